What follows belongs to an exercise in optimizing a design on an open flow for small area and a short achievable clock period; a production flow would make more cautious choices. At most, simulation tests tie the RTL to the original design; equivalence was not proved. The runs stand in the order in which they began. Some may have run side by side, so a run need not build on the results above it, and the first need not be the original design. Some runs may be left out. An edit can pass the tests and still lose a function that they never use. For runs 4 and 5, only the layout was checked, not whether the RTL still works. Power and IR drop assume default switching activity.

`flow/run.sh`:
```
#!/bin/bash
# synth_recipe.tcl (not shown) runs the flow's synth.tcl, then flattens the netlist and writes it again
# the make line also repeats each setting of config.mk as NAME=value (left out here)
make -C /OpenROAD-flow-scripts/flow DESIGN_CONFIG=/design/flow/config.mk WORK_HOME=/design/flow/orfs CLKGATE_MAP_FILE= SYNTH_SCRIPT=/design/flow/synth_recipe.tcl finish
```
`flow/config.mk`:
```
export PLATFORM = sky130hd
export DESIGN_NAME = gen_pack_TSE
export DESIGN_NICKNAME = gen_pack_TSE
export VERILOG_FILES = /design/flow/design.v
export SDC_FILE = /design/flow/constraint.sdc
export NUM_CORES = 4
export LEC_CHECK = 0
export CAP_MARGIN = 20
export CORE_MARGIN = 2
export CORE_UTILIZATION = 45
export PLACE_DENSITY = 0.6
export SLEW_MARGIN = 20
```
`flow/constraint.sdc`:
```
create_clock -name core_clock -period 8.0 [get_ports {clk_i}]
set_input_delay 1.6000 -clock core_clock [delete_from_list [all_inputs] [get_ports {clk_i}]]
set_output_delay 1.6000 -clock core_clock [all_outputs]
set_load 0.01 [all_outputs]
```
`flow/design.v`:
```
module simple_ram
#(parameter DATA_WIDTH = 32, parameter ADDR_WIDTH = 9)
(
	input [(DATA_WIDTH-1):0] data,
	input [(ADDR_WIDTH-1):0] r_w_addr,
	input we, clk,
	output reg [(DATA_WIDTH-1):0] q
);
	reg [DATA_WIDTH-1:0] ram[2**ADDR_WIDTH-1:0];
	always @ (posedge clk)
	begin
		if (we)
			ram[r_w_addr] <= data;
		q <= ram[r_w_addr];
	end
endmodule
module gen_pack_TSE (
input clk_i,
input srst_i,
input [9:0]gen_address_AvMM_S_i,
input gen_write_AvMM_S_i,
input [31:0]gen_writedata_AvMM_S_i,
input gen_read_AvMM_S_i,
output [31:0]gen_readdata_AvMM_S_o,
output gen_readdatavalid_AvMM_S_o,
output gen_waitrequest_AvMM_S_o,
input [31:0]gen_readdata_AvMM_M_i,
input gen_waitrequest_AvMM_M_i,
output [7:0]gen_address_AvMM_M_o,
output gen_write_AvMM_M_o,
output [31:0]gen_writedata_AvMM_M_o,
output gen_read_AvMM_M_o,
input  gen_ready_i,
output [7:0]gen_data_o,
output gen_valid_o,
output gen_startofpacket_o,
output gen_endofpacket_o
);
struct packed{
  logic [31:0]control;
  logic [31:0]count_pack_work;
  logic [31:0]time_work;
  logic [31:0]rand_val_speed;
  } gen_reg;
parameter ADDR_REG      = 10'h3;
parameter ADDR_RAM_1    = 10'h10;
parameter ADDR_RAM_2    = 10'h17D;
parameter ADDR_TSE_1    = 10'h200;
parameter ADDR_TSE_2    = 10'h2E3;
parameter VAL_NOT_FOUND = 32'h404;
parameter INIT_BIT      = 24;
parameter START_S_BIT   = 0;
parameter SIZE_PACK_BIT = 1;
parameter PACK_OR_SEC   = 2;
parameter DATA_WIDTH    = 32;
parameter ADDR_WIDTH    = 6;  
parameter TSE_REG_ADR_COMCONF   = 8'h2;
parameter TSE_REG_VAL_RESET     = 32'h2008;       
parameter TSE_REG_VAL_RESET_COR = 32'h8;          
parameter TSE_REG_VAL_2_COMCONF = 32'h900001b;    
parameter GEN_VAL_PART_OF_SEC   = 32'h30d4;       
parameter RANGE_1024  = 11'h400;     
parameter RANGE_512   = 11'h200;     
parameter RANGE_256   = 11'h100;     
parameter RANGE_128   = 11'h80;      
parameter RANGE_64    = 11'h40;      
parameter RANGE_32    = 11'h20;      
parameter RANGE_16    = 11'h10;      
parameter RANGE_8     = 11'h8;       
parameter RANGE_4     = 11'h4;       
parameter RANGE_2     = 11'h2;       
parameter QUEUE_VAL_0 = 2'h0; 
parameter QUEUE_VAL_1 = 2'h1;
parameter QUEUE_VAL_2 = 2'h2;
parameter QUEUE_VAL_3 = 2'h3;
logic [31:0]gen_readdata_AvMM_S_o_tv;
logic gen_readdatavalid_AvMM_S_o_tv;
logic gen_waitrequest_AvMM_S_o_tv;
logic [7:0]gen_address_AvMM_M_o_tv;
logic gen_write_AvMM_M_o_tv;
logic [31:0]gen_writedata_AvMM_M_o_tv;
logic gen_read_AvMM_M_o_tv;
logic we_tv;
logic [(ADDR_WIDTH-1):0] r_w_addr_tv;
logic [(ADDR_WIDTH-1):0] r_w_addr_tv_ST;
logic [(DATA_WIDTH-1):0] q_tv;
logic [(ADDR_WIDTH-1):0] ram_offset;
assign ram_offset = gen_address_AvMM_S_i[(ADDR_WIDTH-1):0] - ADDR_RAM_1[(ADDR_WIDTH-1):0];
simple_ram     #(
            .DATA_WIDTH (DATA_WIDTH),
            .ADDR_WIDTH (ADDR_WIDTH)
        )     simple_ram_ex (
                .clk        (clk_i),
                .we         (we_tv),
                .data       (gen_writedata_AvMM_S_i),
                .r_w_addr   ((gen_reg.control[START_S_BIT] == 1) ? r_w_addr_tv_ST : r_w_addr_tv ),
                .q          (q_tv)
                );
typedef enum logic [2:0] {IDLE         = 3'b000,
                          WORK_REG     = 3'b001,
                          WORK_RAM     = 3'b010,
                          TSE_RW       = 3'b011,
                          INIT_TSE_ST  = 3'b100,
                          INIT_TSE_RD  = 3'b101,
                          INIT_TSE_WR  = 3'b110,
                          INIT_TSE_CHK = 3'b111    } state_e_MM;                    
state_e_MM state_MM, next_MM;
always_ff @( posedge clk_i )
  begin
    if(srst_i)
      state_MM <= IDLE;
    else
      state_MM <= next_MM;
  end
logic flag_set_control_0_bit;
always_comb
  begin
    next_MM = IDLE;
    case (state_MM)
      IDLE:         if( gen_reg.control[INIT_BIT] == 1 )
                      next_MM = INIT_TSE_ST;
                    else if(( gen_address_AvMM_S_i <= ADDR_REG )&&((gen_write_AvMM_S_i == 1)||(gen_read_AvMM_S_i == 1)))
                      next_MM = WORK_REG;
                    else if((( ADDR_RAM_1 <= gen_address_AvMM_S_i )&&(gen_address_AvMM_S_i <= ADDR_RAM_2))&&((gen_write_AvMM_S_i == 1)||(gen_read_AvMM_S_i == 1)))
                      next_MM = WORK_RAM;
                    else if((( ADDR_TSE_1 <= gen_address_AvMM_S_i )&&( gen_address_AvMM_S_i <= ADDR_TSE_2 ))&&((gen_write_AvMM_S_i == 1)||(gen_read_AvMM_S_i == 1)))
                      next_MM = TSE_RW;
                    else
                      next_MM = IDLE;
      WORK_REG:     if( gen_waitrequest_AvMM_S_o_tv == 0 )
                      next_MM = IDLE;
                    else
                      next_MM = WORK_REG;
      WORK_RAM:     if( gen_waitrequest_AvMM_S_o_tv == 0 )
                      next_MM = IDLE;
                    else
                      next_MM = WORK_RAM;
      TSE_RW  :     if( gen_waitrequest_AvMM_S_o_tv == 0 )
                      next_MM = IDLE;
                    else
                      next_MM = TSE_RW;
      INIT_TSE_ST : if( gen_waitrequest_AvMM_M_i == 0 )
                      next_MM = INIT_TSE_RD;
                    else
                      next_MM = INIT_TSE_ST;
      INIT_TSE_RD : if( gen_waitrequest_AvMM_M_i == 0 )
                      if( gen_readdata_AvMM_M_i == TSE_REG_VAL_RESET_COR )
                        next_MM = INIT_TSE_WR;
                      else
                        next_MM = INIT_TSE_RD;
                    else
                      next_MM = INIT_TSE_RD;
      INIT_TSE_WR : if( gen_waitrequest_AvMM_M_i == 0 )
                      next_MM = INIT_TSE_CHK;
                    else
                      next_MM = INIT_TSE_WR;
      INIT_TSE_CHK: if( gen_waitrequest_AvMM_M_i == 0 )
                      next_MM = IDLE;
                    else
                      next_MM = INIT_TSE_CHK;
      default:    next_MM = IDLE;
    endcase
  end
always_ff @(posedge clk_i)
  begin
    if(srst_i)
      begin
        gen_readdata_AvMM_S_o_tv      <= 0;
        gen_readdatavalid_AvMM_S_o_tv <= 0; 
        gen_waitrequest_AvMM_S_o_tv   <= 1;
        gen_reg.control               <= 0;
        gen_reg.count_pack_work       <= 0;
        gen_reg.time_work             <= 0;
        gen_reg.rand_val_speed        <= 0;
        we_tv                         <= 0;
        r_w_addr_tv                   <= 0;
      end
    else
      begin
        gen_readdatavalid_AvMM_S_o_tv <= 0; 
        gen_waitrequest_AvMM_S_o_tv   <= 1;
        gen_readdata_AvMM_S_o_tv      <= 0;
        we_tv                         <= 0;
        gen_write_AvMM_M_o_tv         <= 0;
        gen_read_AvMM_M_o_tv          <= 0;
        if(flag_set_control_0_bit == 1)
          gen_reg.control[START_S_BIT] <= 0;
        case (next_MM)
          IDLE:     begin
                      if( gen_reg.control[INIT_BIT] == 0 )
                        begin
                          if(( gen_write_AvMM_S_i == 1 ) && (gen_waitrequest_AvMM_S_o_tv != 0))
                            begin
                              gen_waitrequest_AvMM_S_o_tv <= 0;
                            end
                          if(( gen_read_AvMM_S_i == 1 )&&( gen_readdatavalid_AvMM_S_o_tv != 1 ))
                            begin
                              gen_waitrequest_AvMM_S_o_tv   <= 0;
                              gen_readdata_AvMM_S_o_tv      <= VAL_NOT_FOUND;
                              gen_readdatavalid_AvMM_S_o_tv <= 1;
                            end
                        end
                      if( gen_waitrequest_AvMM_M_i == 0 )
                        begin
                          gen_read_AvMM_M_o_tv      <= 0;
                          if( gen_readdata_AvMM_M_i == TSE_REG_VAL_2_COMCONF )
                            gen_reg.control[INIT_BIT] <= 0;
                        end
                    end
          WORK_REG: begin
                      if( gen_write_AvMM_S_i == 1 )
                        begin
                          gen_waitrequest_AvMM_S_o_tv <= 0;
                          if( gen_address_AvMM_S_i == 0 )
                            gen_reg.control         <= gen_writedata_AvMM_S_i;
                          else if( gen_address_AvMM_S_i == 10'h1 )
                            gen_reg.count_pack_work <= gen_writedata_AvMM_S_i;
                          else if( gen_address_AvMM_S_i == 10'h2 )
                            gen_reg.time_work       <= gen_writedata_AvMM_S_i;
                          else if( gen_address_AvMM_S_i == 10'h3 )
                            gen_reg.rand_val_speed  <= gen_writedata_AvMM_S_i;
                        end
                      if( gen_read_AvMM_S_i == 1 )
                        begin
                          gen_waitrequest_AvMM_S_o_tv <= 0;
                          if( gen_address_AvMM_S_i == 0 )
                            begin
                              gen_readdata_AvMM_S_o_tv      <= gen_reg.control;
                              gen_readdatavalid_AvMM_S_o_tv <= 1;
                            end
                          else if( gen_address_AvMM_S_i == 10'h1 )
                            begin
                              gen_readdata_AvMM_S_o_tv      <= gen_reg.count_pack_work;
                              gen_readdatavalid_AvMM_S_o_tv <= 1;
                            end
                          else if( gen_address_AvMM_S_i == 10'h2 )
                            begin
                              gen_readdata_AvMM_S_o_tv      <= gen_reg.time_work;
                              gen_readdatavalid_AvMM_S_o_tv <= 1;
                            end
                          else if( gen_address_AvMM_S_i == 10'h3 )
                            begin
                              gen_readdata_AvMM_S_o_tv      <= gen_reg.rand_val_speed;
                              gen_readdatavalid_AvMM_S_o_tv <= 1;
                            end
                        end
                    end
          WORK_RAM: begin
                      if( gen_reg.control[START_S_BIT] == 0 )
                        begin
                          if( gen_write_AvMM_S_i == 1 )
                            begin
                              gen_waitrequest_AvMM_S_o_tv <= 0;
                              r_w_addr_tv                 <= ram_offset;
                              we_tv                       <= 1;
                            end
                          if( gen_read_AvMM_S_i == 1 )
                            begin
                              r_w_addr_tv <= ram_offset;
                              if(r_w_addr_tv == ram_offset)
                                begin
                                  gen_waitrequest_AvMM_S_o_tv   <= 0;
                                  gen_readdata_AvMM_S_o_tv      <= q_tv;
                                  gen_readdatavalid_AvMM_S_o_tv <= 1;
                                end
                            end
                        end
                      else
                        gen_waitrequest_AvMM_S_o_tv <= 1;
                    end
          TSE_RW  : begin
                      if( gen_read_AvMM_S_i == 1 )
                        begin
                          gen_address_AvMM_M_o_tv <= ( gen_address_AvMM_S_i[7:0] - ADDR_TSE_1[7:0]);
                          gen_read_AvMM_M_o_tv    <= 1;
                          if( gen_waitrequest_AvMM_M_i == 0 )
                            begin
                              gen_waitrequest_AvMM_S_o_tv   <= 0;
                              gen_readdata_AvMM_S_o_tv      <= gen_readdata_AvMM_M_i;
                              gen_readdatavalid_AvMM_S_o_tv <= 1;
                              gen_read_AvMM_M_o_tv          <= 0;
                            end
                        end
                      if( gen_write_AvMM_S_i == 1 )
                        begin
                          gen_address_AvMM_M_o_tv   <= ( gen_address_AvMM_S_i[7:0] - ADDR_TSE_1[7:0]);
                          gen_writedata_AvMM_M_o_tv <= gen_writedata_AvMM_S_i;
                          gen_write_AvMM_M_o_tv     <= 1;
                          if( gen_waitrequest_AvMM_M_i == 0 )
                            begin
                              gen_waitrequest_AvMM_S_o_tv <= 0;
                              gen_write_AvMM_M_o_tv       <= 0;
                            end
                        end
                    end
        INIT_TSE_ST:begin
                      gen_address_AvMM_M_o_tv   <= TSE_REG_ADR_COMCONF;
                      gen_writedata_AvMM_M_o_tv <= TSE_REG_VAL_RESET;   
                      gen_write_AvMM_M_o_tv     <= 1;
                    end
        INIT_TSE_RD:begin
                      gen_address_AvMM_M_o_tv   <= TSE_REG_ADR_COMCONF;
                      gen_read_AvMM_M_o_tv      <= 1;
                    end
        INIT_TSE_WR:begin
                      gen_address_AvMM_M_o_tv   <= TSE_REG_ADR_COMCONF;
                      gen_writedata_AvMM_M_o_tv <= TSE_REG_VAL_2_COMCONF;    
                      gen_write_AvMM_M_o_tv     <= 1;
                    end
      INIT_TSE_CHK: begin
                      gen_address_AvMM_M_o_tv   <= TSE_REG_ADR_COMCONF;
                      gen_read_AvMM_M_o_tv      <= 1;
                    end
       default:     begin
                    end
        endcase
      end  
  end
logic [7:0]gen_data_o_tv;
logic gen_valid_o_tv;
logic gen_startofpacket_o_tv;
logic gen_endofpacket_o_tv;
logic [31:0]temp_val_data_tx;
logic [1:0]count_32to8;
logic [8:0]size_tv;
logic [10:0]count_end_tx;
logic [10:0]size_pack;
logic [31:0]count_pack_work;
logic flag_startwork_tx;
logic [13:0] cout_one_sec;    
logic [31:0] count_time_work;
logic [9:0]work_speed;
logic [9:0]wait_speed;
logic [9:0]wait_speed_const;
logic [10:0]count_work_speed;
logic [10:0]rand_range;
logic flag_range_1_ready;
logic flag_range_2_ready;
logic flag_range_3_ready;
logic [10:0]rand_range_1;
logic [10:0]rand_range_2;
logic [10:0]rand_range_3;
logic flag_next_rand_size;
logic [10:0]rand_range_1_count;
logic [9:0]rand_range_2_count;
logic [9:0]rand_range_3_count;
logic [1:0]range_queue;
logic [10:0]value_rnd_1;
logic [9:0]value_rnd_2;
logic [9:0]value_rnd_3;
typedef enum logic [1:0] {IDLE_ST = 2'b00,
                          SOP     = 2'b01,
                          SEND    = 2'b10,
                          EOP     = 2'b11    } state_e_ST;
state_e_ST state_ST, next_ST;
always_ff @( posedge clk_i )
  begin
    if(srst_i)
      state_ST <= IDLE_ST;
    else
      state_ST <= next_ST;
  end
always_comb
  begin
    next_ST = IDLE_ST;
    case (state_ST)
      IDLE_ST:      if((gen_reg.control[START_S_BIT] == 1 )&&(count_work_speed == 0))
                      next_ST = SOP;
                    else
                      next_ST = IDLE_ST;
      SOP:          if(( gen_ready_i == 1 )&&(gen_startofpacket_o_tv == 1)&&(gen_reg.control[START_S_BIT] != 0))
                      next_ST = SEND;
                    else if(r_w_addr_tv_ST == 5)
                      next_ST = IDLE_ST;
                    else
                      next_ST = SOP;
      SEND:         if(( gen_ready_i == 1 )&&((count_end_tx + 1 ) == size_pack))
                      next_ST = EOP;
                    else
                      next_ST = SEND;
      EOP:          if((count_work_speed > 0)&&((gen_ready_i == 1)))
                      next_ST = IDLE_ST;
                    else if((flag_startwork_tx == 1)&&( gen_ready_i == 1 ))
                      next_ST = SOP;
                    else if( gen_ready_i == 1 )
                      next_ST = IDLE_ST;
                    else
                      next_ST = EOP;
      default:    next_ST = IDLE_ST;
    endcase
  end
always_ff @(posedge clk_i)
  begin
    if(srst_i)
      begin
        gen_data_o_tv          <= 0;
        gen_valid_o_tv         <= 0;
        gen_startofpacket_o_tv <= 0;
        gen_endofpacket_o_tv   <= 0;
        r_w_addr_tv_ST   <= 0;
        count_32to8      <= 0;
        temp_val_data_tx <= 0;
        size_tv          <= 0;
        count_end_tx     <= 0;
        count_pack_work  <= 0;
        flag_startwork_tx <= 0;
        flag_set_control_0_bit <= 0;
      end
    else
      begin
        gen_startofpacket_o_tv <= 0;
        flag_set_control_0_bit <= 0;
        case (next_ST)
          IDLE_ST:  begin
                      if(flag_startwork_tx == 0)
                        r_w_addr_tv_ST       <= 1;
                      else
                        r_w_addr_tv_ST       <= 0;
                      gen_data_o_tv          <= 0;
                      gen_valid_o_tv         <= 0;
                      gen_endofpacket_o_tv   <= 0;
                      count_32to8          <= 0;
                      size_tv              <= 0;
                      count_end_tx         <= 0;
                      if(gen_reg.control[START_S_BIT] == 0)
                        count_pack_work      <= 0;
                    end
          SOP:      begin
                      if( gen_reg.control[START_S_BIT] == 1 )
                        r_w_addr_tv_ST <= 0;
                      else
                        r_w_addr_tv_ST <= 5;
                      if(r_w_addr_tv_ST == 0)
                        count_end_tx <= 1;
                      if(count_end_tx == 1)
                        begin
                          temp_val_data_tx       <= q_tv;
                          gen_data_o_tv          <= q_tv[7:0];
                          gen_valid_o_tv         <= 1;
                          gen_startofpacket_o_tv <= 1;
                          count_32to8            <= 1;
                          size_tv                <= 0;
                        end
                      else if(gen_reg.control[START_S_BIT] == 0)
                        flag_startwork_tx <= 0;
                      else if(flag_startwork_tx == 1)
                        begin
                          count_end_tx           <= 1;
                          temp_val_data_tx       <= q_tv;
                          gen_data_o_tv          <= q_tv[7:0];
                          gen_valid_o_tv         <= 1;
                          gen_startofpacket_o_tv <= 1;
                          count_32to8            <= 1;
                          size_tv                <= 0;
                        end
                      gen_endofpacket_o_tv   <= 0;
                    end
          SEND:     begin
                      gen_valid_o_tv <= 1;
                      if(gen_ready_i == 1)
                        begin
                          if( count_32to8 == 0)
                            gen_data_o_tv <= temp_val_data_tx[7:0];
                          else if( count_32to8 == 1)
                            begin
                              gen_data_o_tv <= temp_val_data_tx[15:8];
                              r_w_addr_tv_ST   <= size_tv + 9'h1;
                            end
                          else if( count_32to8 == 2)
                            gen_data_o_tv <= temp_val_data_tx[23:16];
                          else if( count_32to8 == 3)
                            gen_data_o_tv <= temp_val_data_tx[31:24];
                          count_end_tx <= count_end_tx + 11'h1;
                          count_32to8  <= count_32to8 + 2'h1;
                          if( count_32to8 == 3 )
                            begin
                              size_tv          <= size_tv + 9'h1;
                              temp_val_data_tx <= q_tv;
                            end
                          if(( count_end_tx + 2 ) == size_pack )
                            r_w_addr_tv_ST   <= 0;
                        end
                      if(gen_ready_i == 1)                    
                        if(( count_end_tx + 2 ) == size_pack )
                            begin
                              if( gen_reg.control[PACK_OR_SEC] == 0 )
                                begin
                                  count_pack_work <= count_pack_work + 1;
                                  if((count_pack_work + 1) >= gen_reg.count_pack_work)
                                    begin
                                      flag_set_control_0_bit <= 1;
                                    end
                                end
                              else if(( count_time_work >= gen_reg.time_work) && ( gen_reg.control[PACK_OR_SEC] == 1 ))
                                begin
                                  flag_set_control_0_bit <= 1;
                                end
                            end
                    end
          EOP:      begin
                      gen_valid_o_tv <= 1;
                      if(gen_ready_i == 1)
                        begin
                          if( count_32to8 == 0)
                            gen_data_o_tv <= temp_val_data_tx[7:0];
                          else if( count_32to8 == 1)
                            begin
                              gen_data_o_tv <= temp_val_data_tx[15:8];
                            end
                          else if( count_32to8 == 2)
                            gen_data_o_tv <= temp_val_data_tx[23:16];
                          else if( count_32to8 == 3)
                            gen_data_o_tv <= temp_val_data_tx[31:24];
                          count_end_tx <= count_end_tx + 11'h1;
                          count_32to8  <= count_32to8 + 2'h1;
                          if( count_32to8 == 3 )
                            begin
                              size_tv          <= size_tv + 9'h1;
                              temp_val_data_tx <= q_tv;
                            end
                          r_w_addr_tv_ST   <= 0;
                          if((count_end_tx + 1 )  == size_pack)
                            gen_endofpacket_o_tv <= 1;
                          flag_startwork_tx <= 1;
                        end
                    end
        endcase
      end  
  end
always_ff @( posedge clk_i )
  begin
    if(srst_i)
      begin
        cout_one_sec    <= 0;
        count_time_work <= 0;
      end
    else
      begin
        if( gen_reg.control[START_S_BIT] == 0 )
          begin
            cout_one_sec    <= 0;
            count_time_work <= 0;
          end
        else if( cout_one_sec >= GEN_VAL_PART_OF_SEC )
          begin
            cout_one_sec    <= 0;
            count_time_work <= count_time_work + 1;
          end
        else if( gen_reg.control[START_S_BIT] == 1 )
          begin
            cout_one_sec <= cout_one_sec + 14'h1;
          end
      end
  end                             
always_ff @( posedge clk_i )
  begin
    if(srst_i)
      begin
        work_speed       <= 0;
        wait_speed       <= 0;
        wait_speed_const <= 0;
        count_work_speed <= 0;
      end
    else
      begin
        wait_speed_const <= 10'h000 - gen_reg.rand_val_speed[31:22];
        if(gen_reg.control[START_S_BIT] == 1)
          begin
            if(gen_valid_o_tv == 1)
              begin
                if( (work_speed + 1) < gen_reg.rand_val_speed[31:22] )
                  work_speed <= work_speed + 10'h1;
                else if( gen_reg.rand_val_speed[31:22] < 1000 )
                  begin
                    work_speed       <= 0;
                    count_work_speed <= count_work_speed + 11'h1;
                  end
              end
            else if((gen_valid_o_tv == 0)&&(gen_reg.control[START_S_BIT] == 1)&&(count_work_speed > 0))
              begin
                if((wait_speed + 1) < wait_speed_const)
                  wait_speed <= wait_speed + 10'h1;
                else 
                  begin
                    count_work_speed <= count_work_speed - 11'h1;
                    wait_speed       <= 0;
                  end
              end
          end
        else
          begin
            work_speed       <= 0;
            count_work_speed <= 0;
            wait_speed       <= 0;
          end
      end
  end
always_ff @( posedge clk_i )
  begin
    if(srst_i)
      begin
        size_pack           <= 62;
        flag_next_rand_size <= 0;
        range_queue         <= 0;
        rand_range_1_count  <= 0;
        rand_range_2_count  <= 0;
        rand_range_3_count  <= 0;
        value_rnd_1         <= 0;
        value_rnd_2         <= 0;
        value_rnd_3         <= 0;
      end
    else
      begin
        if( gen_reg.control[SIZE_PACK_BIT] == 0 )
          if( gen_reg.control[13:3] >= 62 )
            size_pack <= gen_reg.control[13:3];              
          else
            size_pack <= 62;
        else if((rand_range == 0)&&(gen_reg.control[SIZE_PACK_BIT] == 1))
          size_pack <= 62;
        if((flag_range_1_ready == 1)&&(flag_range_2_ready == 1)&&(flag_range_3_ready == 1)&&(flag_next_rand_size == 0)&&(next_ST != EOP))
          begin
            range_queue         <= range_queue + 2'h1;
            flag_next_rand_size <= 1;
            if(( ((range_queue == QUEUE_VAL_3)||(range_queue == QUEUE_VAL_1))|| 
                 ((range_queue == QUEUE_VAL_2)&&(rand_range_2_count >= rand_range_2))||
                 ((range_queue == QUEUE_VAL_0)&&(rand_range_3_count >= rand_range_3)) 
                ) &&(rand_range_1_count < rand_range_1))
              begin
                rand_range_1_count <= rand_range_1_count + 11'h1;
                value_rnd_1        <= (value_rnd_1 << 2) + value_rnd_1 + 11'h1;   
                size_pack          <= value_rnd_1 + gen_reg.rand_val_speed[10:0];
              end
            else if(( ( range_queue == QUEUE_VAL_2 )||
                      ((range_queue == QUEUE_VAL_3)||(range_queue == QUEUE_VAL_1))||
                      ((range_queue == QUEUE_VAL_0)&&(rand_range_3_count >= rand_range_3))
                     ) &&(rand_range_2_count < rand_range_2))
              begin
                rand_range_2_count <= rand_range_2_count + 10'h1;
                value_rnd_2        <= (value_rnd_2 << 2) + value_rnd_2 + 10'h1;
                size_pack          <= value_rnd_2 + gen_reg.rand_val_speed[10:0] + rand_range_1;
              end
            else if(rand_range_3_count < rand_range_3)
              begin
                rand_range_3_count <= rand_range_3_count + 10'h1;
                value_rnd_3        <= value_rnd_3 + 10'h1;
                size_pack          <= value_rnd_3 + gen_reg.rand_val_speed[10:0] + rand_range_1 + rand_range_2;
              end
          end
        if((flag_next_rand_size == 1)&&(next_ST == EOP))
          begin
            flag_next_rand_size <= 0;
            if((rand_range_1_count >= rand_range_1)&&
               (rand_range_2_count >= rand_range_2)&&
               (rand_range_3_count >= rand_range_3)   )
              begin
                  rand_range_1_count  <= 0;
                  rand_range_2_count  <= 0;
                  rand_range_3_count  <= 0;
                  value_rnd_1         <= 0;
                  value_rnd_2         <= 0;
                  value_rnd_3         <= 0;
              end
            if     (rand_range_1 == RANGE_1024)     
              value_rnd_1 <= value_rnd_1[9:0];
            else if(rand_range_1 == RANGE_512)     
              value_rnd_1 <= value_rnd_1[8:0];
            else if(rand_range_1 == RANGE_256)     
              value_rnd_1 <= value_rnd_1[7:0];
            else if(rand_range_1 == RANGE_128)     
              value_rnd_1 <= value_rnd_1[6:0];
            else if(rand_range_1 == RANGE_64)      
              value_rnd_1 <= value_rnd_1[5:0];
            else if(rand_range_1 == RANGE_32)      
              value_rnd_1 <= value_rnd_1[4:0];
            else if(rand_range_1 == RANGE_16)      
              value_rnd_1 <= value_rnd_1[3:0];
            else if(rand_range_1 == RANGE_8)       
              value_rnd_1 <= value_rnd_1[2:0];
            else if(rand_range_1 == RANGE_4)       
              value_rnd_1 <= value_rnd_1[1:0];
            else if(rand_range_1 == RANGE_2)       
              value_rnd_1 <= value_rnd_1[0];
            if     (rand_range_2 == RANGE_512)     
              value_rnd_2 <= value_rnd_2[8:0];
            else if(rand_range_2 == RANGE_256)     
              value_rnd_2 <= value_rnd_2[7:0];
            else if(rand_range_2 == RANGE_128)     
              value_rnd_2 <= value_rnd_2[6:0];
            else if(rand_range_2 == RANGE_64)      
              value_rnd_2 <= value_rnd_2[5:0];
            else if(rand_range_2 == RANGE_32)      
              value_rnd_2 <= value_rnd_2[4:0];
            else if(rand_range_2 == RANGE_16)      
              value_rnd_2 <= value_rnd_2[3:0];
            else if(rand_range_2 == RANGE_8)       
             value_rnd_2 <= value_rnd_2[2:0];
            else if(rand_range_2 == RANGE_4)       
              value_rnd_2 <= value_rnd_2[1:0];
            else if(rand_range_2 == RANGE_2)       
              value_rnd_2 <= value_rnd_2[0];
          end
      end
  end
always_ff @( posedge clk_i )
  begin
    if(srst_i)
      begin
        flag_range_1_ready <= 0;
        flag_range_2_ready <= 0;
        flag_range_3_ready <= 0;
        rand_range_1       <= 0;
        rand_range_2       <= 0;
        rand_range_3       <= 0;
        rand_range         <= 0;
      end
    else
      begin
        if((gen_reg.control[START_S_BIT] == 1)&&(gen_reg.control[SIZE_PACK_BIT] == 1))
          rand_range <= gen_reg.rand_val_speed[21:11] - gen_reg.rand_val_speed[10:0] + 11'h1;
        else
          begin
            flag_range_1_ready <= 0;
            flag_range_2_ready <= 0;
            flag_range_3_ready <= 0;
            rand_range         <= 0;
          end
        if(rand_range != 0)
          begin
            if(flag_range_1_ready == 0)
              begin
                if(rand_range > RANGE_1024)     
                  begin
                    rand_range_1        <= RANGE_1024;
                    flag_range_1_ready  <= 1;
                  end
                else if(rand_range > RANGE_512)     
                  begin
                    rand_range_1        <= RANGE_512;
                    flag_range_1_ready  <= 1;
                  end
                else if(rand_range > RANGE_256)     
                  begin
                    rand_range_1        <= RANGE_256;
                    flag_range_1_ready  <= 1;
                  end
                else if(rand_range > RANGE_128)     
                  begin
                    rand_range_1        <= RANGE_128;
                    flag_range_1_ready  <= 1;
                  end
                else if(rand_range > RANGE_64)     
                  begin
                    rand_range_1        <= RANGE_64;
                    flag_range_1_ready  <= 1;
                  end
                else if(rand_range > RANGE_32)     
                  begin
                    rand_range_1        <= RANGE_32;
                    flag_range_1_ready  <= 1;
                  end
                else if(rand_range > RANGE_16)     
                  begin
                    rand_range_1        <= RANGE_16;
                    flag_range_1_ready  <= 1;
                  end
                else if(rand_range > RANGE_8)     
                  begin
                    rand_range_1        <= RANGE_8;
                    flag_range_1_ready  <= 1;
                  end
                else if(rand_range > RANGE_4)     
                  begin
                    rand_range_1        <= RANGE_4;
                    flag_range_1_ready  <= 1;
                  end
                else if(rand_range > RANGE_2)     
                  begin
                    rand_range_1        <= RANGE_2;
                    flag_range_1_ready  <= 1;
                  end
                else
                  begin
                    rand_range_1        <= 0;
                    flag_range_1_ready  <= 1;
                  end
              end
            else if(flag_range_2_ready == 0)
              begin
                if((rand_range - rand_range_1) > RANGE_512)     
                  begin
                    rand_range_2       <= RANGE_512;
                    flag_range_2_ready <= 1;
                  end
                else if((rand_range - rand_range_1) > RANGE_256)     
                  begin
                    rand_range_2       <= RANGE_256;
                    flag_range_2_ready <= 1;
                  end
                else if((rand_range - rand_range_1) > RANGE_128)     
                  begin
                    rand_range_2       <= RANGE_128;
                    flag_range_2_ready <= 1;
                  end
                else if((rand_range - rand_range_1) > RANGE_64)     
                  begin
                    rand_range_2       <= RANGE_64;
                    flag_range_2_ready <= 1;
                  end
                else if((rand_range - rand_range_1) > RANGE_32)     
                  begin
                    rand_range_2       <= RANGE_32;
                    flag_range_2_ready <= 1;
                  end
                else if((rand_range - rand_range_1) > RANGE_16)     
                  begin
                    rand_range_2       <= RANGE_16;
                    flag_range_2_ready <= 1;
                  end
                else if((rand_range - rand_range_1) > RANGE_8)     
                  begin
                    rand_range_2       <= RANGE_8;
                    flag_range_2_ready <= 1;
                  end
                else if((rand_range - rand_range_1) > RANGE_4)     
                  begin
                    rand_range_2       <= RANGE_4;
                    flag_range_2_ready <= 1;
                  end
                else if((rand_range - rand_range_1) > RANGE_2)     
                  begin
                    rand_range_2       <= RANGE_2;
                    flag_range_2_ready <= 1;
                  end
                else
                  begin
                    rand_range_2        <= 0;
                    flag_range_2_ready  <= 1;
                  end
              end
            else if(flag_range_3_ready == 0)             
              begin
                rand_range_3        <= rand_range - rand_range_1 - rand_range_2;
                flag_range_3_ready  <= 1;
              end
          end                      
      end
  end
assign gen_readdata_AvMM_S_o      = gen_readdata_AvMM_S_o_tv;
assign gen_readdatavalid_AvMM_S_o = gen_readdatavalid_AvMM_S_o_tv;
assign gen_waitrequest_AvMM_S_o   = gen_waitrequest_AvMM_S_o_tv;
assign gen_address_AvMM_M_o   = gen_address_AvMM_M_o_tv;
assign gen_write_AvMM_M_o     = gen_write_AvMM_M_o_tv;
assign gen_writedata_AvMM_M_o = gen_writedata_AvMM_M_o_tv;
assign gen_read_AvMM_M_o      = gen_read_AvMM_M_o_tv;
assign gen_data_o          = gen_data_o_tv;
assign gen_valid_o         = gen_valid_o_tv;
assign gen_startofpacket_o = gen_startofpacket_o_tv;
assign gen_endofpacket_o   = gen_endofpacket_o_tv;
endmodule
```
==> run_results.csv, run 1 <==
group,metric,value,unit
synth,syn_area_per_cell,13.6,µm²
floorplanning,die-area,239000,µm²
synth,ys_seq_elements,2605,
floorplanning,die_h,489,µm
place,dp_slack,2.24,ns
place,numPlacedInstances,10853,
detailed_routing,ant_nets,0,
synth,async_reset_ff_share,0,%
timing,max_slew.worst_pin.slew,1.15,ns
floorplanning,die_w,489,µm
clock_tree,ctsResizeCount,0,
synth,yosysSeqAreaShare,68.9,%
synth,syn_nets,8121,
synth,syn_inst,7777,
power,pwr-share-seq,48.0,%
synth,yosys_warnings,2,
timing,drv_slew,0,
worst_setup_path,reg2reg_to,"simple_ram_ex.q[18]$_DFF_P_",
worst_setup_path,cp-end-kind,"register",
synth,ys.flop_type,"edfxtp_1",
place,placedInstanceArea,112000,µm²
final_layout,seqCellArea,73100,µm²
final_layout,n_fill_cell,19696,
worst_setup_path,r2r_slack,2.68,ns
clock_tree,htreeDepth,5,
timing,fin_crit,5.32,ns
timing,timing.slew.headroom,22.5,%
worst_setup_path,crit_path_start,"gen_reg[96]$_SDFF_PP0_",
power,leakagePower,38.9,nW
detailed_routing,initialDrtViolationCount,10422,
detailed_routing,routed_wirelength,354000,µm
detailed_routing,viasPerCell,6.36,
final_layout,final_nets,8337,
clock_tree,numCtsBuffers,286,
global_route,first_global_vias,68172,
final_layout,area_growth,14.2,%
global_route,grt_use_total,28.8,%
clock_tree,cts_hold_buf,0,
global_route,antenna_found_initial,24,
timing,tns,0,ns
worst_setup_path,reg2reg_from,"gen_reg[96]$_SDFF_PP0_",
job,drv_cap,0,
hold_path,hold_path_depth,2,
final_layout,largest_reg_flops,2048,
power,p_comb_share,11.6,%
global_route,grt_max_degree,96,
place,port-buffer-count,166,
worst_setup_path,critPathRequiredTime,8.56,ns
detailed_routing,first_pass_iters,7,
clock_tree,cts-root-buf,"clkbuf_16",
worst_setup_path,reg2reg_depth,11,
timing,fmax,188,MHz
detailed_routing,drc,0,
global_route,grt_use_met2,44.4,%
final_layout,fin_area,121000,µm²
timing,rsz0062_at_grt,"false",
power,powerDensity,259,nW/µm²
final_layout,final_cell_count_no_fill,11346,
worst_setup_path,critPathArrivalTime,5.87,ns
worst_setup_path,endpoint,"simple_ram_ex.q[18]$_DFF_P_",
synth,synth.distinct_cells,90,
clock_tree,clkSinkCount,2605,
synth,syn_area,106000,µm²
synth,synth-edff-count,2090,
power,pwr-share-clk,40.3,%
hold_path,min_path_type,"register to register",
timing,finalHoldViolCount,0,
worst_setup_path,worst-path-max-fanout,82,
floorplanning,fp.coreArea,235000,µm²
global_route,globalRouteMet1Util,40.3,%
global_route,grt_use_met3,5.17,%
power,internal_power,0.0231,W
floorplanning,rows,178,
global_route,grt_overflow,0,
clock_tree,cts.path.max_buffers,4,
floorplanning,ioPinCount,167,
place,gp_congestion,0.942,
timing,fin_crit_sh,66.5,%
clock_tree,clk_pin_slew,0.06,ns
final_layout,multi_input_area,31000,µm²
power,ir_worst_vdd,0.246,mV
status,status,"finished clean",
clock_tree,clk_latency,0.95,ns
timing,skew,0.0759,ns
detailed_routing,dr_total_vias,72140,
detailed_routing,wire_per_inst,31.2,µm
clock_tree,cts_tree,"yes",
clock_tree,cts_setup_buffers,0,
power,sw_frac_of_total,26.2,%
worst_setup_path,worstSetupStartpointType,"register",
power,p_switching,0.00821,W
power,power,0.0313,W
final_layout,drive_gt1_share,10.0,%
timing,setup_violations,0,
place,hpwl,210000,µm
floorplanning,start_util,45.1,%
global_route,globalRoute.busiestLayer,"met2",
worst_setup_path,critical_path_class,"register to register",
timing,finalWorstSetupSlack,2.68,ns
global_route,grt_pass1_wl,498000,µm
[cell usage after synthesis (12+ instances only)]
library cell	number	area, µm²
ha_1	230	2880
mux2i_1	53	531
o21a_1	18	135
a311oi_1	20	175
nand4_1	117	732
and3_1	56	350
a21oi_1	454	2270
nand3b_1	13	97.6
a21o_1	41	308
a31oi_1	107	669
or3_1	28	175
buf_2	35	175
nand3_1	150	751
a222oi_1	84	841
o211ai_1	26	195
o31ai_1	12	90.1
edfxtp_1	2090	62800
a22o_1	93	815
nor2b_1	58	363
mux4_2	32	721
a31o_2	12	105
fa_1	34	681
nor3b_1	16	120
xnor2_1	128	1120
o221ai_1	12	105
nor4_1	45	282
inv_1	240	901
a22oi_1	758	5690
xor2_1	87	762
or4_1	14	105
buf_1	63	236
and2_1	19	119
a221oi_1	110	963
or2_2	15	93.8
nor3_1	85	425
a41oi_1	65	569
o22ai_1	31	194
o21ai_0	191	956
clkbuf_1	356	1340
nand2_1	615	2310
nand2b_1	34	213
a211oi_1	43	323
nor2_1	411	1540
dfxtp_1	515	10300
[cell families (layout without fill, tap and decap cells)]
| kind of cell | Yosys count | after routing | synth area share, % |
|---|---|---|---|
| other | 0 | 4 | 0 |
| muxes | 89 | 89 | 1.22 |
| adders and majority gates | 264 | 264 | 3.36 |
| AOI/OAI and AO/OA | 2191 | 2191 | 14.6 |
| buffers and inverters | 700 | 1115 | 2.54 |
| and+or+nand+nor | 1711 | 1711 | 7.56 |
| DFF | 2605 | 2605 | 68.9 |
| xor gates and xnor gates | 217 | 217 | 1.81 |
[power by group through the flow]
stage	Sequential [W]	Clock [W]	Combinational, W
final	0.0150	0.0126	0.00364
after global routing	0.0150	0.0133	0.00372
after CTS	0.0150	0.0127	0.00354
after detailed placement	0.0153	0	0.00353
after global placement	0.0153	0	0.00351
after floorplan	0.0151	0	0.00157
[how the worst min path moves through the flow]
stage	startpoint	end	slack, ns
floorplan	flag_set_control_0_bit$_SDFF_PP0_	gen_reg[96]$_SDFF_PP0_	0.40
detailed placement	gen_reg[112]$_SDFFE_PP0P_	gen_reg[112]$_SDFFE_PP0P_	0.45
global route	count_pack_work[22]$_SDFFE_PP0P_	count_pack_work[22]$_SDFFE_PP0P_	0.47
finish	count_pack_work[22]$_SDFFE_PP0P_	count_pack_work[22]$_SDFFE_PP0P_	0.45
CTS	gen_reg[112]$_SDFFE_PP0P_	gen_reg[112]$_SDFFE_PP0P_	0.46
global placement	temp_val_data_tx[27]$_SDFFE_PP0P_	temp_val_data_tx[27]$_SDFFE_PP0P_	0.44
[critical path: stages (launching register included)]
cell and delay, ns:
dfxtp_2 0.56, buf_4 0.44, mux2i_4 0.32, buf_12 0.49, nor2_4 0.22, buf_4 0.40
a222oi_1 0.42, a31oi_1 0.21, nor2_1 0.21, o21ai_0 0.12, nor4_1 0.75, o21ai_0 0.69
[layer usage]
layer,wire [µm],vias to the layer above
li1,-,30867
met1,141000,36435
met2,159000,4159
met3,37200,679
met4,16600,0
met5,0,-
[metrics by stage]
stage | utilization [%] | hold WS (ns)
after floorplan | - | 0.398
after global placement | 47.8 | 0.442
after detailed placement | 47.8 | 0.447
after CTS | 51.5 | 0.455
after global routing | 51.6 | 0.471
final | 51.6 | 0.453
[cell usage in the layout, fill, tap and decap left out, types with 58 or more instances in the layout]
cell / n
nand4_1: 117
clkbuf_16: 294
ha_1: 230
a222oi_1: 84
a221oi_1: 110
buf_4: 204
o21ai_0: 188
a22oi_1: 758
a31oi_1: 103
clkdlybuf4s50_1: 131
dfxtp_1: 514
xor2_1: 87
nand3_1: 150
edfxtp_1: 2090
nor3_1: 80
nor2b_1: 58
a22o_1: 93
nor2_1: 336
nor2_4: 73
clkbuf_1: 64
a21oi_1: 451
nand2_1: 610
a41oi_1: 65
inv_1: 240
xnor2_1: 128
[cell type report]
type / count / area share, %
diodes: 4 / 0.00827
repair buffers: 386 / 2.78
clock inverters: 116 / 0.839
well taps: 3150 / 3.26
inverters: 242 / 0.750
multi-input cells: 4472 / 25.6
clock buffers: 371 / 6.42
flip-flops and latches: 2605 / 60.4
==> run 2: changes to the inputs <==
--- a/flow/config.mk
+++ b/flow/config.mk
@@ -6,7 +6,10 @@
 export NUM_CORES = 4
 export LEC_CHECK = 0
+export ABC_CLOCK_PERIOD_IN_PS = 4000
 export CAP_MARGIN = 20
 export CORE_MARGIN = 2
 export CORE_UTILIZATION = 45
 export PLACE_DENSITY = 0.6
+export SETUP_SLACK_MARGIN = 4
 export SLEW_MARGIN = 20
+export TNS_END_PERCENT = 100
==> run_results.csv, run 2 <==
group,metric,value,unit
worst_setup_path,worstSetupStartpointType,"register",
detailed_routing,drc,0,
timing,fmax,244,MHz
synth,ys_seq_elements,2605,
power,pwr-share-seq,47.1,%
power,power,0.0320,W
worst_setup_path,r2r_slack,3.90,ns
power,pwr-share-clk,40.8,%
synth,syn_nets,8121,
final_layout,final_cell_mix,"edfxtp_1, a22oi_1, nand2_1",
timing,rsz0062_at_grt,"true",
synth,async_reset_ff_share,0,%
timing,tns,0,ns
timing,skew,0.102,ns
clock_tree,clkSinkCount,2605,
final_layout,drive_gt1_share,12.1,%
synth,syn_area_per_cell,13.6,µm²
timing,drv_slew,0,
global_route,first_global_vias,68925,
synth,yosysSeqAreaShare,68.9,%
synth,yosysMostFrequentCell,"edfxtp_1",
power,ir_worst_vdd,0.214,mV
synth,synth_top_area_share,59.2,%
synth,ys.flop_type,"edfxtp_1",
detailed_routing,routed_wirelength,364000,µm
final_layout,fin_area,123000,µm²
synth,synth_common_cells,"edfxtp_1, a22oi_1, nand2_1, dfxtp_1, a21oi_1",
detailed_routing,dr_total_vias,73134,
place,gp_congestion,0.925,
final_layout,largest_reg_flops,2048,
clock_tree,clk_pin_slew,0.06,ns
synth,synthMuxAreaShare,1.22,%
detailed_routing,viasPerCell,6.40,
timing,fin_crit_sh,51.3,%
worst_setup_path,worst-path-max-fanout,40,
global_route,antenna_found_initial,19,
job,drv_cap,0,
clock_tree,clk_latency,0.96,ns
detailed_routing,initialDrtViolationCount,10239,
final_layout,final_nets,8415,
worst_setup_path,cp-end-kind,"register",
worst_setup_path,crit_path_start,"gen_reg[96]$_SDFF_PP0_",
power,p_switching,0.00846,W
detailed_routing,first_pass_iters,9,
clock_tree,htreeDepth,5,
floorplanning,die_h,489,µm
synth,synth_top_family_by_area,"compound AO/OA/AOI/OAI gates",
power,powerDensity,261,nW/µm²
final_layout,final_common_cell,"edfxtp_1",
floorplanning,rows,178,
synth,synth-simple-area-share,7.56,%
place,port-buffer-count,166,
power,sw_frac_of_total,26.4,%
timing,timing.slew.headroom,21.0,%
synth,yosys_warnings,2,
floorplanning,fp.coreArea,235000,µm²
synth,synth-edff-count,2090,
synth,syn_area,106000,µm²
global_route,grt_max_degree,98,
timing,max_slew.worst_pin.slew,1.18,ns
hold_path,min_path_type,"register to register",
synth,syn_inst,7777,
clock_tree,cts_hold_buf,0,
worst_setup_path,critPathRequiredTime,8.76,ns
power,internal_power,0.0236,W
hold_path,min_from,"flag_set_control_0_bit$_SDFF_PP0_",
timing,setup_violations,0,
synth,synth_top_area_cell,"edfxtp_1",
timing,finalHoldViolCount,0,
power,p_comb_share,12.1,%
floorplanning,start_util,45.1,%
synth,synth_area_leaders,"edfxtp_1, dfxtp_1, a22oi_1, ha_1, nand2_1",
final_layout,area_growth,15.9,%
worst_setup_path,critical_path_class,"register to register",
clock_tree,cts-root-buf,"clkbuf_16",
detailed_routing,wire_per_inst,31.9,µm
detailed_routing,ant_nets,0,
status,status,"finished clean",
global_route,grt_pass1_wl,510000,µm
power,leakagePower,39.7,nW
place,hpwl,216000,µm
floorplanning,ioPinCount,167,
timing,fin_crit,4.10,ns
global_route,grt_overflow,0,
synth,synth-compound-area-share,14.6,%
floorplanning,die-area,239000,µm²
floorplanning,die_w,489,µm
clock_tree,cts_tree,"yes",
place,placedInstanceArea,112000,µm²
worst_setup_path,critPathArrivalTime,4.86,ns
synth,synth-xor-area-share,1.81,%
synth,synth_adder_area_share,3.36,%
clock_tree,cts.path.max_buffers,4,
clock_tree,numCtsBuffers,290,
synth,synth.distinct_cells,90,
global_route,grt_use_total,29.6,%
worst_setup_path,reg2reg_from,"gen_reg[96]$_SDFF_PP0_",
-- run 2: metal layers --
| layer | vias up | part of all wire, % | GRT usage, % |
|---|---|---|---|
| met5 | - | 0.021 | 0 |
| met4 | 10 | 5.1 | 13.4 |
| met3 | 765 | 11 | 5.73 |
| met2 | 4503 | 45 | 45.9 |
| met1 | 36803 | 39 | 40.6 |
| li1 | 31053 | - | - |
-- run 2: final cells by class --
cell class | instances | area [µm²]
inverter | 242 | 913
antenna | 4 | 10.0
fill | 19569 | 112000
clock buffer | 363 | 7860
sequential | 2605 | 73100
timing repair buffer | 450 | 4080
tap | 3150 | 3940
multi-input combinational | 4482 | 31700
clock inverter | 132 | 1290
-- run 2: worst max-delay path, cell delays in order, from the launching register on --
cell,delay (ns)
dfxtp_4,0.45
mux2i_4,0.38
buf_6,0.45
nor2_4,0.16
buf_4,0.21
buf_4,0.31
a22oi_1,0.23
nand4_1,0.25
a21oi_1,0.70
nor2_1,0.26
nor3_1,0.28
o221ai_1,0.15
-- run 2: logic make-up after synthesis --
family | Yosys count
DFF | 2605
AOI/OAI and AO/OA | 2191
and+or+nand+nor | 1711
buffers and inverters | 700
adders and majority gates | 264
xor gates and xnor gates | 217
muxes | 89
-- run 2: path summary, 6_finish.rpt --
check / to / cells past startpoint
setup / recovery: simple_ram_ex.q[3]$_DFF_P_ / 11
hold / removal: gen_reg[96]$_SDFF_PP0_ / 1
setup reg to reg: simple_ram_ex.q[3]$_DFF_P_ / 11
hold reg to reg: gen_reg[96]$_SDFF_PP0_ / 1
-- run 2: metrics by stage --
step / std cells / hold WS [ns] / utilization (%) / setup slack (ns)
6_report: 11428 / 0.388 / 52.3 / 3.90
2_1_floorplan: 7777 / 0.398 / - / 3.73
3_3_place_gp: 10856 / 0.404 / 47.8 / 1.80
3_5_place_dp: 10858 / 0.412 / 47.8 / 1.76
4_1_cts: 11394 / 0.392 / 52.1 / 3.96
5_1_grt: 11424 / 0.430 / 52.3 / 3.94
-- run 2: repair_timing --
| item | in CTS | in global routing |
|---|---|---|
| endpoints found under the setup margin | 1952 | 354 |
| resized for setup | 129 | 50 |
| pin swaps | 25 | 13 |
| gates cloned | 9 | 5 |
| setup buffers | 32 | 25 |
| endpoints found under the hold margin | 0 | 0 |
-- run 2: power groups by stage --
| stage | clock (W) | combinational, W | sequential [W] |
|---|---|---|---|
| floorplan | 0 | 0.00159 | 0.0151 |
| global placement | 0 | 0.00353 | 0.0154 |
| detailed placement | 0 | 0.00354 | 0.0153 |
| CTS | 0.0132 | 0.00371 | 0.0151 |
| global route | 0.0137 | 0.00393 | 0.0151 |
| finish | 0.0131 | 0.00387 | 0.0151 |
==> run 3: changes to the inputs <==
--- a/flow/config.mk
+++ b/flow/config.mk
@@ -6,10 +6,10 @@
 export NUM_CORES = 4
 export LEC_CHECK = 0
-export ABC_CLOCK_PERIOD_IN_PS = 4000
+export ABC_CLOCK_PERIOD_IN_PS = 5000
 export CAP_MARGIN = 20
 export CORE_MARGIN = 2
 export CORE_UTILIZATION = 45
 export PLACE_DENSITY = 0.6
-export SETUP_SLACK_MARGIN = 4
+export SETUP_SLACK_MARGIN = 3
 export SLEW_MARGIN = 20
 export TNS_END_PERCENT = 100
==> run_results.csv, run 3 <==
group,metric,value,unit
global_route,grt_max_degree,180,
worst_setup_path,r2r_slack,2.96,ns
final_layout,largest_reg_flops,2048,
worst_setup_path,critPathRequiredTime,8.54,ns
timing,finalHoldViolCount,0,
worst_setup_path,reg2reg_depth,7,
hold_path,hold_path_depth,1,
synth,synth_top_area_cell,"edfxtp_1",
global_route,grt_use_met2,44.7,%
synth,async_reset_ff_share,0,%
worst_setup_path,worstPathCellList,"nand3_1 > o21a_1 > nor2_4 > buf_4 > nand2_1 > nor2_4 > buf_4",
power,p_switching,0.00828,W
clock_tree,cts_hold_buf,0,
power,p_comb_share,11.7,%
detailed_routing,viasPerCell,6.37,
status,status,"finished clean",
worst_setup_path,critical_path_class,"register to register",
detailed_routing,drc,0,
global_route,grt_overflow,0,
synth,synth-edff-count,2090,
clock_tree,clk_pin_slew,0.06,ns
clock_tree,cts_tree,"yes",
power,ir_worst_vdd,0.229,mV
synth,syn_inst,7777,
job,drv_cap,0,
timing,skew,0.0668,ns
synth,synth_top_area_share,59.2,%
final_layout,final_common_cell,"edfxtp_1",
timing,timing.slew.headroom,20.6,%
worst_setup_path,crit_buf_inv,2,
global_route,first_global_vias,68279,
timing,drv_slew,0,
timing,fin_crit_sh,63.0,%
worst_setup_path,critPathArrivalTime,5.58,ns
final_layout,final_nets,8349,
floorplanning,die_h,489,µm
synth,syn_nets,8121,
detailed_routing,ant_nets,0,
final_layout,fin_area,121000,µm²
timing,rsz0062_at_grt,"false",
place,placedInstanceArea,112000,µm²
detailed_routing,wire_per_inst,31.5,µm
synth,yosysSeqAreaShare,68.9,%
synth,synth_common_cells,"edfxtp_1, a22oi_1, nand2_1, dfxtp_1, a21oi_1",
worst_setup_path,cp_slowest_cell,"nor2_4",
worst_setup_path,max_stage_delay,0.88,ns
synth,synth.distinct_cells,90,
global_route,grt_use_met3,5.84,%
timing,fmax,199,MHz
synth,synth_area_leaders,"edfxtp_1, dfxtp_1, a22oi_1, ha_1, nand2_1",
final_layout,area_growth,14.1,%
worst_setup_path,cp-end-kind,"register",
global_route,grt_use_total,29.2,%
worst_setup_path,worstSetupStartpointType,"register",
detailed_routing,dr_total_vias,72363,
synth,syn_area,106000,µm²
place,port-buffer-count,166,
synth,yosys_warnings,2,
detailed_routing,first_pass_iters,8,
power,leakagePower,38.9,nW
clock_tree,cts.path.max_buffers,4,
synth,ys_seq_elements,2605,
timing,tns,0,ns
synth,yosysMostFrequentCell,"edfxtp_1",
synth,syn_area_per_cell,13.6,µm²
place,hpwl,214000,µm
final_layout,final_cell_mix,"edfxtp_1, a22oi_1, nand2_1",
clock_tree,htreeDepth,5,
timing,fin_crit,5.04,ns
clock_tree,clk_latency,0.95,ns
global_route,grt_pass1_wl,504000,µm
floorplanning,die_w,489,µm
power,pwr-share-seq,48.4,%
timing,setup_violations,0,
worst_setup_path,path_depth,7,
place,gp_congestion,0.932,
clock_tree,clkSinkCount,2605,
final_layout,drive_gt1_share,10.1,%
detailed_routing,routed_wirelength,358000,µm
clock_tree,cts-root-buf,"clkbuf_16",
power,powerDensity,257,nW/µm²
worst_setup_path,worst-path-max-fanout,23,
floorplanning,die-area,239000,µm²
hold_path,min_path_type,"register to register",
global_route,globalRouteMet1Util,40.8,%
clock_tree,numCtsBuffers,286,
floorplanning,ioPinCount,167,
timing,max_slew.worst_pin.slew,1.19,ns
floorplanning,fp.coreArea,235000,µm²
power,pwr-share-clk,39.8,%
detailed_routing,initialDrtViolationCount,10349,
power,internal_power,0.0228,W
global_route,antenna_found_initial,30,
synth,ys.flop_type,"edfxtp_1",
worst_setup_path,critPathTopFamily,"simple AND/OR/NAND/NOR gates",
floorplanning,start_util,45.1,%
global_route,globalRoute.busiestLayer,"met2",
floorplanning,rows,178,
power,sw_frac_of_total,26.6,%
run 3: cell count changes in the layout (fill, tap and decap cells not counted), moves of 9 or more:
| cell | delta |
|---|---|
| buf_4 | -23 |
| buf_6 | -23 |
| bufinv_16 | -14 |
| clkbuf_1 | +24 |
| clkbuf_16 | -9 |
| clkinv_1 | -18 |
| dfxtp_1 | +9 |
| nor4_1 | +9 |
| o21ai_0 | +14 |
| o21ai_1 | -10 |
run 3: routing by layer:
| layer | vias to the layer above | part of all wire [%] |
|---|---|---|
| met2 | 4264 | 45 |
| met3 | 721 | 11 |
| met1 | 36469 | 40 |
| li1 | 30893 | - |
| met4 | 16 | 4.6 |
| met5 | - | 0.028 |
run 3: area by class of cell:
class / instances / area (µm²)
inverter: 242 / 908
fill: 19662 / 114000
sequential: 2605 / 73100
timing repair buffer: 397 / 3450
tap: 3150 / 3940
antenna: 6 / 15.0
multi-input combinational: 4473 / 31000
clock buffer: 374 / 7680
clock inverter: 110 / 878
run 3: path summary, 6_finish.rpt:
path | start | end
min | flag_set_control_0_bit$_SDFF_PP0_ | gen_reg[96]$_SDFF_PP0_
max | gen_reg[96]$_SDFF_PP0_ | simple_ram_ex.ram[7][14]$_DFFE_PP_
min reg2reg | flag_set_control_0_bit$_SDFF_PP0_ | gen_reg[96]$_SDFF_PP0_
max reg2reg | gen_reg[96]$_SDFF_PP0_ | simple_ram_ex.ram[7][14]$_DFFE_PP_
run 3: timing repair:
action / 4_1_cts / 5_1_grt
gates cloned: 0 / 1
pin swaps: 1 / 1
endpoints found under the setup margin: 2 / 112
buffers inserted: 1 / 6
resized for setup: 0 / 6
run 3: logic make-up after synthesis:
group,synth area share (%)
AND/OR/NAND/NOR,7.56
AO/OA/AOI/OAI,14.6
adder cells (fa/ha/maj),3.36
buffers and inverters,2.54
flip-flops,68.9
multiplexers,1.22
XOR/XNOR,1.81
run 3: power groups by stage:
stage / Combinational, W / Clock, W / Sequential [W]
after floorplan: 0.00157 / 0 / 0.0151
after global placement: 0.00353 / 0 / 0.0153
after detailed placement: 0.00355 / 0 / 0.0153
after CTS: 0.00355 / 0.0125 / 0.0150
after global routing: 0.00373 / 0.0130 / 0.0150
final: 0.00366 / 0.0124 / 0.0151
run 3: per-stage QoR:
stage          setup slack (ns)  total power (W)  utilization [%]  hold slack, ns  instances
2_1_floorplan              3.25           0.0167                -           0.398       7777
5_1_grt                    3.00           0.0318             51.5           0.411      11354
3_3_place_gp               2.42           0.0189             47.8           0.412      10859
4_1_cts                    3.04           0.0311             51.5           0.402      11344
3_5_place_dp               2.30           0.0189             47.8           0.414      10859
6_report                   2.96           0.0311             51.5           0.404      11357
==> run 4: changes to the inputs <==
==> flow/design.v (replaced) <==
module simple_ram
#(parameter DATA_WIDTH = 32, parameter ADDR_WIDTH = 9)
(
	input [(DATA_WIDTH-1):0] data,
	input [(ADDR_WIDTH-1):0] r_w_addr,
	input we, clk,
	output reg [(DATA_WIDTH-1):0] q
);
	reg [DATA_WIDTH-1:0] ram[2**ADDR_WIDTH-1:0];
	always @ (posedge clk)
	begin
		if (we)
			ram[r_w_addr] <= data;
		q <= ram[r_w_addr];
	end
endmodule
module gen_pack_TSE (
input clk_i,
input srst_i,
input [9:0]gen_address_AvMM_S_i,
input gen_write_AvMM_S_i,
input [31:0]gen_writedata_AvMM_S_i,
input gen_read_AvMM_S_i,
output [31:0]gen_readdata_AvMM_S_o,
output gen_readdatavalid_AvMM_S_o,
output gen_waitrequest_AvMM_S_o,
input [31:0]gen_readdata_AvMM_M_i,
input gen_waitrequest_AvMM_M_i,
output [7:0]gen_address_AvMM_M_o,
output gen_write_AvMM_M_o,
output [31:0]gen_writedata_AvMM_M_o,
output gen_read_AvMM_M_o,
input  gen_ready_i,
output [7:0]gen_data_o,
output gen_valid_o,
output gen_startofpacket_o,
output gen_endofpacket_o
);
localparam [31:0] VAL_NOT_FOUND         = 32'h404;
localparam [31:0] TSE_REG_VAL_RESET     = 32'h2008;
localparam [31:0] TSE_REG_VAL_RESET_COR = 32'h8;
localparam [31:0] TSE_REG_VAL_2_COMCONF = 32'h900001b;
localparam [13:0] GEN_VAL_PART_OF_SEC   = 14'h30d4;
localparam [2:0] IDLE         = 3'b000,
                 WORK_REG     = 3'b001,
                 WORK_RAM     = 3'b010,
                 TSE_RW       = 3'b011,
                 INIT_TSE_ST  = 3'b100,
                 INIT_TSE_RD  = 3'b101,
                 INIT_TSE_WR  = 3'b110,
                 INIT_TSE_CHK = 3'b111;
localparam [1:0] IDLE_ST = 2'b00,
                 SOP     = 2'b01,
                 SEND    = 2'b10,
                 EOP     = 2'b11;
logic [31:0] control, count_pack_reg, time_work, rand_val_speed;
logic [31:0] rdata_s;
logic        rvalid_s;
logic        waitreq_s;
logic [7:0]  addr_m;
logic        write_m;
logic [31:0] wdata_m;
logic        read_m;
logic        we_tv;
logic [5:0]  r_w_addr_tv;
logic [5:0]  r_w_addr_tv_ST;
logic [5:0]  ram_addr;
logic [31:0] q_tv;
logic [2:0]  state_MM;
logic [1:0]  state_ST;
logic [7:0]  data_o;
logic        valid_o;
logic        sop_o;
logic        eop_o;
logic [31:0] temp_val_data_tx;
logic [1:0]  count_32to8;
logic [8:0]  size_tv;
logic [10:0] count_end_tx;
logic [10:0] size_pack;
logic [31:0] count_pack_work;
logic        flag_startwork_tx;
logic        flag_set_control_0_bit;
logic [13:0] cout_one_sec;
logic [31:0] count_time_work;
logic [9:0]  work_speed;
logic [9:0]  wait_speed;
logic [9:0]  wait_speed_const;
logic [10:0] count_work_speed;
logic [10:0] rand_range;
logic        flag_range_1_ready;
logic        flag_range_2_ready;
logic        flag_range_3_ready;
logic [10:0] rand_range_1;
logic [10:0] rand_range_2;
logic [10:0] rand_range_3;
logic        flag_next_rand_size;
logic [10:0] rand_range_1_count;
logic [9:0]  rand_range_2_count;
logic [9:0]  rand_range_3_count;
logic [1:0]  range_queue;
logic [10:0] value_rnd_1;
logic [9:0]  value_rnd_2;
logic [9:0]  value_rnd_3;
simple_ram #(.DATA_WIDTH(32), .ADDR_WIDTH(6)) simple_ram_ex (
  .clk      (clk_i),
  .we       (we_tv),
  .data     (gen_writedata_AvMM_S_i),
  .r_w_addr (ram_addr),
  .q        (q_tv)
);
wire [9:0] a_s   = gen_address_AvMM_S_i;
wire       req_s = gen_write_AvMM_S_i | gen_read_AvMM_S_i;
wire [5:0] ram_offset = a_s[5:0] - 6'h10;
wire       m_ok  = ~gen_waitrequest_AvMM_M_i;
logic [2:0] next_MM;
always_comb begin
  next_MM = IDLE;
  case (state_MM)
    IDLE:         if (control[24])
                    next_MM = INIT_TSE_ST;
                  else if (a_s <= 10'h3 && req_s)
                    next_MM = WORK_REG;
                  else if (a_s >= 10'h10 && a_s <= 10'h17D && req_s)
                    next_MM = WORK_RAM;
                  else if (a_s >= 10'h200 && a_s <= 10'h2E3 && req_s)
                    next_MM = TSE_RW;
                  else
                    next_MM = IDLE;
    WORK_REG,
    WORK_RAM,
    TSE_RW:       next_MM = waitreq_s ? state_MM : IDLE;
    INIT_TSE_ST:  next_MM = m_ok ? INIT_TSE_RD : INIT_TSE_ST;
    INIT_TSE_RD:  next_MM = (m_ok && gen_readdata_AvMM_M_i == TSE_REG_VAL_RESET_COR) ? INIT_TSE_WR : INIT_TSE_RD;
    INIT_TSE_WR:  next_MM = m_ok ? INIT_TSE_CHK : INIT_TSE_WR;
    INIT_TSE_CHK: next_MM = m_ok ? IDLE : INIT_TSE_CHK;
    default:      next_MM = IDLE;
  endcase
end
logic [31:0] control_mm_n, count_pack_reg_n, time_work_n, rand_val_speed_n;
logic [31:0] rdata_s_n;
logic        rvalid_s_n, waitreq_s_n;
logic [7:0]  addr_m_n;
logic        write_m_n, read_m_n;
logic [31:0] wdata_m_n;
logic        we_tv_n;
logic [5:0]  r_w_addr_tv_n;
always_comb begin
  rvalid_s_n       = 1'b0;
  waitreq_s_n      = 1'b1;
  rdata_s_n        = 32'h0;
  we_tv_n          = 1'b0;
  write_m_n        = 1'b0;
  read_m_n         = 1'b0;
  addr_m_n         = addr_m;
  wdata_m_n        = wdata_m;
  r_w_addr_tv_n    = r_w_addr_tv;
  control_mm_n     = control;
  count_pack_reg_n = count_pack_reg;
  time_work_n      = time_work;
  rand_val_speed_n = rand_val_speed;
  if (flag_set_control_0_bit)
    control_mm_n[0] = 1'b0;
  case (next_MM)
    IDLE: begin
      if (!control[24]) begin
        if (gen_write_AvMM_S_i && waitreq_s)
          waitreq_s_n = 1'b0;
        if (gen_read_AvMM_S_i && !rvalid_s) begin
          waitreq_s_n = 1'b0;
          rdata_s_n   = VAL_NOT_FOUND;
          rvalid_s_n  = 1'b1;
        end
      end
      if (m_ok && gen_readdata_AvMM_M_i == TSE_REG_VAL_2_COMCONF)
        control_mm_n[24] = 1'b0;
    end
    WORK_REG: begin
      if (gen_write_AvMM_S_i) begin
        waitreq_s_n = 1'b0;
        if (a_s == 10'h0)      control_mm_n     = gen_writedata_AvMM_S_i;
        else if (a_s == 10'h1) count_pack_reg_n = gen_writedata_AvMM_S_i;
        else if (a_s == 10'h2) time_work_n      = gen_writedata_AvMM_S_i;
        else if (a_s == 10'h3) rand_val_speed_n = gen_writedata_AvMM_S_i;
      end
      if (gen_read_AvMM_S_i) begin
        waitreq_s_n = 1'b0;
        if (a_s[9:2] == 8'h0) begin
          rvalid_s_n = 1'b1;
          case (a_s[1:0])
            2'd0: rdata_s_n = control;
            2'd1: rdata_s_n = count_pack_reg;
            2'd2: rdata_s_n = time_work;
            2'd3: rdata_s_n = rand_val_speed;
          endcase
        end
      end
    end
    WORK_RAM: begin
      if (!control[0]) begin
        if (gen_write_AvMM_S_i) begin
          waitreq_s_n   = 1'b0;
          r_w_addr_tv_n = ram_offset;
          we_tv_n       = 1'b1;
        end
        if (gen_read_AvMM_S_i) begin
          r_w_addr_tv_n = ram_offset;
          if (r_w_addr_tv == ram_offset) begin
            waitreq_s_n = 1'b0;
            rdata_s_n   = q_tv;
            rvalid_s_n  = 1'b1;
          end
        end
      end
    end
    TSE_RW: begin
      if (gen_read_AvMM_S_i) begin
        addr_m_n = a_s[7:0];
        read_m_n = 1'b1;
        if (m_ok) begin
          waitreq_s_n = 1'b0;
          rdata_s_n   = gen_readdata_AvMM_M_i;
          rvalid_s_n  = 1'b1;
          read_m_n    = 1'b0;
        end
      end
      if (gen_write_AvMM_S_i) begin
        addr_m_n  = a_s[7:0];
        wdata_m_n = gen_writedata_AvMM_S_i;
        write_m_n = 1'b1;
        if (m_ok) begin
          waitreq_s_n = 1'b0;
          write_m_n   = 1'b0;
        end
      end
    end
    INIT_TSE_ST: begin
      addr_m_n  = 8'h2;
      wdata_m_n = TSE_REG_VAL_RESET;
      write_m_n = 1'b1;
    end
    INIT_TSE_RD: begin
      addr_m_n = 8'h2;
      read_m_n = 1'b1;
    end
    INIT_TSE_WR: begin
      addr_m_n  = 8'h2;
      wdata_m_n = TSE_REG_VAL_2_COMCONF;
      write_m_n = 1'b1;
    end
    INIT_TSE_CHK: begin
      addr_m_n = 8'h2;
      read_m_n = 1'b1;
    end
    default: ;
  endcase
end
logic [1:0] next_ST;
wire [10:0] cnt_p1 = count_end_tx + 11'h1;
wire        last1  = ({1'b0, count_end_tx} + 12'h1 == {1'b0, size_pack});
wire        last2  = ({1'b0, count_end_tx} + 12'h2 == {1'b0, size_pack});
always_comb begin
  next_ST = IDLE_ST;
  case (state_ST)
    IDLE_ST: next_ST = (control[0] && count_work_speed == 11'h0) ? SOP : IDLE_ST;
    SOP:     if (gen_ready_i && sop_o && control[0])
               next_ST = SEND;
             else if (r_w_addr_tv_ST == 6'd5)
               next_ST = IDLE_ST;
             else
               next_ST = SOP;
    SEND:    next_ST = (gen_ready_i && last1) ? EOP : SEND;
    EOP:     if (count_work_speed != 11'h0 && gen_ready_i)
               next_ST = IDLE_ST;
             else if (flag_startwork_tx && gen_ready_i)
               next_ST = SOP;
             else if (gen_ready_i)
               next_ST = IDLE_ST;
             else
               next_ST = EOP;
    default: next_ST = IDLE_ST;
  endcase
end
logic [7:0]  data_o_n;
logic        valid_o_n, sop_o_n, eop_o_n;
logic [5:0]  r_w_addr_tv_ST_n;
logic [1:0]  count_32to8_n;
logic [31:0] temp_val_data_tx_n;
logic [8:0]  size_tv_n;
logic [10:0] count_end_tx_n;
logic [31:0] count_pack_work_n;
logic        flag_startwork_tx_n;
logic        flag_set_n;
logic [7:0] byte_sel;
always_comb begin
  case (count_32to8)
    2'd0: byte_sel = temp_val_data_tx[7:0];
    2'd1: byte_sel = temp_val_data_tx[15:8];
    2'd2: byte_sel = temp_val_data_tx[23:16];
    2'd3: byte_sel = temp_val_data_tx[31:24];
  endcase
end
wire [31:0] cpw_p1 = count_pack_work + 32'h1;
always_comb begin
  data_o_n            = data_o;
  valid_o_n           = valid_o;
  sop_o_n             = 1'b0;
  eop_o_n             = eop_o;
  r_w_addr_tv_ST_n    = r_w_addr_tv_ST;
  count_32to8_n       = count_32to8;
  temp_val_data_tx_n  = temp_val_data_tx;
  size_tv_n           = size_tv;
  count_end_tx_n      = count_end_tx;
  count_pack_work_n   = count_pack_work;
  flag_startwork_tx_n = flag_startwork_tx;
  flag_set_n          = 1'b0;
  case (next_ST)
    IDLE_ST: begin
      r_w_addr_tv_ST_n = flag_startwork_tx ? 6'd0 : 6'd1;
      data_o_n       = 8'h0;
      valid_o_n      = 1'b0;
      eop_o_n        = 1'b0;
      count_32to8_n  = 2'd0;
      size_tv_n      = 9'd0;
      count_end_tx_n = 11'd0;
      if (!control[0])
        count_pack_work_n = 32'h0;
    end
    SOP: begin
      r_w_addr_tv_ST_n = control[0] ? 6'd0 : 6'd5;
      if (r_w_addr_tv_ST == 6'd0)
        count_end_tx_n = 11'd1;
      if (count_end_tx == 11'd1) begin
        temp_val_data_tx_n = q_tv;
        data_o_n           = q_tv[7:0];
        valid_o_n          = 1'b1;
        sop_o_n            = 1'b1;
        count_32to8_n      = 2'd1;
        size_tv_n          = 9'd0;
      end
      else if (!control[0])
        flag_startwork_tx_n = 1'b0;
      else if (flag_startwork_tx) begin
        count_end_tx_n     = 11'd1;
        temp_val_data_tx_n = q_tv;
        data_o_n           = q_tv[7:0];
        valid_o_n          = 1'b1;
        sop_o_n            = 1'b1;
        count_32to8_n      = 2'd1;
        size_tv_n          = 9'd0;
      end
      eop_o_n = 1'b0;
    end
    SEND: begin
      valid_o_n = 1'b1;
      if (gen_ready_i) begin
        data_o_n = byte_sel;
        if (count_32to8 == 2'd1)
          r_w_addr_tv_ST_n = size_tv[5:0] + 6'h1;
        count_end_tx_n = cnt_p1;
        count_32to8_n  = count_32to8 + 2'h1;
        if (count_32to8 == 2'd3) begin
          size_tv_n          = size_tv + 9'h1;
          temp_val_data_tx_n = q_tv;
        end
        if (last2) begin
          r_w_addr_tv_ST_n = 6'd0;
          if (!control[2]) begin
            count_pack_work_n = cpw_p1;
            if (cpw_p1 >= count_pack_reg)
              flag_set_n = 1'b1;
          end
          else if (count_time_work >= time_work)
            flag_set_n = 1'b1;
        end
      end
    end
    EOP: begin
      valid_o_n = 1'b1;
      if (gen_ready_i) begin
        data_o_n       = byte_sel;
        count_end_tx_n = cnt_p1;
        count_32to8_n  = count_32to8 + 2'h1;
        if (count_32to8 == 2'd3) begin
          size_tv_n          = size_tv + 9'h1;
          temp_val_data_tx_n = q_tv;
        end
        r_w_addr_tv_ST_n = 6'd0;
        if (last1)
          eop_o_n = 1'b1;
        flag_startwork_tx_n = 1'b1;
      end
    end
  endcase
end
always_ff @(posedge clk_i) begin
  if (srst_i) begin
    state_MM       <= IDLE;
    rdata_s        <= 32'h0;
    rvalid_s       <= 1'b0;
    waitreq_s      <= 1'b1;
    control        <= 32'h0;
    count_pack_reg <= 32'h0;
    time_work      <= 32'h0;
    rand_val_speed <= 32'h0;
    we_tv          <= 1'b0;
    r_w_addr_tv    <= 6'h0;
    ram_addr       <= 6'h0;
    state_ST          <= IDLE_ST;
    data_o            <= 8'h0;
    valid_o           <= 1'b0;
    sop_o             <= 1'b0;
    eop_o             <= 1'b0;
    r_w_addr_tv_ST    <= 6'h0;
    count_32to8       <= 2'h0;
    temp_val_data_tx  <= 32'h0;
    size_tv           <= 9'h0;
    count_end_tx      <= 11'h0;
    count_pack_work   <= 32'h0;
    flag_startwork_tx <= 1'b0;
    flag_set_control_0_bit <= 1'b0;
  end
  else begin
    state_MM       <= next_MM;
    rdata_s        <= rdata_s_n;
    rvalid_s       <= rvalid_s_n;
    waitreq_s      <= waitreq_s_n;
    control        <= control_mm_n;
    count_pack_reg <= count_pack_reg_n;
    time_work      <= time_work_n;
    rand_val_speed <= rand_val_speed_n;
    we_tv          <= we_tv_n;
    r_w_addr_tv    <= r_w_addr_tv_n;
    ram_addr       <= control_mm_n[0] ? r_w_addr_tv_ST_n : r_w_addr_tv_n;
    state_ST          <= next_ST;
    data_o            <= data_o_n;
    valid_o           <= valid_o_n;
    sop_o             <= sop_o_n;
    eop_o             <= eop_o_n;
    r_w_addr_tv_ST    <= r_w_addr_tv_ST_n;
    count_32to8       <= count_32to8_n;
    temp_val_data_tx  <= temp_val_data_tx_n;
    size_tv           <= size_tv_n;
    count_end_tx      <= count_end_tx_n;
    count_pack_work   <= count_pack_work_n;
    flag_startwork_tx <= flag_startwork_tx_n;
    flag_set_control_0_bit <= flag_set_n;
  end
end
always_ff @(posedge clk_i) begin
  write_m <= write_m_n;
  read_m  <= read_m_n;
  addr_m  <= addr_m_n;
  wdata_m <= wdata_m_n;
end
always_ff @(posedge clk_i) begin
  if (srst_i) begin
    cout_one_sec    <= 14'h0;
    count_time_work <= 32'h0;
  end
  else if (!control[0]) begin
    cout_one_sec    <= 14'h0;
    count_time_work <= 32'h0;
  end
  else if (cout_one_sec >= GEN_VAL_PART_OF_SEC) begin
    cout_one_sec    <= 14'h0;
    count_time_work <= count_time_work + 32'h1;
  end
  else
    cout_one_sec <= cout_one_sec + 14'h1;
end
wire [9:0] spd = rand_val_speed[31:22];
always_ff @(posedge clk_i) begin
  if (srst_i) begin
    work_speed       <= 10'h0;
    wait_speed       <= 10'h0;
    wait_speed_const <= 10'h0;
    count_work_speed <= 11'h0;
  end
  else begin
    wait_speed_const <= 10'h000 - spd;
    if (control[0]) begin
      if (valid_o) begin
        if ({1'b0, work_speed} + 11'h1 < {1'b0, spd})
          work_speed <= work_speed + 10'h1;
        else if (spd < 10'd1000) begin
          work_speed       <= 10'h0;
          count_work_speed <= count_work_speed + 11'h1;
        end
      end
      else if (count_work_speed != 11'h0) begin
        if ({1'b0, wait_speed} + 11'h1 < {1'b0, wait_speed_const})
          wait_speed <= wait_speed + 10'h1;
        else begin
          count_work_speed <= count_work_speed - 11'h1;
          wait_speed       <= 10'h0;
        end
      end
    end
    else begin
      work_speed       <= 10'h0;
      count_work_speed <= 11'h0;
      wait_speed       <= 10'h0;
    end
  end
end
wire [10:0] rmin = rand_val_speed[10:0];
wire        next_is_eop = (next_ST == EOP);
always_ff @(posedge clk_i) begin
  if (srst_i) begin
    size_pack           <= 11'd62;
    flag_next_rand_size <= 1'b0;
    range_queue         <= 2'h0;
    rand_range_1_count  <= 11'h0;
    rand_range_2_count  <= 10'h0;
    rand_range_3_count  <= 10'h0;
    value_rnd_1         <= 11'h0;
    value_rnd_2         <= 10'h0;
    value_rnd_3         <= 10'h0;
  end
  else begin
    if (!control[1])
      size_pack <= (control[13:3] >= 11'd62) ? control[13:3] : 11'd62;
    else if (rand_range == 11'h0)
      size_pack <= 11'd62;
    if (flag_range_1_ready && flag_range_2_ready && flag_range_3_ready && !flag_next_rand_size && !next_is_eop) begin
      range_queue         <= range_queue + 2'h1;
      flag_next_rand_size <= 1'b1;
      if ((range_queue[0] ||
           (range_queue == 2'd2 && {1'b0, rand_range_2_count} >= rand_range_2) ||
           (range_queue == 2'd0 && {1'b0, rand_range_3_count} >= rand_range_3)) &&
          rand_range_1_count < rand_range_1) begin
        rand_range_1_count <= rand_range_1_count + 11'h1;
        value_rnd_1        <= (value_rnd_1 << 2) + value_rnd_1 + 11'h1;
        size_pack          <= value_rnd_1 + rmin;
      end
      else if ((range_queue != 2'd0 ||
                {1'b0, rand_range_3_count} >= rand_range_3) &&
               {1'b0, rand_range_2_count} < rand_range_2) begin
        rand_range_2_count <= rand_range_2_count + 10'h1;
        value_rnd_2        <= (value_rnd_2 << 2) + value_rnd_2 + 10'h1;
        size_pack          <= {1'b0, value_rnd_2} + rmin + rand_range_1;
      end
      else if ({1'b0, rand_range_3_count} < rand_range_3) begin
        rand_range_3_count <= rand_range_3_count + 10'h1;
        value_rnd_3        <= value_rnd_3 + 10'h1;
        size_pack          <= {1'b0, value_rnd_3} + rmin + rand_range_1 + rand_range_2;
      end
    end
    if (flag_next_rand_size && next_is_eop) begin
      flag_next_rand_size <= 1'b0;
      if (rand_range_1_count >= rand_range_1 &&
          {1'b0, rand_range_2_count} >= rand_range_2 &&
          {1'b0, rand_range_3_count} >= rand_range_3) begin
        rand_range_1_count <= 11'h0;
        rand_range_2_count <= 10'h0;
        rand_range_3_count <= 10'h0;
        value_rnd_1        <= 11'h0;
        value_rnd_2        <= 10'h0;
        value_rnd_3        <= 10'h0;
      end
      if      (rand_range_1 == 11'h400) value_rnd_1 <= {1'b0, value_rnd_1[9:0]};
      else if (rand_range_1 == 11'h200) value_rnd_1 <= {2'b0, value_rnd_1[8:0]};
      else if (rand_range_1 == 11'h100) value_rnd_1 <= {3'b0, value_rnd_1[7:0]};
      else if (rand_range_1 == 11'h080) value_rnd_1 <= {4'b0, value_rnd_1[6:0]};
      else if (rand_range_1 == 11'h040) value_rnd_1 <= {5'b0, value_rnd_1[5:0]};
      else if (rand_range_1 == 11'h020) value_rnd_1 <= {6'b0, value_rnd_1[4:0]};
      else if (rand_range_1 == 11'h010) value_rnd_1 <= {7'b0, value_rnd_1[3:0]};
      else if (rand_range_1 == 11'h008) value_rnd_1 <= {8'b0, value_rnd_1[2:0]};
      else if (rand_range_1 == 11'h004) value_rnd_1 <= {9'b0, value_rnd_1[1:0]};
      else if (rand_range_1 == 11'h002) value_rnd_1 <= {10'b0, value_rnd_1[0]};
      if      (rand_range_2 == 11'h200) value_rnd_2 <= {1'b0, value_rnd_2[8:0]};
      else if (rand_range_2 == 11'h100) value_rnd_2 <= {2'b0, value_rnd_2[7:0]};
      else if (rand_range_2 == 11'h080) value_rnd_2 <= {3'b0, value_rnd_2[6:0]};
      else if (rand_range_2 == 11'h040) value_rnd_2 <= {4'b0, value_rnd_2[5:0]};
      else if (rand_range_2 == 11'h020) value_rnd_2 <= {5'b0, value_rnd_2[4:0]};
      else if (rand_range_2 == 11'h010) value_rnd_2 <= {6'b0, value_rnd_2[3:0]};
      else if (rand_range_2 == 11'h008) value_rnd_2 <= {7'b0, value_rnd_2[2:0]};
      else if (rand_range_2 == 11'h004) value_rnd_2 <= {8'b0, value_rnd_2[1:0]};
      else if (rand_range_2 == 11'h002) value_rnd_2 <= {9'b0, value_rnd_2[0]};
    end
  end
end
function automatic [10:0] pow2_below(input [10:0] r, input bit top1024);
  if (top1024 && r > 11'h400) pow2_below = 11'h400;
  else if (r > 11'h200) pow2_below = 11'h200;
  else if (r > 11'h100) pow2_below = 11'h100;
  else if (r > 11'h080) pow2_below = 11'h080;
  else if (r > 11'h040) pow2_below = 11'h040;
  else if (r > 11'h020) pow2_below = 11'h020;
  else if (r > 11'h010) pow2_below = 11'h010;
  else if (r > 11'h008) pow2_below = 11'h008;
  else if (r > 11'h004) pow2_below = 11'h004;
  else if (r > 11'h002) pow2_below = 11'h002;
  else pow2_below = 11'h000;
endfunction
wire [10:0] rr_left = rand_range - rand_range_1;
always_ff @(posedge clk_i) begin
  if (srst_i) begin
    flag_range_1_ready <= 1'b0;
    flag_range_2_ready <= 1'b0;
    flag_range_3_ready <= 1'b0;
    rand_range_1       <= 11'h0;
    rand_range_2       <= 11'h0;
    rand_range_3       <= 11'h0;
    rand_range         <= 11'h0;
  end
  else begin
    if (control[0] && control[1])
      rand_range <= rand_val_speed[21:11] - rand_val_speed[10:0] + 11'h1;
    else begin
      flag_range_1_ready <= 1'b0;
      flag_range_2_ready <= 1'b0;
      flag_range_3_ready <= 1'b0;
      rand_range         <= 11'h0;
    end
    if (rand_range != 11'h0) begin
      if (!flag_range_1_ready) begin
        rand_range_1       <= pow2_below(rand_range, 1'b1);
        flag_range_1_ready <= 1'b1;
      end
      else if (!flag_range_2_ready) begin
        rand_range_2       <= pow2_below(rr_left, 1'b0);
        flag_range_2_ready <= 1'b1;
      end
      else if (!flag_range_3_ready) begin
        rand_range_3       <= rr_left - rand_range_2;
        flag_range_3_ready <= 1'b1;
      end
    end
  end
end
assign gen_readdata_AvMM_S_o      = rdata_s;
assign gen_readdatavalid_AvMM_S_o = rvalid_s;
assign gen_waitrequest_AvMM_S_o   = waitreq_s;
assign gen_address_AvMM_M_o   = addr_m;
assign gen_write_AvMM_M_o     = write_m;
assign gen_writedata_AvMM_M_o = wdata_m;
assign gen_read_AvMM_M_o      = read_m;
assign gen_data_o          = data_o;
assign gen_valid_o         = valid_o;
assign gen_startofpacket_o = sop_o;
assign gen_endofpacket_o   = eop_o;
endmodule
--- a/flow/config.mk
+++ b/flow/config.mk
@@ -6,10 +6,9 @@
 export NUM_CORES = 4
 export LEC_CHECK = 0
-export ABC_CLOCK_PERIOD_IN_PS = 5000
 export CAP_MARGIN = 20
 export CORE_MARGIN = 2
 export CORE_UTILIZATION = 45
 export PLACE_DENSITY = 0.6
-export SETUP_SLACK_MARGIN = 3
+export SETUP_SLACK_MARGIN = 5
 export SLEW_MARGIN = 20
 export TNS_END_PERCENT = 100
==> run_results.csv, run 4 <==
group,metric,value,unit
final_layout,final_cell_mix,"edfxtp_1, a22oi_1, dfxtp_1",
synth,synth_area_leaders,"edfxtp_1, dfxtp_1, a22oi_1, ha_1, a21oi_1",
final_layout,fin_area,130000,µm²
clock_tree,numCtsBuffers,296,
clock_tree,clk_pin_slew,0.06,ns
final_layout,seqCellArea,73400,µm²
global_route,grt_use_total,29.0,%
final_layout,largest-register,"simple_ram_ex.ram",
clock_tree,clkSinkCount,2611,
detailed_routing,ant_nets,0,
job,drv_cap,0,
power,leakagePower,43.2,nW
synth,ys_seq_elements,2611,
place,hpwl,196000,µm
synth,yosysSeqAreaShare,69.2,%
timing,setup_violations,0,
timing,drv_slew,0,
synth,ys.flop_type,"edfxtp_1",
worst_setup_path,worstSetupStartpointType,"register",
synth,synth_common_cells,"edfxtp_1, a22oi_1, dfxtp_1, nand2_1, nor2_1",
clock_tree,cts-root-buf,"clkbuf_16",
worst_setup_path,critical_path_class,"register to register",
global_route,grt_overflow,0,
global_route,antenna_found_initial,19,
synth,yosys_warnings,2,
timing,fmax,288,MHz
place,placedInstanceArea,112000,µm²
worst_setup_path,critPathArrivalTime,4.27,ns
final_layout,final_cell_count_no_fill,11587,
synth,syn_nets,7970,
floorplanning,die_h,489,µm
floorplanning,rows,177,
detailed_routing,first_pass_iters,6,
detailed_routing,viasPerCell,6.37,
worst_setup_path,cp-end-kind,"register",
timing,tns,0,ns
clock_tree,cts.path.max_buffers,4,
final_layout,largest_reg_flops,2048,
place,numPlacedInstances,10643,
final_layout,n_fill_cell,18479,
floorplanning,die_w,489,µm
timing,max_slew.worst_pin.slew,1.28,ns
final_layout,final_nets,8590,
clock_tree,cts_tree,"yes",
timing,finalHoldViolCount,0,
global_route,grt_max_degree,110,
final_layout,drive_gt1_share,25.2,%
timing,skew,0.0545,ns
synth,yosysMostFrequentCell,"edfxtp_1",
place,port-buffer-count,166,
timing,fin_crit,3.48,ns
worst_setup_path,critPathRequiredTime,8.79,ns
detailed_routing,initialDrtViolationCount,10232,
status,status,"finished clean",
floorplanning,start_util,45.4,%
synth,synth_top_area_share,59.3,%
power,powerDensity,235,nW/µm²
detailed_routing,wire_per_inst,31.6,µm
floorplanning,fp.coreArea,233000,µm²
final_layout,area_growth,23.3,%
synth,syn_area_per_cell,13.9,µm²
synth,synth.distinct_cells,97,
final_layout,final_common_cell,"edfxtp_1",
synth,async_reset_ff_share,0,%
power,ir_worst_vdd,0.239,mV
detailed_routing,drc,0,
global_route,grt_pass1_wl,501000,µm
synth,syn_area,106000,µm²
clock_tree,htreeDepth,5,
timing,timing.slew.headroom,14.5,%
floorplanning,ioPinCount,167,
hold_path,min_path_type,"register to register",
detailed_routing,dr_total_vias,73850,
synth,synth-edff-count,2088,
detailed_routing,routed_wirelength,366000,µm
synth,syn_inst,7628,
floorplanning,die-area,239000,µm²
final_layout,multi_input_area,35400,µm²
synth,synth_top_area_cell,"edfxtp_1",
timing,rsz0062_at_grt,"true",
worst_setup_path,worst-path-max-fanout,4,
place,gp_congestion,0.935,
power,power,0.0306,W
clock_tree,clk_latency,0.94,ns
timing,fin_crit_sh,43.5,%
global_route,first_global_vias,69747,
## run 4: changes by cell type after synthesis, sizes merged, moves of 25 or more
cell	previous run	this run
xor2	87	112
o21ai	194	132
a21oi	457	417
a22oi	758	721
nand4	117	161
inv	240	194
a41oi	65	6
a222oi	84	8
a31oi	107	185
a221oi	110	191
a22o	93	187
nand2	615	507
## run 4: worst paths after layout
check / slack (ns) / depth (start not counted) / endpoint / start
min reg2reg: 0.46 / 2 / temp_val_data_tx[0]$_SDFFE_PP0P_ / temp_val_data_tx[0]$_SDFFE_PP0P_
max: 4.52 / 16 / flag_set_control_0_bit$_SDFF_PP0_ / count_pack_work[0]$_SDFFE_PP0P_
max reg2reg: 4.52 / 16 / flag_set_control_0_bit$_SDFF_PP0_ / count_pack_work[0]$_SDFFE_PP0P_
min: 0.46 / 2 / temp_val_data_tx[0]$_SDFFE_PP0P_ / temp_val_data_tx[0]$_SDFFE_PP0P_
## run 4: cells by family (layout without fill, tap and decap cells)
logic type | after synthesis | in the layout | share of synthesized area (%)
adder cells (fa/ha/maj) | 262 | 262 | 3.34
AO/OA/AOI/OAI | 2115 | 2118 | 14.2
buffers and inverters | 649 | 1439 | 2.40
XOR/XNOR | 236 | 236 | 1.97
AND/OR/NAND/NOR | 1669 | 1695 | 7.68
other | 0 | 8 | 0
flip-flops | 2611 | 2611 | 69.2
multiplexers | 86 | 86 | 1.19
## run 4: layout make-up
class | count | area share, %
multi-input combinational | 4397 | 27.2
timing repair buffer | 747 | 6.00
inverter | 195 | 0.602
clock inverter | 118 | 0.805
antenna | 8 | 0.0154
clock buffer | 379 | 6.07
sequential | 2611 | 56.3
tap | 3132 | 3.01
## run 4: repair_timing
item | CTS | global route
setup buffers | 237 | 133
hold buffers | 0 | 0
endpoints found under the setup margin | 2504 | 1014
gates resized for setup | 1147 | 663
pin swaps | 294 | 315
cloned | 46 | 23
## run 4: per-stage QoR
stage / worst slack (ns) / hold WS [ns] / utilization (%)
6_report: 4.52 / 0.458 / 55.9
5_1_grt: 4.39 / 0.474 / 55.9
4_1_cts: 4.62 / 0.455 / 54.1
3_5_place_dp: 2.46 / 0.445 / 48.1
3_3_place_gp: 2.48 / 0.434 / 48.0
2_1_floorplan: 4.08 / 0.429 / -
## run 4: critical path, stage by stage, from the launching register on
cell	delay, ns
dfxtp_4	0.38
ha_4	0.15
nand3_4	0.07
nor2_4	0.10
and3_4	0.21
nand3_4	0.10
nor2_4	0.20
buf_6	0.14
buf_6	0.08
nand4_1	0.18
xnor2_2	0.24
ha_2	0.33
nand4_1	0.13
o211ai_1	0.18
buf_4	0.19
o2111ai_2	0.23
a211oi_4	0.42
## run 4: metal layers
metal / global-route usage (%) / part of all wire, %
met4: 13.2 / 5.2
met2: 44.8 / 45
met1: 39.2 / 38
met3: 6.47 / 11
met5: 0 / 0
## run 4: where the power goes
group | internal, W | total [W] | switching, W
logic | 0.000770 | 0.00266 | 0.00189
registers | 0.0148 | 0.0151 | 0.000315
clock network | 0.00749 | 0.0128 | 0.00535
total | 0.0230 | 0.0306 | 0.00756
==> run 5: changes to the inputs <==
--- a/flow/config.mk
+++ b/flow/config.mk
@@ -8,7 +8,7 @@
 export CAP_MARGIN = 20
 export CORE_MARGIN = 2
-export CORE_UTILIZATION = 45
-export PLACE_DENSITY = 0.6
-export SETUP_SLACK_MARGIN = 5
+export CORE_UTILIZATION = 55
+export PLACE_DENSITY = 0.65
+export SETUP_SLACK_MARGIN = 4.5
 export SLEW_MARGIN = 20
 export TNS_END_PERCENT = 100
==> run_results.csv, run 5 <==
group,metric,value,unit
worst_setup_path,reg2reg_to,"flag_set_control_0_bit$_SDFF_PP0_",
worst_setup_path,crit_buf_inv,2,
synth,syn_area,106000,µm²
timing,finalHoldViolCount,0,
floorplanning,fp.coreArea,191000,µm²
place,hpwl,190000,µm
floorplanning,die_w,442,µm
worst_setup_path,reg2reg_depth,18,
timing,rsz0062_at_grt,"true",
clock_tree,numCtsBuffers,285,
power,leakagePower,40.0,nW
synth,syn_area_per_cell,13.9,µm²
global_route,grt_use_met3,5.97,%
worst_setup_path,max_stage_delay,0.38,ns
synth,synth_top_area_cell,"edfxtp_1",
worst_setup_path,r2r_slack,4.37,ns
timing,fin_crit_sh,45.3,%
worst_setup_path,critical_path_class,"register to register",
place,dp_slack,2.37,ns
worst_setup_path,critPathRequiredTime,8.70,ns
timing,drv_slew,0,
global_route,grt_use_total,32.8,%
detailed_routing,viasPerCell,6.68,
detailed_routing,initialDrtViolationCount,9357,
synth,ys.flop_type,"edfxtp_1",
worst_setup_path,critPathTopFamily,"simple AND/OR/NAND/NOR gates",
worst_setup_path,reg2reg_from,"count_pack_work[1]$_SDFFE_PP0P_",
synth,yosys_warnings,2,
global_route,first_global_vias,66094,
timing,finalWorstSetupSlack,4.37,ns
timing,max_slew.worst_pin.slew,1.20,ns
clock_tree,clk_latency,0.93,ns
worst_setup_path,endpoint,"flag_set_control_0_bit$_SDFF_PP0_",
global_route,globalRouteMet1Util,45.1,%
worst_setup_path,cp_slowest_cell,"dfxtp_4",
synth,syn_nets,7970,
detailed_routing,wire_per_inst,31.0,µm
hold_path,min_path_type,"register to register",
floorplanning,rows,160,
synth,yosysSeqAreaShare,69.2,%
timing,fmax,276,MHz
power,ir_worst_vdd,0.229,mV
synth,synth_area_leaders,"edfxtp_1, dfxtp_1, a22oi_1, ha_1, a21oi_1",
synth,ys_seq_elements,2611,
clock_tree,cts_tree,"yes",
final_layout,n_fill_cell,13926,
job,drv_cap,0,
power,powerDensity,245,nW/µm²
detailed_routing,ant_nets,0,
detailed_routing,dr_total_vias,70991,
clock_tree,htreeDepth,5,
floorplanning,start_util,55.5,%
global_route,grt_use_met2,50.1,%
timing,skew,0.0593,ns
synth,synth-edff-count,2088,
place,gp_congestion,0.935,
global_route,grt_pass1_wl,468000,µm
worst_setup_path,worstSetupStartpointType,"register",
status,status,"finished clean",
timing,setup_violations,0,
timing,fin_crit,3.63,ns
detailed_routing,first_pass_iters,6,
global_route,grt_max_degree,108,
synth,synth_top_area_share,59.3,%
worst_setup_path,critPathArrivalTime,4.32,ns
worst_setup_path,path_depth,18,
hold_path,min_from,"temp_val_data_tx[1]$_SDFFE_PP0P_",
floorplanning,die-area,196000,µm²
synth,syn_inst,7628,
clock_tree,clkSinkCount,2611,
final_layout,final_common_cell,"edfxtp_1",
global_route,globalRoute.busiestLayer,"met2",
worst_setup_path,crit_path_start,"count_pack_work[1]$_SDFFE_PP0P_",
synth,async_reset_ff_share,0,%
final_layout,area_growth,15.5,%
detailed_routing,drc,0,
synth,synth.distinct_cells,97,
clock_tree,cts.path.max_buffers,4,
global_route,grt_overflow,0,
clock_tree,cts-root-buf,"clkbuf_16",
power,power,0.0299,W
final_layout,final_nets,8262,
final_layout,drive_gt1_share,14.0,%
worst_setup_path,cp-end-kind,"register",
floorplanning,die_h,442,µm
timing,timing.slew.headroom,20.0,%
clock_tree,clk_pin_slew,0.06,ns
final_layout,largest-register,"simple_ram_ex.ram",
final_layout,post-route-util,64.0,%
final_layout,final_cell_mix,"edfxtp_1, a22oi_1, dfxtp_1",
synth,synth_common_cells,"edfxtp_1, a22oi_1, dfxtp_1, nand2_1, nor2_1",
place,port-buffer-count,166,
worst_setup_path,worstPathCellList,"ha_4 > nand3_4 > nor2_4 > and3_4 > nand3_4 > nor2_4 > and4_4 > nand3_2 > xnor2_2 > ha_1 > nor2b_1 > o21ai_0 > o211ai_1 > buf_4 > buf_4 > or3_1 > a21oi_2 > a211oi_2",
floorplanning,ioPinCount,167,
global_route,antenna_found_initial,14,
timing,tns,0,ns
detailed_routing,routed_wirelength,330000,µm
worst_setup_path,worst-path-max-fanout,5,
final_layout,largest_reg_flops,2048,
synth,yosysMostFrequentCell,"edfxtp_1",
## run 5: tightest hold or removal path, delay by kind of cell (launching register included)
kind,cells,cell delay (ns)
compound gates,1,0.05
flops,1,0.31
simple gates,1,0.05
## run 5: worst min-delay path by stage
stage                                             end  cells after the start
floorplan                    control[14]$_SDFFE_PP0P_                      2
global placement             control[14]$_SDFFE_PP0P_                      2
detailed placement       rand_range_3[9]$_SDFFE_PP0P_                      2
CTS                 temp_val_data_tx[23]$_SDFFE_PP0P_                      2
global route               cout_one_sec[0]$_SDFF_PP0_                      1
finish               temp_val_data_tx[1]$_SDFFE_PP0P_                      2
## run 5: cells by family (layout without fill, tap and decap cells)
logic type | count (synthesis) | count (layout) | share of synthesized area [%]
other | 0 | 4 | 0
flip-flops | 2611 | 2611 | 69.2
adder cells (fa/ha/maj) | 262 | 262 | 3.34
AO/OA/AOI/OAI | 2115 | 2115 | 14.2
AND/OR/NAND/NOR | 1669 | 1674 | 7.68
XOR/XNOR | 236 | 236 | 1.97
multiplexers | 86 | 86 | 1.19
buffers and inverters | 649 | 1133 | 2.40
## run 5: area by class of cell
type / count / area [µm²] / share of cell area, %
inverter: 195 / 766 / 0.627
timing repair buffer: 454 / 4350 / 3.57
tap: 2511 / 3140 / 2.57
clock inverter: 117 / 1020 / 0.833
antenna: 4 / 10.0 / 0.00820
sequential: 2611 / 73300 / 60.0
multi-input combinational: 4373 / 31800 / 26.0
clock buffer: 367 / 7740 / 6.34
## run 5: repair_timing
action | CTS | global route
hold buffers | 0 | 0
resized for setup | 249 | 243
pin swaps | 42 | 90
gates cloned | 12 | 5
endpoints found under the setup margin | 1432 | 562
buffers inserted | 47 | 43
## run 5: where the power goes
group          total [W]  leakage, nW  internal, W  switching, W
sequential        0.0151         23.0       0.0148      0.000323
combinational    0.00229         12.6     0.000617       0.00167
clock             0.0125         4.30      0.00740       0.00515
total             0.0299         40.0       0.0228       0.00714
## run 5: metal layers
metal | part of all wire [%] | vias up
met4 | 6.0 | 8
met1 | 39 | 35769
met5 | 0.013 | -
li1 | - | 30545
met3 | 9.9 | 739
met2 | 45 | 3930
## run 5: stage by stage
step	instance area, µm²	instances	hold slack [ns]
2_1_floorplan	106000	7628	0.429
3_3_place_gp	111000	10035	0.434
4_1_cts	121000	10578	0.451
6_report	122000	10632	0.452
3_5_place_dp	111000	10035	0.443
5_1_grt	122000	10629	0.464
==> run 6: changes to the inputs <==
--- a/flow/design.v
+++ b/flow/design.v
@@ -67,5 +67,4 @@
 logic [5:0]  ram_addr;
 logic [31:0] q_tv;
-logic [2:0]  state_MM;
 logic [1:0]  state_ST;
 logic [7:0]  data_o;
@@ -78,5 +77,5 @@
 logic [10:0] count_end_tx;
 logic [10:0] size_pack;
-logic [31:0] count_pack_work;
+logic [31:0] count_pack_work1;    
 logic        flag_startwork_tx;
 logic        flag_set_control_0_bit;
@@ -113,28 +112,22 @@
 wire [5:0] ram_offset = a_s[5:0] - 6'h10;
 wire       m_ok  = ~gen_waitrequest_AvMM_M_i;
-logic [2:0] next_MM;
-always_comb begin
-  next_MM = IDLE;
-  case (state_MM)
-    IDLE:         if (control[24])
-                    next_MM = INIT_TSE_ST;
-                  else if (a_s <= 10'h3 && req_s)
-                    next_MM = WORK_REG;
-                  else if (a_s >= 10'h10 && a_s <= 10'h17D && req_s)
-                    next_MM = WORK_RAM;
-                  else if (a_s >= 10'h200 && a_s <= 10'h2E3 && req_s)
-                    next_MM = TSE_RW;
-                  else
-                    next_MM = IDLE;
-    WORK_REG,
-    WORK_RAM,
-    TSE_RW:       next_MM = waitreq_s ? state_MM : IDLE;
-    INIT_TSE_ST:  next_MM = m_ok ? INIT_TSE_RD : INIT_TSE_ST;
-    INIT_TSE_RD:  next_MM = (m_ok && gen_readdata_AvMM_M_i == TSE_REG_VAL_RESET_COR) ? INIT_TSE_WR : INIT_TSE_RD;
-    INIT_TSE_WR:  next_MM = m_ok ? INIT_TSE_CHK : INIT_TSE_WR;
-    INIT_TSE_CHK: next_MM = m_ok ? IDLE : INIT_TSE_CHK;
-    default:      next_MM = IDLE;
-  endcase
-end
+wire in_reg = (a_s[9:2] == 8'h0);                                    
+wire in_ram = ~a_s[9] & (a_s[8] ? (~a_s[7] & ~(&a_s[6:1]))           
+                                : (a_s[7:4] != 4'h0));               
+wire in_tse = a_s[9] & ~a_s[8] & ~((&a_s[7:5]) & (a_s[4:2] != 3'h0));  
+logic s_idle, s_reg, s_ram, s_tse, s_ist, s_ird, s_iwr, s_ichk;
+wire idle_ok = s_idle & ~control[24];
+wire rd_cor  = (gen_readdata_AvMM_M_i == TSE_REG_VAL_RESET_COR);
+wire rd_conf = (gen_readdata_AvMM_M_i == TSE_REG_VAL_2_COMCONF);
+wire n_reg  = (idle_ok & req_s & in_reg) | (s_reg & waitreq_s);
+wire n_ram  = (idle_ok & req_s & in_ram) | (s_ram & waitreq_s);
+wire n_tse  = (idle_ok & req_s & in_tse) | (s_tse & waitreq_s);
+wire n_ist  = (s_idle & control[24]) | (s_ist & ~m_ok);
+wire n_ird  = (s_ist & m_ok) | (s_ird & ~(m_ok & rd_cor));
+wire n_iwr  = (s_ird & m_ok & rd_cor) | (s_iwr & ~m_ok);
+wire n_ichk = (s_iwr & m_ok) | (s_ichk & ~m_ok);
+wire n_idle = (idle_ok & ~(req_s & (in_reg | in_ram | in_tse))) |
+              ((s_reg | s_ram | s_tse) & ~waitreq_s) |
+              (s_ichk & m_ok);
 logic [31:0] control_mm_n, count_pack_reg_n, time_work_n, rand_val_speed_n;
 logic [31:0] rdata_s_n;
@@ -145,14 +138,32 @@
 logic        we_tv_n;
 logic [5:0]  r_w_addr_tv_n;
+wire rd_s = gen_read_AvMM_S_i;
+wire wr_s = gen_write_AvMM_S_i;
+wire ack_404 = n_idle & ~control[24] & rd_s & ~rvalid_s;
+wire ack_reg = n_reg & rd_s & in_reg;
+wire ram_hit = (r_w_addr_tv == ram_offset);
+wire ack_ram = n_ram & ~control[0] & rd_s & ram_hit;
+wire ack_tse = n_tse & rd_s & m_ok;
+logic [31:0] reg_sel;
+always_comb
+  case (a_s[1:0])
+    2'd0: reg_sel = control;
+    2'd1: reg_sel = count_pack_reg;
+    2'd2: reg_sel = time_work;
+    2'd3: reg_sel = rand_val_speed;
+  endcase
+wire wr_reg = n_reg & wr_s & in_reg;
 always_comb begin
-  rvalid_s_n       = 1'b0;
-  waitreq_s_n      = 1'b1;
-  rdata_s_n        = 32'h0;
-  we_tv_n          = 1'b0;
-  write_m_n        = 1'b0;
-  read_m_n         = 1'b0;
-  addr_m_n         = addr_m;
-  wdata_m_n        = wdata_m;
-  r_w_addr_tv_n    = r_w_addr_tv;
+  rvalid_s_n  = ack_404 | ack_reg | ack_ram | ack_tse;
+  waitreq_s_n = ~((n_idle & ~control[24] & ((wr_s & waitreq_s) | (rd_s & ~rvalid_s))) |
+                  (n_reg & req_s) |
+                  (n_ram & ~control[0] & (wr_s | (rd_s & ram_hit))) |
+                  (n_tse & req_s & m_ok));
+  rdata_s_n   = ({32{ack_404}} & VAL_NOT_FOUND) |
+                ({32{ack_reg}} & reg_sel) |
+                ({32{ack_ram}} & q_tv) |
+                ({32{ack_tse}} & gen_readdata_AvMM_M_i);
+  we_tv_n       = n_ram & ~control[0] & wr_s;
+  r_w_addr_tv_n = (n_ram & ~control[0] & req_s) ? ram_offset : r_w_addr_tv;
   control_mm_n     = control;
   count_pack_reg_n = count_pack_reg;
@@ -161,97 +172,18 @@
   if (flag_set_control_0_bit)
     control_mm_n[0] = 1'b0;
-  case (next_MM)
-    IDLE: begin
-      if (!control[24]) begin
-        if (gen_write_AvMM_S_i && waitreq_s)
-          waitreq_s_n = 1'b0;
-        if (gen_read_AvMM_S_i && !rvalid_s) begin
-          waitreq_s_n = 1'b0;
-          rdata_s_n   = VAL_NOT_FOUND;
-          rvalid_s_n  = 1'b1;
-        end
-      end
-      if (m_ok && gen_readdata_AvMM_M_i == TSE_REG_VAL_2_COMCONF)
-        control_mm_n[24] = 1'b0;
-    end
-    WORK_REG: begin
-      if (gen_write_AvMM_S_i) begin
-        waitreq_s_n = 1'b0;
-        if (a_s == 10'h0)      control_mm_n     = gen_writedata_AvMM_S_i;
-        else if (a_s == 10'h1) count_pack_reg_n = gen_writedata_AvMM_S_i;
-        else if (a_s == 10'h2) time_work_n      = gen_writedata_AvMM_S_i;
-        else if (a_s == 10'h3) rand_val_speed_n = gen_writedata_AvMM_S_i;
-      end
-      if (gen_read_AvMM_S_i) begin
-        waitreq_s_n = 1'b0;
-        if (a_s[9:2] == 8'h0) begin
-          rvalid_s_n = 1'b1;
-          case (a_s[1:0])
-            2'd0: rdata_s_n = control;
-            2'd1: rdata_s_n = count_pack_reg;
-            2'd2: rdata_s_n = time_work;
-            2'd3: rdata_s_n = rand_val_speed;
-          endcase
-        end
-      end
-    end
-    WORK_RAM: begin
-      if (!control[0]) begin
-        if (gen_write_AvMM_S_i) begin
-          waitreq_s_n   = 1'b0;
-          r_w_addr_tv_n = ram_offset;
-          we_tv_n       = 1'b1;
-        end
-        if (gen_read_AvMM_S_i) begin
-          r_w_addr_tv_n = ram_offset;
-          if (r_w_addr_tv == ram_offset) begin
-            waitreq_s_n = 1'b0;
-            rdata_s_n   = q_tv;
-            rvalid_s_n  = 1'b1;
-          end
-        end
-      end
-    end
-    TSE_RW: begin
-      if (gen_read_AvMM_S_i) begin
-        addr_m_n = a_s[7:0];
-        read_m_n = 1'b1;
-        if (m_ok) begin
-          waitreq_s_n = 1'b0;
-          rdata_s_n   = gen_readdata_AvMM_M_i;
-          rvalid_s_n  = 1'b1;
-          read_m_n    = 1'b0;
-        end
-      end
-      if (gen_write_AvMM_S_i) begin
-        addr_m_n  = a_s[7:0];
-        wdata_m_n = gen_writedata_AvMM_S_i;
-        write_m_n = 1'b1;
-        if (m_ok) begin
-          waitreq_s_n = 1'b0;
-          write_m_n   = 1'b0;
-        end
-      end
-    end
-    INIT_TSE_ST: begin
-      addr_m_n  = 8'h2;
-      wdata_m_n = TSE_REG_VAL_RESET;
-      write_m_n = 1'b1;
-    end
-    INIT_TSE_RD: begin
-      addr_m_n = 8'h2;
-      read_m_n = 1'b1;
-    end
-    INIT_TSE_WR: begin
-      addr_m_n  = 8'h2;
-      wdata_m_n = TSE_REG_VAL_2_COMCONF;
-      write_m_n = 1'b1;
-    end
-    INIT_TSE_CHK: begin
-      addr_m_n = 8'h2;
-      read_m_n = 1'b1;
-    end
-    default: ;
-  endcase
+  if (n_idle & m_ok & rd_conf)
+    control_mm_n[24] = 1'b0;
+  if (wr_reg)
+    case (a_s[1:0])
+      2'd0: control_mm_n     = gen_writedata_AvMM_S_i;
+      2'd1: count_pack_reg_n = gen_writedata_AvMM_S_i;
+      2'd2: time_work_n      = gen_writedata_AvMM_S_i;
+      2'd3: rand_val_speed_n = gen_writedata_AvMM_S_i;
+    endcase
+  write_m_n = (n_tse & wr_s & ~m_ok) | n_ist | n_iwr;
+  read_m_n  = (n_tse & rd_s & ~m_ok) | n_ird | n_ichk;
+  addr_m_n  = n_tse ? a_s[7:0] : 8'h2;
+  wdata_m_n = n_ist ? TSE_REG_VAL_RESET :
+              n_iwr ? TSE_REG_VAL_2_COMCONF : gen_writedata_AvMM_S_i;
 end
 logic [1:0] next_ST;
@@ -288,5 +220,5 @@
 logic [8:0]  size_tv_n;
 logic [10:0] count_end_tx_n;
-logic [31:0] count_pack_work_n;
+logic [31:0] count_pack_work1_n;
 logic        flag_startwork_tx_n;
 logic        flag_set_n;
@@ -300,5 +232,4 @@
   endcase
 end
-wire [31:0] cpw_p1 = count_pack_work + 32'h1;
 always_comb begin
   data_o_n            = data_o;
@@ -311,5 +242,5 @@
   size_tv_n           = size_tv;
   count_end_tx_n      = count_end_tx;
-  count_pack_work_n   = count_pack_work;
+  count_pack_work1_n  = count_pack_work1;
   flag_startwork_tx_n = flag_startwork_tx;
   flag_set_n          = 1'b0;
@@ -324,5 +255,5 @@
       count_end_tx_n = 11'd0;
       if (!control[0])
-        count_pack_work_n = 32'h0;
+        count_pack_work1_n = 32'h1;
     end
     SOP: begin
@@ -366,6 +297,6 @@
           r_w_addr_tv_ST_n = 6'd0;
           if (!control[2]) begin
-            count_pack_work_n = cpw_p1;
-            if (cpw_p1 >= count_pack_reg)
+            count_pack_work1_n = count_pack_work1 + 32'h1;
+            if (count_pack_work1 >= count_pack_reg)
               flag_set_n = 1'b1;
           end
@@ -395,5 +326,6 @@
 always_ff @(posedge clk_i) begin
   if (srst_i) begin
-    state_MM       <= IDLE;
+    s_idle <= 1'b1; s_reg <= 1'b0; s_ram <= 1'b0; s_tse <= 1'b0;
+    s_ist  <= 1'b0; s_ird <= 1'b0; s_iwr <= 1'b0; s_ichk <= 1'b0;
     rdata_s        <= 32'h0;
     rvalid_s       <= 1'b0;
@@ -416,10 +348,11 @@
     size_tv           <= 9'h0;
     count_end_tx      <= 11'h0;
-    count_pack_work   <= 32'h0;
+    count_pack_work1  <= 32'h1;
     flag_startwork_tx <= 1'b0;
     flag_set_control_0_bit <= 1'b0;
   end
   else begin
-    state_MM       <= next_MM;
+    s_idle <= n_idle; s_reg <= n_reg; s_ram <= n_ram; s_tse <= n_tse;
+    s_ist  <= n_ist;  s_ird <= n_ird; s_iwr <= n_iwr; s_ichk <= n_ichk;
     rdata_s        <= rdata_s_n;
     rvalid_s       <= rvalid_s_n;
@@ -442,5 +375,5 @@
     size_tv           <= size_tv_n;
     count_end_tx      <= count_end_tx_n;
-    count_pack_work   <= count_pack_work_n;
+    count_pack_work1  <= count_pack_work1_n;
     flag_startwork_tx <= flag_startwork_tx_n;
     flag_set_control_0_bit <= flag_set_n;
--- a/flow/config.mk
+++ b/flow/config.mk
@@ -8,7 +8,7 @@
 export CAP_MARGIN = 20
 export CORE_MARGIN = 2
-export CORE_UTILIZATION = 55
-export PLACE_DENSITY = 0.65
-export SETUP_SLACK_MARGIN = 4.5
+export CORE_UTILIZATION = 45
+export PLACE_DENSITY = 0.6
+export SETUP_SLACK_MARGIN = 5
 export SLEW_MARGIN = 20
 export TNS_END_PERCENT = 100
==> run_results.csv, run 6 <==
group,metric,value,unit
final_layout,final_cell_mix,"edfxtp_1, a22oi_1, nand2_1",
worst_setup_path,critPathArrivalTime,4.18,ns
worst_setup_path,r2r_slack,4.58,ns
hold_path,holdPathEnd,"control[18]$_SDFFE_PP0P_",
worst_setup_path,reg2reg_to,"size_pack[10]$_SDFF_PP0_",
synth,synth_top_area_share,58.5,%
timing,fin_crit_sh,42.8,%
synth,synth-xor-area-share,1.61,%
worst_setup_path,cp_common_cell,"fa_1",
final_layout,final_nets,8494,
timing,setup_violations,0,
clock_tree,cts_tree,"yes",
synth,synth_common_cells,"edfxtp_1, a22oi_1, dfxtp_1, nand2_1, nor2_1",
synth,syn_area_per_cell,13.9,µm²
clock_tree,cts-root-buf,"clkbuf_16",
worst_setup_path,reg2reg_depth,13,
final_layout,largest_reg_flops,2048,
power,powerDensity,228,nW/µm²
worst_setup_path,worstPathCellList,"fa_1 > fa_1 > ha_2 > inv_2 > fa_2 > nor2b_4 > o2111ai_4 > a31oi_2 > or3_1 > a311oi_2 > a311o_1 > a31oi_1 > nor2_1",
synth,yosys_warnings,2,
synth,synth-edff-count,2048,
worst_setup_path,reg2reg_from,"rand_range_1[2]$_SDFFE_PP0P_",
worst_setup_path,max_stage_delay,0.52,ns
final_layout,final_cell_count_no_fill,11394,
final_layout,drive_gt1_share,21.0,%
worst_setup_path,critPathRequiredTime,8.76,ns
synth,synth-compound-area-share,14.4,%
final_layout,n_fill_cell,18607,
synth,synthMuxAreaShare,1.32,%
timing,fmax,292,MHz
synth,syn_nets,7916,
floorplanning,die_w,487,µm
place,hpwl,197000,µm
floorplanning,ioPinCount,167,
timing,timing.slew.headroom,25.8,%
final_layout,final_common_cell,"edfxtp_1",
power,leakagePower,41.5,nW
synth,ys.flop_type,"edfxtp_1",
floorplanning,fp.coreArea,232000,µm²
synth,yosysSeqAreaShare,69.3,%
timing,fin_crit,3.42,ns
hold_path,hold_path_depth,2,
status,status,"finished clean",
global_route,grt_use_total,29.2,%
synth,synth_area_leaders,"edfxtp_1, dfxtp_1, a22oi_1, ha_1, a21oi_1",
detailed_routing,initialDrtViolationCount,10205,
worst_setup_path,worst-path-max-fanout,4,
place,numPlacedInstances,10540,
worst_setup_path,critical_path_class,"register to register",
timing,drv_slew,0,
timing,skew,0.0547,ns
power,ir_worst_vdd,0.175,mV
synth,synth_adder_area_share,3.33,%
detailed_routing,drc,0,
synth,synth.distinct_cells,99,
worst_setup_path,cp-end-kind,"register",
timing,rsz0062_at_grt,"true",
clock_tree,clk_pin_slew,0.06,ns
clock_tree,cts.path.max_buffers,4,
job,drv_cap,0,
final_layout,post-route-util,54.9,%
global_route,grt_max_degree,114,
synth,syn_inst,7577,
timing,tns,0,ns
global_route,first_global_vias,68582,
floorplanning,rows,177,
hold_path,min_path_type,"register to register",
global_route,grt_overflow,0,
detailed_routing,first_pass_iters,8,
detailed_routing,ant_nets,0,
clock_tree,clk_latency,0.91,ns
clock_tree,numCtsBuffers,287,
timing,max_slew.worst_pin.slew,1.11,ns
final_layout,area_growth,21.2,%
global_route,antenna_found_initial,20,
synth,synth_top_area_cell,"edfxtp_1",
detailed_routing,wire_per_inst,32.5,µm
final_layout,largest-register,"simple_ram_ex.ram",
worst_setup_path,cp_slowest_cell,"fa_1",
synth,syn_area,105000,µm²
floorplanning,start_util,45.2,%
floorplanning,die-area,237000,µm²
timing,finalHoldViolCount,0,
detailed_routing,dr_total_vias,73554,
detailed_routing,routed_wirelength,370000,µm
floorplanning,die_h,487,µm
global_route,grt_pass1_wl,501000,µm
hold_path,min_from,"control[18]$_SDFFE_PP0P_",
worst_setup_path,worstSetupStartpointType,"register",
clock_tree,htreeDepth,5,
place,gp_congestion,0.910,
detailed_routing,viasPerCell,6.46,
synth,synth-simple-area-share,7.66,%
clock_tree,clkSinkCount,2616,
place,port-buffer-count,166,
synth,ys_seq_elements,2616,
synth,yosysMostFrequentCell,"edfxtp_1",
synth,async_reset_ff_share,0,%
synth,synth_top_family_by_area,"compound AO/OA/AOI/OAI gates",
[run 6: worst max-delay path, delay by kind of cell, from the launching register on]
| kind | cells | cell delay [ns] |
|---|---|---|
| adder cells (fa/ha/maj) | 4 | 1.57 |
| AO/OA/AOI/OAI | 5 | 0.93 |
| AND/OR/NAND/NOR | 3 | 0.36 |
| buffers and inverters | 1 | 0.04 |
| flip-flops | 1 | 0.39 |
[run 6: metrics by stage]
stage / power, W / hold WS (ns) / area (µm²) / worst slack [ns]
floorplan: 0.0157 / 0.432 / 107000 / 4.48
global placement: 0.0166 / 0.439 / 112000 / 2.29
detailed placement: 0.0166 / 0.447 / 112000 / 2.24
CTS: 0.0289 / 0.454 / 124000 / 4.63
global route: 0.0297 / 0.476 / 127000 / 4.47
finish: 0.0290 / 0.455 / 127000 / 4.58
[run 6: metal layers]
| layer | track usage, % | wire length, µm | vias up |
|---|---|---|---|
| met5 | 0 | 13 | - |
| met4 | 10.4 | 16200 | 2 |
| met3 | 4.75 | 38000 | 759 |
| met2 | 46.7 | 172000 | 4504 |
| met1 | 40.4 | 145000 | 37185 |
| li1 | - | - | 31104 |
[run 6: worst max-delay path by stage]
stage                                 start  cells past startpoint  slack [ns]                            endpoint
4_1_cts        rand_range_1[2]$_SDFFE_PP0P_                     13        4.63            size_pack[10]$_SDFF_PP0_
2_1_floorplan        ram_addr[2]$_SDFF_PP0_                      7        4.48  simple_ram_ex.ram[13][0]$_DFFE_PP_
6_report       rand_range_1[2]$_SDFFE_PP0P_                     13        4.58            size_pack[10]$_SDFF_PP0_
3_3_place_gp                    gen_ready_i                      9        2.29   count_pack_work1[24]$_SDFFE_PP0P_
5_1_grt        rand_range_1[2]$_SDFFE_PP0P_                     13        4.47            size_pack[10]$_SDFF_PP0_
3_5_place_dp                    gen_ready_i                      9        2.24   count_pack_work1[24]$_SDFFE_PP0P_
[run 6: logic make-up (layout without fill, tap and decap cells)]
logic type	count (synthesis)	after routing
flip-flops	2616	2616
AO/OA/AOI/OAI	2108	2112
AND/OR/NAND/NOR	1659	1667
buffers and inverters	644	1400
adder cells (fa/ha/maj)	259	259
XOR/XNOR	193	193
multiplexers	98	98
other	0	6
[run 6: area by class of cell]
cell class                 count  area (µm²)  share of cell area, %
inverter                     200         800                  0.627
clock buffer                 364        7720                   6.06
timing repair buffer         721        7420                   5.82
sequential                  2616       73100                   57.4
antenna                        6        15.0                 0.0118
clock inverter               115         823                  0.646
tap                         3043        3810                   2.99
multi-input combinational   4329       33700                   26.5
[run 6: what timing repair did]
item,4_1_cts,5_1_grt
setup buffers,141,162
endpoints found under the setup margin,2314,588
pin swaps,118,170
hold buffers,0,0
gates resized for setup,819,366
gates cloned,26,40
[run 6: where the power goes]
part           total (W)  internal [W]  switching [W]
clock             0.0124       0.00713        0.00527
combinational    0.00177      0.000528        0.00124
sequential        0.0149        0.0147       0.000161
total             0.0290        0.0224        0.00667
==> run 7: changes to the inputs <==
--- a/flow/design.v
+++ b/flow/design.v
@@ -472,10 +472,10 @@
         rand_range_2_count <= rand_range_2_count + 10'h1;
         value_rnd_2        <= (value_rnd_2 << 2) + value_rnd_2 + 10'h1;
-        size_pack          <= {1'b0, value_rnd_2} + rmin + rand_range_1;
+        size_pack          <= {1'b0, value_rnd_2} + base_2;
       end
       else if ({1'b0, rand_range_3_count} < rand_range_3) begin
         rand_range_3_count <= rand_range_3_count + 10'h1;
         value_rnd_3        <= value_rnd_3 + 10'h1;
-        size_pack          <= {1'b0, value_rnd_3} + rmin + rand_range_1 + rand_range_2;
+        size_pack          <= {1'b0, value_rnd_3} + base_2 + rand_range_2;
       end
     end
@@ -515,17 +515,26 @@
 end
 function automatic [10:0] pow2_below(input [10:0] r, input bit top1024);
-  if (top1024 && r > 11'h400) pow2_below = 11'h400;
-  else if (r > 11'h200) pow2_below = 11'h200;
-  else if (r > 11'h100) pow2_below = 11'h100;
-  else if (r > 11'h080) pow2_below = 11'h080;
-  else if (r > 11'h040) pow2_below = 11'h040;
-  else if (r > 11'h020) pow2_below = 11'h020;
-  else if (r > 11'h010) pow2_below = 11'h010;
-  else if (r > 11'h008) pow2_below = 11'h008;
-  else if (r > 11'h004) pow2_below = 11'h004;
-  else if (r > 11'h002) pow2_below = 11'h002;
-  else pow2_below = 11'h000;
+  logic [10:0] gt;
+  integer k;
+  for (k = 1; k <= 10; k = k + 1)
+    gt[k] = (|(r >> (k + 1))) | (r[k] & (|(r & ((11'h1 << k) - 11'h1))));
+  gt[0] = 1'b0;
+  if (!top1024) gt[10] = 1'b0;
+  pow2_below = 11'h0;
+  for (k = 1; k <= 10; k = k + 1)
+    if (gt[k]) pow2_below = 11'h1 << k;
 endfunction
 wire [10:0] rr_left = rand_range - rand_range_1;
+wire        rr_go   = (rand_range != 11'h0);
+wire [10:0] rand_range_1_n = (rr_go && !flag_range_1_ready) ? pow2_below(rand_range, 1'b1) : rand_range_1;
+wire wr_rvs = wr_reg & (a_s[1:0] == 2'd3);
+logic [10:0] base_k, base_w;
+logic        base_sel;
+always_ff @(posedge clk_i) begin
+  base_k   <= rand_val_speed[10:0] + rand_range_1;
+  base_w   <= gen_writedata_AvMM_S_i[10:0] + rand_range_1;
+  base_sel <= wr_rvs & ~srst_i;
+end
+wire [10:0] base_2 = base_sel ? base_w : base_k;
 always_ff @(posedge clk_i) begin
   if (srst_i) begin
@@ -547,9 +556,8 @@
       rand_range         <= 11'h0;
     end
-    if (rand_range != 11'h0) begin
-      if (!flag_range_1_ready) begin
-        rand_range_1       <= pow2_below(rand_range, 1'b1);
+    rand_range_1 <= rand_range_1_n;
+    if (rr_go) begin
+      if (!flag_range_1_ready)
         flag_range_1_ready <= 1'b1;
-      end
       else if (!flag_range_2_ready) begin
         rand_range_2       <= pow2_below(rr_left, 1'b0);
--- a/flow/config.mk
+++ b/flow/config.mk
@@ -8,6 +8,9 @@
 export CAP_MARGIN = 20
 export CORE_MARGIN = 2
-export CORE_UTILIZATION = 45
-export PLACE_DENSITY = 0.6
+export CORE_UTILIZATION = 60
+export CTS_BUF_LIST = sky130_fd_sc_hd__clkbuf_16
+export CTS_CLUSTER_DIAMETER = 50
+export CTS_CLUSTER_SIZE = 28
+export PLACE_DENSITY = 0.7
 export SETUP_SLACK_MARGIN = 5
 export SLEW_MARGIN = 20
==> run_results.csv, run 7 <==
group,metric,value,unit
worst_setup_path,worst-path-max-fanout,4,
detailed_routing,routed_wirelength,329000,µm
clock_tree,cts_tree,"yes",
power,power,0.0271,W
worst_setup_path,worstPathCellList,"mux2i_4 > inv_2 > fa_1 > ha_2 > inv_2 > fa_2 > nor2b_4 > o31a_1 > o21a_1 > o211ai_1 > a21boi_1 > nor3b_2 > o211ai_1 > a221oi_2",
floorplanning,start_util,60.4,%
timing,fin_crit_sh,40.9,%
worst_setup_path,critPathRequiredTime,8.68,ns
final_layout,final_nets,8443,
worst_setup_path,reg2reg_to,"size_pack[9]$_SDFF_PP0_",
place,port-buffer-count,166,
global_route,grt_pass1_wl,467000,µm
timing,skew,0.0414,ns
detailed_routing,drc,0,
synth,synth_top_family_by_area,"compound AO/OA/AOI/OAI gates",
floorplanning,rows,154,
timing,fin_crit,3.28,ns
global_route,first_global_vias,69425,
final_layout,largest_reg_flops,2048,
clock_tree,clkSinkCount,2639,
worst_setup_path,reg2reg_from,"base_sel$_DFF_P_",
worst_setup_path,max_stage_delay,0.50,ns
synth,synth_common_cells,"edfxtp_1, a22oi_1, dfxtp_1, nand2_1, a21oi_1",
detailed_routing,viasPerCell,6.94,
clock_tree,cts-root-buf,"clkbuf_16",
global_route,grt_max_degree,98,
final_layout,n_fill_cell,11872,
detailed_routing,dr_total_vias,73603,
synth,syn_inst,7784,
power,ir_worst_vdd,0.233,mV
synth,ys.flop_type,"edfxtp_1",
final_layout,drive_gt1_share,17.7,%
timing,finalHoldViolCount,0,
final_layout,final_cell_mix,"edfxtp_1, a22oi_1, dfxtp_1",
detailed_routing,wire_per_inst,31.0,µm
synth,synthMuxAreaShare,1.08,%
clock_tree,cts.path.max_buffers,3,
final_layout,post-route-util,69.7,%
worst_setup_path,cp_slowest_cell,"fa_1",
floorplanning,ioPinCount,167,
synth,yosysMostFrequentCell,"edfxtp_1",
final_layout,multi_input_area,33400,µm²
final_layout,largest-register,"simple_ram_ex.ram",
synth,synth-xor-area-share,1.47,%
floorplanning,die_h,425,µm
floorplanning,die_w,425,µm
worst_setup_path,cp-end-kind,"register",
synth,synth_top_area_cell,"edfxtp_1",
timing,tns,0,ns
global_route,grt_use_total,35.3,%
global_route,grt_overflow,0,
power,leakagePower,40.0,nW
timing,timing.slew.headroom,15.1,%
clock_tree,clk_latency,0.87,ns
final_layout,final_common_cell,"edfxtp_1",
place,gp_congestion,0.954,
job,drv_cap,0,
floorplanning,die-area,181000,µm²
clock_tree,clk_pin_slew,0.07,ns
status,status,"finished clean",
detailed_routing,first_pass_iters,10,
synth,syn_nets,8126,
hold_path,min_path_type,"register to register",
synth,synth_adder_area_share,3.22,%
synth,syn_area_per_cell,13.7,µm²
worst_setup_path,worstSetupStartpointType,"register",
worst_setup_path,r2r_slack,4.73,ns
floorplanning,fp.coreArea,176000,µm²
final_layout,area_growth,15.5,%
detailed_routing,ant_nets,0,
synth,synth-edff-count,2048,
global_route,antenna_found_initial,16,
timing,setup_violations,0,
hold_path,hold_path_depth,2,
synth,synth-compound-area-share,15.0,%
place,numPlacedInstances,10002,
synth,synth_area_leaders,"edfxtp_1, dfxtp_1, a22oi_1, ha_1, a21oi_1",
worst_setup_path,reg2reg_depth,14,
synth,yosysSeqAreaShare,69.0,%
timing,max_slew.worst_pin.slew,1.27,ns
synth,synth-simple-area-share,7.75,%
power,powerDensity,221,nW/µm²
worst_setup_path,critPathArrivalTime,3.95,ns
synth,yosys_warnings,2,
synth,async_reset_ff_share,0,%
hold_path,min_from,"control[22]$_SDFFE_PP0P_",
hold_path,holdPathEnd,"control[22]$_SDFFE_PP0P_",
final_layout,final_cell_count_no_fill,10613,
clock_tree,htreeDepth,4,
timing,fmax,305,MHz
synth,synth.distinct_cells,91,
clock_tree,numCtsBuffers,193,
place,hpwl,187000,µm
final_layout,seqCellArea,73500,µm²
synth,synth_top_area_share,57.8,%
synth,syn_area,106000,µm²
timing,rsz0062_at_grt,"true",
synth,ys_seq_elements,2639,
timing,drv_slew,0,
worst_setup_path,critical_path_class,"register to register",
detailed_routing,initialDrtViolationCount,11182,
run 7: cells by family after synthesis:
kind of cell | Yosys count
and+or+nand+nor | 1677
muxes | 73
AOI/OAI and AO/OA | 2271
xor gates and xnor gates | 177
adders and majority gates | 263
DFF | 2639
buffers and inverters | 684
run 7: power by group:
group          internal, W  switching [W]
clock              0.00524        0.00539
sequential          0.0148       0.000177
combinational     0.000412        0.00108
run 7: metrics by stage:
stage | hold slack [ns] | cell area, µm² | worst slack, ns
2_1_floorplan | 0.377 | 108000 | 4.43
3_3_place_gp | 0.437 | 112000 | 2.74
3_5_place_dp | 0.444 | 112000 | 2.58
4_1_cts | 0.457 | 121000 | 4.72
5_1_grt | 0.478 | 123000 | 4.61
6_report | 0.456 | 123000 | 4.73
run 7: critical path: cells and delay by family (launching register included):
| kind | cells | cell delay [ns] |
|---|---|---|
| AOI/OAI and AO/OA | 6 | 0.97 |
| adders and majority gates | 3 | 1.08 |
| buffers and inverters | 2 | 0.14 |
| DFF | 1 | 0.39 |
| muxes | 1 | 0.33 |
| and+or+nand+nor | 2 | 0.21 |
run 7: worst max path at each step:
stage                       startpoint                     endpoint  slack, ns  cells after the start
6_report              base_sel$_DFF_P_      size_pack[9]$_SDFF_PP0_       4.73                     14
3_5_place_dp               gen_ready_i  value_rnd_2[2]$_SDFFE_PP0P_       2.58                     10
2_1_floorplan  gen_address_AvMM_S_i[4]       ram_addr[5]$_SDFF_PP0_       4.43                     11
4_1_cts               base_sel$_DFF_P_      size_pack[9]$_SDFF_PP0_       4.72                     14
3_3_place_gp               gen_ready_i  value_rnd_2[2]$_SDFFE_PP0P_       2.74                     10
5_1_grt               base_sel$_DFF_P_      size_pack[9]$_SDFF_PP0_       4.61                     13
run 7: layout make-up:
| class | count | share of cell area, % |
|---|---|---|
| clock buffer | 197 | 4.02 |
| multi-input combinational | 4483 | 27.2 |
| timing repair buffer | 569 | 4.14 |
| tap | 2340 | 2.38 |
| inverter | 215 | 0.693 |
| clock inverter | 164 | 1.65 |
| antenna | 6 | 0.0122 |
| sequential | 2639 | 59.9 |
run 7: repair_timing:
action,4_1_cts,5_1_grt
cloned,20,18
buffers inserted,120,86
pin swaps,112,116
gates resized for setup,690,254
hold buffers,0,0
endpoints found under the hold margin,0,0
endpoints found under the setup margin,2141,528
run 7: routing by layer:
| layer | vias to the layer above | routed length, µm | track usage (%) |
|---|---|---|---|
| met1 | 36660 | 123000 | 48.0 |
| met3 | 810 | 38300 | 7.93 |
| met5 | - | 73 | 0 |
| met4 | 12 | 14200 | 13.2 |
| met2 | 4680 | 153000 | 55.9 |
| li1 | 31441 | - | - |
==> run 8: changes to the inputs <==
--- a/flow/config.mk
+++ b/flow/config.mk
@@ -8,9 +8,9 @@
 export CAP_MARGIN = 20
 export CORE_MARGIN = 2
-export CORE_UTILIZATION = 60
+export CORE_UTILIZATION = 70
 export CTS_BUF_LIST = sky130_fd_sc_hd__clkbuf_16
 export CTS_CLUSTER_DIAMETER = 50
 export CTS_CLUSTER_SIZE = 28
-export PLACE_DENSITY = 0.7
+export PLACE_DENSITY = 0.8
 export SETUP_SLACK_MARGIN = 5
 export SLEW_MARGIN = 20
==> run_results.csv, run 8 <==
group,metric,value,unit
power,powerDensity,217,nW/µm²
global_route,grt_pass1_wl,471000,µm
synth,synth-simple-area-share,7.75,%
floorplanning,fp.coreArea,151000,µm²
floorplanning,rows,143,
synth,synth_common_cells,"edfxtp_1, a22oi_1, dfxtp_1, nand2_1, a21oi_1",
worst_setup_path,worstSetupStartpointType,"register",
timing,fin_crit_sh,44.3,%
synth,yosys_warnings,2,
timing,setup_violations,0,
global_route,grt_max_degree,241,
detailed_routing,viasPerCell,7.44,
worst_setup_path,worst-path-max-fanout,3,
synth,synth.distinct_cells,91,
detailed_routing,routed_wirelength,337000,µm
worst_setup_path,cp-end-kind,"register",
global_route,first_global_vias,71782,
timing,tns,0,ns
clock_tree,clk_pin_slew,0.08,ns
worst_setup_path,critPathRequiredTime,8.69,ns
power,leakagePower,39.8,nW
worst_setup_path,cp_slowest_cell,"o211ai_1",
floorplanning,start_util,70.2,%
final_layout,final_nets,8462,
floorplanning,die_h,394,µm
detailed_routing,drc,0,
detailed_routing,dr_total_vias,76738,
detailed_routing,initialDrtViolationCount,12829,
final_layout,largest-register,"simple_ram_ex.ram",
job,drv_cap,0,
clock_tree,numCtsBuffers,176,
synth,syn_inst,7784,
synth,syn_area_per_cell,13.7,µm²
synth,ys.flop_type,"edfxtp_1",
final_layout,post-route-util,80.9,%
detailed_routing,wire_per_inst,32.7,µm
worst_setup_path,critical_path_class,"register to register",
worst_setup_path,crit_buf_inv,2,
synth,syn_nets,8126,
global_route,antenna_found_initial,19,
final_layout,largest_reg_flops,2048,
timing,max_slew.worst_pin.slew,1.33,ns
synth,synthMuxAreaShare,1.08,%
timing,timing.slew.headroom,11.1,%
detailed_routing,ant_nets,0,
place,gp_congestion,0.948,
clock_tree,clkSinkCount,2639,
final_layout,drive_gt1_share,18.2,%
floorplanning,die-area,155000,µm²
timing,finalHoldViolCount,0,
synth,synth_top_area_share,57.8,%
clock_tree,clk_latency,0.85,ns
worst_setup_path,max_stage_delay,0.48,ns
worst_setup_path,critPathTopFamily,"compound AO/OA/AOI/OAI gates",
timing,drv_slew,0,
synth,async_reset_ff_share,0,%
synth,synth_adder_area_share,3.22,%
synth,synth_area_leaders,"edfxtp_1, dfxtp_1, a22oi_1, ha_1, a21oi_1",
synth,synth-compound-area-share,15.0,%
synth,syn_area,106000,µm²
global_route,grt_overflow,0,
floorplanning,ioPinCount,167,
clock_tree,cts-root-buf,"clkbuf_16",
final_layout,final_cell_mix,"edfxtp_1, a22oi_1, dfxtp_1",
timing,rsz0062_at_grt,"true",
place,numPlacedInstances,9694,
timing,fmax,282,MHz
synth,yosysSeqAreaShare,69.0,%
power,ir_worst_vdd,0.267,mV
final_layout,area_growth,15.1,%
final_layout,n_fill_cell,8025,
synth,ys_seq_elements,2639,
hold_path,min_path_type,"register to register",
final_layout,final_common_cell,"edfxtp_1",
clock_tree,cts.path.max_buffers,3,
synth,synth_top_area_cell,"edfxtp_1",
timing,finalWorstSetupSlack,4.45,ns
global_route,grt_use_total,41.1,%
place,placedInstanceArea,111000,µm²
final_layout,final_cell_count_no_fill,10308,
clock_tree,cts_tree,"yes",
worst_setup_path,critPathArrivalTime,4.23,ns
synth,synth-xor-area-share,1.47,%
place,hpwl,186000,µm
worst_setup_path,worstPathCellList,"mux2i_4 > inv_2 > fa_1 > ha_2 > inv_2 > fa_2 > nor2b_4 > o31a_1 > o21a_1 > o211ai_1 > nand3b_1 > nor3b_2 > o211ai_1 > a221oi_2",
synth,synth-edff-count,2048,
floorplanning,die_w,394,µm
synth,synth_top_family_by_area,"compound AO/OA/AOI/OAI gates",
place,port-buffer-count,166,
synth,yosysMostFrequentCell,"edfxtp_1",
status,status,"finished clean",
timing,skew,0.0398,ns
detailed_routing,first_pass_iters,14,
clock_tree,htreeDepth,4,
final_layout,fin_area,122000,µm²
timing,fin_crit,3.55,ns
place,dp_slack,2.73,ns
==> run 8: final timing paths <==
kind,startpoint,to,slack (ns),depth (start not counted)
worst min-delay path,rand_range_3[8]$_SDFFE_PP0P_,rand_range_3[8]$_SDFFE_PP0P_,0.46,2
worst min register to register,rand_range_3[8]$_SDFFE_PP0P_,rand_range_3[8]$_SDFFE_PP0P_,0.46,2
worst max-delay path,base_sel$_DFF_P_,size_pack[9]$_SDFF_PP0_,4.45,14
worst max register to register,base_sel$_DFF_P_,size_pack[9]$_SDFF_PP0_,4.45,14
==> run 8: cell type report <==
class | count | area, µm² | area share [%]
Antenna cell | 5 | 12.5 | 0.0102
Sequential cell | 2639 | 73500 | 60.1
Timing Repair Buffer | 594 | 5400 | 4.41
Clock buffer | 180 | 4500 | 3.68
Multi-Input combinational cell | 4493 | 33700 | 27.5
Clock inverter | 151 | 1890 | 1.54
Inverter | 215 | 852 | 0.696
Tap cell | 2030 | 2540 | 2.07
Timing Repair inverter | 1 | 5.00 | 0.00409
==> run 8: metrics by stage <==
| stage | power [W] | hold WS, ns |
|---|---|---|
| finish | 0.0265 | 0.457 |
| global route | 0.0270 | 0.467 |
| CTS | 0.0264 | 0.458 |
| detailed placement | 0.0167 | 0.446 |
| global placement | 0.0166 | 0.437 |
| floorplan | 0.0158 | 0.377 |
==> run 8: tightest hold or removal path: stages, from the launching register on <==
cell     delay [ns]
dfxtp_1        0.31
nand2_1        0.05
a21oi_1        0.05
==> run 8: layer usage <==
metal | share of wire, % | global-route usage, % | routed length [µm]
met1 | 33 | 54.5 | 111000
met2 | 45 | 63.5 | 152000
met3 | 15 | 10.4 | 51500
met4 | 6.8 | 21.6 | 23000
met5 | 0.027 | 0 | 90
==> run 8: what timing repair did <==
item | 4_1_cts | 5_1_grt
hold buffers | 0 | 0
resized for setup | 586 | 338
setup endpoints to repair | 2262 | 629
buffers inserted | 99 | 124
pin swaps | 101 | 115
gates cloned | 21 | 33
==> run 8: cell families (layout without fill, tap and decap cells) <==
| logic type | Yosys count | after routing |
|---|---|---|
| XOR/XNOR | 177 | 177 |
| AND/OR/NAND/NOR | 1677 | 1685 |
| AO/OA/AOI/OAI | 2271 | 2295 |
| adder cells (fa/ha/maj) | 263 | 263 |
| buffers and inverters | 684 | 1141 |
| flip-flops | 2639 | 2639 |
| multiplexers | 73 | 73 |
| other | 0 | 5 |
==> run 8: power breakdown <==
group	internal, W	leakage (nW)	switching, W	total, W
Sequential	0.0148	23.2	0.000178	0.0150
Clock	0.00474	3.11	0.00530	0.0100
Combinational	0.000423	13.5	0.00109	0.00152
Total	0.0200	39.8	0.00657	0.0265
==> run 9: changes to the inputs <==
--- a/flow/design.v
+++ b/flow/design.v
@@ -75,5 +75,5 @@
 logic [1:0]  count_32to8;
 logic [8:0]  size_tv;
-logic [10:0] count_end_tx;
+logic [11:0] cet1, cet2;           
 logic [10:0] size_pack;
 logic [31:0] count_pack_work1;    
@@ -84,5 +84,5 @@
 logic [9:0]  work_speed;
 logic [9:0]  wait_speed;
-logic [9:0]  wait_speed_const;
+logic [9:0]  wait_speed_lim;     
 logic [10:0] count_work_speed;
 logic [10:0] rand_range;
@@ -93,4 +93,5 @@
 logic [10:0] rand_range_2;
 logic [10:0] rand_range_3;
+logic [10:0] m1, m2;                
 logic        flag_next_rand_size;
 logic [10:0] rand_range_1_count;
@@ -188,7 +189,8 @@
 end
 logic [1:0] next_ST;
-wire [10:0] cnt_p1 = count_end_tx + 11'h1;
-wire        last1  = ({1'b0, count_end_tx} + 12'h1 == {1'b0, size_pack});
-wire        last2  = ({1'b0, count_end_tx} + 12'h2 == {1'b0, size_pack});
+wire [11:0] cet1_inc = cet1[11] ? 12'd1 : cet1 + 12'd1;
+wire [11:0] cet2_inc = (cet2 == 12'd2049) ? 12'd2 : cet2 + 12'd1;
+wire        last1  = (cet1 == {1'b0, size_pack});
+wire        last2  = (cet2 == {1'b0, size_pack});
 always_comb begin
   next_ST = IDLE_ST;
@@ -219,5 +221,5 @@
 logic [31:0] temp_val_data_tx_n;
 logic [8:0]  size_tv_n;
-logic [10:0] count_end_tx_n;
+logic [11:0] cet1_n, cet2_n;
 logic [31:0] count_pack_work1_n;
 logic        flag_startwork_tx_n;
@@ -241,5 +243,6 @@
   temp_val_data_tx_n  = temp_val_data_tx;
   size_tv_n           = size_tv;
-  count_end_tx_n      = count_end_tx;
+  cet1_n              = cet1;
+  cet2_n              = cet2;
   count_pack_work1_n  = count_pack_work1;
   flag_startwork_tx_n = flag_startwork_tx;
@@ -253,5 +256,6 @@
       count_32to8_n  = 2'd0;
       size_tv_n      = 9'd0;
-      count_end_tx_n = 11'd0;
+      cet1_n = 12'd1;
+      cet2_n = 12'd2;
       if (!control[0])
         count_pack_work1_n = 32'h1;
@@ -260,6 +264,7 @@
       r_w_addr_tv_ST_n = control[0] ? 6'd0 : 6'd5;
       if (r_w_addr_tv_ST == 6'd0)
-        count_end_tx_n = 11'd1;
-      if (count_end_tx == 11'd1) begin
+        cet1_n = 12'd2;
+        cet2_n = 12'd3;
+      if (cet1 == 12'd2) begin
         temp_val_data_tx_n = q_tv;
         data_o_n           = q_tv[7:0];
@@ -272,5 +277,6 @@
         flag_startwork_tx_n = 1'b0;
       else if (flag_startwork_tx) begin
-        count_end_tx_n     = 11'd1;
+        cet1_n             = 12'd2;
+        cet2_n             = 12'd3;
         temp_val_data_tx_n = q_tv;
         data_o_n           = q_tv[7:0];
@@ -288,5 +294,6 @@
         if (count_32to8 == 2'd1)
           r_w_addr_tv_ST_n = size_tv[5:0] + 6'h1;
-        count_end_tx_n = cnt_p1;
+        cet1_n = cet1_inc;
+        cet2_n = cet2_inc;
         count_32to8_n  = count_32to8 + 2'h1;
         if (count_32to8 == 2'd3) begin
@@ -310,5 +317,6 @@
       if (gen_ready_i) begin
         data_o_n       = byte_sel;
-        count_end_tx_n = cnt_p1;
+        cet1_n = cet1_inc;
+        cet2_n = cet2_inc;
         count_32to8_n  = count_32to8 + 2'h1;
         if (count_32to8 == 2'd3) begin
@@ -347,5 +355,6 @@
     temp_val_data_tx  <= 32'h0;
     size_tv           <= 9'h0;
-    count_end_tx      <= 11'h0;
+    cet1              <= 12'd1;
+    cet2              <= 12'd2;
     count_pack_work1  <= 32'h1;
     flag_startwork_tx <= 1'b0;
@@ -374,5 +383,6 @@
     temp_val_data_tx  <= temp_val_data_tx_n;
     size_tv           <= size_tv_n;
-    count_end_tx      <= count_end_tx_n;
+    cet1              <= cet1_n;
+    cet2              <= cet2_n;
     count_pack_work1  <= count_pack_work1_n;
     flag_startwork_tx <= flag_startwork_tx_n;
@@ -403,16 +413,18 @@
 end
 wire [9:0] spd = rand_val_speed[31:22];
+wire work_lt = (work_speed < spd) & ({1'b0, work_speed} + 11'h1 != {1'b0, spd});
+wire wait_lt = (wait_speed < wait_speed_lim) & ~(&wait_speed_lim);
+always_ff @(posedge clk_i)
+  wait_speed_lim <= ~spd;
 always_ff @(posedge clk_i) begin
   if (srst_i) begin
     work_speed       <= 10'h0;
     wait_speed       <= 10'h0;
-    wait_speed_const <= 10'h0;
     count_work_speed <= 11'h0;
   end
   else begin
-    wait_speed_const <= 10'h000 - spd;
     if (control[0]) begin
       if (valid_o) begin
-        if ({1'b0, work_speed} + 11'h1 < {1'b0, spd})
+        if (work_lt)
           work_speed <= work_speed + 10'h1;
         else if (spd < 10'd1000) begin
@@ -422,5 +434,5 @@
       end
       else if (count_work_speed != 11'h0) begin
-        if ({1'b0, wait_speed} + 11'h1 < {1'b0, wait_speed_const})
+        if (wait_lt)
           wait_speed <= wait_speed + 10'h1;
         else begin
@@ -439,4 +451,6 @@
 wire [10:0] rmin = rand_val_speed[10:0];
 wire        next_is_eop = (next_ST == EOP);
+wire c1_lt = m1[10] & ~|(rand_range_1_count & m1);            
+wire c2_lt = m2[10] & ~|({1'b0, rand_range_2_count} & m2);    
 always_ff @(posedge clk_i) begin
   if (srst_i) begin
@@ -460,7 +474,7 @@
       flag_next_rand_size <= 1'b1;
       if ((range_queue[0] ||
-           (range_queue == 2'd2 && {1'b0, rand_range_2_count} >= rand_range_2) ||
+           (range_queue == 2'd2 && !c2_lt) ||
            (range_queue == 2'd0 && {1'b0, rand_range_3_count} >= rand_range_3)) &&
-          rand_range_1_count < rand_range_1) begin
+          c1_lt) begin
         rand_range_1_count <= rand_range_1_count + 11'h1;
         value_rnd_1        <= (value_rnd_1 << 2) + value_rnd_1 + 11'h1;
@@ -469,5 +483,5 @@
       else if ((range_queue != 2'd0 ||
                 {1'b0, rand_range_3_count} >= rand_range_3) &&
-               {1'b0, rand_range_2_count} < rand_range_2) begin
+               c2_lt) begin
         rand_range_2_count <= rand_range_2_count + 10'h1;
         value_rnd_2        <= (value_rnd_2 << 2) + value_rnd_2 + 10'h1;
@@ -482,6 +496,5 @@
     if (flag_next_rand_size && next_is_eop) begin
       flag_next_rand_size <= 1'b0;
-      if (rand_range_1_count >= rand_range_1 &&
-          {1'b0, rand_range_2_count} >= rand_range_2 &&
+      if (!c1_lt && !c2_lt &&
           {1'b0, rand_range_3_count} >= rand_range_3) begin
         rand_range_1_count <= 11'h0;
@@ -492,23 +505,6 @@
         value_rnd_3        <= 10'h0;
       end
-      if      (rand_range_1 == 11'h400) value_rnd_1 <= {1'b0, value_rnd_1[9:0]};
-      else if (rand_range_1 == 11'h200) value_rnd_1 <= {2'b0, value_rnd_1[8:0]};
-      else if (rand_range_1 == 11'h100) value_rnd_1 <= {3'b0, value_rnd_1[7:0]};
-      else if (rand_range_1 == 11'h080) value_rnd_1 <= {4'b0, value_rnd_1[6:0]};
-      else if (rand_range_1 == 11'h040) value_rnd_1 <= {5'b0, value_rnd_1[5:0]};
-      else if (rand_range_1 == 11'h020) value_rnd_1 <= {6'b0, value_rnd_1[4:0]};
-      else if (rand_range_1 == 11'h010) value_rnd_1 <= {7'b0, value_rnd_1[3:0]};
-      else if (rand_range_1 == 11'h008) value_rnd_1 <= {8'b0, value_rnd_1[2:0]};
-      else if (rand_range_1 == 11'h004) value_rnd_1 <= {9'b0, value_rnd_1[1:0]};
-      else if (rand_range_1 == 11'h002) value_rnd_1 <= {10'b0, value_rnd_1[0]};
-      if      (rand_range_2 == 11'h200) value_rnd_2 <= {1'b0, value_rnd_2[8:0]};
-      else if (rand_range_2 == 11'h100) value_rnd_2 <= {2'b0, value_rnd_2[7:0]};
-      else if (rand_range_2 == 11'h080) value_rnd_2 <= {3'b0, value_rnd_2[6:0]};
-      else if (rand_range_2 == 11'h040) value_rnd_2 <= {4'b0, value_rnd_2[5:0]};
-      else if (rand_range_2 == 11'h020) value_rnd_2 <= {5'b0, value_rnd_2[4:0]};
-      else if (rand_range_2 == 11'h010) value_rnd_2 <= {6'b0, value_rnd_2[3:0]};
-      else if (rand_range_2 == 11'h008) value_rnd_2 <= {7'b0, value_rnd_2[2:0]};
-      else if (rand_range_2 == 11'h004) value_rnd_2 <= {8'b0, value_rnd_2[1:0]};
-      else if (rand_range_2 == 11'h002) value_rnd_2 <= {9'b0, value_rnd_2[0]};
+      if (rand_range_1 != 11'h0) value_rnd_1 <= value_rnd_1 & ~m1;
+      if (rand_range_2 != 11'h0) value_rnd_2 <= value_rnd_2 & ~m2[9:0];
     end
   end
@@ -527,4 +523,8 @@
 wire [10:0] rr_left = rand_range - rand_range_1;
 wire        rr_go   = (rand_range != 11'h0);
+function automatic [10:0] or_up(input [10:0] v);
+  integer k;
+  for (k = 0; k < 11; k = k + 1) or_up[k] = |(v & ((11'h2 << k) - 11'h1));
+endfunction
 wire [10:0] rand_range_1_n = (rr_go && !flag_range_1_ready) ? pow2_below(rand_range, 1'b1) : rand_range_1;
 wire wr_rvs = wr_reg & (a_s[1:0] == 2'd3);
@@ -545,4 +545,6 @@
     rand_range_2       <= 11'h0;
     rand_range_3       <= 11'h0;
+    m1                 <= 11'h0;
+    m2                 <= 11'h0;
     rand_range         <= 11'h0;
   end
@@ -557,4 +559,5 @@
     end
     rand_range_1 <= rand_range_1_n;
+    m1           <= or_up(rand_range_1_n);
     if (rr_go) begin
       if (!flag_range_1_ready)
@@ -562,4 +565,5 @@
       else if (!flag_range_2_ready) begin
         rand_range_2       <= pow2_below(rr_left, 1'b0);
+        m2                 <= or_up(pow2_below(rr_left, 1'b0));
         flag_range_2_ready <= 1'b1;
       end
--- a/flow/config.mk
+++ b/flow/config.mk
@@ -8,9 +8,9 @@
 export CAP_MARGIN = 20
 export CORE_MARGIN = 2
-export CORE_UTILIZATION = 70
+export CORE_UTILIZATION = 60
 export CTS_BUF_LIST = sky130_fd_sc_hd__clkbuf_16
 export CTS_CLUSTER_DIAMETER = 50
 export CTS_CLUSTER_SIZE = 28
-export PLACE_DENSITY = 0.8
+export PLACE_DENSITY = 0.7
 export SETUP_SLACK_MARGIN = 5
 export SLEW_MARGIN = 20
==> run_results.csv, run 9 <==
group,metric,value,unit
synth,synth_top_area_share,57.9,%
final_layout,post-route-util,69.1,%
worst_setup_path,worst-path-max-fanout,5,
floorplanning,ioPinCount,167,
synth,yosys_warnings,2,
power,ir_worst_vdd,0.245,mV
power,powerDensity,225,nW/µm²
floorplanning,die_w,425,µm
clock_tree,cts_hold_buf,0,
timing,setup_violations,0,
worst_setup_path,worstSetupStartpointType,"register",
timing,timing.slew.headroom,26.4,%
floorplanning,die-area,180000,µm²
floorplanning,rows,154,
clock_tree,cts-root-buf,"clkbuf_16",
power,power,0.0274,W
synth,syn_inst,7762,
synth,ys_seq_elements,2671,
place,hpwl,190000,µm
final_layout,final_common_cell,"edfxtp_1",
clock_tree,numCtsBuffers,195,
clock_tree,clk_pin_slew,0.07,ns
global_route,grt_max_degree,105,
clock_tree,cts.path.max_buffers,3,
detailed_routing,ant_nets,0,
clock_tree,clk_latency,0.86,ns
timing,fin_crit_sh,39.1,%
detailed_routing,viasPerCell,6.82,
synth,synth.distinct_cells,108,
final_layout,n_fill_cell,12004,
place,port-buffer-count,166,
timing,skew,0.0355,ns
status,status,"finished clean",
global_route,grt_pass1_wl,467000,µm
timing,fmax,320,MHz
timing,tns,0,ns
worst_setup_path,critPathArrivalTime,3.83,ns
synth,yosysMostFrequentCell,"edfxtp_1",
detailed_routing,routed_wirelength,328000,µm
global_route,antenna_found_initial,14,
timing,max_slew.worst_pin.slew,1.10,ns
timing,finalHoldViolCount,0,
job,drv_cap,0,
final_layout,area_growth,14.6,%
timing,rsz0062_at_grt,"true",
timing,drv_slew,0,
place,placedInstanceArea,112000,µm²
final_layout,fin_area,122000,µm²
synth,synth-edff-count,2048,
final_layout,drive_gt1_share,16.6,%
worst_setup_path,critical_path_class,"register to register",
hold_path,min_path_type,"register to register",
global_route,first_global_vias,68381,
clock_tree,cts_tree,"yes",
floorplanning,die_h,425,µm
timing,fin_crit,3.12,ns
detailed_routing,wire_per_inst,31.2,µm
final_layout,final_nets,8343,
worst_setup_path,critPathRequiredTime,8.71,ns
synth,async_reset_ff_share,0,%
synth,syn_nets,8089,
synth,syn_area_per_cell,13.7,µm²
synth,synth_area_leaders,"edfxtp_1, dfxtp_1, a22oi_1, ha_1, a21oi_1",
detailed_routing,dr_total_vias,71902,
floorplanning,fp.coreArea,176000,µm²
detailed_routing,first_pass_iters,8,
clock_tree,htreeDepth,4,
detailed_routing,drc,0,
global_route,grt_use_total,35.5,%
power,leakagePower,39.6,nW
final_layout,largest_reg_flops,2048,
synth,ys.flop_type,"edfxtp_1",
worst_setup_path,cp-end-kind,"register",
worst_setup_path,cp_slowest_cell,"fa_2",
synth,yosysSeqAreaShare,69.6,%
place,gp_congestion,0.930,
synth,synth_top_area_cell,"edfxtp_1",
final_layout,largest-register,"simple_ram_ex.ram",
synth,synth_common_cells,"edfxtp_1, a22oi_1, dfxtp_1, nand2_1, a21oi_1",
worst_setup_path,worstPathCellList,"buf_12 > mux2i_4 > inv_2 > fa_2 > ha_4 > inv_1 > fa_2 > nor2b_2 > o21ai_2 > a21oi_2 > o41ai_1 > xor2_1 > nor2_1 > o22ai_2 > o22ai_2",
detailed_routing,initialDrtViolationCount,10532,
final_layout,final_cell_mix,"edfxtp_1, a22oi_1, nand2_1",
clock_tree,clkSinkCount,2671,
global_route,grt_overflow,0,
worst_setup_path,max_stage_delay,0.55,ns
synth,syn_area,106000,µm²
floorplanning,start_util,60.3,%
==> run 9: cell count changes in the layout (fill, tap and decap cells not counted), sizes merged, moves of 37 or more <==
cell   change
nand2     +64
a22o      -42
or4       -37
a22oi     +98
buf       -57
o31ai     -42
==> run 9: cell type report <==
type,count,area [µm²],share of cell area (%)
diodes,9,22.5,0.0185
clock buffers,197,4930,4.05
clock inverters,172,2150,1.77
inverters,228,885,0.727
multi-input cells,4426,32300,26.5
flip-flops and latches,2671,74100,60.9
well taps,2340,2930,2.40
repair buffers,494,4400,3.61
==> run 9: critical path: cells and delay by family (launching register included) <==
family / cells / cell delay [ns]
and+or+nand+nor: 2 / 0.22
adders and majority gates: 3 / 1.05
xor gates and xnor gates: 1 / 0.22
DFF: 1 / 0.41
muxes: 1 / 0.24
buffers and inverters: 3 / 0.25
AOI/OAI and AO/OA: 5 / 0.58
==> run 9: kinds of logic after synthesis <==
| group | share of synthesized area (%) |
|---|---|
| XOR/XNOR | 1.87 |
| AO/OA/AOI/OAI | 14.4 |
| multiplexers | 0.946 |
| AND/OR/NAND/NOR | 7.70 |
| adder cells (fa/ha/maj) | 3.04 |
| buffers and inverters | 2.43 |
| flip-flops | 69.6 |
==> run 9: power by group <==
| part | switching, W | leakage, nW | internal (W) |
|---|---|---|---|
| combinational | 0.00109 | 12.7 | 0.000394 |
| sequential | 0.000162 | 23.5 | 0.0150 |
| clock | 0.00557 | 3.44 | 0.00523 |
| total | 0.00683 | 39.6 | 0.0206 |
==> run 9: stage by stage <==
step	hold slack, ns	setup WS (ns)	instances
detailed placement	0.447	2.80	10001
global placement	0.446	2.83	10001
CTS	0.455	4.73	10467
floorplan	0.380	4.18	7762
global route	0.477	4.76	10528
finish	0.452	4.88	10537
==> run 9: timing repair <==
action | in CTS | in global routing
endpoints found under the setup margin | 2347 | 549
buffers inserted | 87 | 50
gates resized for setup | 667 | 189
gates cloned | 10 | 10
pin swaps | 89 | 96
==> run 9: metal layers <==
layer	up-vias	track usage, %	share of wire [%]
met5	-	0	0.023
met4	12	15.6	4.8
met3	739	6.80	11
met2	4302	56.1	47
met1	35986	48.3	38
li1	30863	-	-
==> run 9: final timing paths <==
| check | from | to | slack [ns] | cells after the start |
|---|---|---|---|---|
| worst max-delay path | base_sel$_DFF_P_ | size_pack[9]$_SDFF_PP0_ | 4.88 | 15 |
| worst min-delay path | rand_range_3[2]$_SDFFE_PP0P_ | rand_range_3[2]$_SDFFE_PP0P_ | 0.45 | 2 |
| worst max register to register | base_sel$_DFF_P_ | size_pack[9]$_SDFF_PP0_ | 4.88 | 15 |
| worst min register to register | rand_range_3[2]$_SDFFE_PP0P_ | rand_range_3[2]$_SDFFE_PP0P_ | 0.45 | 2 |
==> run 10: changes to the inputs <==
--- a/flow/design.v
+++ b/flow/design.v
@@ -7,11 +7,24 @@
 	output reg [(DATA_WIDTH-1):0] q
 );
-	reg [DATA_WIDTH-1:0] ram[2**ADDR_WIDTH-1:0];
-	always @ (posedge clk)
-	begin
-		if (we)
-			ram[r_w_addr] <= data;
-		q <= ram[r_w_addr];
+	localparam N = 2**ADDR_WIDTH;
+	reg [DATA_WIDTH-1:0] ram[N-1:0];
+	wire [7:0] lo = 8'h1 << r_w_addr[2:0];
+	wire [7:0] hi = 8'h1 << r_w_addr[5:3];
+	wire [N-1:0] sel;
+	genvar i;
+	generate for (i = 0; i < N; i = i + 1) begin : g
+		assign sel[i] = hi[i / 8] & lo[i % 8];
+		always @(posedge clk)
+			if (we & sel[i]) ram[i] <= data;
+	end endgenerate
+	integer k;
+	reg [DATA_WIDTH-1:0] rd;
+	always @* begin
+		rd = {DATA_WIDTH{1'b0}};
+		for (k = 0; k < N; k = k + 1)
+			rd = rd | (ram[k] & {DATA_WIDTH{sel[k]}});
 	end
+	always @(posedge clk)
+		q <= rd;
 endmodule
 module gen_pack_TSE (
@@ -336,5 +349,4 @@
     s_idle <= 1'b1; s_reg <= 1'b0; s_ram <= 1'b0; s_tse <= 1'b0;
     s_ist  <= 1'b0; s_ird <= 1'b0; s_iwr <= 1'b0; s_ichk <= 1'b0;
-    rdata_s        <= 32'h0;
     rvalid_s       <= 1'b0;
     waitreq_s      <= 1'b1;
@@ -347,15 +359,5 @@
     ram_addr       <= 6'h0;
     state_ST          <= IDLE_ST;
-    data_o            <= 8'h0;
-    valid_o           <= 1'b0;
     sop_o             <= 1'b0;
-    eop_o             <= 1'b0;
-    r_w_addr_tv_ST    <= 6'h0;
-    count_32to8       <= 2'h0;
-    temp_val_data_tx  <= 32'h0;
-    size_tv           <= 9'h0;
-    cet1              <= 12'd1;
-    cet2              <= 12'd2;
-    count_pack_work1  <= 32'h1;
     flag_startwork_tx <= 1'b0;
     flag_set_control_0_bit <= 1'b0;
@@ -364,5 +366,4 @@
     s_idle <= n_idle; s_reg <= n_reg; s_ram <= n_ram; s_tse <= n_tse;
     s_ist  <= n_ist;  s_ird <= n_ird; s_iwr <= n_iwr; s_ichk <= n_ichk;
-    rdata_s        <= rdata_s_n;
     rvalid_s       <= rvalid_s_n;
     waitreq_s      <= waitreq_s_n;
@@ -375,15 +376,5 @@
     ram_addr       <= control_mm_n[0] ? r_w_addr_tv_ST_n : r_w_addr_tv_n;
     state_ST          <= next_ST;
-    data_o            <= data_o_n;
-    valid_o           <= valid_o_n;
     sop_o             <= sop_o_n;
-    eop_o             <= eop_o_n;
-    r_w_addr_tv_ST    <= r_w_addr_tv_ST_n;
-    count_32to8       <= count_32to8_n;
-    temp_val_data_tx  <= temp_val_data_tx_n;
-    size_tv           <= size_tv_n;
-    cet1              <= cet1_n;
-    cet2              <= cet2_n;
-    count_pack_work1  <= count_pack_work1_n;
     flag_startwork_tx <= flag_startwork_tx_n;
     flag_set_control_0_bit <= flag_set_n;
@@ -391,4 +382,17 @@
 end
 always_ff @(posedge clk_i) begin
+  rdata_s        <= rdata_s_n;
+  data_o            <= data_o_n;
+  valid_o           <= valid_o_n;
+  eop_o             <= eop_o_n;
+  r_w_addr_tv_ST    <= r_w_addr_tv_ST_n;
+  count_32to8       <= count_32to8_n;
+  temp_val_data_tx  <= temp_val_data_tx_n;
+  size_tv           <= size_tv_n;
+  cet1              <= cet1_n;
+  cet2              <= cet2_n;
+  count_pack_work1  <= count_pack_work1_n;
+end
+always_ff @(posedge clk_i) begin
   write_m <= write_m_n;
   read_m  <= read_m_n;
@@ -397,9 +401,5 @@
 end
 always_ff @(posedge clk_i) begin
-  if (srst_i) begin
-    cout_one_sec    <= 14'h0;
-    count_time_work <= 32'h0;
-  end
-  else if (!control[0]) begin
+  if (!control[0]) begin
     cout_one_sec    <= 14'h0;
     count_time_work <= 32'h0;
@@ -418,10 +418,5 @@
   wait_speed_lim <= ~spd;
 always_ff @(posedge clk_i) begin
-  if (srst_i) begin
-    work_speed       <= 10'h0;
-    wait_speed       <= 10'h0;
-    count_work_speed <= 11'h0;
-  end
-  else begin
+  begin
     if (control[0]) begin
       if (valid_o) begin
==> run_results.csv, run 10 <==
group,metric,value,unit
synth,synth_top_area_cell,"edfxtp_1",
final_layout,drive_gt1_share,18.3,%
timing,tns,0,ns
timing,drv_slew,0,
final_layout,final_common_cell,"edfxtp_1",
floorplanning,fp.coreArea,176000,µm²
place,gp_congestion,0.930,
final_layout,final_cell_mix,"edfxtp_1, nand2_1, dfxtp_1",
final_layout,area_growth,15.6,%
clock_tree,cts_tree,"yes",
worst_setup_path,critPathArrivalTime,3.86,ns
final_layout,largest-register,"simple_ram_ex.ram",
floorplanning,die_w,424,µm
floorplanning,ioPinCount,167,
place,hpwl,235000,µm
synth,synth_common_cells,"edfxtp_1, nand2_1, dfxtp_1, a22o_1, a221oi_1",
global_route,grt_pass1_wl,556000,µm
synth,synth-edff-count,2154,
job,drv_cap,0,
detailed_routing,routed_wirelength,414000,µm
synth,ys.flop_type,"edfxtp_1",
place,dp_slack,2.47,ns
clock_tree,numCtsBuffers,194,
synth,yosys_warnings,3,
synth,syn_area,106000,µm²
global_route,grt_overflow,0,
timing,setup_violations,0,
detailed_routing,initialDrtViolationCount,15824,
synth,syn_nets,7671,
clock_tree,clkSinkCount,2671,
floorplanning,rows,154,
timing,fin_crit_sh,39.4,%
detailed_routing,ant_nets,0,
floorplanning,start_util,60.2,%
hold_path,min_path_type,"register to register",
synth,yosysMostFrequentCell,"edfxtp_1",
synth,async_reset_ff_share,0,%
synth,yosysSeqAreaShare,70.9,%
floorplanning,die_h,424,µm
worst_setup_path,worstSetupStartpointType,"register",
synth,syn_area_per_cell,14.4,µm²
worst_setup_path,worst-path-max-fanout,7,
place,port-buffer-count,166,
timing,finalHoldViolCount,0,
global_route,grt_max_degree,92,
final_layout,final_nets,8114,
worst_setup_path,critical_path_class,"register to register",
timing,finalWorstSetupSlack,4.85,ns
clock_tree,cts-root-buf,"clkbuf_16",
clock_tree,clk_pin_slew,0.06,ns
clock_tree,htreeDepth,4,
power,leakagePower,41.3,nW
detailed_routing,drc,0,
floorplanning,die-area,180000,µm²
detailed_routing,viasPerCell,7.46,
power,powerDensity,220,nW/µm²
global_route,grt_use_total,45.1,%
worst_setup_path,cp-end-kind,"register",
detailed_routing,first_pass_iters,9,
clock_tree,clk_latency,0.91,ns
synth,syn_inst,7344,
detailed_routing,wire_per_inst,40.1,µm
detailed_routing,dr_total_vias,76999,
final_layout,n_fill_cell,11751,
final_layout,largest_reg_flops,2048,
global_route,antenna_found_initial,22,
timing,skew,0.0492,ns
synth,ys_seq_elements,2671,
timing,max_slew.worst_pin.slew,1.18,ns
final_layout,post-route-util,69.6,%
status,status,"finished clean",
global_route,first_global_vias,69976,
synth,synth.distinct_cells,87,
power,ir_worst_vdd,0.298,mV
clock_tree,cts.path.max_buffers,3,
worst_setup_path,critPathRequiredTime,8.70,ns
timing,timing.slew.headroom,21.1,%
synth,synth_area_leaders,"edfxtp_1, dfxtp_1, a22o_1, a221oi_1, ha_1",
synth,synth_top_area_share,61.1,%
clock_tree,cts_hold_buf,0,
timing,rsz0062_at_grt,"true",
timing,fmax,317,MHz
timing,fin_crit,3.15,ns
-- run 10: routing by layer --
layer / vias to the layer above / GRT usage, % / share of wire, %
met5: - / 0.349 / 0.038
met4: 20 / 30.6 / 8.8
met3: 2031 / 18.1 / 17
met2: 7740 / 64.9 / 42
met1: 37294 / 56.1 / 32
li1: 29914 / - / -
-- run 10: worst paths after layout --
path / start / end / slack, ns / depth (start not counted)
setup / recovery: base_sel$_DFF_P_ / size_pack[10]$_SDFF_PP0_ / 4.85 / 13
hold / removal: rand_range_3[8]$_SDFFE_PP0P_ / rand_range_3[8]$_SDFFE_PP0P_ / 0.46 / 2
setup reg to reg: base_sel$_DFF_P_ / size_pack[10]$_SDFF_PP0_ / 4.85 / 13
hold reg to reg: rand_range_3[8]$_SDFFE_PP0P_ / rand_range_3[8]$_SDFFE_PP0P_ / 0.46 / 2
-- run 10: cell families (layout without fill, tap and decap cells) --
group / Yosys count / in the layout / share of synthesized area, %
flip-flops: 2671 / 2671 / 70.9
AO/OA/AOI/OAI: 1785 / 1789 / 12.7
AND/OR/NAND/NOR: 1751 / 1756 / 8.14
buffers and inverters: 570 / 1177 / 2.06
adder cells (fa/ha/maj): 247 / 247 / 3.05
XOR/XNOR: 243 / 243 / 2.01
multiplexers: 77 / 77 / 1.13
other: 0 / 27 / 0
-- run 10: cell type report --
cell class                      instances  area, µm²  share of cell area [%]
Tap cell                             2340       2930                    2.39
Timing Repair inverter                  1       5.00                 0.00409
Clock inverter                        172       2020                    1.65
Antenna cell                           27       67.6                  0.0552
Timing Repair Buffer                  591       5170                    4.22
Clock buffer                          197       4930                    4.03
Multi-Input combinational cell       4112      31200                    25.5
Sequential cell                      2671      75100                    61.4
Inverter                              216        848                   0.693
-- run 10: per-stage QoR --
step	power, W	instances	hold slack [ns]	instance area [µm²]
final	0.0269	10327	0.456	122000
after CTS	0.0267	10248	0.455	121000
after detailed placement	0.0164	9727	0.449	112000
after floorplan	0.0157	7344	0.380	107000
after global placement	0.0163	9725	0.442	112000
after global routing	0.0273	10301	0.481	122000
-- run 10: where the power goes --
group	leakage (nW)	switching, W	internal (W)	total, W
logic	14.1	0.000726	0.000257	0.000984
clock network	3.41	0.00562	0.00513	0.0107
registers	23.8	0.000140	0.0151	0.0152
-- run 10: repair_timing --
| item | CTS | global route |
|---|---|---|
| buffers inserted | 144 | 47 |
| pin swaps | 109 | 90 |
| setup endpoints to repair | 2525 | 661 |
| gates cloned | 8 | 5 |
| hold endpoints to repair | 0 | 0 |
| resized for setup | 765 | 199 |
-- run 10: worst max-delay path, cell delays in order (launching register included) --
cell      delay [ns]
dfxtp_4         0.44
mux2i_4         0.31
inv_2           0.09
fa_1            0.51
ha_4            0.19
buf_4           0.13
a21oi_2         0.16
o211ai_1        0.18
o41ai_4         0.30
o21ai_1         0.12
xnor2_1         0.16
nor2_1          0.08
a211oi_1        0.21
o32ai_1         0.11
==> run 11: changes to the inputs <==
--- a/flow/design.v
+++ b/flow/design.v
@@ -505,22 +505,23 @@
   end
 end
-function automatic [10:0] pow2_below(input [10:0] r, input bit top1024);
-  logic [10:0] gt;
+function automatic [10:0] pow2_mask(input [10:0] r, input bit top1024);
+  logic [11:0] gt;
   integer k;
+  gt = 12'h0;
   for (k = 1; k <= 10; k = k + 1)
     gt[k] = (|(r >> (k + 1))) | (r[k] & (|(r & ((11'h1 << k) - 11'h1))));
-  gt[0] = 1'b0;
   if (!top1024) gt[10] = 1'b0;
-  pow2_below = 11'h0;
+  pow2_mask[0] = 1'b0;
   for (k = 1; k <= 10; k = k + 1)
-    if (gt[k]) pow2_below = 11'h1 << k;
+    pow2_mask[k] = gt[1] & ~gt[k + 1];
+endfunction
+function automatic [10:0] low_bit(input [10:0] m);
+  low_bit = m & ~(m << 1);
 endfunction
 wire [10:0] rr_left = rand_range - rand_range_1;
 wire        rr_go   = (rand_range != 11'h0);
-function automatic [10:0] or_up(input [10:0] v);
-  integer k;
-  for (k = 0; k < 11; k = k + 1) or_up[k] = |(v & ((11'h2 << k) - 11'h1));
-endfunction
-wire [10:0] rand_range_1_n = (rr_go && !flag_range_1_ready) ? pow2_below(rand_range, 1'b1) : rand_range_1;
+wire        rr1_set = rr_go && !flag_range_1_ready;
+wire [10:0] m1_new  = pow2_mask(rand_range, 1'b1);
+wire [10:0] rand_range_1_n = rr1_set ? low_bit(m1_new) : rand_range_1;
 wire wr_rvs = wr_reg & (a_s[1:0] == 2'd3);
 logic [10:0] base_k, base_w;
@@ -554,11 +555,11 @@
     end
     rand_range_1 <= rand_range_1_n;
-    m1           <= or_up(rand_range_1_n);
+    if (rr1_set) m1 <= m1_new;
     if (rr_go) begin
       if (!flag_range_1_ready)
         flag_range_1_ready <= 1'b1;
       else if (!flag_range_2_ready) begin
-        rand_range_2       <= pow2_below(rr_left, 1'b0);
-        m2                 <= or_up(pow2_below(rr_left, 1'b0));
+        rand_range_2       <= low_bit(pow2_mask(rr_left, 1'b0));
+        m2                 <= pow2_mask(rr_left, 1'b0);
         flag_range_2_ready <= 1'b1;
       end
==> run_results.csv, run 11 <==
group,metric,value,unit
timing,tns,0,ns
synth,ys.flop_type,"edfxtp_1",
timing,fin_crit_sh,40.5,%
synth,synth_common_cells,"edfxtp_1, a22o_1, dfxtp_1, a221oi_1, nand2_1",
clock_tree,clk_latency,0.92,ns
worst_setup_path,critPathArrivalTime,4.05,ns
worst_setup_path,worst-path-max-fanout,3,
synth,syn_area_per_cell,14.6,µm²
worst_setup_path,worstSetupStartpointType,"register",
power,sw_frac_of_total,24.3,%
final_layout,final_common_cell,"edfxtp_1",
hold_path,hold_path_depth,2,
detailed_routing,initialDrtViolationCount,15290,
synth,yosys_warnings,3,
final_layout,post-route-util,70.0,%
clock_tree,clk_pin_slew,0.09,ns
global_route,grt_use_total,45.6,%
floorplanning,fp.coreArea,174000,µm²
synth,syn_nets,7549,
synth,yosysMostFrequentCell,"edfxtp_1",
power,pwr-share-clk,39.6,%
clock_tree,cts.path.max_buffers,3,
final_layout,area_growth,15.6,%
worst_setup_path,critPathRequiredTime,8.81,ns
timing,max_slew.worst_pin.slew,1.36,ns
final_layout,drive_gt1_share,18.6,%
detailed_routing,wire_per_inst,40.9,µm
synth,syn_inst,7225,
global_route,first_global_vias,69777,
final_layout,final_nets,8002,
timing,drv_slew,0,
power,powerDensity,221,nW/µm²
final_layout,largest_reg_flops,2048,
worst_setup_path,critical_path_class,"register to register",
power,p_comb_share,4.0,%
global_route,grt_max_degree,77,
floorplanning,die_w,423,µm
power,ir_worst_vdd,0.259,mV
power,leakagePower,41.1,nW
timing,finalHoldViolCount,0,
timing,skew,0.0530,ns
place,hpwl,235000,µm
timing,timing.slew.headroom,9.50,%
synth,ys_seq_elements,2669,
global_route,antenna_found_initial,29,
detailed_routing,drc,0,
clock_tree,cts_tree,"yes",
place,numPlacedInstances,9581,
synth,syn_area,105000,µm²
place,gp_congestion,0.933,
floorplanning,rows,153,
synth,synth_top_area_cell,"edfxtp_1",
worst_setup_path,reg2reg_depth,12,
status,status,"finished clean",
hold_path,min_path_type,"register to register",
worst_setup_path,cp-end-kind,"register",
power,p_switching,0.00655,W
power,pwr-share-seq,56.4,%
timing,setup_violations,0,
place,port-buffer-count,166,
final_layout,largest-register,"simple_ram_ex.ram",
final_layout,final_cell_count_no_fill,10208,
synth,yosysSeqAreaShare,71.1,%
final_layout,final_cell_mix,"edfxtp_1, a22o_1, nand2_1",
synth,synth-edff-count,2154,
global_route,grt_overflow,0,
detailed_routing,ant_nets,0,
timing,fmax,309,MHz
clock_tree,htreeDepth,4,
detailed_routing,dr_total_vias,76972,
clock_tree,cts_hold_buf,0,
synth,synth_area_leaders,"edfxtp_1, dfxtp_1, a22o_1, a221oi_1, ha_1",
synth,async_reset_ff_share,0,%
synth,synth_top_area_share,61.3,%
power,internal_power,0.0204,W
floorplanning,start_util,60.6,%
floorplanning,die-area,179000,µm²
clock_tree,numCtsBuffers,188,
synth,synth.distinct_cells,84,
timing,rsz0062_at_grt,"true",
clock_tree,cts-root-buf,"clkbuf_16",
job,drv_cap,0,
final_layout,n_fill_cell,11479,
detailed_routing,routed_wirelength,418000,µm
floorplanning,ioPinCount,167,
detailed_routing,viasPerCell,7.54,
timing,fin_crit,3.24,ns
detailed_routing,first_pass_iters,9,
global_route,grt_pass1_wl,560000,µm
floorplanning,die_h,423,µm
clock_tree,clkSinkCount,2669,
[run 11: worst max-delay path, stage by stage, from the launching register on]
cell and delay, ns:
dfxtp_4 0.41, buf_6 0.11, mux2_4 0.32, fa_1 0.60, inv_2 0.06, fa_2 0.43, nor2b_4 0.14, o2111ai_2 0.15
a31oi_1 0.18, or3_1 0.14, nand3_1 0.10, a221oi_2 0.30, o221a_4 0.21
[run 11: what timing repair did]
action                                  in CTS  in global routing
endpoints found under the setup margin    2474                600
setup buffers                              161                 63
cloned                                       4                  4
resized for setup                          735                214
pin swaps                                  133                 94
[run 11: final timing paths]
check / slack, ns / from / to
min: 0.45 / rand_range_3[7]$_SDFFE_PP0P_ / rand_range_3[7]$_SDFFE_PP0P_
max reg2reg: 4.76 / base_sel$_DFF_P_ / size_pack[9]$_SDFF_PP0_
min reg2reg: 0.45 / rand_range_3[7]$_SDFFE_PP0P_ / rand_range_3[7]$_SDFFE_PP0P_
max: 4.76 / base_sel$_DFF_P_ / size_pack[9]$_SDFF_PP0_
[run 11: stage by stage]
| step | setup WS [ns] | cell area [µm²] | total power (W) | hold WS (ns) |
|---|---|---|---|---|
| finish | 4.76 | 122000 | 0.0269 | 0.452 |
| floorplan | 4.56 | 106000 | 0.0157 | 0.377 |
| global route | 4.62 | 122000 | 0.0273 | 0.468 |
| CTS | 4.75 | 120000 | 0.0267 | 0.455 |
| global placement | 3.18 | 111000 | 0.0164 | 0.439 |
| detailed placement | 3.27 | 111000 | 0.0164 | 0.448 |
[run 11: layout make-up]
type	count	area (µm²)	share of cell area [%]
diodes	37	92.6	0.0759
clock buffers	188	4700	3.86
clock inverters	170	2130	1.75
inverters	238	930	0.762
multi-input cells	3968	30700	25.2
flip-flops and latches	2669	75100	61.6
well taps	2325	2910	2.39
repair buffers	613	5330	4.37
[run 11: cell families (layout without fill, tap and decap cells)]
| logic type | count (synthesis) | in the layout | share of synthesized area (%) |
|---|---|---|---|
| DFF | 2669 | 2669 | 71.1 |
| AOI/OAI and AO/OA | 1799 | 1799 | 13.2 |
| and+or+nand+nor | 1614 | 1621 | 7.56 |
| buffers and inverters | 595 | 1209 | 2.14 |
| adders and majority gates | 244 | 244 | 3.02 |
| xor gates and xnor gates | 242 | 242 | 2.01 |
| muxes | 62 | 62 | 0.986 |
| other | 0 | 37 | 0 |
[run 11: metal layers]
metal	part of all wire, %	up-vias	global-route usage [%]
met4	8.6	22	30.0
met5	0.082	-	0.376
met1	32	37366	56.0
met2	43	7936	66.0
li1	-	29582	-
met3	17	2066	19.1
[run 11: power groups by stage]
stage	sequential, W	combinational (W)	clock, W
after floorplan	0.0154	0.000294	0
after global placement	0.0155	0.000893	0
after detailed placement	0.0155	0.000905	0
after CTS	0.0152	0.000955	0.0106
after global routing	0.0152	0.00107	0.0111
final	0.0152	0.00109	0.0107
==> run 12: changes to the inputs <==
==> flow/design.v: back to that of run 9 <==
--- a/flow/config.mk
+++ b/flow/config.mk
@@ -8,9 +8,9 @@
 export CAP_MARGIN = 20
 export CORE_MARGIN = 2
-export CORE_UTILIZATION = 60
+export CORE_UTILIZATION = 55
 export CTS_BUF_LIST = sky130_fd_sc_hd__clkbuf_16
 export CTS_CLUSTER_DIAMETER = 50
 export CTS_CLUSTER_SIZE = 28
-export PLACE_DENSITY = 0.7
+export PLACE_DENSITY = 0.65
 export SETUP_SLACK_MARGIN = 5
 export SLEW_MARGIN = 20
==> run_results.csv, run 12 <==
group,metric,value,unit
worst_setup_path,r2r_slack,4.72,ns
floorplanning,rows,161,
floorplanning,start_util,55.3,%
place,hpwl,193000,µm
worst_setup_path,cp-end-kind,"register",
timing,drv_slew,0,
worst_setup_path,crit_buf_inv,0,
final_layout,final_common_cell,"edfxtp_1",
clock_tree,htreeDepth,4,
synth,synth.distinct_cells,108,
worst_setup_path,reg2reg_from,"base_sel$_DFF_P_",
synth,syn_inst,7762,
clock_tree,cts-root-buf,"clkbuf_16",
timing,timing.slew.headroom,19.1,%
global_route,antenna_found_initial,16,
synth,synth-edff-count,2048,
global_route,grt_use_total,32.7,%
final_layout,largest-register,"simple_ram_ex.ram",
global_route,grt_max_degree,93,
detailed_routing,initialDrtViolationCount,9587,
detailed_routing,dr_total_vias,71341,
floorplanning,die_h,444,µm
worst_setup_path,critical_path_class,"register to register",
job,drv_cap,0,
timing,finalHoldViolCount,0,
synth,syn_nets,8089,
synth,yosysSeqAreaShare,69.6,%
clock_tree,clk_pin_slew,0.07,ns
global_route,first_global_vias,67328,
timing,fin_crit,3.28,ns
synth,yosysMostFrequentCell,"edfxtp_1",
floorplanning,die_w,444,µm
timing,max_slew.worst_pin.slew,1.20,ns
synth,async_reset_ff_share,0,%
detailed_routing,wire_per_inst,30.7,µm
power,pwr-share-clk,41.3,%
global_route,grt_pass1_wl,471000,µm
worst_setup_path,critPathTopFamily,"compound AO/OA/AOI/OAI gates",
worst_setup_path,worstPathCellList,"mux2_4 > fa_1 > ha_1 > a21oi_2 > o211ai_1 > o41ai_2 > o21a_1 > xnor2_1 > o211ai_1 > a21oi_1 > a2111oi_0",
synth,syn_area,106000,µm²
worst_setup_path,cp_common_cell,"o211ai_1",
worst_setup_path,critPathRequiredTime,8.74,ns
global_route,grt_overflow,0,
power,sw_frac_of_total,24.6,%
place,numPlacedInstances,10191,
floorplanning,die-area,197000,µm²
worst_setup_path,critPathArrivalTime,4.03,ns
floorplanning,fp.coreArea,192000,µm²
synth,synth_area_leaders,"edfxtp_1, dfxtp_1, a22oi_1, ha_1, a21oi_1",
clock_tree,numCtsBuffers,218,
detailed_routing,ant_nets,0,
hold_path,min_from,"control[16]$_SDFFE_PP0P_",
place,gp_congestion,0.940,
worst_setup_path,worstSetupStartpointType,"register",
synth,yosys_warnings,2,
final_layout,largest_reg_flops,2048,
power,powerDensity,231,nW/µm²
timing,fmax,305,MHz
clock_tree,clkSinkCount,2671,
synth,ys_seq_elements,2671,
status,status,"finished clean",
worst_setup_path,cp_slowest_cell,"fa_1",
worst_setup_path,crit_path_start,"base_sel$_DFF_P_",
power,p_comb_share,5.3,%
timing,tns,0,ns
detailed_routing,drc,0,
final_layout,drive_gt1_share,16.9,%
power,ir_worst_vdd,0.227,mV
final_layout,final_cell_count_no_fill,10769,
floorplanning,ioPinCount,167,
power,pwr-share-seq,53.5,%
synth,synth_top_area_share,57.9,%
final_layout,final_nets,8368,
clock_tree,cts_tree,"yes",
clock_tree,cts.path.max_buffers,3,
final_layout,final_cell_mix,"edfxtp_1, a22oi_1, nand2_1",
timing,setup_violations,0,
worst_setup_path,max_stage_delay,0.49,ns
synth,ys.flop_type,"edfxtp_1",
power,internal_power,0.0214,W
synth,synth_common_cells,"edfxtp_1, a22oi_1, dfxtp_1, nand2_1, a21oi_1",
detailed_routing,viasPerCell,6.62,
final_layout,area_growth,15.5,%
detailed_routing,routed_wirelength,330000,µm
place,port-buffer-count,166,
timing,fin_crit_sh,41.0,%
synth,synth_top_area_cell,"edfxtp_1",
timing,rsz0062_at_grt,"true",
hold_path,min_path_type,"register to register",
power,p_switching,0.00696,W
clock_tree,clk_latency,0.89,ns
detailed_routing,first_pass_iters,6,
worst_setup_path,worst-path-max-fanout,7,
clock_tree,cts_hold_buf,0,
final_layout,n_fill_cell,14144,
timing,skew,0.0514,ns
synth,syn_area_per_cell,13.7,µm²
power,leakagePower,40.0,nW
==> run 12: changes by cell type after synthesis, sizes merged, moves of 65 or more <==
cell | before | now
a21oi | 293 | 482
a221oi | 504 | 168
a22o | 522 | 159
a22oi | 40 | 761
a31oi | 18 | 190
and2 | 123 | 58
dfxtp | 515 | 623
edfxtp | 2154 | 2048
nand2 | 482 | 594
==> run 12: layout make-up <==
type	instances	area (µm²)	area share, %
clock buffer	222	5560	4.53
clock inverter	190	2350	1.92
multi-input combinational	4425	32400	26.4
sequential	2671	74100	60.4
antenna	10	25.0	0.0204
timing repair buffer	497	4290	3.49
tap	2526	3160	2.58
inverter	228	887	0.723
==> run 12: metrics by stage <==
step / util (%) / worst slack (ns) / cell area, µm² / power, W / hold slack (ns)
after floorplan: - / 4.18 / 108000 / 0.0159 / 0.380
after global placement: 58.2 / 2.63 / 112000 / 0.0168 / 0.445
after detailed placement: 58.2 / 2.49 / 112000 / 0.0168 / 0.449
after CTS: 63.2 / 4.69 / 121000 / 0.0283 / 0.459
after global routing: 63.9 / 4.60 / 123000 / 0.0289 / 0.482
final: 63.9 / 4.72 / 123000 / 0.0283 / 0.461
==> run 12: worst reg2reg max path, delay by kind of cell (launching register included) <==
family / cells / cell delay, ns
muxes: 1 / 0.35
xor gates and xnor gates: 1 / 0.10
DFF: 1 / 0.44
adders and majority gates: 2 / 0.82
AOI/OAI and AO/OA: 7 / 1.45
==> run 12: final timing paths <==
kind / depth (start not counted) / to
worst min-delay path: 2 / control[16]$_SDFFE_PP0P_
worst max register to register: 11 / size_pack[10]$_SDFF_PP0_
worst max-delay path: 11 / size_pack[10]$_SDFF_PP0_
worst min register to register: 2 / control[16]$_SDFFE_PP0P_
==> run 12: repair_timing <==
action                                   CTS  global route
pin swaps                                 93            97
endpoints found under the setup margin  2445           648
resized for setup                        668           191
setup buffers                             89            53
cloned                                    10             4
==> run 12: cells by family (layout without fill, tap and decap cells) <==
logic type | after synthesis | after routing | synth area share [%]
simple gates | 1693 | 1699 | 7.70
other cells | 0 | 10 | 0
xor+xnor | 226 | 226 | 1.87
flops | 2671 | 2671 | 69.6
buf+inv | 673 | 1137 | 2.43
compound gates | 2193 | 2194 | 14.4
mux | 59 | 59 | 0.946
fa+ha+maj | 247 | 247 | 3.04
==> run 12: power groups by stage <==
| stage | Combinational [W] | Clock [W] | Sequential (W) |
|---|---|---|---|
| after floorplan | 0.000621 | 0 | 0.0153 |
| after global placement | 0.00137 | 0 | 0.0154 |
| after detailed placement | 0.00139 | 0 | 0.0154 |
| after CTS | 0.00143 | 0.0118 | 0.0151 |
| after global routing | 0.00155 | 0.0123 | 0.0151 |
| final | 0.00149 | 0.0117 | 0.0151 |
==> run 12: per-layer routing <==
metal / vias up / GRT usage [%] / part of all wire, %
met3: 618 / 6.56 / 10
met4: 16 / 12.2 / 4.1
met2: 3838 / 52.3 / 47
met5: - / 0 / 0.037
li1: 30941 / - / -
met1: 35928 / 44.5 / 39
==> run 13: changes to the inputs <==
--- a/flow/design.v
+++ b/flow/design.v
@@ -7,11 +7,24 @@
 	output reg [(DATA_WIDTH-1):0] q
 );
-	reg [DATA_WIDTH-1:0] ram[2**ADDR_WIDTH-1:0];
-	always @ (posedge clk)
-	begin
-		if (we)
-			ram[r_w_addr] <= data;
-		q <= ram[r_w_addr];
+	localparam N = 2**ADDR_WIDTH;
+	reg [DATA_WIDTH-1:0] ram[N-1:0];
+	wire [7:0] lo = 8'h1 << r_w_addr[2:0];
+	wire [7:0] hi = 8'h1 << r_w_addr[5:3];
+	wire [N-1:0] sel;
+	genvar i;
+	generate for (i = 0; i < N; i = i + 1) begin : g
+		assign sel[i] = hi[i / 8] & lo[i % 8];
+		always @(posedge clk)
+			if (we & sel[i]) ram[i] <= data;
+	end endgenerate
+	integer k;
+	reg [DATA_WIDTH-1:0] rd;
+	always @* begin
+		rd = {DATA_WIDTH{1'b0}};
+		for (k = 0; k < N; k = k + 1)
+			rd = rd | (ram[k] & {DATA_WIDTH{sel[k]}});
 	end
+	always @(posedge clk)
+		q <= rd;
 endmodule
 module gen_pack_TSE (
@@ -336,5 +349,4 @@
     s_idle <= 1'b1; s_reg <= 1'b0; s_ram <= 1'b0; s_tse <= 1'b0;
     s_ist  <= 1'b0; s_ird <= 1'b0; s_iwr <= 1'b0; s_ichk <= 1'b0;
-    rdata_s        <= 32'h0;
     rvalid_s       <= 1'b0;
     waitreq_s      <= 1'b1;
@@ -347,15 +359,5 @@
     ram_addr       <= 6'h0;
     state_ST          <= IDLE_ST;
-    data_o            <= 8'h0;
-    valid_o           <= 1'b0;
     sop_o             <= 1'b0;
-    eop_o             <= 1'b0;
-    r_w_addr_tv_ST    <= 6'h0;
-    count_32to8       <= 2'h0;
-    temp_val_data_tx  <= 32'h0;
-    size_tv           <= 9'h0;
-    cet1              <= 12'd1;
-    cet2              <= 12'd2;
-    count_pack_work1  <= 32'h1;
     flag_startwork_tx <= 1'b0;
     flag_set_control_0_bit <= 1'b0;
@@ -364,5 +366,4 @@
     s_idle <= n_idle; s_reg <= n_reg; s_ram <= n_ram; s_tse <= n_tse;
     s_ist  <= n_ist;  s_ird <= n_ird; s_iwr <= n_iwr; s_ichk <= n_ichk;
-    rdata_s        <= rdata_s_n;
     rvalid_s       <= rvalid_s_n;
     waitreq_s      <= waitreq_s_n;
@@ -375,15 +376,5 @@
     ram_addr       <= control_mm_n[0] ? r_w_addr_tv_ST_n : r_w_addr_tv_n;
     state_ST          <= next_ST;
-    data_o            <= data_o_n;
-    valid_o           <= valid_o_n;
     sop_o             <= sop_o_n;
-    eop_o             <= eop_o_n;
-    r_w_addr_tv_ST    <= r_w_addr_tv_ST_n;
-    count_32to8       <= count_32to8_n;
-    temp_val_data_tx  <= temp_val_data_tx_n;
-    size_tv           <= size_tv_n;
-    cet1              <= cet1_n;
-    cet2              <= cet2_n;
-    count_pack_work1  <= count_pack_work1_n;
     flag_startwork_tx <= flag_startwork_tx_n;
     flag_set_control_0_bit <= flag_set_n;
@@ -391,4 +382,17 @@
 end
 always_ff @(posedge clk_i) begin
+  rdata_s        <= rdata_s_n;
+  data_o            <= data_o_n;
+  valid_o           <= valid_o_n;
+  eop_o             <= eop_o_n;
+  r_w_addr_tv_ST    <= r_w_addr_tv_ST_n;
+  count_32to8       <= count_32to8_n;
+  temp_val_data_tx  <= temp_val_data_tx_n;
+  size_tv           <= size_tv_n;
+  cet1              <= cet1_n;
+  cet2              <= cet2_n;
+  count_pack_work1  <= count_pack_work1_n;
+end
+always_ff @(posedge clk_i) begin
   write_m <= write_m_n;
   read_m  <= read_m_n;
@@ -397,9 +401,5 @@
 end
 always_ff @(posedge clk_i) begin
-  if (srst_i) begin
-    cout_one_sec    <= 14'h0;
-    count_time_work <= 32'h0;
-  end
-  else if (!control[0]) begin
+  if (!control[0]) begin
     cout_one_sec    <= 14'h0;
     count_time_work <= 32'h0;
@@ -418,10 +418,5 @@
   wait_speed_lim <= ~spd;
 always_ff @(posedge clk_i) begin
-  if (srst_i) begin
-    work_speed       <= 10'h0;
-    wait_speed       <= 10'h0;
-    count_work_speed <= 11'h0;
-  end
-  else begin
+  begin
     if (control[0]) begin
       if (valid_o) begin
@@ -510,31 +505,29 @@
   end
 end
-function automatic [10:0] pow2_below(input [10:0] r, input bit top1024);
-  logic [10:0] gt;
+function automatic [10:0] pow2_mask(input [10:0] r, input bit top1024);
+  logic [11:0] gt;
   integer k;
+  gt = 12'h0;
   for (k = 1; k <= 10; k = k + 1)
     gt[k] = (|(r >> (k + 1))) | (r[k] & (|(r & ((11'h1 << k) - 11'h1))));
-  gt[0] = 1'b0;
   if (!top1024) gt[10] = 1'b0;
-  pow2_below = 11'h0;
+  pow2_mask[0] = 1'b0;
   for (k = 1; k <= 10; k = k + 1)
-    if (gt[k]) pow2_below = 11'h1 << k;
+    pow2_mask[k] = gt[1] & ~gt[k + 1];
+endfunction
+function automatic [10:0] low_bit(input [10:0] m);
+  low_bit = m & ~(m << 1);
 endfunction
 wire [10:0] rr_left = rand_range - rand_range_1;
 wire        rr_go   = (rand_range != 11'h0);
-function automatic [10:0] or_up(input [10:0] v);
-  integer k;
-  for (k = 0; k < 11; k = k + 1) or_up[k] = |(v & ((11'h2 << k) - 11'h1));
-endfunction
-wire [10:0] rand_range_1_n = (rr_go && !flag_range_1_ready) ? pow2_below(rand_range, 1'b1) : rand_range_1;
+wire        rr1_set = rr_go && !flag_range_1_ready;
+wire [10:0] m1_new  = pow2_mask(rand_range, 1'b1);
+wire [10:0] rand_range_1_n = rr1_set ? low_bit(m1_new) : rand_range_1;
 wire wr_rvs = wr_reg & (a_s[1:0] == 2'd3);
-logic [10:0] base_k, base_w;
-logic        base_sel;
-always_ff @(posedge clk_i) begin
-  base_k   <= rand_val_speed[10:0] + rand_range_1;
-  base_w   <= gen_writedata_AvMM_S_i[10:0] + rand_range_1;
-  base_sel <= wr_rvs & ~srst_i;
-end
-wire [10:0] base_2 = base_sel ? base_w : base_k;
+wire [10:0] base_w = gen_writedata_AvMM_S_i[10:0] + rand_range_1;
+wire [10:0] base_k = rand_val_speed[10:0] + rand_range_1;
+logic [10:0] base_2;
+always_ff @(posedge clk_i)
+  base_2 <= ({11{wr_rvs}} & base_w) | ({11{~wr_rvs}} & base_k);
 always_ff @(posedge clk_i) begin
   if (srst_i) begin
@@ -559,11 +552,11 @@
     end
     rand_range_1 <= rand_range_1_n;
-    m1           <= or_up(rand_range_1_n);
+    if (rr1_set) m1 <= m1_new;
     if (rr_go) begin
       if (!flag_range_1_ready)
         flag_range_1_ready <= 1'b1;
       else if (!flag_range_2_ready) begin
-        rand_range_2       <= pow2_below(rr_left, 1'b0);
-        m2                 <= or_up(pow2_below(rr_left, 1'b0));
+        rand_range_2       <= low_bit(pow2_mask(rr_left, 1'b0));
+        m2                 <= pow2_mask(rr_left, 1'b0);
         flag_range_2_ready <= 1'b1;
       end
--- a/flow/config.mk
+++ b/flow/config.mk
@@ -8,9 +8,9 @@
 export CAP_MARGIN = 20
 export CORE_MARGIN = 2
-export CORE_UTILIZATION = 55
+export CORE_UTILIZATION = 60
 export CTS_BUF_LIST = sky130_fd_sc_hd__clkbuf_16
 export CTS_CLUSTER_DIAMETER = 50
 export CTS_CLUSTER_SIZE = 28
-export PLACE_DENSITY = 0.65
+export PLACE_DENSITY = 0.7
 export SETUP_SLACK_MARGIN = 5
 export SLEW_MARGIN = 20
==> run_results.csv, run 13 <==
group,metric,value,unit
synth,synth_top_area_share,61.5,%
floorplanning,die_h,423,µm
detailed_routing,routed_wirelength,412000,µm
timing,fin_crit,3.26,ns
synth,async_reset_ff_share,0,%
global_route,grt_max_degree,146,
synth,synth_area_leaders,"edfxtp_1, dfxtp_1, a221oi_1, a22o_1, ha_1",
worst_setup_path,crit_path_start,"ram_addr[0]$_SDFF_PP0_",
synth,yosys_warnings,3,
place,hpwl,228000,µm
final_layout,area_growth,14.8,%
floorplanning,die_w,423,µm
synth,synth.distinct_cells,81,
final_layout,largest_reg_flops,2048,
timing,timing.slew.headroom,11.9,%
global_route,antenna_found_initial,28,
detailed_routing,wire_per_inst,40.5,µm
floorplanning,start_util,60.4,%
place,dp_slack,2.77,ns
clock_tree,cts-root-buf,"clkbuf_16",
detailed_routing,wl_met3,69500,µm
floorplanning,fp.coreArea,174000,µm²
final_layout,final_common_cell,"edfxtp_1",
final_layout,final_cell_mix,"edfxtp_1, nand2_1, dfxtp_1",
timing,finalWorstSetupSlack,4.74,ns
power,leakagePower,40.6,nW
synth,ys.flop_type,"edfxtp_1",
timing,finalHoldViolCount,0,
detailed_routing,wl_met2,174000,µm
global_route,first_global_vias,69189,
timing,skew,0.0466,ns
detailed_routing,dr_total_vias,76866,
synth,syn_area,105000,µm²
floorplanning,ioPinCount,167,
clock_tree,numCtsBuffers,183,
clock_tree,cts_tree,"yes",
hold_path,min_from,"rand_range_3[6]$_SDFFE_PP0P_",
floorplanning,die-area,179000,µm²
clock_tree,htreeDepth,4,
timing,drv_slew,0,
synth,syn_inst,7284,
power,power,0.0266,W
hold_path,hold_path_depth,2,
timing,max_slew.worst_pin.slew,1.32,ns
status,status,"finished clean",
worst_setup_path,worstSetupStartpointType,"register",
final_layout,final_nets,8004,
timing,fin_crit_sh,40.8,%
detailed_routing,drt-met1-wl,131000,µm
clock_tree,clk_pin_slew,0.08,ns
detailed_routing,drc,0,
timing,whs,0.455,ns
worst_setup_path,reg2reg_depth,9,
clock_tree,cts.path.max_buffers,3,
hold_path,min_path_type,"register to register",
worst_setup_path,critPathRequiredTime,8.67,ns
synth,synth_common_cells,"edfxtp_1, dfxtp_1, nand2_1, nor2_1, a221oi_1",
detailed_routing,first_pass_iters,13,
global_route,grt_pass1_wl,550000,µm
place,gp_congestion,0.928,
synth,synth_top_area_cell,"edfxtp_1",
global_route,grt_use_total,44.9,%
synth,synth-edff-count,2154,
synth,syn_area_per_cell,14.4,µm²
timing,setup_violations,0,
power,ir_worst_vdd,0.249,mV
synth,syn_nets,7608,
worst_setup_path,reg2reg_from,"ram_addr[0]$_SDFF_PP0_",
final_layout,largest-register,"simple_ram_ex.ram",
final_layout,post-route-util,69.4,%
worst_setup_path,cp-end-kind,"register",
power,powerDensity,221,nW/µm²
final_layout,drive_gt1_share,16.9,%
synth,yosysMostFrequentCell,"edfxtp_1",
detailed_routing,ant_nets,0,
clock_tree,cts_hold_buf,0,
clock_tree,clkSinkCount,2657,
detailed_routing,viasPerCell,7.54,
worst_setup_path,critical_path_class,"register to register",
job,drv_cap,0,
place,port-buffer-count,166,
global_route,grt_overflow,0,
timing,rsz0062_at_grt,"true",
worst_setup_path,worst-path-max-fanout,18,
clock_tree,clk_latency,0.89,ns
timing,fmax,307,MHz
detailed_routing,highest_layer,"met5",
synth,yosysSeqAreaShare,71.1,%
worst_setup_path,critPathArrivalTime,3.93,ns
synth,ys_seq_elements,2657,
final_layout,n_fill_cell,11590,
timing,tns,0,ns
floorplanning,rows,153,
detailed_routing,initialDrtViolationCount,16382,
-- run 13: changes by cell type after synthesis, moves of 33 or more --
cell      previous run  this run
a31oi_1            189        21
and2_1              58       126
edfxtp_1          2048      2154
a21oi_1            480       287
a22o_1             159       375
nand2_1            593       479
xor2_1              96       131
nor3_1             104        71
dfxtp_1            623       503
a22oi_1            761       294
a221oi_1           167       377
clkbuf_1           366       319
nor2_1             341       396
-- run 13: worst max-delay path, cell delays in order, from the launching register on --
cell and delay, ns:
dfxtp_2 0.48, nor2_1 0.13, nand2_4 0.25, nor2_4 0.17, buf_4 0.34, a22o_1 0.31, a221oi_1 0.32, nand4_1 0.32
nor3_1 0.36, nand2_2 0.31
-- run 13: what timing repair did --
item | 4_1_cts | 5_1_grt
endpoints found under the setup margin | 2453 | 553
resized for setup | 687 | 238
gates cloned | 14 | 7
pin swaps | 63 | 84
setup buffers | 114 | 53
-- run 13: worst paths after layout --
kind              slack (ns)                      endpoint
hold / removal          0.45  rand_range_3[6]$_SDFFE_PP0P_
hold reg to reg         0.45  rand_range_3[6]$_SDFFE_PP0P_
setup reg to reg        4.74    simple_ram_ex.q[0]$_DFF_P_
setup / recovery        4.74    simple_ram_ex.q[0]$_DFF_P_
-- run 13: layout make-up --
class                           count  area, µm²  area share [%]
Tap cell                         2325       2910            2.41
Multi-Input combinational cell   4050      30400            25.2
Inverter                          233        911           0.754
Clock inverter                    148       1820            1.51
Antenna cell                       36       90.1          0.0746
Timing Repair Buffer              555       4930            4.09
Clock buffer                      192       4800            3.98
Sequential cell                  2657      74800            62.0
-- run 13: kinds of logic after synthesis --
family	Yosys count	share of synthesized area, %
and+or+nand+nor	1686	7.84
xor gates and xnor gates	247	2.06
buffers and inverters	589	2.10
adders and majority gates	244	3.03
muxes	60	0.954
AOI/OAI and AO/OA	1801	12.9
DFF	2657	71.1
-- run 13: stage by stage --
step	cell area (µm²)	std cells
after CTS	119000	10100
after detailed placement	111000	9632
after global placement	111000	9632
after global routing	121000	10163
after floorplan	106000	7284
final	121000	10196
-- run 13: power breakdown --
group	internal [W]	switching (W)	leakage (nW)	total (W)
logic	0.000273	0.000787	13.7	0.00106
clock network	0.00492	0.00550	3.22	0.0104
registers	0.0150	0.000162	23.7	0.0152
-- run 13: routing by layer --
layer	vias up	global-route usage (%)
li1	29574	-
met1	37488	55.5
met2	7783	64.6
met3	1999	17.5
met4	22	31.6
met5	-	0.403
==> run 14: changes to the inputs <==
==> flow/design.v: back to that of run 9 <==
--- a/flow/config.mk
+++ b/flow/config.mk
@@ -8,9 +8,9 @@
 export CAP_MARGIN = 20
 export CORE_MARGIN = 2
-export CORE_UTILIZATION = 60
+export CORE_UTILIZATION = 62
 export CTS_BUF_LIST = sky130_fd_sc_hd__clkbuf_16
 export CTS_CLUSTER_DIAMETER = 50
 export CTS_CLUSTER_SIZE = 28
-export PLACE_DENSITY = 0.7
+export PLACE_DENSITY = 0.75
 export SETUP_SLACK_MARGIN = 5
 export SLEW_MARGIN = 20
==> run_results.csv, run 14 <==
group,metric,value,unit
status,status,"finished clean",
final_layout,final_common_cell,"edfxtp_1",
timing,fin_crit_sh,39.3,%
power,p_switching,0.00661,W
worst_setup_path,critPathRequiredTime,8.77,ns
place,placedInstanceArea,112000,µm²
timing,max_slew.worst_pin.slew,1.24,ns
power,p_comb_share,5.7,%
worst_setup_path,r2r_slack,4.86,ns
place,port-buffer-count,166,
synth,synth-edff-count,2048,
clock_tree,cts_tree,"yes",
timing,fmax,318,MHz
floorplanning,fp.coreArea,170000,µm²
global_route,grt_pass1_wl,465000,µm
detailed_routing,ant_nets,0,
clock_tree,htreeDepth,4,
floorplanning,die-area,175000,µm²
floorplanning,die_h,418,µm
final_layout,final_cell_mix,"edfxtp_1, a22oi_1, nand2_1",
worst_setup_path,reg2reg_to,"size_pack[9]$_SDFF_PP0_",
power,pwr-share-seq,56.4,%
floorplanning,start_util,62.5,%
worst_setup_path,reg2reg_depth,16,
clock_tree,cts.path.max_buffers,3,
job,drv_cap,0,
timing,drv_slew,0,
power,power,0.0268,W
detailed_routing,drc,0,
synth,yosysSeqAreaShare,69.6,%
final_layout,largest_reg_flops,2048,
synth,yosys_warnings,2,
synth,async_reset_ff_share,0,%
detailed_routing,wire_per_inst,31.6,µm
timing,whs,0.457,ns
worst_setup_path,reg2reg_from,"base_sel$_DFF_P_",
clock_tree,cts-root-buf,"clkbuf_16",
timing,fin_crit,3.14,ns
final_layout,area_growth,14.1,%
hold_path,min_from,"rand_range_3[2]$_SDFFE_PP0P_",
synth,synth_area_leaders,"edfxtp_1, dfxtp_1, a22oi_1, ha_1, a21oi_1",
worst_setup_path,critPathArrivalTime,3.92,ns
final_layout,largest-register,"simple_ram_ex.ram",
worst_setup_path,worst-path-max-fanout,6,
hold_path,min_path_type,"register to register",
final_layout,final_nets,8339,
clock_tree,numCtsBuffers,181,
detailed_routing,viasPerCell,7.03,
worst_setup_path,crit_path_start,"base_sel$_DFF_P_",
clock_tree,clk_pin_slew,0.07,ns
final_layout,fin_area,121000,µm²
synth,ys_seq_elements,2671,
hold_path,holdPathEnd,"rand_range_3[2]$_SDFFE_PP0P_",
clock_tree,clk_latency,0.88,ns
detailed_routing,routed_wirelength,328000,µm
timing,timing.slew.headroom,16.5,%
synth,synth_top_area_cell,"edfxtp_1",
timing,skew,0.0590,ns
global_route,grt_use_total,36.6,%
floorplanning,die_w,418,µm
place,hpwl,188000,µm
place,gp_congestion,0.973,
timing,finalHoldViolCount,0,
power,sw_frac_of_total,24.7,%
worst_setup_path,critical_path_class,"register to register",
synth,syn_inst,7762,
clock_tree,clkSinkCount,2671,
power,powerDensity,221,nW/µm²
synth,syn_nets,8089,
power,pwr-share-clk,38.0,%
worst_setup_path,worstSetupStartpointType,"register",
power,ir_worst_vdd,0.263,mV
final_layout,drive_gt1_share,16.5,%
final_layout,post-route-util,71.4,%
synth,ys.flop_type,"edfxtp_1",
synth,synth.distinct_cells,108,
timing,rsz0062_at_grt,"true",
clock_tree,cts_hold_buf,0,
final_layout,n_fill_cell,10881,
synth,synth_top_area_share,57.9,%
global_route,antenna_found_initial,20,
hold_path,hold_path_depth,2,
floorplanning,rows,151,
timing,setup_violations,0,
synth,syn_area_per_cell,13.7,µm²
synth,yosysMostFrequentCell,"edfxtp_1",
detailed_routing,first_pass_iters,8,
detailed_routing,initialDrtViolationCount,12025,
detailed_routing,dr_total_vias,73022,
global_route,first_global_vias,68427,
synth,synth_common_cells,"edfxtp_1, a22oi_1, dfxtp_1, nand2_1, a21oi_1",
power,leakagePower,39.5,nW
floorplanning,ioPinCount,167,
global_route,grt_max_degree,137,
global_route,grt_overflow,0,
synth,syn_area,106000,µm²
power,internal_power,0.0202,W
timing,tns,0,ns
worst_setup_path,cp-end-kind,"register",
-- run 14: timing repair --
action | 4_1_cts | 5_1_grt
setup endpoints to repair | 2140 | 420
buffers inserted | 90 | 56
gates resized for setup | 666 | 197
hold endpoints to repair | 0 | 0
cloned | 16 | 8
pin swaps | 90 | 91
-- run 14: final cells by class --
class | count | area (µm²) | area share, %
Antenna cell | 4 | 10.0 | 0.00826
Clock buffer | 187 | 4680 | 3.86
Clock inverter | 154 | 1910 | 1.57
Inverter | 228 | 882 | 0.727
Multi-Input combinational cell | 4430 | 32400 | 26.7
Sequential cell | 2671 | 74100 | 61.1
Tap cell | 2218 | 2780 | 2.29
Timing Repair Buffer | 500 | 4470 | 3.68
-- run 14: worst max path at each step --
stage                                               to
finish                         size_pack[9]$_SDFF_PP0_
global placement     temp_val_data_tx[30]$_SDFFE_PP0P_
CTS                           size_pack[10]$_SDFF_PP0_
floorplan           simple_ram_ex.ram[43][0]$_DFFE_PP_
global route                  size_pack[10]$_SDFF_PP0_
detailed placement    temp_val_data_tx[9]$_SDFFE_PP0P_
-- run 14: power by group through the flow --
stage               Combinational [W]  Sequential (W)  Clock (W)
floorplan                    0.000621          0.0153          0
global placement              0.00135          0.0154          0
detailed placement            0.00137          0.0154          0
CTS                           0.00143          0.0151     0.0102
global route                  0.00155          0.0151     0.0107
finish                        0.00152          0.0151     0.0102
-- run 14: through the flow --
stage                     worst slack, ns  instances
final                                4.86      10392
after global routing                 4.68      10389
after CTS                            4.72      10324
after detailed placement             2.69       9877
after global placement               2.77       9877
after floorplan                      4.18       7762
-- run 14: cell families after synthesis --
kind of cell,Yosys count,share of synthesized area [%]
flops,2671,69.6
simple gates,1693,7.70
xor+xnor,226,1.87
compound gates,2193,14.4
mux,59,0.946
buf+inv,673,2.43
fa+ha+maj,247,3.04
-- run 14: metal layers --
| layer | wire length, µm | global-route usage (%) | up-vias |
|---|---|---|---|
| met5 | 86 | 0 | - |
| met4 | 17500 | 16.6 | 12 |
| met3 | 43200 | 7.75 | 888 |
| met2 | 151000 | 56.8 | 5602 |
| met1 | 117000 | 49.9 | 35685 |
| li1 | - | - | 30835 |
-- run 14: worst max-delay path: stages (launching register included) --
cell     delay (ns)
dfxtp_4        0.42
buf_12         0.12
mux2i_4        0.24
inv_2          0.07
fa_2           0.56
ha_4           0.16
inv_2          0.04
fa_2           0.34
nor2b_2        0.13
o21ai_2        0.08
a21oi_2        0.15
buf_4          0.13
o41ai_2        0.05
xor2_1         0.15
nor2_1         0.17
o22ai_2        0.10
o22ai_1        0.14
==> run 15: changes to the inputs <==
==> flow/design.v: back to that of run 10 <==
==> run_results.csv, run 15 <==
group,metric,value,unit
worst_setup_path,worstSetupStartpointType,"register",
final_layout,final_cell_count_no_fill,10171,
hold_path,min_path_type,"register to register",
timing,max_slew.worst_pin.slew,1.38,ns
floorplanning,die-area,174000,µm²
place,dp_slack,2.67,ns
synth,yosysSeqAreaShare,70.9,%
timing,skew,0.0537,ns
worst_setup_path,critPathTopFamily,"simple AND/OR/NAND/NOR gates",
synth,synth.distinct_cells,87,
worst_setup_path,cp_common_cell,"buf_6",
detailed_routing,first_pass_iters,12,
timing,timing.slew.headroom,7.87,%
floorplanning,rows,151,
final_layout,final_common_cell,"edfxtp_1",
synth,ys.flop_type,"edfxtp_1",
clock_tree,cts-root-buf,"clkbuf_16",
synth,yosys_warnings,3,
status,status,"finished clean",
worst_setup_path,critPathArrivalTime,3.88,ns
global_route,first_global_vias,70971,
global_route,grt_overflow,0,
clock_tree,cts.path.max_buffers,3,
detailed_routing,drc,0,
timing,finalHoldViolCount,0,
timing,drv_slew,0,
clock_tree,numCtsBuffers,182,
synth,synth_top_area_cell,"edfxtp_1",
detailed_routing,viasPerCell,7.67,
power,leakagePower,40.9,nW
synth,synth_common_cells,"edfxtp_1, nand2_1, dfxtp_1, a22o_1, a221oi_1",
synth,synth_area_leaders,"edfxtp_1, dfxtp_1, a22o_1, a221oi_1, ha_1",
final_layout,drive_gt1_share,17.7,%
synth,syn_inst,7344,
final_layout,final_nets,8080,
worst_setup_path,r2r_slack,4.62,ns
timing,fmax,296,MHz
synth,yosysMostFrequentCell,"edfxtp_1",
timing,fin_crit_sh,42.2,%
final_layout,area_growth,14.8,%
place,numPlacedInstances,9586,
timing,whs,0.452,ns
place,port-buffer-count,166,
synth,async_reset_ff_share,0,%
worst_setup_path,critical_path_class,"register to register",
final_layout,post-route-util,71.7,%
synth,syn_nets,7671,
timing,fin_crit,3.38,ns
clock_tree,clk_latency,0.89,ns
global_route,grt_max_degree,176,
place,gp_congestion,0.928,
global_route,grt_pass1_wl,555000,µm
timing,setup_violations,0,
detailed_routing,ant_nets,0,
detailed_routing,routed_wirelength,411000,µm
worst_setup_path,worstPathCellList,"nand3b_1 > buf_6 > buf_4 > nor2_4 > and2_2 > buf_6",
global_route,antenna_found_initial,30,
final_layout,largest_reg_flops,2048,
final_layout,largest-register,"simple_ram_ex.ram",
floorplanning,start_util,62.5,%
job,drv_cap,0,
worst_setup_path,max_stage_delay,1.00,ns
synth,syn_area_per_cell,14.4,µm²
place,hpwl,231000,µm
floorplanning,die_w,417,µm
worst_setup_path,cp-end-kind,"register",
detailed_routing,initialDrtViolationCount,16530,
clock_tree,clkSinkCount,2671,
final_layout,n_fill_cell,10616,
worst_setup_path,crit_buf_inv,3,
timing,tns,0,ns
final_layout,final_cell_mix,"edfxtp_1, nand2_1, dfxtp_1",
timing,finalWorstSetupSlack,4.62,ns
worst_setup_path,worst-path-max-fanout,32,
synth,synth-edff-count,2154,
global_route,grt_use_total,46.3,%
clock_tree,htreeDepth,4,
power,powerDensity,218,nW/µm²
synth,synth_top_area_share,61.1,%
floorplanning,ioPinCount,167,
synth,ys_seq_elements,2671,
timing,rsz0062_at_grt,"true",
floorplanning,fp.coreArea,169000,µm²
synth,syn_area,106000,µm²
power,ir_worst_vdd,0.249,mV
floorplanning,die_h,417,µm
detailed_routing,wire_per_inst,40.4,µm
worst_setup_path,cp_slowest_cell,"nor2_4",
clock_tree,cts_tree,"yes",
clock_tree,cts_hold_buf,0,
clock_tree,clk_pin_slew,0.07,ns
worst_setup_path,critPathRequiredTime,8.50,ns
detailed_routing,dr_total_vias,78033,
run 15: changes by cell type in the layout (fill, tap and decap cells not counted), moves of 52 or more:
cell / before / now
a22o_1: 158 / 419
a221oi_1: 162 / 397
buf_6: 40 / 103
a31oi_1: 180 / 26
dfxtp_1: 556 / 449
xor2_1: 93 / 145
a22oi_1: 758 / 246
nand2_1: 571 / 511
edfxtp_1: 2048 / 2154
a21oi_1: 414 / 256
run 15: cell type report:
type	instances	area, µm²	area share (%)
repair buffers	568	5010	4.13
inverters	216	841	0.692
clock buffers	188	4700	3.87
clock inverters	155	1820	1.50
flip-flops and latches	2671	75200	61.9
diodes	41	103	0.0844
well taps	2218	2780	2.28
multi-input cells	4113	31100	25.6
repair inverters	1	5.00	0.00412
run 15: report_power, final:
part | leakage, nW | switching, W | total (W) | internal [W]
Clock | 3.17 | 0.00545 | 0.0103 | 0.00484
Combinational | 13.9 | 0.000745 | 0.00101 | 0.000266
Sequential | 23.8 | 0.000126 | 0.0152 | 0.0151
Total | 40.9 | 0.00632 | 0.0265 | 0.0202
run 15: worst register-to-register path, delay by kind of cell (launching register included):
family | cells | cell delay [ns]
flops | 1 | 0.39
buf+inv | 3 | 0.98
simple gates | 3 | 1.59
run 15: repair_timing:
action / CTS / global route
cloned: 10 / 2
setup endpoints to repair: 2425 / 551
pin swaps: 115 / 70
buffers inserted: 132 / 57
gates resized for setup: 760 / 190
run 15: metal layers:
layer / global-route usage, % / share of wire (%) / wire length (µm)
met5: 1.19 / 0.18 / 746
met4: 33.0 / 9.4 / 38600
met3: 20.8 / 18 / 74500
met2: 65.9 / 42 / 171000
met1: 56.1 / 31 / 127000
run 15: logic make-up after synthesis:
group	synth area share, %
flops	70.9
simple gates	8.14
compound gates	12.7
mux	1.13
buf+inv	2.06
xor+xnor	2.01
fa+ha+maj	3.05
run 15: path summary, 6_finish.rpt:
path	depth (start not counted)	startpoint	end
setup / recovery	6	ram_addr[4]$_SDFF_PP0_	simple_ram_ex.ram[47][4]$_DFFE_PP_
hold / removal	2	rand_range_3[6]$_SDFFE_PP0P_	rand_range_3[6]$_SDFFE_PP0P_
setup reg to reg	6	ram_addr[4]$_SDFF_PP0_	simple_ram_ex.ram[47][4]$_DFFE_PP_
hold reg to reg	2	rand_range_3[6]$_SDFFE_PP0P_	rand_range_3[6]$_SDFFE_PP0P_
run 15: per-stage QoR:
stage               area, µm²  power, W
global placement       111000    0.0163
finish                 122000    0.0265
global route           121000    0.0268
CTS                    120000    0.0262
detailed placement     111000    0.0163
floorplan              107000    0.0157
==> run 16: changes to the inputs <==
--- a/flow/design.v
+++ b/flow/design.v
@@ -505,31 +505,29 @@
   end
 end
-function automatic [10:0] pow2_below(input [10:0] r, input bit top1024);
-  logic [10:0] gt;
+function automatic [10:0] pow2_mask(input [10:0] r, input bit top1024);
+  logic [11:0] gt;
   integer k;
+  gt = 12'h0;
   for (k = 1; k <= 10; k = k + 1)
     gt[k] = (|(r >> (k + 1))) | (r[k] & (|(r & ((11'h1 << k) - 11'h1))));
-  gt[0] = 1'b0;
   if (!top1024) gt[10] = 1'b0;
-  pow2_below = 11'h0;
+  pow2_mask[0] = 1'b0;
   for (k = 1; k <= 10; k = k + 1)
-    if (gt[k]) pow2_below = 11'h1 << k;
+    pow2_mask[k] = gt[1] & ~gt[k + 1];
+endfunction
+function automatic [10:0] low_bit(input [10:0] m);
+  low_bit = m & ~(m << 1);
 endfunction
 wire [10:0] rr_left = rand_range - rand_range_1;
 wire        rr_go   = (rand_range != 11'h0);
-function automatic [10:0] or_up(input [10:0] v);
-  integer k;
-  for (k = 0; k < 11; k = k + 1) or_up[k] = |(v & ((11'h2 << k) - 11'h1));
-endfunction
-wire [10:0] rand_range_1_n = (rr_go && !flag_range_1_ready) ? pow2_below(rand_range, 1'b1) : rand_range_1;
+wire        rr1_set = rr_go && !flag_range_1_ready;
+wire [10:0] m1_new  = pow2_mask(rand_range, 1'b1);
+wire [10:0] rand_range_1_n = rr1_set ? low_bit(m1_new) : rand_range_1;
 wire wr_rvs = wr_reg & (a_s[1:0] == 2'd3);
-logic [10:0] base_k, base_w;
-logic        base_sel;
-always_ff @(posedge clk_i) begin
-  base_k   <= rand_val_speed[10:0] + rand_range_1;
-  base_w   <= gen_writedata_AvMM_S_i[10:0] + rand_range_1;
-  base_sel <= wr_rvs & ~srst_i;
-end
-wire [10:0] base_2 = base_sel ? base_w : base_k;
+wire [10:0] base_w = gen_writedata_AvMM_S_i[10:0] + rand_range_1;
+wire [10:0] base_k = rand_val_speed[10:0] + rand_range_1;
+logic [10:0] base_2;
+always_ff @(posedge clk_i)
+  base_2 <= ({11{wr_rvs}} & base_w) | ({11{~wr_rvs}} & base_k);
 always_ff @(posedge clk_i) begin
   if (srst_i) begin
@@ -554,11 +552,11 @@
     end
     rand_range_1 <= rand_range_1_n;
-    m1           <= or_up(rand_range_1_n);
+    if (rr1_set) m1 <= m1_new;
     if (rr_go) begin
       if (!flag_range_1_ready)
         flag_range_1_ready <= 1'b1;
       else if (!flag_range_2_ready) begin
-        rand_range_2       <= pow2_below(rr_left, 1'b0);
-        m2                 <= or_up(pow2_below(rr_left, 1'b0));
+        rand_range_2       <= low_bit(pow2_mask(rr_left, 1'b0));
+        m2                 <= pow2_mask(rr_left, 1'b0);
         flag_range_2_ready <= 1'b1;
       end
==> run_results.csv, run 16 <==
group,metric,value,unit
status,status,"finished clean",
global_route,grt_use_total,45.6,%
final_layout,area_growth,14.6,%
clock_tree,numCtsBuffers,181,
clock_tree,cts.path.max_buffers,3,
place,gp_congestion,0.946,
synth,synth-edff-count,2154,
worst_setup_path,worstSetupStartpointType,"register",
timing,tns,0,ns
worst_setup_path,cp_slowest_cell,"or4_4",
place,hpwl,227000,µm
power,p_comb_share,4.0,%
timing,finalHoldViolCount,0,
power,pwr-share-seq,57.1,%
floorplanning,die_w,416,µm
global_route,grt_overflow,0,
synth,ys.flop_type,"edfxtp_1",
floorplanning,die_h,416,µm
final_layout,largest_reg_flops,2048,
worst_setup_path,worst-path-max-fanout,6,
worst_setup_path,cp-end-kind,"register",
floorplanning,die-area,173000,µm²
synth,synth_top_area_share,61.5,%
power,sw_frac_of_total,24.2,%
synth,syn_inst,7284,
final_layout,final_common_cell,"edfxtp_1",
final_layout,final_cell_mix,"edfxtp_1, nand2_1, dfxtp_1",
power,leakagePower,40.5,nW
detailed_routing,wire_per_inst,40.2,µm
clock_tree,cts_tree,"yes",
floorplanning,ioPinCount,167,
timing,fmax,303,MHz
synth,synth_area_leaders,"edfxtp_1, dfxtp_1, a221oi_1, a22o_1, ha_1",
synth,synth_common_cells,"edfxtp_1, dfxtp_1, nand2_1, nor2_1, a221oi_1",
synth,yosysSeqAreaShare,71.1,%
timing,rsz0062_at_grt,"true",
detailed_routing,initialDrtViolationCount,16834,
synth,syn_nets,7608,
timing,max_slew.worst_pin.slew,1.31,ns
power,p_switching,0.00642,W
timing,fin_crit,3.30,ns
timing,timing.slew.headroom,12.1,%
worst_setup_path,critPathArrivalTime,4.09,ns
synth,ys_seq_elements,2657,
detailed_routing,viasPerCell,7.66,
global_route,antenna_found_initial,25,
clock_tree,clk_latency,0.91,ns
synth,synth_top_area_cell,"edfxtp_1",
final_layout,post-route-util,71.4,%
synth,syn_area_per_cell,14.4,µm²
clock_tree,clk_pin_slew,0.08,ns
detailed_routing,ant_nets,0,
worst_setup_path,worstPathCellList,"or4_4 > o21ai_4 > o41ai_4 > o211ai_4 > inv_4 > or4_4 > or4b_4 > or4_4 > a21oi_1",
timing,skew,0.0730,ns
detailed_routing,drc,0,
final_layout,largest-register,"simple_ram_ex.ram",
synth,yosysMostFrequentCell,"edfxtp_1",
final_layout,seqCellArea,74900,µm²
worst_setup_path,critPathTopFamily,"simple AND/OR/NAND/NOR gates",
clock_tree,htreeDepth,4,
clock_tree,clkSinkCount,2657,
job,drv_cap,0,
global_route,grt_pass1_wl,544000,µm
power,ir_worst_vdd,0.293,mV
detailed_routing,dr_total_vias,77222,
clock_tree,cts-root-buf,"clkbuf_16",
synth,syn_area,105000,µm²
worst_setup_path,critPathRequiredTime,8.78,ns
synth,yosys_warnings,3,
timing,drv_slew,0,
floorplanning,fp.coreArea,169000,µm²
synth,async_reset_ff_share,0,%
detailed_routing,routed_wirelength,405000,µm
power,powerDensity,220,nW/µm²
worst_setup_path,max_stage_delay,0.57,ns
synth,synth.distinct_cells,81,
worst_setup_path,critical_path_class,"register to register",
final_layout,drive_gt1_share,16.9,%
timing,setup_violations,0,
floorplanning,rows,151,
final_layout,final_nets,8000,
hold_path,min_path_type,"register to register",
final_layout,multi_input_area,30400,µm²
detailed_routing,first_pass_iters,15,
floorplanning,start_util,62.3,%
power,internal_power,0.0201,W
timing,fin_crit_sh,41.3,%
place,port-buffer-count,166,
worst_setup_path,cp_common_cell,"or4_4",
worst_setup_path,crit_buf_inv,1,
global_route,grt_max_degree,78,
power,pwr-share-clk,38.9,%
final_layout,n_fill_cell,10738,
global_route,first_global_vias,69852,
==> run 16: changes by cell type after synthesis, sizes merged, moves of 13 or more <==
cell	delta
o22ai	-13
a22oi	+47
inv	+17
xnor2	+22
xor2	-18
a22o	-45
nand2	-44
a222oi	+30
clkbuf	+14
a221oi	-41
dfxtp	-14
==> run 16: layout make-up <==
cell class | instances | share of cell area (%)
well taps | 2218 | 2.30
multi-input cells | 4046 | 25.2
clock buffers | 187 | 3.88
inverters | 233 | 0.751
repair buffers | 557 | 4.17
clock inverters | 151 | 1.54
flip-flops and latches | 2657 | 62.1
diodes | 35 | 0.0726
==> run 16: tightest hold or removal path: cells and delay by family (launching register included) <==
| family | cells | cell delay [ns] |
|---|---|---|
| AO/OA/AOI/OAI | 1 | 0.05 |
| AND/OR/NAND/NOR | 1 | 0.06 |
| flip-flops | 1 | 0.31 |
==> run 16: worst paths after layout <==
kind | from | endpoint | slack, ns | depth (start not counted)
hold / removal | control[17]$_SDFFE_PP0P_ | control[17]$_SDFFE_PP0P_ | 0.46 | 2
setup reg to reg | r_w_addr_tv_ST[4]$_DFF_P_ | rand_range_3_count[9]$_SDFF_PP0_ | 4.70 | 9
setup / recovery | r_w_addr_tv_ST[4]$_DFF_P_ | rand_range_3_count[9]$_SDFF_PP0_ | 4.70 | 9
hold reg to reg | control[17]$_SDFFE_PP0P_ | control[17]$_SDFFE_PP0P_ | 0.46 | 2
==> run 16: routing by layer <==
layer / share of wire, % / GRT usage (%) / routed length (µm) / vias up
li1: - / - / - / 29586
met1: 31 / 55.4 / 124000 / 36751
met2: 41 / 64.9 / 167000 / 8462
met3: 18 / 20.2 / 73500 / 2392
met4: 9.7 / 32.7 / 39400 / 31
met5: 0.17 / 0.250 / 671 / -
==> run 16: power by group through the flow <==
stage          combinational (W)  sequential, W  clock [W]
2_1_floorplan           0.000301         0.0154          0
3_3_place_gp            0.000879         0.0154          0
4_1_cts                 0.000937         0.0151     0.0102
6_report                 0.00106         0.0151     0.0103
3_5_place_dp            0.000897         0.0154          0
5_1_grt                  0.00104         0.0151     0.0107
==> run 16: timing repair <==
| action | CTS | global route |
|---|---|---|
| gates cloned | 6 | 9 |
| pin swaps | 63 | 77 |
| setup endpoints to repair | 2386 | 602 |
| buffers inserted | 112 | 50 |
| hold buffers | 0 | 0 |
| resized for setup | 707 | 211 |
==> run 16: cell families (layout without fill, tap and decap cells) <==
| kind of cell | after synthesis | in the layout | synth area share (%) |
|---|---|---|---|
| flip-flops | 2657 | 2657 | 71.1 |
| multiplexers | 60 | 60 | 0.954 |
| adder cells (fa/ha/maj) | 244 | 244 | 3.03 |
| buffers and inverters | 589 | 1128 | 2.10 |
| other | 0 | 35 | 0 |
| XOR/XNOR | 247 | 247 | 2.06 |
| AND/OR/NAND/NOR | 1686 | 1692 | 7.84 |
| AO/OA/AOI/OAI | 1801 | 1803 | 12.9 |
==> run 16: metrics by stage <==
step                hold WS [ns]  setup WS, ns  cell area [µm²]  cells  total power [W]
finish                     0.464          4.70           121000  10084           0.0265
global route               0.487          4.68           120000  10053           0.0269
CTS                        0.463          4.66           119000   9990           0.0263
detailed placement         0.453          2.77           111000   9534           0.0163
global placement           0.445          2.92           111000   9533           0.0163
floorplan                  0.380          4.06           106000   7284           0.0157

afterwards: timing with drivers on the ports:
The results above use ideal ports. As a check the final layouts listed here were re-extracted and re-timed, cells and wires unchanged.
Step 1: set_driving_cell puts a clkbuf_16 on clk_i and a buf_2 on each other input, an assumption about the parent block.
Step 2 also shifts input and output timing later by t, the mid clock arrival at the registers, as if the neighbouring blocks saw the same clock.
Three values: no drivers, after step 1, after step 2; two values: the first two.
run | t (ns) | setup slack, ns | worst setup path at the end
run 1 | 1.004 | 2.683 / 2.683 / 1.990 | input to register
run 2 | 1.003 | 3.900 / 3.900 / 3.064 | input to register
run 3 | 1.007 | 2.963 / 2.963 / 2.156 | input to register
run 4 | 1.014 | 4.523 / 4.523 / 3.588 | input to register
run 5 | 0.990 | 4.375 / 4.375 / 3.524 | input to register
run 6 | 0.986 | 4.580 / 4.580 / 3.947 | input to register
run 7 | 0.952 | 4.725 / 4.725 / 4.014 | input to register
run 8 | 0.921 | 4.455 / 4.455 / 3.947 | input to register
run 9 | 0.941 | 4.875 / 4.865 / 3.990 | input to register
run 10 | 0.966 | 4.845 / 4.781 / 4.106 | input to register
run 11 | 0.980 | 4.760 / 4.735 / 3.999 | input to register
run 12 | 0.969 | 4.716 / 4.716 / 4.091 | input to register
run 13 | 0.967 | 4.740 / 4.664 / 3.805 | input to register
run 14 | 0.951 | 4.858 / 4.858 / 4.089 | input to register
run 15 | 0.969 | 4.621 / 4.621 / 4.110 | input to register
run 16 | 0.970 | 4.695 / 4.695 / 3.743 | input to register
After both steps every run listed still meets setup and hold. For run 16, which loses most, drivers alone change the setup slack by 0.000 ns; drivers and shift together by -0.952 ns.
